This design comes from an exercise in tuning for small area on the open sky130 flow, not from production work.
At most, simulation tests tie the RTL to the original design; equivalence was not proved.
The runs stand in the order in which they began. Some may have run side by side, so a run need not build on the results above it, and the first need not be the original design.
Not every run is shown, and edits may drop behaviour that the tests do not exercise.
Only the layout flow was run in runs 2, 3, 5 to 7 and 15; the RTL was not checked for function there.
No activity file was given, so power comes from the tool's default toggle rates.

--- design.v ---
module adder_tree #(
    parameter DATA_I_W      = 8,
    parameter DATA_NUM      = 16,
    parameter C_DATA_O_W    = DATA_I_W + $clog2(DATA_NUM)
    )(
    input   clk,
    input   rst_n,
    input   [DATA_I_W * DATA_NUM    -1 : 0] s_axis_din_data,
    input                                   s_axis_din_valid,
    output                                  s_axis_din_ready,
    output  [C_DATA_O_W             -1 : 0] m_axis_dout_data,
    output                                  m_axis_dout_valid,
    input                                   m_axis_dout_ready
    );
    localparam PIPE_NUM = C_DATA_O_W - DATA_I_W;
    reg     [PIPE_NUM  -1 : 0] valid_r;
    wire    has_workload = (|valid_r) || s_axis_din_valid;
    wire    stall = m_axis_dout_valid && !m_axis_dout_ready;
    always @ (posedge clk) begin
        if (~rst_n) begin
            valid_r <= {PIPE_NUM{1'b0}};
        end
        else if (!stall && has_workload) begin
            valid_r <= {valid_r[PIPE_NUM -2 : 0], s_axis_din_valid};
        end
    end
    assign  s_axis_din_ready = !stall;
    assign  m_axis_dout_valid = valid_r[PIPE_NUM - 1];
    wire    [C_DATA_O_W * (DATA_NUM * 2 - 1)    -1 : 0] internal_res;
    genvar i;
    generate
        for (i = 0; i < DATA_NUM - 1; i = i + 1) begin: ADDER_ARRAY
            reg     [C_DATA_O_W -1 : 0] sum_r;
            wire    [C_DATA_O_W -1 : 0] op1, op2;
            assign  internal_res[C_DATA_O_W * (i + 1) -1 -: C_DATA_O_W] = sum_r;
            assign  op1 = internal_res[C_DATA_O_W * (i * 2 + 2) -1 -: C_DATA_O_W];
            assign  op2 = internal_res[C_DATA_O_W * (i * 2 + 3) -1 -: C_DATA_O_W];
            always @ (posedge clk) begin
                if (!stall && has_workload) begin
                    sum_r <= op1 + op2;
                end
            end
        end: ADDER_ARRAY
        for (i = 0; i < DATA_NUM; i = i + 1) begin: INPUT_ARRAY
            wire    sign;
            assign  sign = s_axis_din_data[(i + 1) * DATA_I_W - 1];
            assign  internal_res[C_DATA_O_W * (DATA_NUM + i) -1 -: C_DATA_O_W] = {
                {(C_DATA_O_W - DATA_I_W){sign}},     
                s_axis_din_data[(i + 1) * DATA_I_W - 1 -: DATA_I_W]
            };
        end: INPUT_ARRAY
    endgenerate
    assign  m_axis_dout_data = internal_res[C_DATA_O_W  -1 : 0];
endmodule
--- run.sh ---
#!/bin/bash
# synth_recipe.tcl (not shown) runs the flow's synth.tcl, then flattens the netlist and writes it again
# the make line also repeats each setting of config.mk as NAME=value (left out here)
make -C /OpenROAD-flow-scripts/flow DESIGN_CONFIG=/design/flow/config.mk WORK_HOME=/design/flow/orfs CLKGATE_MAP_FILE= SYNTH_SCRIPT=/design/flow/synth_recipe.tcl finish
--- config.mk ---
export PLATFORM = sky130hd
export DESIGN_NAME = adder_tree
export DESIGN_NICKNAME = adder_tree
export VERILOG_FILES = /design/flow/design.v
export SDC_FILE = /design/flow/constraint.sdc
export NUM_CORES = 4
export LEC_CHECK = 0
export CAP_MARGIN = 20
export CORE_MARGIN = 2
export CORE_UTILIZATION = 40
export SLEW_MARGIN = 20
--- constraint.sdc ---
create_clock -name core_clock -period 3.7 [get_ports {clk}]
set_input_delay 0.7400 -clock core_clock [delete_from_list [all_inputs] [get_ports {clk}]]
set_output_delay 0.7400 -clock core_clock [all_outputs]
set_load 0.01 [all_outputs]
==> results of run 1 <==
==> cell usage in the layout (no fill, tap or decap), types with 19 or more instances in the layout <==
master,instances
clkdlybuf4s50_1,145
a21o_1,23
nor2_1,53
xnor2_1,63
nor3_1,25
a21oi_1,59
nand3_1,26
xor2_1,37
o21ai_0,37
edfxtp_1,156
inv_1,19
ha_1,133
nand2_1,49
==> metal layers <==
metal / vias up / global-route usage (%) / part of all wire, %
met4: 0 / 3.62 / 0.73
met3: 9 / 3.46 / 3.8
met2: 121 / 22.7 / 46
li1: 3552 / - / -
met1: 3126 / 20.0 / 50
met5: - / 0 / 0
==> worst min-delay path by stage <==
stage | from | end | slack [ns] | cells past startpoint
after floorplan | valid_r[0] | valid_r[0] | 0.45 | 2
after global placement | valid_r[2] | valid_r[2] | 0.47 | 2
after detailed placement | valid_r[0] | valid_r[0] | 0.48 | 2
after CTS | valid_r[0] | valid_r[0] | 0.49 | 2
after global routing | valid_r[0] | valid_r[0] | 0.51 | 2
final | valid_r[0] | valid_r[0] | 0.49 | 2
==> layout make-up <==
class / count / area (sq um) / share of cell area (%)
Clock inverter: 15 / 241 / 1.90
Timing Repair Buffer: 152 / 1550 / 12.2
Multi-Input combinational cell: 661 / 5240 / 41.2
Tap cell: 330 / 413 / 3.25
Sequential cell: 160 / 4760 / 37.5
Clock buffer: 17 / 425 / 3.35
Inverter: 19 / 71.3 / 0.561
==> worst min-delay path: cells and delay by family (launching register included) <==
kind             cells  cell delay [ns]
AND/OR/NAND/NOR      1             0.05
flip-flops           1             0.32
AO/OA/AOI/OAI        1             0.06
==> stage by stage <==
stage	cells	area (sq um)	power, mW	util (%)
floorplan	842	10100	6.15	-
global placement	1322	12000	7.17	48.3
detailed placement	1322	12000	7.20	48.3
CTS	1354	12700	9.21	50.9
global route	1354	12700	9.84	50.9
finish	1354	12700	9.14	50.9
==> flip-flops by register name, summed over array words and instances, names as in the netlist <==
signal,flops
ADDER_ARRAY.sum_r,156
valid_r,4
==> where the power goes <==
group | switching (mW) | internal (mW) | leakage [nW]
Combinational | 2.07 | 1.91 | 3.07
Sequential | 0.252 | 2.95 | 1.61
Clock | 0.698 | 1.26 | 0.316
==> cells by family after synthesis <==
| kind of cell | after synthesis | synth area share, % |
|---|---|---|
| buffers and inverters | 21 | 0.784 |
| flip-flops | 160 | 47.4 |
| adder cells (fa/ha/maj) | 148 | 19.5 |
| XOR/XNOR | 100 | 8.71 |
| AO/OA/AOI/OAI | 209 | 14.0 |
| AND/OR/NAND/NOR | 204 | 9.59 |
==> results.sh, run 1 <==
export IMPL_grt_usage_pct=14.4
export IMPL_drt_initial_drc_count=320
export IMPL_startpoint_type="input pin"
export IMPL_ctsResizeCount=0
export IMPL_final_nets=1291
export IMPL_grt_pass1_wl_mm=30.4
export IMPL_crit_path_end="s_axis_din_ready"
export IMPL_synth_seq_area_share_pct=47.4
export IMPL_layout_drive_gt1_share_pct=5.37
export IMPL_synthTopCellsByArea="edfxtp_1, ha_1, xnor2_1"
export IMPL_hp_class="reg -> reg"
export IMPL_period_share_pct=73.5
export IMPL_ys_flop_type="edfxtp_1"
export IMPL_die_area_sq_mm=0.0264
export IMPL_core_sq_mm=0.0250
export IMPL_grt_pass1_vias=6607
export IMPL_htree_levels=4
export IMPL_clkTransAtPathRegs_ns=0.06
export IMPL_tns_ns=0
export IMPL_crit_cells=4
export IMPL_drc=0
export IMPL_critPathMaxStageDelay_ns=0.49
export IMPL_antenna_left=0
export IMPL_totalWireLength_mm=18.0
export IMPL_ys_async_sr_fraction_pct=0
export IMPL_crit_path_max_fanout=6
export IMPL_rr_worst_depth=7
export IMPL_required_ns=2.96
export IMPL_rows=58
export IMPL_p_leak_nw=5.00
export IMPL_crit_top_cell="clkdlybuf4s50_1"
export IMPL_ios=146
export IMPL_slew_viol_final=0
export IMPL_hold_buffers=0
export IMPL_nFillCells=2227
export IMPL_reg2reg_slack_ns=1.16
export IMPL_ir_drop_mv=0.417
export IMPL_initial_core_util_pct=40.3
export IMPL_postCtsSetupBuffers=0
export IMPL_clock_skew_ns=0.00766
export IMPL_final_hold_viol_count=0
export IMPL_ys_top_cells_by_count="edfxtp_1, ha_1, xnor2_1"
export IMPL_rsz0062_at_grt="no"
export IMPL_grt_max_degree=39
export IMPL_cts_tree="yes"
export IMPL_io_buffers=145
export IMPL_cp_cell_sequence="clkdlybuf4s50_1, nor2b_4, inv_1, clkdlybuf4s50_1"
export IMPL_r2r_start="ADDER_ARRAY[5].sum_r[0]"
export IMPL_hpwlAfterDp_mm=14.2
export IMPL_gp_congestion=0.794
export IMPL_antennaDiodeCount=0
export IMPL_reg2reg_to="ADDER_ARRAY[2].sum_r[8]"
export IMPL_grt_overflow=0
export IMPL_syn_to_final_growth_pct=26.4
export IMPL_ys_types=42
export IMPL_yosys_warnings=1
export IMPL_firstDrtPassIters=5
export IMPL_max_slew_worst_pin_slew_ns=0.852
export IMPL_hold_slack_ns=0.486
export IMPL_wl_per_cell_um=13.3
export IMPL_synth_seq_cells=160
export IMPL_critPathKind="in -> out"
export IMPL_layout_min_cycle_time_ns=2.72
export IMPL_drv_cap=0
export IMPL_grt_antenna_before_repair=0
export IMPL_cp_slowest_cell="clkdlybuf4s50_1"
export IMPL_max_slew_margin_pct=43.0
export IMPL_syn_area_sq_mm=0.0101
export IMPL_path_buf_inv=3
export IMPL_critical_path_top_delay_family="buffers and inverters"
export IMPL_setup_slack_ns=0.982
export IMPL_cts_buffers_inserted=17
export IMPL_power_density_mw_per_mm2=719
export IMPL_cts_sinks=160
export IMPL_status="no timing/DRC/antenna violations"
export IMPL_ctsLongestPathBuffers=2
export IMPL_crit_start="m_axis_dout_ready"
export IMPL_die_h_um=163
export IMPL_clk_latency_ns=0.42
export IMPL_via_per_inst=5.03
export IMPL_netlist_instances=842
export IMPL_avgSynthCellArea_sq_um=11.9
export IMPL_vias=6808
export IMPL_yosysTopAreaCell="edfxtp_1"
export IMPL_arrival_ns=1.98
export IMPL_synth_most_common_cell="edfxtp_1"
export IMPL_preCtsSetupSlack_ns=0.709
export IMPL_synth_edff_count=156
export IMPL_die_w_um=163
export IMPL_cts_root_buf="clkbuf_16"
export IMPL_max_freq_mhz=368
export IMPL_synth_top_cell_area_share_pct=46.6
export IMPL_endpoint_kind="output pin"
export IMPL_setup_viol=0
==> inputs of run 2 (changes only) <==
==> design.v (replaced) <==
module adder_tree (
    input           clk,
    input           rst_n,
    input  [127:0]  s_axis_din_data,
    input           s_axis_din_valid,
    output          s_axis_din_ready,
    output [11:0]   m_axis_dout_data,
    output          m_axis_dout_valid,
    input           m_axis_dout_ready
);
    reg  vld;
    wire ld = ~vld | m_axis_dout_ready;
    assign s_axis_din_ready  = ld;
    assign m_axis_dout_valid = vld;
    always @(posedge clk)
        if (~rst_n) vld <= 1'b0;
        else if (ld) vld <= s_axis_din_valid;
    wire s1;
    wire c2;
    wire s3;
    wire c4;
    wire s5;
    wire c6;
    wire s7;
    wire c8;
    wire s9;
    wire c10;
    wire s11;
    wire c12;
    wire s13;
    wire c14;
    wire s15;
    wire c16;
    wire s17;
    wire c18;
    wire s19;
    wire c20;
    wire s21;
    wire c22;
    wire s23;
    wire c24;
    wire s25;
    wire c26;
    wire s27;
    wire c28;
    wire s29;
    wire c30;
    wire s31;
    wire c32;
    wire s33;
    wire c34;
    wire s35;
    wire c36;
    wire s37;
    wire c38;
    wire s39;
    wire c40;
    wire s41;
    wire c42;
    wire s43;
    wire c44;
    wire s45;
    wire c46;
    wire s47;
    wire c48;
    wire s49;
    wire c50;
    wire s51;
    wire c52;
    wire s53;
    wire c54;
    wire s55;
    wire c56;
    wire s57;
    wire c58;
    wire s59;
    wire c60;
    wire s61;
    wire c62;
    wire s63;
    wire c64;
    wire s65;
    wire c66;
    wire s67;
    wire c68;
    wire s69;
    wire c70;
    wire s71;
    wire c72;
    wire s73;
    wire c74;
    wire s75;
    wire c76;
    wire s77;
    wire c78;
    wire s79;
    wire c80;
    wire s81;
    wire c82;
    wire s83;
    wire c84;
    wire s85;
    wire c86;
    wire s87;
    wire c88;
    wire s89;
    wire c90;
    wire s91;
    wire c92;
    wire s93;
    wire c94;
    wire s95;
    wire c96;
    wire s97;
    wire c98;
    wire s99;
    wire c100;
    wire s101;
    wire c102;
    wire s103;
    wire c104;
    wire s105;
    wire c106;
    wire s107;
    wire c108;
    wire s109;
    wire c110;
    wire s111;
    wire c112;
    wire s113;
    wire c114;
    wire s115;
    wire c116;
    wire s117;
    wire c118;
    wire s119;
    wire c120;
    wire s121;
    wire c122;
    wire s123;
    wire c124;
    wire s125;
    wire c126;
    wire s127;
    wire c128;
    wire s129;
    wire c130;
    wire s131;
    wire c132;
    wire s133;
    wire c134;
    wire s135;
    wire c136;
    wire s137;
    wire c138;
    wire s139;
    wire c140;
    wire s141;
    wire c142;
    wire s143;
    wire c144;
    wire s145;
    wire c146;
    wire s147;
    wire c148;
    wire n149;
    wire s150;
    wire c151;
    wire s152;
    wire c153;
    wire s154;
    wire c155;
    wire s156;
    wire c157;
    wire s158;
    wire c159;
    wire s160;
    wire c161;
    wire s162;
    wire c163;
    wire s164;
    wire c165;
    wire s166;
    wire c167;
    wire s168;
    wire c169;
    wire s170;
    wire c171;
    wire s172;
    wire c173;
    wire s174;
    wire c175;
    wire s176;
    wire c177;
    wire s178;
    wire c179;
    wire s180;
    wire c181;
    wire s182;
    wire c183;
    wire n184;
    wire s185;
    wire c186;
    wire s187;
    wire c188;
    wire s189;
    wire c190;
    wire s191;
    wire c192;
    wire s193;
    wire c194;
    wire s195;
    wire c196;
    wire s197;
    wire c198;
    wire s199;
    wire c200;
    wire s201;
    wire c202;
    wire s203;
    wire c204;
    wire s205;
    wire c206;
    wire s207;
    wire c208;
    wire s209;
    wire c210;
    wire s211;
    wire c212;
    wire s213;
    wire c214;
    wire s215;
    wire c216;
    wire s217;
    wire c218;
    wire s219;
    wire c220;
    wire s221;
    wire c222;
    wire s223;
    wire c224;
    wire s225;
    wire c226;
    wire n227;
    wire s228;
    wire c229;
    wire n230;
    wire s231;
    wire c232;
    adder_tree_fa u_s1 (.a(s_axis_din_data[0]), .b(s_axis_din_data[8]), .c(s_axis_din_data[16]), .s(s1), .co(c2));
    adder_tree_ha u_s3 (.a(s_axis_din_data[24]), .b(s_axis_din_data[32]), .s(s3), .co(c4));
    adder_tree_fa u_s5 (.a(s_axis_din_data[1]), .b(s_axis_din_data[9]), .c(s_axis_din_data[17]), .s(s5), .co(c6));
    adder_tree_fa u_s7 (.a(s_axis_din_data[25]), .b(s_axis_din_data[33]), .c(s_axis_din_data[41]), .s(s7), .co(c8));
    adder_tree_ha u_s9 (.a(s_axis_din_data[49]), .b(s_axis_din_data[57]), .s(s9), .co(c10));
    adder_tree_fa u_s11 (.a(s_axis_din_data[2]), .b(s_axis_din_data[10]), .c(s_axis_din_data[18]), .s(s11), .co(c12));
    adder_tree_fa u_s13 (.a(s_axis_din_data[26]), .b(s_axis_din_data[34]), .c(s_axis_din_data[42]), .s(s13), .co(c14));
    adder_tree_fa u_s15 (.a(s_axis_din_data[50]), .b(s_axis_din_data[58]), .c(s_axis_din_data[66]), .s(s15), .co(c16));
    adder_tree_fa u_s17 (.a(s_axis_din_data[3]), .b(s_axis_din_data[11]), .c(s_axis_din_data[19]), .s(s17), .co(c18));
    adder_tree_fa u_s19 (.a(s_axis_din_data[27]), .b(s_axis_din_data[35]), .c(s_axis_din_data[43]), .s(s19), .co(c20));
    adder_tree_fa u_s21 (.a(s_axis_din_data[51]), .b(s_axis_din_data[59]), .c(s_axis_din_data[67]), .s(s21), .co(c22));
    adder_tree_fa u_s23 (.a(s_axis_din_data[4]), .b(s_axis_din_data[12]), .c(s_axis_din_data[20]), .s(s23), .co(c24));
    adder_tree_fa u_s25 (.a(s_axis_din_data[28]), .b(s_axis_din_data[36]), .c(s_axis_din_data[44]), .s(s25), .co(c26));
    adder_tree_fa u_s27 (.a(s_axis_din_data[52]), .b(s_axis_din_data[60]), .c(s_axis_din_data[68]), .s(s27), .co(c28));
    adder_tree_fa u_s29 (.a(s_axis_din_data[5]), .b(s_axis_din_data[13]), .c(s_axis_din_data[21]), .s(s29), .co(c30));
    adder_tree_fa u_s31 (.a(s_axis_din_data[29]), .b(s_axis_din_data[37]), .c(s_axis_din_data[45]), .s(s31), .co(c32));
    adder_tree_fa u_s33 (.a(s_axis_din_data[53]), .b(s_axis_din_data[61]), .c(s_axis_din_data[69]), .s(s33), .co(c34));
    adder_tree_fa u_s35 (.a(s_axis_din_data[6]), .b(s_axis_din_data[14]), .c(s_axis_din_data[22]), .s(s35), .co(c36));
    adder_tree_fa u_s37 (.a(s_axis_din_data[30]), .b(s_axis_din_data[38]), .c(s_axis_din_data[46]), .s(s37), .co(c38));
    adder_tree_fa u_s39 (.a(s_axis_din_data[54]), .b(s_axis_din_data[62]), .c(s_axis_din_data[70]), .s(s39), .co(c40));
    adder_tree_fa u_s41 (.a(s_axis_din_data[7]), .b(s_axis_din_data[15]), .c(s_axis_din_data[23]), .s(s41), .co(c42));
    adder_tree_fa u_s43 (.a(s_axis_din_data[31]), .b(s_axis_din_data[39]), .c(s_axis_din_data[47]), .s(s43), .co(c44));
    adder_tree_fa u_s45 (.a(s_axis_din_data[55]), .b(s_axis_din_data[63]), .c(s_axis_din_data[71]), .s(s45), .co(c46));
    adder_tree_fa u_s47 (.a(s1), .b(s3), .c(s_axis_din_data[40]), .s(s47), .co(c48));
    adder_tree_fa u_s49 (.a(s_axis_din_data[48]), .b(s_axis_din_data[56]), .c(s_axis_din_data[64]), .s(s49), .co(c50));
    adder_tree_fa u_s51 (.a(c2), .b(c4), .c(s5), .s(s51), .co(c52));
    adder_tree_fa u_s53 (.a(s7), .b(s9), .c(s_axis_din_data[65]), .s(s53), .co(c54));
    adder_tree_fa u_s55 (.a(s_axis_din_data[73]), .b(s_axis_din_data[81]), .c(s_axis_din_data[89]), .s(s55), .co(c56));
    adder_tree_fa u_s57 (.a(c6), .b(c8), .c(c10), .s(s57), .co(c58));
    adder_tree_fa u_s59 (.a(s11), .b(s13), .c(s15), .s(s59), .co(c60));
    adder_tree_fa u_s61 (.a(s_axis_din_data[74]), .b(s_axis_din_data[82]), .c(s_axis_din_data[90]), .s(s61), .co(c62));
    adder_tree_ha u_s63 (.a(s_axis_din_data[98]), .b(s_axis_din_data[106]), .s(s63), .co(c64));
    adder_tree_fa u_s65 (.a(c12), .b(c14), .c(c16), .s(s65), .co(c66));
    adder_tree_fa u_s67 (.a(s17), .b(s19), .c(s21), .s(s67), .co(c68));
    adder_tree_fa u_s69 (.a(s_axis_din_data[75]), .b(s_axis_din_data[83]), .c(s_axis_din_data[91]), .s(s69), .co(c70));
    adder_tree_fa u_s71 (.a(s_axis_din_data[99]), .b(s_axis_din_data[107]), .c(s_axis_din_data[115]), .s(s71), .co(c72));
    adder_tree_fa u_s73 (.a(c18), .b(c20), .c(c22), .s(s73), .co(c74));
    adder_tree_fa u_s75 (.a(s23), .b(s25), .c(s27), .s(s75), .co(c76));
    adder_tree_fa u_s77 (.a(s_axis_din_data[76]), .b(s_axis_din_data[84]), .c(s_axis_din_data[92]), .s(s77), .co(c78));
    adder_tree_fa u_s79 (.a(s_axis_din_data[100]), .b(s_axis_din_data[108]), .c(s_axis_din_data[116]), .s(s79), .co(c80));
    adder_tree_fa u_s81 (.a(c24), .b(c26), .c(c28), .s(s81), .co(c82));
    adder_tree_fa u_s83 (.a(s29), .b(s31), .c(s33), .s(s83), .co(c84));
    adder_tree_fa u_s85 (.a(s_axis_din_data[77]), .b(s_axis_din_data[85]), .c(s_axis_din_data[93]), .s(s85), .co(c86));
    adder_tree_fa u_s87 (.a(s_axis_din_data[101]), .b(s_axis_din_data[109]), .c(s_axis_din_data[117]), .s(s87), .co(c88));
    adder_tree_fa u_s89 (.a(c30), .b(c32), .c(c34), .s(s89), .co(c90));
    adder_tree_fa u_s91 (.a(s35), .b(s37), .c(s39), .s(s91), .co(c92));
    adder_tree_fa u_s93 (.a(s_axis_din_data[78]), .b(s_axis_din_data[86]), .c(s_axis_din_data[94]), .s(s93), .co(c94));
    adder_tree_fa u_s95 (.a(s_axis_din_data[102]), .b(s_axis_din_data[110]), .c(s_axis_din_data[118]), .s(s95), .co(c96));
    adder_tree_fa u_s97 (.a(s41), .b(s43), .c(s45), .s(s97), .co(c98));
    adder_tree_fa u_s99 (.a(s_axis_din_data[79]), .b(s_axis_din_data[87]), .c(s_axis_din_data[95]), .s(s99), .co(c100));
    adder_tree_fa u_s101 (.a(s_axis_din_data[103]), .b(s_axis_din_data[111]), .c(s_axis_din_data[119]), .s(s101), .co(c102));
    adder_tree_fa u_s103 (.a(c36), .b(c38), .c(c40), .s(s103), .co(c104));
    adder_tree_fa u_s105 (.a(s47), .b(s49), .c(s_axis_din_data[72]), .s(s105), .co(c106));
    adder_tree_ha u_s107 (.a(s_axis_din_data[80]), .b(s_axis_din_data[88]), .s(s107), .co(c108));
    adder_tree_fa u_s109 (.a(c48), .b(c50), .c(s51), .s(s109), .co(c110));
    adder_tree_fa u_s111 (.a(s53), .b(s55), .c(s_axis_din_data[97]), .s(s111), .co(c112));
    adder_tree_ha u_s113 (.a(s_axis_din_data[105]), .b(s_axis_din_data[113]), .s(s113), .co(c114));
    adder_tree_fa u_s115 (.a(c52), .b(c54), .c(c56), .s(s115), .co(c116));
    adder_tree_fa u_s117 (.a(s57), .b(s59), .c(s61), .s(s117), .co(c118));
    adder_tree_fa u_s119 (.a(s63), .b(s_axis_din_data[114]), .c(s_axis_din_data[122]), .s(s119), .co(c120));
    adder_tree_fa u_s121 (.a(c58), .b(c60), .c(c62), .s(s121), .co(c122));
    adder_tree_fa u_s123 (.a(c64), .b(s65), .c(s67), .s(s123), .co(c124));
    adder_tree_fa u_s125 (.a(s69), .b(s71), .c(s_axis_din_data[123]), .s(s125), .co(c126));
    adder_tree_fa u_s127 (.a(c66), .b(c68), .c(c70), .s(s127), .co(c128));
    adder_tree_fa u_s129 (.a(c72), .b(s73), .c(s75), .s(s129), .co(c130));
    adder_tree_fa u_s131 (.a(s77), .b(s79), .c(s_axis_din_data[124]), .s(s131), .co(c132));
    adder_tree_fa u_s133 (.a(c74), .b(c76), .c(c78), .s(s133), .co(c134));
    adder_tree_fa u_s135 (.a(c80), .b(s81), .c(s83), .s(s135), .co(c136));
    adder_tree_fa u_s137 (.a(s85), .b(s87), .c(s_axis_din_data[125]), .s(s137), .co(c138));
    adder_tree_fa u_s139 (.a(c82), .b(c84), .c(c86), .s(s139), .co(c140));
    adder_tree_fa u_s141 (.a(c88), .b(s89), .c(s91), .s(s141), .co(c142));
    adder_tree_fa u_s143 (.a(s93), .b(s95), .c(s_axis_din_data[126]), .s(s143), .co(c144));
    adder_tree_fa u_s145 (.a(s97), .b(s99), .c(s101), .s(s145), .co(c146));
    adder_tree_fa u_s147 (.a(c90), .b(c92), .c(c94), .s(s147), .co(c148));
    assign n149 = ~s_axis_din_data[127];
    adder_tree_fa u_s150 (.a(c96), .b(s103), .c(n149), .s(s150), .co(c151));
    adder_tree_fa u_s152 (.a(c98), .b(c100), .c(c102), .s(s152), .co(c153));
    adder_tree_fa u_s154 (.a(c42), .b(c44), .c(c46), .s(s154), .co(c155));
    adder_tree_fa u_s156 (.a(s105), .b(s107), .c(s_axis_din_data[96]), .s(s156), .co(c157));
    adder_tree_fa u_s158 (.a(c106), .b(c108), .c(s109), .s(s158), .co(c159));
    adder_tree_ha u_s160 (.a(s111), .b(s113), .s(s160), .co(c161));
    adder_tree_fa u_s162 (.a(c110), .b(c112), .c(c114), .s(s162), .co(c163));
    adder_tree_fa u_s164 (.a(s115), .b(s117), .c(s119), .s(s164), .co(c165));
    adder_tree_fa u_s166 (.a(c116), .b(c118), .c(c120), .s(s166), .co(c167));
    adder_tree_fa u_s168 (.a(s121), .b(s123), .c(s125), .s(s168), .co(c169));
    adder_tree_fa u_s170 (.a(c122), .b(c124), .c(c126), .s(s170), .co(c171));
    adder_tree_fa u_s172 (.a(s127), .b(s129), .c(s131), .s(s172), .co(c173));
    adder_tree_fa u_s174 (.a(c128), .b(c130), .c(c132), .s(s174), .co(c175));
    adder_tree_fa u_s176 (.a(s133), .b(s135), .c(s137), .s(s176), .co(c177));
    adder_tree_fa u_s178 (.a(c134), .b(c136), .c(c138), .s(s178), .co(c179));
    adder_tree_fa u_s180 (.a(s139), .b(s141), .c(s143), .s(s180), .co(c181));
    adder_tree_fa u_s182 (.a(c140), .b(c142), .c(c144), .s(s182), .co(c183));
    assign n184 = ~s145;
    adder_tree_fa u_s185 (.a(s147), .b(s150), .c(n184), .s(s185), .co(c186));
    adder_tree_fa u_s187 (.a(c146), .b(s152), .c(s154), .s(s187), .co(c188));
    adder_tree_fa u_s189 (.a(c148), .b(c151), .c(c104), .s(s189), .co(c190));
    adder_tree_ha u_s191 (.a(s156), .b(s_axis_din_data[104]), .s(s191), .co(c192));
    adder_tree_fa u_s193 (.a(c157), .b(s158), .c(s160), .s(s193), .co(c194));
    adder_tree_fa u_s195 (.a(c159), .b(c161), .c(s162), .s(s195), .co(c196));
    adder_tree_fa u_s197 (.a(c163), .b(c165), .c(s166), .s(s197), .co(c198));
    adder_tree_fa u_s199 (.a(c167), .b(c169), .c(s170), .s(s199), .co(c200));
    adder_tree_fa u_s201 (.a(c171), .b(c173), .c(s174), .s(s201), .co(c202));
    adder_tree_fa u_s203 (.a(c175), .b(c177), .c(s178), .s(s203), .co(c204));
    adder_tree_fa u_s205 (.a(c179), .b(c181), .c(s182), .s(s205), .co(c206));
    adder_tree_fa u_s207 (.a(c183), .b(c186), .c(s189), .s(s207), .co(c208));
    adder_tree_fa u_s209 (.a(c188), .b(c153), .c(c155), .s(s209), .co(c210));
    adder_tree_ha u_s211 (.a(s191), .b(s_axis_din_data[112]), .s(s211), .co(c212));
    adder_tree_fa u_s213 (.a(c192), .b(s193), .c(s_axis_din_data[121]), .s(s213), .co(c214));
    adder_tree_fa u_s215 (.a(c194), .b(s195), .c(s164), .s(s215), .co(c216));
    adder_tree_fa u_s217 (.a(c196), .b(s197), .c(s168), .s(s217), .co(c218));
    adder_tree_fa u_s219 (.a(c198), .b(s199), .c(s172), .s(s219), .co(c220));
    adder_tree_fa u_s221 (.a(c200), .b(s201), .c(s176), .s(s221), .co(c222));
    adder_tree_fa u_s223 (.a(c202), .b(s203), .c(s180), .s(s223), .co(c224));
    adder_tree_fa u_s225 (.a(c204), .b(s205), .c(s185), .s(s225), .co(c226));
    assign n227 = ~s187;
    adder_tree_fa u_s228 (.a(c206), .b(s207), .c(n227), .s(s228), .co(c229));
    assign n230 = ~s209;
    adder_tree_fa u_s231 (.a(c208), .b(c190), .c(n230), .s(s231), .co(c232));
    wire [11:0] ra = {1'b0, c232, c229, c226, c224, c222, c220, c218, c216, c214, c212, s211};
    wire [11:0] rb = {1'b0, ~c210, s231, s228, s225, s223, s221, s219, s217, s215, s213, s_axis_din_data[120]};
    reg  [11:0] qa, qb;
    always @(posedge clk)
        if (ld) begin qa <= ra; qb <= rb; end
    assign m_axis_dout_data = (qa + qb) ^ 12'h800;
endmodule
module adder_tree_fa (input a, input b, input c, output s, output co);
    assign s  = a ^ b ^ c;
    assign co = (a & b) | (a & c) | (b & c);
endmodule
module adder_tree_ha (input a, input b, output s, output co);
    assign s  = a ^ b;
    assign co = a & b;
endmodule
--- a/config.mk
+++ b/config.mk
@@ -11 +11,3 @@
 export SLEW_MARGIN = 20
+export SYNTH_HIERARCHICAL = 1
+export SYNTH_MINIMUM_KEEP_SIZE = 0
==> results.sh, run 2 <==
export IMPL_status="finished with violations"
export IMPL_violations="negative setup slack"
export IMPL_nFillCells=678
export IMPL_ys_top_cells_by_count="fa_1, edfxtp_1, ha_1"
export IMPL_drc=0
export IMPL_synth_top_cell_area_share_pct=62.0
export IMPL_clk_latency_ns=0.26
export IMPL_preCtsSetupSlack_ns=-0.637
export IMPL_reg2reg_to="qb[8]"
export IMPL_vias=2189
export IMPL_hpwlAfterDp_mm=6.47
export IMPL_rsz0062_at_grt="yes"
export IMPL_ctsLongestPathBuffers=2
export IMPL_cts_tree="yes"
export IMPL_required_ns=3.71
export IMPL_critPathKind="in -> reg"
export IMPL_avgSynthCellArea_sq_um=16.4
export IMPL_netlist_instances=210
export IMPL_grt_usage_pct=15.9
export IMPL_finalNonFillerCells=463
export IMPL_setup_viol=4
export IMPL_power_switching_mw=1.49
export IMPL_rows=33
export IMPL_cp_slowest_cell="fa_2"
export IMPL_initial_core_util_pct=41.6
export IMPL_power_frac_seq_pct=16.9
export IMPL_antenna_left=0
export IMPL_p_leak_nw=1.97
export IMPL_syn_to_final_growth_pct=45.7
export IMPL_arrival_ns=3.81
export IMPL_grt_overflow=0
export IMPL_period_share_pct=103
export IMPL_drt_initial_drc_count=39
export IMPL_gp_congestion=0.767
export IMPL_p_int_mw=2.22
export IMPL_final_hold_viol_count=0
export IMPL_ys_types=28
export IMPL_die_w_um=96.9
export IMPL_firstDrtPassIters=4
export IMPL_antennaDiodeCount=0
export IMPL_holdPathEnd="qa[10]"
export IMPL_place_area_sq_mm=0.00508
export IMPL_critical_path_top_delay_family="adder cells"
export IMPL_hp_class="reg -> reg"
export IMPL_rr_worst_depth=2
export IMPL_htree_levels=1
export IMPL_startpoint_type="input pin"
export IMPL_total_power_mw=3.71
export IMPL_die_h_um=96.9
export IMPL_cts_sinks=23
export IMPL_synth_seq_area_share_pct=19.7
export IMPL_crit_top_cell="fa_2"
export IMPL_dpl_cell_count=459
export IMPL_slew_viol_final=0
export IMPL_synth_edff_count=22
export IMPL_final_nets=617
export IMPL_synthTopCellsByArea="fa_1, edfxtp_1, ha_1"
export IMPL_ir_drop_mv=0.361
export IMPL_synth_seq_cells=23
export IMPL_grt_pass1_vias=2680
export IMPL_reg2reg_slack_ns=2.69
export IMPL_endpoint_kind="flop"
export IMPL_ys_async_sr_fraction_pct=0
export IMPL_max_freq_mhz=263
export IMPL_cts_root_buf="clkbuf_8"
export IMPL_grt_antenna_before_repair=0
export IMPL_ios=146
export IMPL_final_cell_mix="clkdlybuf4s50_1, fa_1, fa_2, buf_2, edfxtp_1"
export IMPL_comb_power_share_pct=78.9
export IMPL_min_path_cells=2
export IMPL_min_from="vld"
export IMPL_die_area_sq_mm=0.00939
export IMPL_cts_buffers_inserted=3
export IMPL_register_area_sq_um=681
export IMPL_max_slew_worst_pin_slew_ns=0.287
export IMPL_yosys_warnings=7
export IMPL_clkTransAtPathRegs_ns=0.08
export IMPL_power_density_mw_per_mm2=738
export IMPL_grt_pass1_wl_mm=12.3
export IMPL_max_slew_margin_pct=80.9
export IMPL_layout_commonest_cell="clkdlybuf4s50_1"
export IMPL_top_regs="qa (11), qb (11), vld (1)"
export IMPL_switching_share_pct=40.1
export IMPL_critPathMaxStageDelay_ns=0.58
export IMPL_syn_area_sq_mm=0.00345
export IMPL_core_sq_mm=0.00830
export IMPL_setup_slack_ns=-0.102
export IMPL_drv_cap=0
export IMPL_yosysTopAreaCell="fa_1"
export IMPL_stdcell_area_sq_mm=0.00503
export IMPL_crit_path_max_fanout=1
export IMPL_layout_drive_gt1_share_pct=34.1
export IMPL_cp_cell_sequence="clkdlybuf4s50_1, ha_4, fa_2, fa_2, fa_2, fa_2, fa_1"
export IMPL_totalWireLength_mm=6.84
export IMPL_grt_max_degree=24
export IMPL_synth_most_common_cell="fa_1"
export IMPL_wl_per_cell_um=14.8
export IMPL_clock_skew_ns=0.00224
export IMPL_layout_min_cycle_time_ns=3.80
export IMPL_via_per_inst=4.73
export IMPL_r2r_start="vld"
export IMPL_ys_flop_type="edfxtp_1"
export IMPL_path_buf_inv=1
export IMPL_tns_ns=-0.207
export IMPL_clockPowerShare_pct=4.2
export IMPL_io_buffers=145
export IMPL_multi_input_area_sq_mm=0.00286
run 2: cell count changes after synthesis, moves of 20 or more:
cell      change
a21o_1       -20
a21oi_1      -55
edfxtp_1    -134
fa_1         +92
ha_1        -114
nand2_1      -44
nand3_1      -24
nor2_1       -50
nor3_1       -25
o21ai_0      -37
xnor2_1      -56
xor2_1       -36
run 2: layer usage:
layer  up-vias  track usage [%]  share of wire (%)  wire [um]
met5         -                0                  0          0
met4         0             1.52               0.51         35
met3         6             3.18                5.9        405
met2        86             29.3                 53       3650
met1      1099             20.1                 40       2750
li1        998                -                  -          -
run 2: worst register-to-register path, cell delays in order, from the launching register on:
cell and delay (ns):
dfxtp_1 0.32, nand2b_1 0.08, buf_4 0.29
run 2: power groups by stage:
| stage | logic [mW] | clock network, mW | registers [mW] |
|---|---|---|---|
| after floorplan | 1.93 | 0 | 0.621 |
| after global placement | 2.93 | 0 | 0.632 |
| after detailed placement | 2.96 | 0 | 0.635 |
| after CTS | 2.99 | 0.164 | 0.630 |
| after global routing | 3.36 | 0.172 | 0.645 |
| final | 2.93 | 0.157 | 0.627 |
run 2: what timing repair did:
item | 4_1_cts | 5_1_grt
hold buffers | 0 | 0
gates resized for setup | 234 | 42
pin swaps | 69 | 50
setup buffers | 0 | 0
endpoints found under the setup margin | 19 | 16
run 2: layout make-up:
cell class                 count  area share, %
sequential                    23           13.5
inverter                      10          0.746
multi-input combinational    175           56.9
tap                          105           2.61
clock buffer                   3          0.820
timing repair buffer         146           25.3
clock inverter                 1          0.149
run 2: through the flow:
step,hold slack (ns),util (%)
final,0.832,60.6
after CTS,0.842,60.3
after global placement,0.810,61.2
after global routing,0.902,60.6
after detailed placement,0.824,61.2
after floorplan,0.839,-
run 2: worst max path at each step:
stage / from / end / slack (ns) / cells after the start
final: s_axis_din_data[24] / qb[1] / -0.10 / 7
after global routing: s_axis_din_data[17] / qb[1] / -0.14 / 7
after CTS: s_axis_din_data[17] / qb[1] / -0.14 / 7
after detailed placement: s_axis_din_data[1] / qb[1] / -0.64 / 7
after global placement: s_axis_din_data[1] / qb[1] / -0.62 / 7
after floorplan: s_axis_din_data[1] / qb[1] / -0.1 / 6
run 2: Yosys stat by module (local to each module, per instance):
module	cells inside	cell area [sq um]	flip-flops and latches	times used
adder_tree	96	1230	23	1
adder_tree_ha	1	12.5	0	8
adder_tree_fa	1	20.0	0	106
run 2: cell families after synthesis:
| family | Yosys count | synth area share, % |
|---|---|---|
| adders and majority gates | 126 | 68.9 |
| AOI/OAI and AO/OA | 24 | 4.89 |
| DFF | 23 | 19.7 |
| and+or+nand+nor | 15 | 2.14 |
| buffers and inverters | 12 | 1.74 |
| xor gates and xnor gates | 8 | 2.03 |
| muxes | 2 | 0.580 |
==> inputs of run 3 (changes only) <==
==> flow/run.sh (new file) <==
#!/bin/bash
# Own layout flow: the standard ORFS flow (standard.sh, unchanged
# synthesis), with two layout choices changed:
#  - the port buffers that global placement inserts on every input and output
#    are the smallest buffer, sky130_fd_sc_hd__buf_1, instead of the default
#    pick (a delay cell), and
#  - clock tree synthesis uses small clock buffers and inserts no dummy loads.
# Every tool's full output is kept: make's output in flow_make.log, and each
# ORFS step's log under orfs/logs/.
set -euo pipefail
cd "$(dirname "${BASH_SOURCE[0]}")/.."
CTS_BUFS="${CTS_BUFS:-sky130_fd_sc_hd__clkbuf_8}"
bash standard.sh REMOVE_ABC_BUFFERS=1 \
  "BUFFER_PORTS_ARGS=-buffer_cell sky130_fd_sc_hd__buf_1" \
  "CTS_ARGS=-sink_clustering_enable -repair_clock_nets -dont_use_dummy_load -buf_list $CTS_BUFS" \
  finish > flow_make.log 2>&1
test -f out/final.def
==> standard.sh (new file) <==
#!/bin/bash
# synth_recipe.tcl (not shown) runs the flow's synth.tcl, then flattens the netlist and writes it again
# the make line also repeats each setting of config.mk as NAME=value (left out here)
make -C /OpenROAD-flow-scripts/flow DESIGN_CONFIG=/design/flow/config.mk WORK_HOME=/design/flow/orfs CLKGATE_MAP_FILE= SYNTH_SCRIPT=/design/flow/synth_recipe.tcl "${@:-finish}"
removed: run.sh
==> results.sh, run 3 <==
export IMPL_cts_root_buf="clkbuf_8"
export IMPL_setup_viol=1
export IMPL_grt_max_degree=25
export IMPL_via_per_inst=4.69
export IMPL_ios=146
export IMPL_synthAdderAreaFrac_pct=68.9
export IMPL_synthMuxAreaShare_pct=0.580
export IMPL_top_regs="qa (11), qb (11), vld (1)"
export IMPL_max_freq_mhz=270
export IMPL_synth_edff_count=22
export IMPL_arrival_ns=3.70
export IMPL_cts_buffers_inserted=3
export IMPL_final_cell_mix="buf_1, fa_1, fa_2, edfxtp_1, ha_1"
export IMPL_crit_path_max_fanout=1
export IMPL_synth_xor_area_share_pct=2.03
export IMPL_avgSynthCellArea_sq_um=16.4
export IMPL_totalWireLength_mm=5.98
export IMPL_min_from="s_axis_din_data[120]"
export IMPL_r2r_start="vld"
export IMPL_syn_to_final_growth_pct=24.4
export IMPL_final_nets=617
export IMPL_layout_commonest_cell="buf_1"
export IMPL_setup_slack_ns=-0.00922
export IMPL_synth_top_family_by_area="adder cells"
export IMPL_synthSimpleGateAreaFrac_pct=2.14
export IMPL_slew_viol_final=0
export IMPL_grt_antenna_before_repair=0
export IMPL_firstDrtPassIters=4
export IMPL_yosys_warnings=7
export IMPL_ctsLongestPathBuffers=2
export IMPL_antennaDiodeCount=0
export IMPL_grt_overflow=0
export IMPL_synth_top_cell_area_share_pct=62.0
export IMPL_drc=0
export IMPL_power_density_mw_per_mm2=769
export IMPL_endpoint_kind="flop"
export IMPL_gp_congestion=0.780
export IMPL_yosysTopAreaCell="fa_1"
export IMPL_hp_class="in -> reg"
export IMPL_status="finished with violations"
export IMPL_ir_drop_mv=0.265
export IMPL_drt_initial_drc_count=58
export IMPL_clock_skew_ns=0.00931
export IMPL_critPathKind="in -> reg"
export IMPL_synthTopCellsByArea="fa_1, edfxtp_1, ha_1"
export IMPL_stdcell_area_sq_mm=0.00430
export IMPL_max_slew_margin_pct=79.5
export IMPL_synth_seq_cells=23
export IMPL_vias=2168
export IMPL_ys_flop_type="edfxtp_1"
export IMPL_period_share_pct=100
export IMPL_violations="negative setup slack"
export IMPL_hold_slack_ns=0.655
export IMPL_io_buffers=145
export IMPL_htree_levels=1
export IMPL_rows=33
export IMPL_drv_cap=0
export IMPL_synth_compound_area_share_pct=4.89
export IMPL_grt_pass1_wl_mm=11.2
export IMPL_postCtsSetupBuffers=0
export IMPL_final_hold_viol_count=0
export IMPL_place_area_sq_mm=0.00411
export IMPL_ys_top_cells_by_count="fa_1, edfxtp_1, ha_1"
export IMPL_clkTransAtPathRegs_ns=0.07
export IMPL_hpwlAfterDp_mm=5.72
export IMPL_crit_start="s_axis_din_data[1]"
export IMPL_netlist_instances=210
export IMPL_synth_most_common_cell="fa_1"
export IMPL_wl_per_cell_um=12.9
export IMPL_layout_drive_gt1_share_pct=14.3
export IMPL_max_slew_worst_pin_slew_ns=0.306
export IMPL_synth_seq_area_share_pct=19.7
export IMPL_initial_core_util_pct=41.6
export IMPL_ys_types=28
export IMPL_clk_latency_ns=0.26
export IMPL_ys_async_sr_fraction_pct=0
export IMPL_core_sq_mm=0.00830
export IMPL_grt_pass1_vias=2621
export IMPL_required_ns=3.69
export IMPL_p_leak_nw=1.55
export IMPL_layout_min_cycle_time_ns=3.71
export IMPL_die_area_sq_mm=0.00939
export IMPL_startpoint_type="input pin"
export IMPL_rsz0062_at_grt="yes"
export IMPL_cts_sinks=23
export IMPL_grt_usage_pct=14.3
export IMPL_total_power_mw=3.30
export IMPL_syn_area_sq_mm=0.00345
export IMPL_cts_tree="yes"
export IMPL_die_h_um=96.9
export IMPL_die_w_um=96.9
export IMPL_antenna_left=0
==> run 3: metrics by stage <==
stage / TNS, ns / worst slack [ns] / utilization (%) / instances
2_1_floorplan: -2.50 / -0.248 / - / 208
3_3_place_gp: -5.69 / -0.416 / 49.6 / 459
3_5_place_dp: -6.07 / -0.427 / 49.6 / 459
4_1_cts: -0.0264 / -0.0135 / 50.8 / 462
5_1_grt: -0.469 / -0.0944 / 51.8 / 462
6_report: -0.00922 / -0.00922 / 51.8 / 462
==> run 3: path summary, 6_finish.rpt <==
path                end  slack [ns]  depth (start not counted)
setup / recovery  qb[1]      -0.009                          7
hold / removal    qb[0]        0.65                          1
setup reg to reg  qa[3]        2.71                          2
hold reg to reg   qa[5]        0.81                          2
==> run 3: report_power, final <==
group	internal, mW	switching (mW)
combinational	1.19	1.35
clock	0.0725	0.0716
sequential	0.586	0.0381
total	1.85	1.45
==> run 3: critical path: stages <==
cell   delay, ns
buf_6       0.09
fa_1        0.55
fa_1        0.44
fa_1        0.52
fa_1        0.43
fa_1        0.52
fa_1        0.42
==> run 3: Yosys stat by module (local to each module, per instance) <==
module | flops+latches | area, sq um
adder_tree_ha | 0 | 12.5
adder_tree | 23 | 1230
adder_tree_fa | 0 | 20.0
==> run 3: routing by layer <==
layer	vias up	part of all wire (%)	track usage [%]
met4	0	0.30	0.975
met3	2	6.7	2.46
met5	-	0	0
met2	96	55	27.4
met1	1076	38	17.5
li1	994	-	-
==> run 3: area by class of cell <==
class | instances | area (sq um)
well taps | 105 | 131
clock buffers | 3 | 41.3
multi-input cells | 175 | 2800
flip-flops and latches | 23 | 681
repair buffers | 146 | 604
fillers | 753 | 4000
inverters | 10 | 37.5
==> run 3: timing repair <==
action | in CTS | in global routing
pin swaps | 24 | 29
gates cloned | 0 | 0
setup endpoints to repair | 15 | 15
hold buffers | 0 | 0
resized for setup | 25 | 25
==> run 3: kinds of logic after synthesis <==
| family | Yosys count |
|---|---|
| AO/OA/AOI/OAI | 24 |
| XOR/XNOR | 8 |
| adder cells (fa/ha/maj) | 126 |
| buffers and inverters | 12 |
| flip-flops | 23 |
| multiplexers | 2 |
| AND/OR/NAND/NOR | 15 |
==> inputs of run 4 (changes only) <==
==> design.v (replaced) <==
module adder_tree (
    input           clk,
    input           rst_n,
    input  [127:0]  s_axis_din_data,
    input           s_axis_din_valid,
    output          s_axis_din_ready,
    output [11:0]   m_axis_dout_data,
    output          m_axis_dout_valid,
    input           m_axis_dout_ready
);
    reg  vld;
    wire ld = ~vld | m_axis_dout_ready;
    assign s_axis_din_ready  = ld;
    assign m_axis_dout_valid = vld;
    always @(posedge clk)
        if (~rst_n) vld <= 1'b0;
        else if (ld) vld <= s_axis_din_valid;
    wire s1;
    wire c2;
    wire s3;
    wire c4;
    wire s5;
    wire c6;
    wire s7;
    wire c8;
    wire s9;
    wire c10;
    wire s11;
    wire c12;
    wire s13;
    wire c14;
    wire s15;
    wire c16;
    wire s17;
    wire c18;
    wire s19;
    wire c20;
    wire s21;
    wire c22;
    wire s23;
    wire c24;
    wire s25;
    wire c26;
    wire s27;
    wire c28;
    wire s29;
    wire c30;
    wire s31;
    wire c32;
    wire s33;
    wire c34;
    wire s35;
    wire c36;
    wire s37;
    wire c38;
    wire s39;
    wire c40;
    wire s41;
    wire c42;
    wire s43;
    wire c44;
    wire s45;
    wire c46;
    wire s47;
    wire c48;
    wire s49;
    wire c50;
    wire s51;
    wire c52;
    wire s53;
    wire c54;
    wire s55;
    wire c56;
    wire s57;
    wire c58;
    wire s59;
    wire c60;
    wire s61;
    wire c62;
    wire s63;
    wire c64;
    wire s65;
    wire c66;
    wire s67;
    wire c68;
    wire s69;
    wire c70;
    wire s71;
    wire c72;
    wire s73;
    wire c74;
    wire s75;
    wire c76;
    wire s77;
    wire c78;
    wire s79;
    wire c80;
    wire s81;
    wire c82;
    wire s83;
    wire c84;
    wire s85;
    wire c86;
    wire s87;
    wire c88;
    wire s89;
    wire c90;
    wire s91;
    wire c92;
    wire s93;
    wire c94;
    wire s95;
    wire c96;
    wire s97;
    wire c98;
    wire s99;
    wire c100;
    wire s101;
    wire c102;
    wire s103;
    wire c104;
    wire s105;
    wire c106;
    wire s107;
    wire c108;
    wire s109;
    wire c110;
    wire s111;
    wire c112;
    wire s113;
    wire c114;
    wire s115;
    wire c116;
    wire s117;
    wire c118;
    wire s119;
    wire c120;
    wire s121;
    wire c122;
    wire s123;
    wire c124;
    wire s125;
    wire c126;
    wire s127;
    wire c128;
    wire s129;
    wire c130;
    wire s131;
    wire c132;
    wire s133;
    wire c134;
    wire s135;
    wire c136;
    wire s137;
    wire c138;
    wire s139;
    wire c140;
    wire s141;
    wire c142;
    wire s143;
    wire c144;
    wire s145;
    wire c146;
    wire s147;
    wire c148;
    wire s149;
    wire c150;
    wire s151;
    wire c152;
    wire s153;
    wire c154;
    wire s155;
    wire c156;
    wire s157;
    wire c158;
    wire s159;
    wire c160;
    wire s161;
    wire c162;
    wire s163;
    wire c164;
    wire s165;
    wire c166;
    wire s167;
    wire c168;
    wire s169;
    wire c170;
    wire s171;
    wire c172;
    wire s173;
    wire c174;
    wire s175;
    wire c176;
    wire s177;
    wire c178;
    wire s179;
    wire c180;
    wire s181;
    wire c182;
    wire s183;
    wire c184;
    wire s185;
    wire c186;
    wire s187;
    wire c188;
    wire s189;
    wire c190;
    wire n191;
    wire s192;
    wire c193;
    wire s194;
    wire c195;
    wire s196;
    wire c197;
    wire n198;
    wire s199;
    wire c200;
    wire n201;
    wire s202;
    wire c203;
    wire n204;
    wire s205;
    wire c206;
    wire s207;
    wire c208;
    wire s209;
    wire c210;
    wire s211;
    wire c212;
    wire s213;
    wire c214;
    wire n215;
    wire s216;
    wire c217;
    wire s218;
    wire c219;
    wire s220;
    wire c221;
    wire n222;
    wire s223;
    wire c224;
    wire s225;
    wire c226;
    wire n227;
    wire s228;
    wire c229;
    wire n230;
    wire s231;
    wire c232;
    reg q0_0;
    reg q1_0;
    reg q2_0;
    reg q3_0;
    reg q3_1;
    reg q4_0;
    reg q4_1;
    reg q5_0;
    reg q5_1;
    reg q6_0;
    reg q6_1;
    reg q7_0;
    reg q7_1;
    reg q8_0;
    reg q8_1;
    reg q9_0;
    reg q9_1;
    reg q10_0;
    reg q10_1;
    always @(posedge clk)
        if (ld) begin
            q0_0 <= s15;
            q1_0 <= s39;
            q2_0 <= s67;
            q3_0 <= c68;
            q3_1 <= s95;
            q4_0 <= c96;
            q4_1 <= s123;
            q5_0 <= c124;
            q5_1 <= s151;
            q6_0 <= c152;
            q6_1 <= s179;
            q7_0 <= c180;
            q7_1 <= s211;
            q8_0 <= c212;
            q8_1 <= s225;
            q9_0 <= c226;
            q9_1 <= s231;
            q10_0 <= c229;
            q10_1 <= c232;
        end
    adder_tree_fa u_s1 (.a(s_axis_din_data[0]), .b(s_axis_din_data[8]), .ci(s_axis_din_data[16]), .s(s1), .co(c2));
    adder_tree_fa u_s3 (.a(s_axis_din_data[24]), .b(s_axis_din_data[32]), .ci(s_axis_din_data[40]), .s(s3), .co(c4));
    adder_tree_fa u_s5 (.a(s_axis_din_data[48]), .b(s_axis_din_data[56]), .ci(s_axis_din_data[64]), .s(s5), .co(c6));
    adder_tree_fa u_s7 (.a(s_axis_din_data[72]), .b(s_axis_din_data[80]), .ci(s_axis_din_data[88]), .s(s7), .co(c8));
    adder_tree_fa u_s9 (.a(s_axis_din_data[96]), .b(s_axis_din_data[104]), .ci(s_axis_din_data[112]), .s(s9), .co(c10));
    adder_tree_fa u_s11 (.a(s_axis_din_data[120]), .b(s1), .ci(s3), .s(s11), .co(c12));
    adder_tree_fa u_s13 (.a(s5), .b(s7), .ci(s9), .s(s13), .co(c14));
    adder_tree_ha u_s15 (.a(s11), .b(s13), .s(s15), .co(c16));
    adder_tree_fa u_s17 (.a(s_axis_din_data[1]), .b(s_axis_din_data[9]), .ci(s_axis_din_data[17]), .s(s17), .co(c18));
    adder_tree_fa u_s19 (.a(s_axis_din_data[25]), .b(s_axis_din_data[33]), .ci(s_axis_din_data[41]), .s(s19), .co(c20));
    adder_tree_fa u_s21 (.a(s_axis_din_data[49]), .b(s_axis_din_data[57]), .ci(s_axis_din_data[65]), .s(s21), .co(c22));
    adder_tree_fa u_s23 (.a(s_axis_din_data[73]), .b(s_axis_din_data[81]), .ci(s_axis_din_data[89]), .s(s23), .co(c24));
    adder_tree_fa u_s25 (.a(s_axis_din_data[97]), .b(s_axis_din_data[105]), .ci(s_axis_din_data[113]), .s(s25), .co(c26));
    adder_tree_fa u_s27 (.a(s_axis_din_data[121]), .b(c2), .ci(c4), .s(s27), .co(c28));
    adder_tree_fa u_s29 (.a(c6), .b(c8), .ci(c10), .s(s29), .co(c30));
    adder_tree_fa u_s31 (.a(s17), .b(s19), .ci(s21), .s(s31), .co(c32));
    adder_tree_fa u_s33 (.a(s23), .b(s25), .ci(c12), .s(s33), .co(c34));
    adder_tree_fa u_s35 (.a(s27), .b(c14), .ci(s29), .s(s35), .co(c36));
    adder_tree_fa u_s37 (.a(s31), .b(c16), .ci(s33), .s(s37), .co(c38));
    adder_tree_ha u_s39 (.a(s35), .b(s37), .s(s39), .co(c40));
    adder_tree_fa u_s41 (.a(s_axis_din_data[2]), .b(s_axis_din_data[10]), .ci(s_axis_din_data[18]), .s(s41), .co(c42));
    adder_tree_fa u_s43 (.a(s_axis_din_data[26]), .b(s_axis_din_data[34]), .ci(s_axis_din_data[42]), .s(s43), .co(c44));
    adder_tree_fa u_s45 (.a(s_axis_din_data[50]), .b(s_axis_din_data[58]), .ci(s_axis_din_data[66]), .s(s45), .co(c46));
    adder_tree_fa u_s47 (.a(s_axis_din_data[74]), .b(s_axis_din_data[82]), .ci(s_axis_din_data[90]), .s(s47), .co(c48));
    adder_tree_fa u_s49 (.a(s_axis_din_data[98]), .b(s_axis_din_data[106]), .ci(s_axis_din_data[114]), .s(s49), .co(c50));
    adder_tree_fa u_s51 (.a(s_axis_din_data[122]), .b(c18), .ci(c20), .s(s51), .co(c52));
    adder_tree_fa u_s53 (.a(c22), .b(c24), .ci(c26), .s(s53), .co(c54));
    adder_tree_fa u_s55 (.a(s41), .b(s43), .ci(s45), .s(s55), .co(c56));
    adder_tree_fa u_s57 (.a(s47), .b(s49), .ci(c28), .s(s57), .co(c58));
    adder_tree_fa u_s59 (.a(c30), .b(s51), .ci(c32), .s(s59), .co(c60));
    adder_tree_fa u_s61 (.a(s53), .b(s55), .ci(s57), .s(s61), .co(c62));
    adder_tree_fa u_s63 (.a(c34), .b(c36), .ci(s59), .s(s63), .co(c64));
    adder_tree_fa u_s65 (.a(s61), .b(c38), .ci(s63), .s(s65), .co(c66));
    adder_tree_ha u_s67 (.a(c40), .b(s65), .s(s67), .co(c68));
    adder_tree_fa u_s69 (.a(s_axis_din_data[3]), .b(s_axis_din_data[11]), .ci(s_axis_din_data[19]), .s(s69), .co(c70));
    adder_tree_fa u_s71 (.a(s_axis_din_data[27]), .b(s_axis_din_data[35]), .ci(s_axis_din_data[43]), .s(s71), .co(c72));
    adder_tree_fa u_s73 (.a(s_axis_din_data[51]), .b(s_axis_din_data[59]), .ci(s_axis_din_data[67]), .s(s73), .co(c74));
    adder_tree_fa u_s75 (.a(s_axis_din_data[75]), .b(s_axis_din_data[83]), .ci(s_axis_din_data[91]), .s(s75), .co(c76));
    adder_tree_fa u_s77 (.a(s_axis_din_data[99]), .b(s_axis_din_data[107]), .ci(s_axis_din_data[115]), .s(s77), .co(c78));
    adder_tree_fa u_s79 (.a(s_axis_din_data[123]), .b(c42), .ci(c44), .s(s79), .co(c80));
    adder_tree_fa u_s81 (.a(c46), .b(c48), .ci(c50), .s(s81), .co(c82));
    adder_tree_fa u_s83 (.a(s69), .b(s71), .ci(s73), .s(s83), .co(c84));
    adder_tree_fa u_s85 (.a(s75), .b(s77), .ci(c52), .s(s85), .co(c86));
    adder_tree_fa u_s87 (.a(c54), .b(s79), .ci(c56), .s(s87), .co(c88));
    adder_tree_fa u_s89 (.a(s81), .b(s83), .ci(c58), .s(s89), .co(c90));
    adder_tree_fa u_s91 (.a(s85), .b(c60), .ci(s87), .s(s91), .co(c92));
    adder_tree_fa u_s93 (.a(c62), .b(s89), .ci(c64), .s(s93), .co(c94));
    adder_tree_fa u_s95 (.a(s91), .b(c66), .ci(s93), .s(s95), .co(c96));
    adder_tree_fa u_s97 (.a(s_axis_din_data[4]), .b(s_axis_din_data[12]), .ci(s_axis_din_data[20]), .s(s97), .co(c98));
    adder_tree_fa u_s99 (.a(s_axis_din_data[28]), .b(s_axis_din_data[36]), .ci(s_axis_din_data[44]), .s(s99), .co(c100));
    adder_tree_fa u_s101 (.a(s_axis_din_data[52]), .b(s_axis_din_data[60]), .ci(s_axis_din_data[68]), .s(s101), .co(c102));
    adder_tree_fa u_s103 (.a(s_axis_din_data[76]), .b(s_axis_din_data[84]), .ci(s_axis_din_data[92]), .s(s103), .co(c104));
    adder_tree_fa u_s105 (.a(s_axis_din_data[100]), .b(s_axis_din_data[108]), .ci(s_axis_din_data[116]), .s(s105), .co(c106));
    adder_tree_fa u_s107 (.a(s_axis_din_data[124]), .b(c70), .ci(c72), .s(s107), .co(c108));
    adder_tree_fa u_s109 (.a(c74), .b(c76), .ci(c78), .s(s109), .co(c110));
    adder_tree_fa u_s111 (.a(s97), .b(s99), .ci(s101), .s(s111), .co(c112));
    adder_tree_fa u_s113 (.a(s103), .b(s105), .ci(c80), .s(s113), .co(c114));
    adder_tree_fa u_s115 (.a(c82), .b(s107), .ci(c84), .s(s115), .co(c116));
    adder_tree_fa u_s117 (.a(s109), .b(s111), .ci(c86), .s(s117), .co(c118));
    adder_tree_fa u_s119 (.a(s113), .b(c88), .ci(s115), .s(s119), .co(c120));
    adder_tree_fa u_s121 (.a(c90), .b(s117), .ci(c92), .s(s121), .co(c122));
    adder_tree_fa u_s123 (.a(s119), .b(c94), .ci(s121), .s(s123), .co(c124));
    adder_tree_fa u_s125 (.a(s_axis_din_data[5]), .b(s_axis_din_data[13]), .ci(s_axis_din_data[21]), .s(s125), .co(c126));
    adder_tree_fa u_s127 (.a(s_axis_din_data[29]), .b(s_axis_din_data[37]), .ci(s_axis_din_data[45]), .s(s127), .co(c128));
    adder_tree_fa u_s129 (.a(s_axis_din_data[53]), .b(s_axis_din_data[61]), .ci(s_axis_din_data[69]), .s(s129), .co(c130));
    adder_tree_fa u_s131 (.a(s_axis_din_data[77]), .b(s_axis_din_data[85]), .ci(s_axis_din_data[93]), .s(s131), .co(c132));
    adder_tree_fa u_s133 (.a(s_axis_din_data[101]), .b(s_axis_din_data[109]), .ci(s_axis_din_data[117]), .s(s133), .co(c134));
    adder_tree_fa u_s135 (.a(s_axis_din_data[125]), .b(c98), .ci(c100), .s(s135), .co(c136));
    adder_tree_fa u_s137 (.a(c102), .b(c104), .ci(c106), .s(s137), .co(c138));
    adder_tree_fa u_s139 (.a(s125), .b(s127), .ci(s129), .s(s139), .co(c140));
    adder_tree_fa u_s141 (.a(s131), .b(s133), .ci(c108), .s(s141), .co(c142));
    adder_tree_fa u_s143 (.a(c110), .b(s135), .ci(c112), .s(s143), .co(c144));
    adder_tree_fa u_s145 (.a(s137), .b(s139), .ci(c114), .s(s145), .co(c146));
    adder_tree_fa u_s147 (.a(s141), .b(c116), .ci(s143), .s(s147), .co(c148));
    adder_tree_fa u_s149 (.a(c118), .b(s145), .ci(c120), .s(s149), .co(c150));
    adder_tree_fa u_s151 (.a(s147), .b(c122), .ci(s149), .s(s151), .co(c152));
    adder_tree_fa u_s153 (.a(s_axis_din_data[6]), .b(s_axis_din_data[14]), .ci(s_axis_din_data[22]), .s(s153), .co(c154));
    adder_tree_fa u_s155 (.a(s_axis_din_data[30]), .b(s_axis_din_data[38]), .ci(s_axis_din_data[46]), .s(s155), .co(c156));
    adder_tree_fa u_s157 (.a(s_axis_din_data[54]), .b(s_axis_din_data[62]), .ci(s_axis_din_data[70]), .s(s157), .co(c158));
    adder_tree_fa u_s159 (.a(s_axis_din_data[78]), .b(s_axis_din_data[86]), .ci(s_axis_din_data[94]), .s(s159), .co(c160));
    adder_tree_fa u_s161 (.a(s_axis_din_data[102]), .b(s_axis_din_data[110]), .ci(s_axis_din_data[118]), .s(s161), .co(c162));
    adder_tree_fa u_s163 (.a(s_axis_din_data[126]), .b(c126), .ci(c128), .s(s163), .co(c164));
    adder_tree_fa u_s165 (.a(c130), .b(c132), .ci(c134), .s(s165), .co(c166));
    adder_tree_fa u_s167 (.a(s153), .b(s155), .ci(s157), .s(s167), .co(c168));
    adder_tree_fa u_s169 (.a(s159), .b(s161), .ci(c136), .s(s169), .co(c170));
    adder_tree_fa u_s171 (.a(c138), .b(s163), .ci(c140), .s(s171), .co(c172));
    adder_tree_fa u_s173 (.a(s165), .b(s167), .ci(c142), .s(s173), .co(c174));
    adder_tree_fa u_s175 (.a(s169), .b(c144), .ci(s171), .s(s175), .co(c176));
    adder_tree_fa u_s177 (.a(c146), .b(s173), .ci(c148), .s(s177), .co(c178));
    adder_tree_fa u_s179 (.a(s175), .b(c150), .ci(s177), .s(s179), .co(c180));
    adder_tree_fa u_s181 (.a(s_axis_din_data[7]), .b(s_axis_din_data[15]), .ci(s_axis_din_data[23]), .s(s181), .co(c182));
    adder_tree_fa u_s183 (.a(s_axis_din_data[31]), .b(s_axis_din_data[39]), .ci(s_axis_din_data[47]), .s(s183), .co(c184));
    adder_tree_fa u_s185 (.a(s_axis_din_data[55]), .b(s_axis_din_data[63]), .ci(s_axis_din_data[71]), .s(s185), .co(c186));
    adder_tree_fa u_s187 (.a(s_axis_din_data[79]), .b(s_axis_din_data[87]), .ci(s_axis_din_data[95]), .s(s187), .co(c188));
    adder_tree_fa u_s189 (.a(s_axis_din_data[103]), .b(s_axis_din_data[111]), .ci(s_axis_din_data[119]), .s(s189), .co(c190));
    assign n191 = ~s_axis_din_data[127];
    adder_tree_fa u_s192 (.a(n191), .b(c154), .ci(c156), .s(s192), .co(c193));
    adder_tree_fa u_s194 (.a(c158), .b(c160), .ci(c162), .s(s194), .co(c195));
    adder_tree_fa u_s196 (.a(s181), .b(s183), .ci(s185), .s(s196), .co(c197));
    assign n198 = ~s187;
    adder_tree_fa u_s199 (.a(n198), .b(c164), .ci(c166), .s(s199), .co(c200));
    assign n201 = ~s189;
    adder_tree_fa u_s202 (.a(n201), .b(s192), .ci(c168), .s(s202), .co(c203));
    assign n204 = ~s196;
    adder_tree_fa u_s205 (.a(s194), .b(n204), .ci(c170), .s(s205), .co(c206));
    adder_tree_fa u_s207 (.a(c172), .b(s199), .ci(s202), .s(s207), .co(c208));
    adder_tree_fa u_s209 (.a(c174), .b(s205), .ci(c176), .s(s209), .co(c210));
    adder_tree_fa u_s211 (.a(s207), .b(c178), .ci(s209), .s(s211), .co(c212));
    adder_tree_fa u_s213 (.a(c182), .b(c184), .ci(c186), .s(s213), .co(c214));
    assign n215 = ~c188;
    adder_tree_fa u_s216 (.a(n215), .b(c193), .ci(c195), .s(s216), .co(c217));
    adder_tree_fa u_s218 (.a(c190), .b(c197), .ci(s213), .s(s218), .co(c219));
    adder_tree_fa u_s220 (.a(c200), .b(c203), .ci(s216), .s(s220), .co(c221));
    assign n222 = ~s218;
    adder_tree_fa u_s223 (.a(n222), .b(c206), .ci(c208), .s(s223), .co(c224));
    adder_tree_fa u_s225 (.a(s220), .b(c210), .ci(s223), .s(s225), .co(c226));
    assign n227 = ~c217;
    adder_tree_fa u_s228 (.a(c214), .b(n227), .ci(c219), .s(s228), .co(c229));
    assign n230 = ~s228;
    adder_tree_fa u_s231 (.a(c221), .b(n230), .ci(c224), .s(s231), .co(c232));
    wire [11:0] ra = {1'b0, ~q10_0, q9_0, q8_0, q7_0, q6_0, q5_0, q4_0, q3_0, q2_0, q1_0, q0_0};
    wire [11:0] rb = {1'b0, q10_1, q9_1, q8_1, q7_1, q6_1, q5_1, q4_1, q3_1, 1'b0, 1'b0, 1'b0};
    assign m_axis_dout_data = (ra + rb) ^ 12'h800;
endmodule
module adder_tree_fa (input a, input b, input ci, output s, output co);
    assign s  = a ^ b ^ ci;
    assign co = (a & b) | (a & ci) | (b & ci);
endmodule
module adder_tree_ha (input a, input b, output s, output co);
    assign s  = a ^ b;
    assign co = a & b;
endmodule
--- a/flow/run.sh
+++ b/flow/run.sh
@@ -11,6 +11,6 @@
 cd "$(dirname "${BASH_SOURCE[0]}")/.."
-CTS_BUFS="${CTS_BUFS:-sky130_fd_sc_hd__clkbuf_8}"
+CTS_BUFS="${CTS_BUFS:-sky130_fd_sc_hd__clkbuf_4}"
 bash standard.sh REMOVE_ABC_BUFFERS=1 \
   "BUFFER_PORTS_ARGS=-buffer_cell sky130_fd_sc_hd__buf_1" \
-  "CTS_ARGS=-sink_clustering_enable -repair_clock_nets -dont_use_dummy_load -buf_list $CTS_BUFS" \
+  "CTS_ARGS=-sink_clustering_enable -repair_clock_nets -dont_use_dummy_load -sink_clustering_size ${CTS_CLUSTER:-10} -buf_list $CTS_BUFS" \
   finish > flow_make.log 2>&1
--- a/config.mk
+++ b/config.mk
@@ -9,3 +9,4 @@
 export CORE_MARGIN = 2
-export CORE_UTILIZATION = 40
+export CORE_UTILIZATION = 65
+export SETUP_SLACK_MARGIN = 0.05
 export SLEW_MARGIN = 20
==> results.sh, run 4 <==
export IMPL_required_ns=3.74
export IMPL_arrival_ns=3.62
export IMPL_period_share_pct=96.7
export IMPL_ys_async_sr_fraction_pct=0
export IMPL_yosys_warnings=7
export IMPL_ctsLongestPathBuffers=2
export IMPL_ir_drop_mv=0.552
export IMPL_multi_input_area_sq_mm=0.00253
export IMPL_netlist_instances=190
export IMPL_clk_latency_ns=0.31
export IMPL_rsz0062_at_grt="no"
export IMPL_register_area_sq_um=591
export IMPL_ys_flop_type="edfxtp_1"
export IMPL_grt_overflow=0
export IMPL_startpoint_type="input pin"
export IMPL_postCtsSetupBuffers=0
export IMPL_synthSimpleGateAreaFrac_pct=2.03
export IMPL_ios=146
export IMPL_io_buffers=145
export IMPL_final_util_pct=80.9
export IMPL_final_hold_viol_count=0
export IMPL_drt_initial_drc_count=45
export IMPL_cts_buffers_inserted=3
export IMPL_final_nets=591
export IMPL_cts_root_buf="clkbuf_4"
export IMPL_status="no timing/DRC/antenna violations"
export IMPL_clock_skew_ns=0.0145
export IMPL_cts_sinks=20
export IMPL_grt_pass1_wl_mm=9.20
export IMPL_grt_pass1_vias=2315
export IMPL_avgSynthCellArea_sq_um=16.9
export IMPL_syn_to_final_growth_pct=20.0
export IMPL_endpoint_kind="flop"
export IMPL_rows=25
export IMPL_core_sq_mm=0.00475
export IMPL_place_area_sq_mm=0.00382
export IMPL_setup_viol=0
export IMPL_antennaDiodeCount=0
export IMPL_vias=2007
export IMPL_die_area_sq_mm=0.00551
export IMPL_grt_antenna_before_repair=0
export IMPL_stdcell_area_sq_mm=0.00385
export IMPL_via_per_inst=4.98
export IMPL_grt_max_degree=22
export IMPL_synthAdderAreaFrac_pct=73.0
export IMPL_syn_area_sq_mm=0.00321
export IMPL_hold_buffers=0
export IMPL_layout_min_cycle_time_ns=3.58
export IMPL_synth_compound_area_share_pct=2.22
export IMPL_synth_edff_count=19
export IMPL_total_power_mw=2.66
export IMPL_max_slew_margin_pct=81.4
export IMPL_synth_top_cell_area_share_pct=68.7
export IMPL_hpwlAfterDp_mm=5.60
export IMPL_firstDrtPassIters=4
export IMPL_layout_commonest_cell="buf_1"
export IMPL_ys_types=22
export IMPL_initial_core_util_pct=67.4
export IMPL_wl_per_cell_um=13.8
export IMPL_drv_cap=0
export IMPL_die_w_um=74.2
export IMPL_max_slew_worst_pin_slew_ns=0.278
export IMPL_final_cell_mix="buf_1, fa_1, edfxtp_1, inv_1, ha_1"
export IMPL_critPathKind="in -> reg"
export IMPL_power_density_mw_per_mm2=691
export IMPL_ys_top_cells_by_count="fa_1, edfxtp_1, inv_1"
export IMPL_synth_top_family_by_area="adder cells"
export IMPL_synthMuxAreaShare_pct=0
export IMPL_synthTopCellsByArea="fa_1, edfxtp_1, ha_1"
export IMPL_clkTransAtPathRegs_ns=0.09
export IMPL_synth_xor_area_share_pct=1.64
export IMPL_slew_viol_final=0
export IMPL_synth_seq_cells=20
export IMPL_hp_class="in -> reg"
export IMPL_gp_congestion=0.758
export IMPL_layout_drive_gt1_share_pct=2.68
export IMPL_grt_usage_pct=22.6
export IMPL_drc=0
export IMPL_max_freq_mhz=279
export IMPL_die_h_um=74.2
export IMPL_synth_most_common_cell="fa_1"
export IMPL_yosysTopAreaCell="fa_1"
export IMPL_antenna_left=0
export IMPL_totalWireLength_mm=5.58
export IMPL_synth_seq_area_share_pct=18.4
export IMPL_crit_path_max_fanout=1
export IMPL_nFillCells=292
export IMPL_cts_tree="yes"
export IMPL_p_leak_nw=1.43
export IMPL_htree_levels=1
[run 4: cell types whose count changed after synthesis, sizes merged, moves of 2 or more]
cell	before	now
ha	19	11
inv	10	17
a21o	3	0
a21oi	7	4
a31oi	3	0
edfxtp	22	19
fa	107	110
o211ai	3	0
mux2i	2	0
nand3	2	0
xnor2	7	5
[run 4: metal layers]
| metal | global-route usage, % | vias up | share of wire (%) |
|---|---|---|---|
| li1 | - | 889 | - |
| met1 | 25.9 | 1019 | 32 |
| met2 | 44.4 | 89 | 61 |
| met3 | 2.30 | 10 | 5.5 |
| met4 | 6.75 | 0 | 1.5 |
| met5 | 0 | - | 0 |
[run 4: repair_timing]
item / CTS / global route
setup endpoints to repair: 0 / 1
hold endpoints to repair: 0 / 0
gates resized for setup: 0 / 2
[run 4: per-module statistics from Yosys (local to each module, per instance)]
| module | flops+latches | times used | area, sq um |
|---|---|---|---|
| adder_tree | 20 | 1 | 986 |
| adder_tree_fa | 0 | 109 | 20.0 |
| adder_tree_ha | 0 | 3 | 12.5 |
[run 4: path summary, 6_finish.rpt]
check                                        start     to  slack, ns  cells past startpoint
worst min-delay path                         rst_n    vld       0.66                      2
worst min register to register                 vld   q2_0       0.77                      2
worst max register to register                 vld  q10_0       2.75                      2
worst max-delay path            s_axis_din_data[5]   q8_1       0.12                      7
[run 4: per-stage QoR]
stage / hold WS [ns] / cells / setup slack [ns] / TNS (ns)
final: 0.661 / 403 / 0.122 / 0
after global routing: 0.674 / 403 / 0.0538 / 0
after CTS: 0.660 / 403 / 0.101 / 0
after detailed placement: 0.767 / 400 / -0.225 / -2.14
after global placement: 0.763 / 400 / -0.185 / -1.59
after floorplan: 0.879 / 187 / -0.00420 / -0.00420
[run 4: cell type report]
cell class	count	share of cell area [%]
tap	67	2.18
multi-input combinational	150	65.9
inverter	17	1.66
sequential	20	15.4
clock buffer	3	0.586
timing repair buffer	146	14.3
[run 4: cell families (layout without fill, tap and decap cells)]
group,after synthesis,after routing
AO/OA/AOI/OAI,10,10
buffers and inverters,20,166
adder cells (fa/ha/maj),121,121
XOR/XNOR,6,6
flip-flops,20,20
AND/OR/NAND/NOR,13,13
[run 4: power breakdown]
part | switching (mW) | internal [mW]
registers | 0.0352 | 0.526
logic | 1.06 | 0.934
clock network | 0.0617 | 0.0380
[run 4: critical path: stages]
cell and delay (ns):
buf_1 0.10, fa_1 0.46, fa_1 0.52, fa_1 0.45
fa_1 0.45, fa_1 0.51, fa_1 0.40
==> inputs of run 5 (changes only) <==
--- a/design.v
+++ b/design.v
@@ -207,20 +207,20 @@
     wire c190;
-    wire n191;
-    wire s192;
-    wire c193;
-    wire s194;
-    wire c195;
+    wire s191;
+    wire c192;
+    wire s193;
+    wire c194;
+    wire n195;
     wire s196;
     wire c197;
-    wire n198;
-    wire s199;
-    wire c200;
-    wire n201;
-    wire s202;
-    wire c203;
-    wire n204;
-    wire s205;
-    wire c206;
-    wire s207;
-    wire c208;
+    wire s198;
+    wire c199;
+    wire s200;
+    wire c201;
+    wire n202;
+    wire s203;
+    wire c204;
+    wire n205;
+    wire s206;
+    wire c207;
+    wire n208;
     wire s209;
@@ -231,20 +231,37 @@
     wire c214;
-    wire n215;
-    wire s216;
-    wire c217;
-    wire s218;
-    wire c219;
+    wire s215;
+    wire c216;
+    wire s217;
+    wire c218;
+    wire n219;
     wire s220;
     wire c221;
-    wire n222;
-    wire s223;
-    wire c224;
-    wire s225;
-    wire c226;
-    wire n227;
-    wire s228;
-    wire c229;
-    wire n230;
-    wire s231;
-    wire c232;
+    wire s222;
+    wire c223;
+    wire s224;
+    wire c225;
+    wire n226;
+    wire s227;
+    wire c228;
+    wire s229;
+    wire c230;
+    wire n231;
+    wire s232;
+    wire c233;
+    wire n234;
+    wire s235;
+    wire c236;
+    wire s237;
+    wire c238;
+    wire s239;
+    wire c240;
+    wire s241;
+    wire c242;
+    wire s243;
+    wire c244;
+    wire s245;
+    wire c246;
+    wire n247;
+    wire s248;
+    wire c249;
     reg q0_0;
@@ -253,7 +270,6 @@
     reg q3_0;
-    reg q3_1;
     reg q4_0;
-    reg q4_1;
     reg q5_0;
     reg q5_1;
+    reg q5_2;
     reg q6_0;
@@ -273,18 +289,17 @@
             q2_0 <= s67;
-            q3_0 <= c68;
-            q3_1 <= s95;
-            q4_0 <= c96;
-            q4_1 <= s123;
-            q5_0 <= c124;
-            q5_1 <= s151;
-            q6_0 <= c152;
-            q6_1 <= s179;
-            q7_0 <= c180;
-            q7_1 <= s211;
-            q8_0 <= c212;
-            q8_1 <= s225;
-            q9_0 <= c226;
-            q9_1 <= s231;
-            q10_0 <= c229;
-            q10_1 <= c232;
+            q3_0 <= s97;
+            q4_0 <= s127;
+            q5_0 <= c126;
+            q5_1 <= s155;
+            q5_2 <= c128;
+            q6_0 <= c156;
+            q6_1 <= s183;
+            q7_0 <= c184;
+            q7_1 <= s215;
+            q8_0 <= c216;
+            q8_1 <= s229;
+            q9_0 <= c230;
+            q9_1 <= s235;
+            q10_0 <= c233;
+            q10_1 <= c236;
         end
@@ -338,76 +353,85 @@
     adder_tree_fa u_s95 (.a(s91), .b(c66), .ci(s93), .s(s95), .co(c96));
-    adder_tree_fa u_s97 (.a(s_axis_din_data[4]), .b(s_axis_din_data[12]), .ci(s_axis_din_data[20]), .s(s97), .co(c98));
-    adder_tree_fa u_s99 (.a(s_axis_din_data[28]), .b(s_axis_din_data[36]), .ci(s_axis_din_data[44]), .s(s99), .co(c100));
-    adder_tree_fa u_s101 (.a(s_axis_din_data[52]), .b(s_axis_din_data[60]), .ci(s_axis_din_data[68]), .s(s101), .co(c102));
-    adder_tree_fa u_s103 (.a(s_axis_din_data[76]), .b(s_axis_din_data[84]), .ci(s_axis_din_data[92]), .s(s103), .co(c104));
-    adder_tree_fa u_s105 (.a(s_axis_din_data[100]), .b(s_axis_din_data[108]), .ci(s_axis_din_data[116]), .s(s105), .co(c106));
-    adder_tree_fa u_s107 (.a(s_axis_din_data[124]), .b(c70), .ci(c72), .s(s107), .co(c108));
-    adder_tree_fa u_s109 (.a(c74), .b(c76), .ci(c78), .s(s109), .co(c110));
-    adder_tree_fa u_s111 (.a(s97), .b(s99), .ci(s101), .s(s111), .co(c112));
-    adder_tree_fa u_s113 (.a(s103), .b(s105), .ci(c80), .s(s113), .co(c114));
-    adder_tree_fa u_s115 (.a(c82), .b(s107), .ci(c84), .s(s115), .co(c116));
-    adder_tree_fa u_s117 (.a(s109), .b(s111), .ci(c86), .s(s117), .co(c118));
-    adder_tree_fa u_s119 (.a(s113), .b(c88), .ci(s115), .s(s119), .co(c120));
-    adder_tree_fa u_s121 (.a(c90), .b(s117), .ci(c92), .s(s121), .co(c122));
-    adder_tree_fa u_s123 (.a(s119), .b(c94), .ci(s121), .s(s123), .co(c124));
-    adder_tree_fa u_s125 (.a(s_axis_din_data[5]), .b(s_axis_din_data[13]), .ci(s_axis_din_data[21]), .s(s125), .co(c126));
-    adder_tree_fa u_s127 (.a(s_axis_din_data[29]), .b(s_axis_din_data[37]), .ci(s_axis_din_data[45]), .s(s127), .co(c128));
-    adder_tree_fa u_s129 (.a(s_axis_din_data[53]), .b(s_axis_din_data[61]), .ci(s_axis_din_data[69]), .s(s129), .co(c130));
-    adder_tree_fa u_s131 (.a(s_axis_din_data[77]), .b(s_axis_din_data[85]), .ci(s_axis_din_data[93]), .s(s131), .co(c132));
-    adder_tree_fa u_s133 (.a(s_axis_din_data[101]), .b(s_axis_din_data[109]), .ci(s_axis_din_data[117]), .s(s133), .co(c134));
-    adder_tree_fa u_s135 (.a(s_axis_din_data[125]), .b(c98), .ci(c100), .s(s135), .co(c136));
-    adder_tree_fa u_s137 (.a(c102), .b(c104), .ci(c106), .s(s137), .co(c138));
-    adder_tree_fa u_s139 (.a(s125), .b(s127), .ci(s129), .s(s139), .co(c140));
-    adder_tree_fa u_s141 (.a(s131), .b(s133), .ci(c108), .s(s141), .co(c142));
-    adder_tree_fa u_s143 (.a(c110), .b(s135), .ci(c112), .s(s143), .co(c144));
-    adder_tree_fa u_s145 (.a(s137), .b(s139), .ci(c114), .s(s145), .co(c146));
-    adder_tree_fa u_s147 (.a(s141), .b(c116), .ci(s143), .s(s147), .co(c148));
-    adder_tree_fa u_s149 (.a(c118), .b(s145), .ci(c120), .s(s149), .co(c150));
-    adder_tree_fa u_s151 (.a(s147), .b(c122), .ci(s149), .s(s151), .co(c152));
-    adder_tree_fa u_s153 (.a(s_axis_din_data[6]), .b(s_axis_din_data[14]), .ci(s_axis_din_data[22]), .s(s153), .co(c154));
-    adder_tree_fa u_s155 (.a(s_axis_din_data[30]), .b(s_axis_din_data[38]), .ci(s_axis_din_data[46]), .s(s155), .co(c156));
-    adder_tree_fa u_s157 (.a(s_axis_din_data[54]), .b(s_axis_din_data[62]), .ci(s_axis_din_data[70]), .s(s157), .co(c158));
-    adder_tree_fa u_s159 (.a(s_axis_din_data[78]), .b(s_axis_din_data[86]), .ci(s_axis_din_data[94]), .s(s159), .co(c160));
-    adder_tree_fa u_s161 (.a(s_axis_din_data[102]), .b(s_axis_din_data[110]), .ci(s_axis_din_data[118]), .s(s161), .co(c162));
-    adder_tree_fa u_s163 (.a(s_axis_din_data[126]), .b(c126), .ci(c128), .s(s163), .co(c164));
-    adder_tree_fa u_s165 (.a(c130), .b(c132), .ci(c134), .s(s165), .co(c166));
-    adder_tree_fa u_s167 (.a(s153), .b(s155), .ci(s157), .s(s167), .co(c168));
-    adder_tree_fa u_s169 (.a(s159), .b(s161), .ci(c136), .s(s169), .co(c170));
-    adder_tree_fa u_s171 (.a(c138), .b(s163), .ci(c140), .s(s171), .co(c172));
-    adder_tree_fa u_s173 (.a(s165), .b(s167), .ci(c142), .s(s173), .co(c174));
-    adder_tree_fa u_s175 (.a(s169), .b(c144), .ci(s171), .s(s175), .co(c176));
-    adder_tree_fa u_s177 (.a(c146), .b(s173), .ci(c148), .s(s177), .co(c178));
-    adder_tree_fa u_s179 (.a(s175), .b(c150), .ci(s177), .s(s179), .co(c180));
-    adder_tree_fa u_s181 (.a(s_axis_din_data[7]), .b(s_axis_din_data[15]), .ci(s_axis_din_data[23]), .s(s181), .co(c182));
-    adder_tree_fa u_s183 (.a(s_axis_din_data[31]), .b(s_axis_din_data[39]), .ci(s_axis_din_data[47]), .s(s183), .co(c184));
-    adder_tree_fa u_s185 (.a(s_axis_din_data[55]), .b(s_axis_din_data[63]), .ci(s_axis_din_data[71]), .s(s185), .co(c186));
-    adder_tree_fa u_s187 (.a(s_axis_din_data[79]), .b(s_axis_din_data[87]), .ci(s_axis_din_data[95]), .s(s187), .co(c188));
-    adder_tree_fa u_s189 (.a(s_axis_din_data[103]), .b(s_axis_din_data[111]), .ci(s_axis_din_data[119]), .s(s189), .co(c190));
-    assign n191 = ~s_axis_din_data[127];
-    adder_tree_fa u_s192 (.a(n191), .b(c154), .ci(c156), .s(s192), .co(c193));
-    adder_tree_fa u_s194 (.a(c158), .b(c160), .ci(c162), .s(s194), .co(c195));
-    adder_tree_fa u_s196 (.a(s181), .b(s183), .ci(s185), .s(s196), .co(c197));
-    assign n198 = ~s187;
-    adder_tree_fa u_s199 (.a(n198), .b(c164), .ci(c166), .s(s199), .co(c200));
-    assign n201 = ~s189;
-    adder_tree_fa u_s202 (.a(n201), .b(s192), .ci(c168), .s(s202), .co(c203));
-    assign n204 = ~s196;
-    adder_tree_fa u_s205 (.a(s194), .b(n204), .ci(c170), .s(s205), .co(c206));
-    adder_tree_fa u_s207 (.a(c172), .b(s199), .ci(s202), .s(s207), .co(c208));
-    adder_tree_fa u_s209 (.a(c174), .b(s205), .ci(c176), .s(s209), .co(c210));
-    adder_tree_fa u_s211 (.a(s207), .b(c178), .ci(s209), .s(s211), .co(c212));
-    adder_tree_fa u_s213 (.a(c182), .b(c184), .ci(c186), .s(s213), .co(c214));
-    assign n215 = ~c188;
-    adder_tree_fa u_s216 (.a(n215), .b(c193), .ci(c195), .s(s216), .co(c217));
-    adder_tree_fa u_s218 (.a(c190), .b(c197), .ci(s213), .s(s218), .co(c219));
-    adder_tree_fa u_s220 (.a(c200), .b(c203), .ci(s216), .s(s220), .co(c221));
-    assign n222 = ~s218;
-    adder_tree_fa u_s223 (.a(n222), .b(c206), .ci(c208), .s(s223), .co(c224));
-    adder_tree_fa u_s225 (.a(s220), .b(c210), .ci(s223), .s(s225), .co(c226));
-    assign n227 = ~c217;
-    adder_tree_fa u_s228 (.a(c214), .b(n227), .ci(c219), .s(s228), .co(c229));
-    assign n230 = ~s228;
-    adder_tree_fa u_s231 (.a(c221), .b(n230), .ci(c224), .s(s231), .co(c232));
-    wire [11:0] ra = {1'b0, ~q10_0, q9_0, q8_0, q7_0, q6_0, q5_0, q4_0, q3_0, q2_0, q1_0, q0_0};
-    wire [11:0] rb = {1'b0, q10_1, q9_1, q8_1, q7_1, q6_1, q5_1, q4_1, q3_1, 1'b0, 1'b0, 1'b0};
+    adder_tree_ha u_s97 (.a(c68), .b(s95), .s(s97), .co(c98));
+    adder_tree_fa u_s99 (.a(s_axis_din_data[4]), .b(s_axis_din_data[12]), .ci(s_axis_din_data[20]), .s(s99), .co(c100));
+    adder_tree_fa u_s101 (.a(s_axis_din_data[28]), .b(s_axis_din_data[36]), .ci(s_axis_din_data[44]), .s(s101), .co(c102));
+    adder_tree_fa u_s103 (.a(s_axis_din_data[52]), .b(s_axis_din_data[60]), .ci(s_axis_din_data[68]), .s(s103), .co(c104));
+    adder_tree_fa u_s105 (.a(s_axis_din_data[76]), .b(s_axis_din_data[84]), .ci(s_axis_din_data[92]), .s(s105), .co(c106));
+    adder_tree_fa u_s107 (.a(s_axis_din_data[100]), .b(s_axis_din_data[108]), .ci(s_axis_din_data[116]), .s(s107), .co(c108));
+    adder_tree_fa u_s109 (.a(s_axis_din_data[124]), .b(c70), .ci(c72), .s(s109), .co(c110));
+    adder_tree_fa u_s111 (.a(c74), .b(c76), .ci(c78), .s(s111), .co(c112));
+    adder_tree_fa u_s113 (.a(s99), .b(s101), .ci(s103), .s(s113), .co(c114));
+    adder_tree_fa u_s115 (.a(s105), .b(s107), .ci(c80), .s(s115), .co(c116));
+    adder_tree_fa u_s117 (.a(c82), .b(s109), .ci(c84), .s(s117), .co(c118));
+    adder_tree_fa u_s119 (.a(s111), .b(s113), .ci(c86), .s(s119), .co(c120));
+    adder_tree_fa u_s121 (.a(s115), .b(c88), .ci(s117), .s(s121), .co(c122));
+    adder_tree_fa u_s123 (.a(c90), .b(s119), .ci(c92), .s(s123), .co(c124));
+    adder_tree_fa u_s125 (.a(s121), .b(c94), .ci(s123), .s(s125), .co(c126));
+    adder_tree_fa u_s127 (.a(c96), .b(s125), .ci(c98), .s(s127), .co(c128));
+    adder_tree_fa u_s129 (.a(s_axis_din_data[5]), .b(s_axis_din_data[13]), .ci(s_axis_din_data[21]), .s(s129), .co(c130));
+    adder_tree_fa u_s131 (.a(s_axis_din_data[29]), .b(s_axis_din_data[37]), .ci(s_axis_din_data[45]), .s(s131), .co(c132));
+    adder_tree_fa u_s133 (.a(s_axis_din_data[53]), .b(s_axis_din_data[61]), .ci(s_axis_din_data[69]), .s(s133), .co(c134));
+    adder_tree_fa u_s135 (.a(s_axis_din_data[77]), .b(s_axis_din_data[85]), .ci(s_axis_din_data[93]), .s(s135), .co(c136));
+    adder_tree_fa u_s137 (.a(s_axis_din_data[101]), .b(s_axis_din_data[109]), .ci(s_axis_din_data[117]), .s(s137), .co(c138));
+    adder_tree_fa u_s139 (.a(s_axis_din_data[125]), .b(c100), .ci(c102), .s(s139), .co(c140));
+    adder_tree_fa u_s141 (.a(c104), .b(c106), .ci(c108), .s(s141), .co(c142));
+    adder_tree_fa u_s143 (.a(s129), .b(s131), .ci(s133), .s(s143), .co(c144));
+    adder_tree_fa u_s145 (.a(s135), .b(s137), .ci(c110), .s(s145), .co(c146));
+    adder_tree_fa u_s147 (.a(c112), .b(s139), .ci(c114), .s(s147), .co(c148));
+    adder_tree_fa u_s149 (.a(s141), .b(s143), .ci(c116), .s(s149), .co(c150));
+    adder_tree_fa u_s151 (.a(s145), .b(c118), .ci(s147), .s(s151), .co(c152));
+    adder_tree_fa u_s153 (.a(c120), .b(s149), .ci(c122), .s(s153), .co(c154));
+    adder_tree_fa u_s155 (.a(s151), .b(c124), .ci(s153), .s(s155), .co(c156));
+    adder_tree_fa u_s157 (.a(s_axis_din_data[6]), .b(s_axis_din_data[14]), .ci(s_axis_din_data[22]), .s(s157), .co(c158));
+    adder_tree_fa u_s159 (.a(s_axis_din_data[30]), .b(s_axis_din_data[38]), .ci(s_axis_din_data[46]), .s(s159), .co(c160));
+    adder_tree_fa u_s161 (.a(s_axis_din_data[54]), .b(s_axis_din_data[62]), .ci(s_axis_din_data[70]), .s(s161), .co(c162));
+    adder_tree_fa u_s163 (.a(s_axis_din_data[78]), .b(s_axis_din_data[86]), .ci(s_axis_din_data[94]), .s(s163), .co(c164));
+    adder_tree_fa u_s165 (.a(s_axis_din_data[102]), .b(s_axis_din_data[110]), .ci(s_axis_din_data[118]), .s(s165), .co(c166));
+    adder_tree_fa u_s167 (.a(s_axis_din_data[126]), .b(c130), .ci(c132), .s(s167), .co(c168));
+    adder_tree_fa u_s169 (.a(c134), .b(c136), .ci(c138), .s(s169), .co(c170));
+    adder_tree_fa u_s171 (.a(s157), .b(s159), .ci(s161), .s(s171), .co(c172));
+    adder_tree_fa u_s173 (.a(s163), .b(s165), .ci(c140), .s(s173), .co(c174));
+    adder_tree_fa u_s175 (.a(c142), .b(s167), .ci(c144), .s(s175), .co(c176));
+    adder_tree_fa u_s177 (.a(s169), .b(s171), .ci(c146), .s(s177), .co(c178));
+    adder_tree_fa u_s179 (.a(s173), .b(c148), .ci(s175), .s(s179), .co(c180));
+    adder_tree_fa u_s181 (.a(c150), .b(s177), .ci(c152), .s(s181), .co(c182));
+    adder_tree_fa u_s183 (.a(s179), .b(c154), .ci(s181), .s(s183), .co(c184));
+    adder_tree_fa u_s185 (.a(s_axis_din_data[7]), .b(s_axis_din_data[15]), .ci(s_axis_din_data[23]), .s(s185), .co(c186));
+    adder_tree_fa u_s187 (.a(s_axis_din_data[31]), .b(s_axis_din_data[39]), .ci(s_axis_din_data[47]), .s(s187), .co(c188));
+    adder_tree_fa u_s189 (.a(s_axis_din_data[55]), .b(s_axis_din_data[63]), .ci(s_axis_din_data[71]), .s(s189), .co(c190));
+    adder_tree_fa u_s191 (.a(s_axis_din_data[79]), .b(s_axis_din_data[87]), .ci(s_axis_din_data[95]), .s(s191), .co(c192));
+    adder_tree_fa u_s193 (.a(s_axis_din_data[103]), .b(s_axis_din_data[111]), .ci(s_axis_din_data[119]), .s(s193), .co(c194));
+    assign n195 = ~s_axis_din_data[127];
+    adder_tree_fa u_s196 (.a(n195), .b(c158), .ci(c160), .s(s196), .co(c197));
+    adder_tree_fa u_s198 (.a(c162), .b(c164), .ci(c166), .s(s198), .co(c199));
+    adder_tree_fa u_s200 (.a(s185), .b(s187), .ci(s189), .s(s200), .co(c201));
+    assign n202 = ~s191;
+    adder_tree_fa u_s203 (.a(n202), .b(c168), .ci(c170), .s(s203), .co(c204));
+    assign n205 = ~s193;
+    adder_tree_fa u_s206 (.a(n205), .b(s196), .ci(c172), .s(s206), .co(c207));
+    assign n208 = ~s200;
+    adder_tree_fa u_s209 (.a(s198), .b(n208), .ci(c174), .s(s209), .co(c210));
+    adder_tree_fa u_s211 (.a(c176), .b(s203), .ci(s206), .s(s211), .co(c212));
+    adder_tree_fa u_s213 (.a(c178), .b(s209), .ci(c180), .s(s213), .co(c214));
+    adder_tree_fa u_s215 (.a(s211), .b(c182), .ci(s213), .s(s215), .co(c216));
+    adder_tree_fa u_s217 (.a(c186), .b(c188), .ci(c190), .s(s217), .co(c218));
+    assign n219 = ~c192;
+    adder_tree_fa u_s220 (.a(n219), .b(c197), .ci(c199), .s(s220), .co(c221));
+    adder_tree_fa u_s222 (.a(c194), .b(c201), .ci(s217), .s(s222), .co(c223));
+    adder_tree_fa u_s224 (.a(c204), .b(c207), .ci(s220), .s(s224), .co(c225));
+    assign n226 = ~s222;
+    adder_tree_fa u_s227 (.a(n226), .b(c210), .ci(c212), .s(s227), .co(c228));
+    adder_tree_fa u_s229 (.a(s224), .b(c214), .ci(s227), .s(s229), .co(c230));
+    assign n231 = ~c221;
+    adder_tree_fa u_s232 (.a(c218), .b(n231), .ci(c223), .s(s232), .co(c233));
+    assign n234 = ~s232;
+    adder_tree_fa u_s235 (.a(c225), .b(n234), .ci(c228), .s(s235), .co(c236));
+    adder_tree_fa u_s237 (.a(q5_0), .b(q5_1), .ci(q5_2), .s(s237), .co(c238));
+    adder_tree_fa u_s239 (.a(q6_0), .b(q6_1), .ci(c238), .s(s239), .co(c240));
+    adder_tree_fa u_s241 (.a(q7_0), .b(q7_1), .ci(c240), .s(s241), .co(c242));
+    adder_tree_fa u_s243 (.a(q8_0), .b(q8_1), .ci(c242), .s(s243), .co(c244));
+    adder_tree_fa u_s245 (.a(q9_0), .b(q9_1), .ci(c244), .s(s245), .co(c246));
+    assign n247 = ~q10_0;
+    adder_tree_fa u_s248 (.a(n247), .b(q10_1), .ci(c246), .s(s248), .co(c249));
+    wire [11:0] ra = {c249, s248, s245, s243, s241, s239, s237, q4_0, q3_0, q2_0, q1_0, q0_0};
+    wire [11:0] rb = {1'b0, 1'b0, 1'b0, 1'b0, 1'b0, 1'b0, 1'b0, 1'b0, 1'b0, 1'b0, 1'b0, 1'b0};
     assign m_axis_dout_data = (ra + rb) ^ 12'h800;
==> results.sh, run 5 <==
export IMPL_io_buffers=145
export IMPL_final_nets=554
export IMPL_max_freq_mhz=242
export IMPL_via_per_inst=5.06
export IMPL_die_w_um=72.9
export IMPL_wl_per_cell_um=14.8
export IMPL_initial_core_util_pct=66.1
export IMPL_synth_most_common_cell="fa_1"
export IMPL_ctsLongestPathBuffers=2
export IMPL_required_ns=3.73
export IMPL_slew_viol_final=0
export IMPL_p_leak_nw=1.33
export IMPL_cts_tree="yes"
export IMPL_layout_min_cycle_time_ns=4.12
export IMPL_setup_viol=5
export IMPL_antenna_left=0
export IMPL_hold_buffers=0
export IMPL_yosysTopAreaCell="fa_1"
export IMPL_setup_slack_ns=-0.424
export IMPL_cts_sinks=19
export IMPL_busiest_layer="met2"
export IMPL_synth_seq_area_share_pct=18.2
export IMPL_groute_layer_met1_usage_pct=24.3
export IMPL_clkTransAtPathRegs_ns=0.09
export IMPL_synthTopCellsByArea="fa_1, edfxtp_1, buf_4"
export IMPL_final_util_pct=79.7
export IMPL_clock_skew_ns=0.00546
export IMPL_grt_pass1_wl_mm=8.58
export IMPL_layout_commonest_cell="buf_1"
export IMPL_ys_types=8
export IMPL_die_h_um=72.9
export IMPL_layout_drive_gt1_share_pct=9.67
export IMPL_cts_buffers_inserted=3
export IMPL_power_density_mw_per_mm2=716
export IMPL_htree_levels=1
export IMPL_grt_antenna_before_repair=0
export IMPL_final_hold_viol_count=0
export IMPL_clk_latency_ns=0.29
export IMPL_hp_class="in -> reg"
export IMPL_grtUsageMet2_pct=42.8
export IMPL_arrival_ns=4.16
export IMPL_status="finished with violations"
export IMPL_final_cell_mix="buf_1, fa_1, fa_2, edfxtp_1, inv_1"
export IMPL_grt_max_degree=21
export IMPL_crit_path_max_fanout=1
export IMPL_drt_initial_drc_count=30
export IMPL_drv_cap=0
export IMPL_rows=25
export IMPL_firstDrtPassIters=4
export IMPL_ys_async_sr_fraction_pct=0
export IMPL_avgSynthCellArea_sq_um=18.9
export IMPL_totalWireLength_mm=5.25
export IMPL_core_sq_mm=0.00466
export IMPL_yosys_warnings=7
export IMPL_max_slew_margin_pct=82.4
export IMPL_grt_usage_pct=21.9
export IMPL_syn_area_sq_mm=0.00308
export IMPL_syn_to_final_growth_pct=20.6
export IMPL_rsz0062_at_grt="yes"
export IMPL_synth_seq_cells=19
export IMPL_endpoint_kind="flop"
export IMPL_vias=1792
export IMPL_drc=0
export IMPL_grt_use_met3_pct=4.01
export IMPL_grt_pass1_vias=2093
export IMPL_antennaDiodeCount=0
export IMPL_gp_congestion=0.838
export IMPL_grt_overflow=0
export IMPL_tns_ns=-1.07
export IMPL_ys_top_cells_by_count="fa_1, edfxtp_1, buf_4, inv_1, ha_1"
export IMPL_period_share_pct=111
export IMPL_netlist_instances=163
export IMPL_violations="negative setup slack"
export IMPL_ys_flop_type="edfxtp_1"
export IMPL_cts_root_buf="clkbuf_4"
export IMPL_max_slew_worst_pin_slew_ns=0.264
export IMPL_ios=146
export IMPL_ir_drop_mv=0.393
export IMPL_startpoint_type="input pin"
export IMPL_synth_edff_count=18
export IMPL_nFillCells=276
export IMPL_die_area_sq_mm=0.00531
export IMPL_critPathKind="in -> reg"
export IMPL_synth_top_cell_area_share_pct=75.4
export IMPL_hpwlAfterDp_mm=5.18
==> run 5: cell count changes after synthesis, moves of 2 or more <==
cell     delta
nand2_1     -4
a21oi_1     -3
nor2b_1     -2
fa_1        +6
inv_1       -6
ha_1        -7
nor2_1      -4
xnor2_1     -5
buf_4       +8
==> run 5: worst paths after layout <==
path	start	to	slack, ns	depth (start not counted)
max	s_axis_din_data[49]	q4_0	-0.42	9
min	s_axis_din_valid	vld	0.67	3
max reg2reg	vld	q5_0	2.82	1
min reg2reg	vld	vld	0.69	2
==> run 5: kinds of logic after synthesis <==
family | after synthesis | synth area share, %
compound gates | 1 | 0.365
fa+ha+maj | 120 | 77.0
simple gates | 1 | 0.447
flops | 19 | 18.2
buf+inv | 22 | 4.02
==> run 5: Yosys stat by module, one instance, submodules excluded <==
module	flip-flops and latches	cells
adder_tree	19	43
adder_tree_ha	0	1
adder_tree_fa	0	1
==> run 5: area by class of cell <==
class                           instances  area (sq um)  area share [%]
Sequential cell                        19           561            15.1
Tap cell                               54          67.6            1.82
Timing Repair Buffer                  145           567            15.3
Clock buffer                            3          22.5           0.606
Multi-Input combinational cell        122          2460            66.1
Inverter                               11          41.3            1.11
==> run 5: per-stage QoR <==
stage          hold WS [ns]  cell area (sq um)  power [mW]  cells  worst slack, ns
2_1_floorplan         0.690               3000        1.88    152           -0.626
3_3_place_gp          0.686               3610        2.39    351           -0.814
3_5_place_dp          0.693               3610        2.43    351           -0.878
4_1_cts               0.656               3680        2.64    354           -0.455
5_1_grt               0.665               3720        3.00    354           -0.485
6_report              0.669               3720        2.66    354           -0.424
==> run 5: power breakdown <==
group	internal [mW]	switching, mW	total (mW)
Sequential	0.531	0.0535	0.584
Clock	0.0378	0.0550	0.0928
Combinational	0.983	1.00	1.98
==> run 5: timing repair <==
item                                    CTS  global route
resized for setup                        17            11
pin swaps                                 7             3
buffers inserted                          0             0
endpoints found under the setup margin    6             5
==> run 5: per-layer routing <==
metal / part of all wire, % / wire length (um)
met2: 62 / 3280
met1: 30 / 1550
met4: 2.2 / 118
met5: 0 / 0
met3: 5.8 / 302
==> run 5: critical path, stage by stage <==
cell   delay, ns
buf_1       0.09
fa_1        0.52
fa_2        0.41
fa_1        0.47
fa_2        0.35
fa_1        0.47
fa_1        0.52
ha_4        0.18
fa_1        0.42
==> inputs of run 6 (changes only) <==
--- a/design.v
+++ b/design.v
@@ -207,20 +207,20 @@
     wire c190;
-    wire s191;
-    wire c192;
-    wire s193;
-    wire c194;
-    wire n195;
+    wire n191;
+    wire s192;
+    wire c193;
+    wire s194;
+    wire c195;
     wire s196;
     wire c197;
-    wire s198;
-    wire c199;
-    wire s200;
-    wire c201;
-    wire n202;
-    wire s203;
-    wire c204;
-    wire n205;
-    wire s206;
-    wire c207;
-    wire n208;
+    wire n198;
+    wire s199;
+    wire c200;
+    wire n201;
+    wire s202;
+    wire c203;
+    wire n204;
+    wire s205;
+    wire c206;
+    wire s207;
+    wire c208;
     wire s209;
@@ -231,22 +231,22 @@
     wire c214;
-    wire s215;
-    wire c216;
-    wire s217;
-    wire c218;
-    wire n219;
+    wire n215;
+    wire s216;
+    wire c217;
+    wire s218;
+    wire c219;
     wire s220;
     wire c221;
-    wire s222;
-    wire c223;
-    wire s224;
-    wire c225;
-    wire n226;
-    wire s227;
-    wire c228;
-    wire s229;
-    wire c230;
-    wire n231;
-    wire s232;
-    wire c233;
-    wire n234;
+    wire n222;
+    wire s223;
+    wire c224;
+    wire s225;
+    wire c226;
+    wire n227;
+    wire s228;
+    wire c229;
+    wire n230;
+    wire s231;
+    wire c232;
+    wire s233;
+    wire c234;
     wire s235;
@@ -266,2 +266,7 @@
     wire c249;
+    wire u250;
+    wire u251;
+    wire u252;
+    wire u253;
+    wire u254;
     reg q0_0;
@@ -270,6 +275,7 @@
     reg q3_0;
+    reg q3_1;
     reg q4_0;
+    reg q4_1;
     reg q5_0;
     reg q5_1;
-    reg q5_2;
     reg q6_0;
@@ -289,17 +295,18 @@
             q2_0 <= s67;
-            q3_0 <= s97;
-            q4_0 <= s127;
-            q5_0 <= c126;
-            q5_1 <= s155;
-            q5_2 <= c128;
-            q6_0 <= c156;
-            q6_1 <= s183;
-            q7_0 <= c184;
-            q7_1 <= s215;
-            q8_0 <= c216;
-            q8_1 <= s229;
-            q9_0 <= c230;
-            q9_1 <= s235;
-            q10_0 <= c233;
-            q10_1 <= c236;
+            q3_0 <= c68;
+            q3_1 <= s95;
+            q4_0 <= c96;
+            q4_1 <= s123;
+            q5_0 <= c124;
+            q5_1 <= s151;
+            q6_0 <= c152;
+            q6_1 <= s179;
+            q7_0 <= c180;
+            q7_1 <= s211;
+            q8_0 <= c212;
+            q8_1 <= s225;
+            q9_0 <= c226;
+            q9_1 <= s231;
+            q10_0 <= c229;
+            q10_1 <= c232;
         end
@@ -353,79 +360,79 @@
     adder_tree_fa u_s95 (.a(s91), .b(c66), .ci(s93), .s(s95), .co(c96));
-    adder_tree_ha u_s97 (.a(c68), .b(s95), .s(s97), .co(c98));
-    adder_tree_fa u_s99 (.a(s_axis_din_data[4]), .b(s_axis_din_data[12]), .ci(s_axis_din_data[20]), .s(s99), .co(c100));
-    adder_tree_fa u_s101 (.a(s_axis_din_data[28]), .b(s_axis_din_data[36]), .ci(s_axis_din_data[44]), .s(s101), .co(c102));
-    adder_tree_fa u_s103 (.a(s_axis_din_data[52]), .b(s_axis_din_data[60]), .ci(s_axis_din_data[68]), .s(s103), .co(c104));
-    adder_tree_fa u_s105 (.a(s_axis_din_data[76]), .b(s_axis_din_data[84]), .ci(s_axis_din_data[92]), .s(s105), .co(c106));
-    adder_tree_fa u_s107 (.a(s_axis_din_data[100]), .b(s_axis_din_data[108]), .ci(s_axis_din_data[116]), .s(s107), .co(c108));
-    adder_tree_fa u_s109 (.a(s_axis_din_data[124]), .b(c70), .ci(c72), .s(s109), .co(c110));
-    adder_tree_fa u_s111 (.a(c74), .b(c76), .ci(c78), .s(s111), .co(c112));
-    adder_tree_fa u_s113 (.a(s99), .b(s101), .ci(s103), .s(s113), .co(c114));
-    adder_tree_fa u_s115 (.a(s105), .b(s107), .ci(c80), .s(s115), .co(c116));
-    adder_tree_fa u_s117 (.a(c82), .b(s109), .ci(c84), .s(s117), .co(c118));
-    adder_tree_fa u_s119 (.a(s111), .b(s113), .ci(c86), .s(s119), .co(c120));
-    adder_tree_fa u_s121 (.a(s115), .b(c88), .ci(s117), .s(s121), .co(c122));
-    adder_tree_fa u_s123 (.a(c90), .b(s119), .ci(c92), .s(s123), .co(c124));
-    adder_tree_fa u_s125 (.a(s121), .b(c94), .ci(s123), .s(s125), .co(c126));
-    adder_tree_fa u_s127 (.a(c96), .b(s125), .ci(c98), .s(s127), .co(c128));
-    adder_tree_fa u_s129 (.a(s_axis_din_data[5]), .b(s_axis_din_data[13]), .ci(s_axis_din_data[21]), .s(s129), .co(c130));
-    adder_tree_fa u_s131 (.a(s_axis_din_data[29]), .b(s_axis_din_data[37]), .ci(s_axis_din_data[45]), .s(s131), .co(c132));
-    adder_tree_fa u_s133 (.a(s_axis_din_data[53]), .b(s_axis_din_data[61]), .ci(s_axis_din_data[69]), .s(s133), .co(c134));
-    adder_tree_fa u_s135 (.a(s_axis_din_data[77]), .b(s_axis_din_data[85]), .ci(s_axis_din_data[93]), .s(s135), .co(c136));
-    adder_tree_fa u_s137 (.a(s_axis_din_data[101]), .b(s_axis_din_data[109]), .ci(s_axis_din_data[117]), .s(s137), .co(c138));
-    adder_tree_fa u_s139 (.a(s_axis_din_data[125]), .b(c100), .ci(c102), .s(s139), .co(c140));
-    adder_tree_fa u_s141 (.a(c104), .b(c106), .ci(c108), .s(s141), .co(c142));
-    adder_tree_fa u_s143 (.a(s129), .b(s131), .ci(s133), .s(s143), .co(c144));
-    adder_tree_fa u_s145 (.a(s135), .b(s137), .ci(c110), .s(s145), .co(c146));
-    adder_tree_fa u_s147 (.a(c112), .b(s139), .ci(c114), .s(s147), .co(c148));
-    adder_tree_fa u_s149 (.a(s141), .b(s143), .ci(c116), .s(s149), .co(c150));
-    adder_tree_fa u_s151 (.a(s145), .b(c118), .ci(s147), .s(s151), .co(c152));
-    adder_tree_fa u_s153 (.a(c120), .b(s149), .ci(c122), .s(s153), .co(c154));
-    adder_tree_fa u_s155 (.a(s151), .b(c124), .ci(s153), .s(s155), .co(c156));
-    adder_tree_fa u_s157 (.a(s_axis_din_data[6]), .b(s_axis_din_data[14]), .ci(s_axis_din_data[22]), .s(s157), .co(c158));
-    adder_tree_fa u_s159 (.a(s_axis_din_data[30]), .b(s_axis_din_data[38]), .ci(s_axis_din_data[46]), .s(s159), .co(c160));
-    adder_tree_fa u_s161 (.a(s_axis_din_data[54]), .b(s_axis_din_data[62]), .ci(s_axis_din_data[70]), .s(s161), .co(c162));
-    adder_tree_fa u_s163 (.a(s_axis_din_data[78]), .b(s_axis_din_data[86]), .ci(s_axis_din_data[94]), .s(s163), .co(c164));
-    adder_tree_fa u_s165 (.a(s_axis_din_data[102]), .b(s_axis_din_data[110]), .ci(s_axis_din_data[118]), .s(s165), .co(c166));
-    adder_tree_fa u_s167 (.a(s_axis_din_data[126]), .b(c130), .ci(c132), .s(s167), .co(c168));
-    adder_tree_fa u_s169 (.a(c134), .b(c136), .ci(c138), .s(s169), .co(c170));
-    adder_tree_fa u_s171 (.a(s157), .b(s159), .ci(s161), .s(s171), .co(c172));
-    adder_tree_fa u_s173 (.a(s163), .b(s165), .ci(c140), .s(s173), .co(c174));
-    adder_tree_fa u_s175 (.a(c142), .b(s167), .ci(c144), .s(s175), .co(c176));
-    adder_tree_fa u_s177 (.a(s169), .b(s171), .ci(c146), .s(s177), .co(c178));
-    adder_tree_fa u_s179 (.a(s173), .b(c148), .ci(s175), .s(s179), .co(c180));
-    adder_tree_fa u_s181 (.a(c150), .b(s177), .ci(c152), .s(s181), .co(c182));
-    adder_tree_fa u_s183 (.a(s179), .b(c154), .ci(s181), .s(s183), .co(c184));
-    adder_tree_fa u_s185 (.a(s_axis_din_data[7]), .b(s_axis_din_data[15]), .ci(s_axis_din_data[23]), .s(s185), .co(c186));
-    adder_tree_fa u_s187 (.a(s_axis_din_data[31]), .b(s_axis_din_data[39]), .ci(s_axis_din_data[47]), .s(s187), .co(c188));
-    adder_tree_fa u_s189 (.a(s_axis_din_data[55]), .b(s_axis_din_data[63]), .ci(s_axis_din_data[71]), .s(s189), .co(c190));
-    adder_tree_fa u_s191 (.a(s_axis_din_data[79]), .b(s_axis_din_data[87]), .ci(s_axis_din_data[95]), .s(s191), .co(c192));
-    adder_tree_fa u_s193 (.a(s_axis_din_data[103]), .b(s_axis_din_data[111]), .ci(s_axis_din_data[119]), .s(s193), .co(c194));
-    assign n195 = ~s_axis_din_data[127];
-    adder_tree_fa u_s196 (.a(n195), .b(c158), .ci(c160), .s(s196), .co(c197));
-    adder_tree_fa u_s198 (.a(c162), .b(c164), .ci(c166), .s(s198), .co(c199));
-    adder_tree_fa u_s200 (.a(s185), .b(s187), .ci(s189), .s(s200), .co(c201));
-    assign n202 = ~s191;
-    adder_tree_fa u_s203 (.a(n202), .b(c168), .ci(c170), .s(s203), .co(c204));
-    assign n205 = ~s193;
-    adder_tree_fa u_s206 (.a(n205), .b(s196), .ci(c172), .s(s206), .co(c207));
-    assign n208 = ~s200;
-    adder_tree_fa u_s209 (.a(s198), .b(n208), .ci(c174), .s(s209), .co(c210));
-    adder_tree_fa u_s211 (.a(c176), .b(s203), .ci(s206), .s(s211), .co(c212));
-    adder_tree_fa u_s213 (.a(c178), .b(s209), .ci(c180), .s(s213), .co(c214));
-    adder_tree_fa u_s215 (.a(s211), .b(c182), .ci(s213), .s(s215), .co(c216));
-    adder_tree_fa u_s217 (.a(c186), .b(c188), .ci(c190), .s(s217), .co(c218));
-    assign n219 = ~c192;
-    adder_tree_fa u_s220 (.a(n219), .b(c197), .ci(c199), .s(s220), .co(c221));
-    adder_tree_fa u_s222 (.a(c194), .b(c201), .ci(s217), .s(s222), .co(c223));
-    adder_tree_fa u_s224 (.a(c204), .b(c207), .ci(s220), .s(s224), .co(c225));
-    assign n226 = ~s222;
-    adder_tree_fa u_s227 (.a(n226), .b(c210), .ci(c212), .s(s227), .co(c228));
-    adder_tree_fa u_s229 (.a(s224), .b(c214), .ci(s227), .s(s229), .co(c230));
-    assign n231 = ~c221;
-    adder_tree_fa u_s232 (.a(c218), .b(n231), .ci(c223), .s(s232), .co(c233));
-    assign n234 = ~s232;
-    adder_tree_fa u_s235 (.a(c225), .b(n234), .ci(c228), .s(s235), .co(c236));
-    adder_tree_fa u_s237 (.a(q5_0), .b(q5_1), .ci(q5_2), .s(s237), .co(c238));
+    adder_tree_fa u_s97 (.a(s_axis_din_data[4]), .b(s_axis_din_data[12]), .ci(s_axis_din_data[20]), .s(s97), .co(c98));
+    adder_tree_fa u_s99 (.a(s_axis_din_data[28]), .b(s_axis_din_data[36]), .ci(s_axis_din_data[44]), .s(s99), .co(c100));
+    adder_tree_fa u_s101 (.a(s_axis_din_data[52]), .b(s_axis_din_data[60]), .ci(s_axis_din_data[68]), .s(s101), .co(c102));
+    adder_tree_fa u_s103 (.a(s_axis_din_data[76]), .b(s_axis_din_data[84]), .ci(s_axis_din_data[92]), .s(s103), .co(c104));
+    adder_tree_fa u_s105 (.a(s_axis_din_data[100]), .b(s_axis_din_data[108]), .ci(s_axis_din_data[116]), .s(s105), .co(c106));
+    adder_tree_fa u_s107 (.a(s_axis_din_data[124]), .b(c70), .ci(c72), .s(s107), .co(c108));
+    adder_tree_fa u_s109 (.a(c74), .b(c76), .ci(c78), .s(s109), .co(c110));
+    adder_tree_fa u_s111 (.a(s97), .b(s99), .ci(s101), .s(s111), .co(c112));
+    adder_tree_fa u_s113 (.a(s103), .b(s105), .ci(c80), .s(s113), .co(c114));
+    adder_tree_fa u_s115 (.a(c82), .b(s107), .ci(c84), .s(s115), .co(c116));
+    adder_tree_fa u_s117 (.a(s109), .b(s111), .ci(c86), .s(s117), .co(c118));
+    adder_tree_fa u_s119 (.a(s113), .b(c88), .ci(s115), .s(s119), .co(c120));
+    adder_tree_fa u_s121 (.a(c90), .b(s117), .ci(c92), .s(s121), .co(c122));
+    adder_tree_fa u_s123 (.a(s119), .b(c94), .ci(s121), .s(s123), .co(c124));
+    adder_tree_fa u_s125 (.a(s_axis_din_data[5]), .b(s_axis_din_data[13]), .ci(s_axis_din_data[21]), .s(s125), .co(c126));
+    adder_tree_fa u_s127 (.a(s_axis_din_data[29]), .b(s_axis_din_data[37]), .ci(s_axis_din_data[45]), .s(s127), .co(c128));
+    adder_tree_fa u_s129 (.a(s_axis_din_data[53]), .b(s_axis_din_data[61]), .ci(s_axis_din_data[69]), .s(s129), .co(c130));
+    adder_tree_fa u_s131 (.a(s_axis_din_data[77]), .b(s_axis_din_data[85]), .ci(s_axis_din_data[93]), .s(s131), .co(c132));
+    adder_tree_fa u_s133 (.a(s_axis_din_data[101]), .b(s_axis_din_data[109]), .ci(s_axis_din_data[117]), .s(s133), .co(c134));
+    adder_tree_fa u_s135 (.a(s_axis_din_data[125]), .b(c98), .ci(c100), .s(s135), .co(c136));
+    adder_tree_fa u_s137 (.a(c102), .b(c104), .ci(c106), .s(s137), .co(c138));
+    adder_tree_fa u_s139 (.a(s125), .b(s127), .ci(s129), .s(s139), .co(c140));
+    adder_tree_fa u_s141 (.a(s131), .b(s133), .ci(c108), .s(s141), .co(c142));
+    adder_tree_fa u_s143 (.a(c110), .b(s135), .ci(c112), .s(s143), .co(c144));
+    adder_tree_fa u_s145 (.a(s137), .b(s139), .ci(c114), .s(s145), .co(c146));
+    adder_tree_fa u_s147 (.a(s141), .b(c116), .ci(s143), .s(s147), .co(c148));
+    adder_tree_fa u_s149 (.a(c118), .b(s145), .ci(c120), .s(s149), .co(c150));
+    adder_tree_fa u_s151 (.a(s147), .b(c122), .ci(s149), .s(s151), .co(c152));
+    adder_tree_fa u_s153 (.a(s_axis_din_data[6]), .b(s_axis_din_data[14]), .ci(s_axis_din_data[22]), .s(s153), .co(c154));
+    adder_tree_fa u_s155 (.a(s_axis_din_data[30]), .b(s_axis_din_data[38]), .ci(s_axis_din_data[46]), .s(s155), .co(c156));
+    adder_tree_fa u_s157 (.a(s_axis_din_data[54]), .b(s_axis_din_data[62]), .ci(s_axis_din_data[70]), .s(s157), .co(c158));
+    adder_tree_fa u_s159 (.a(s_axis_din_data[78]), .b(s_axis_din_data[86]), .ci(s_axis_din_data[94]), .s(s159), .co(c160));
+    adder_tree_fa u_s161 (.a(s_axis_din_data[102]), .b(s_axis_din_data[110]), .ci(s_axis_din_data[118]), .s(s161), .co(c162));
+    adder_tree_fa u_s163 (.a(s_axis_din_data[126]), .b(c126), .ci(c128), .s(s163), .co(c164));
+    adder_tree_fa u_s165 (.a(c130), .b(c132), .ci(c134), .s(s165), .co(c166));
+    adder_tree_fa u_s167 (.a(s153), .b(s155), .ci(s157), .s(s167), .co(c168));
+    adder_tree_fa u_s169 (.a(s159), .b(s161), .ci(c136), .s(s169), .co(c170));
+    adder_tree_fa u_s171 (.a(c138), .b(s163), .ci(c140), .s(s171), .co(c172));
+    adder_tree_fa u_s173 (.a(s165), .b(s167), .ci(c142), .s(s173), .co(c174));
+    adder_tree_fa u_s175 (.a(s169), .b(c144), .ci(s171), .s(s175), .co(c176));
+    adder_tree_fa u_s177 (.a(c146), .b(s173), .ci(c148), .s(s177), .co(c178));
+    adder_tree_fa u_s179 (.a(s175), .b(c150), .ci(s177), .s(s179), .co(c180));
+    adder_tree_fa u_s181 (.a(s_axis_din_data[7]), .b(s_axis_din_data[15]), .ci(s_axis_din_data[23]), .s(s181), .co(c182));
+    adder_tree_fa u_s183 (.a(s_axis_din_data[31]), .b(s_axis_din_data[39]), .ci(s_axis_din_data[47]), .s(s183), .co(c184));
+    adder_tree_fa u_s185 (.a(s_axis_din_data[55]), .b(s_axis_din_data[63]), .ci(s_axis_din_data[71]), .s(s185), .co(c186));
+    adder_tree_fa u_s187 (.a(s_axis_din_data[79]), .b(s_axis_din_data[87]), .ci(s_axis_din_data[95]), .s(s187), .co(c188));
+    adder_tree_fa u_s189 (.a(s_axis_din_data[103]), .b(s_axis_din_data[111]), .ci(s_axis_din_data[119]), .s(s189), .co(c190));
+    assign n191 = ~s_axis_din_data[127];
+    adder_tree_fa u_s192 (.a(n191), .b(c154), .ci(c156), .s(s192), .co(c193));
+    adder_tree_fa u_s194 (.a(c158), .b(c160), .ci(c162), .s(s194), .co(c195));
+    adder_tree_fa u_s196 (.a(s181), .b(s183), .ci(s185), .s(s196), .co(c197));
+    assign n198 = ~s187;
+    adder_tree_fa u_s199 (.a(n198), .b(c164), .ci(c166), .s(s199), .co(c200));
+    assign n201 = ~s189;
+    adder_tree_fa u_s202 (.a(n201), .b(s192), .ci(c168), .s(s202), .co(c203));
+    assign n204 = ~s196;
+    adder_tree_fa u_s205 (.a(s194), .b(n204), .ci(c170), .s(s205), .co(c206));
+    adder_tree_fa u_s207 (.a(c172), .b(s199), .ci(s202), .s(s207), .co(c208));
+    adder_tree_fa u_s209 (.a(c174), .b(s205), .ci(c176), .s(s209), .co(c210));
+    adder_tree_fa u_s211 (.a(s207), .b(c178), .ci(s209), .s(s211), .co(c212));
+    adder_tree_fa u_s213 (.a(c182), .b(c184), .ci(c186), .s(s213), .co(c214));
+    assign n215 = ~c188;
+    adder_tree_fa u_s216 (.a(n215), .b(c193), .ci(c195), .s(s216), .co(c217));
+    adder_tree_fa u_s218 (.a(c190), .b(c197), .ci(s213), .s(s218), .co(c219));
+    adder_tree_fa u_s220 (.a(c200), .b(c203), .ci(s216), .s(s220), .co(c221));
+    assign n222 = ~s218;
+    adder_tree_fa u_s223 (.a(n222), .b(c206), .ci(c208), .s(s223), .co(c224));
+    adder_tree_fa u_s225 (.a(s220), .b(c210), .ci(s223), .s(s225), .co(c226));
+    assign n227 = ~c217;
+    adder_tree_fa u_s228 (.a(c214), .b(n227), .ci(c219), .s(s228), .co(c229));
+    assign n230 = ~s228;
+    adder_tree_fa u_s231 (.a(c221), .b(n230), .ci(c224), .s(s231), .co(c232));
+    adder_tree_ha u_s233 (.a(q3_0), .b(q3_1), .s(s233), .co(c234));
+    adder_tree_fa u_s235 (.a(q4_0), .b(q4_1), .ci(c234), .s(s235), .co(c236));
+    adder_tree_fa u_s237 (.a(q5_0), .b(q5_1), .ci(c236), .s(s237), .co(c238));
     adder_tree_fa u_s239 (.a(q6_0), .b(q6_1), .ci(c238), .s(s239), .co(c240));
-    adder_tree_fa u_s241 (.a(q7_0), .b(q7_1), .ci(c240), .s(s241), .co(c242));
+    adder_tree_ha u_s241 (.a(q7_0), .b(q7_1), .s(s241), .co(c242));
     adder_tree_fa u_s243 (.a(q8_0), .b(q8_1), .ci(c242), .s(s243), .co(c244));
@@ -434,5 +441,8 @@
     adder_tree_fa u_s248 (.a(n247), .b(q10_1), .ci(c246), .s(s248), .co(c249));
-    wire [11:0] ra = {c249, s248, s245, s243, s241, s239, s237, q4_0, q3_0, q2_0, q1_0, q0_0};
-    wire [11:0] rb = {1'b0, 1'b0, 1'b0, 1'b0, 1'b0, 1'b0, 1'b0, 1'b0, 1'b0, 1'b0, 1'b0, 1'b0};
-    assign m_axis_dout_data = (ra + rb) ^ 12'h800;
+    assign u250 = s241 ^ (c240);
+    assign u251 = s243 ^ (c240 & s241);
+    assign u252 = s245 ^ (c240 & s241 & s243);
+    assign u253 = s248 ^ (c240 & s241 & s243 & s245);
+    assign u254 = c249 ^ (c240 & s241 & s243 & s245 & s248);
+    assign m_axis_dout_data = {u254, u253, u252, u251, u250, s239, s237, s235, s233, q2_0, q1_0, q0_0} ^ 12'h800;
 endmodule
==> results.sh, run 6 <==
export IMPL_io_buffers=145
export IMPL_synth_edff_count=19
export IMPL_grt_pass1_wl_mm=8.87
export IMPL_final_nets=563
export IMPL_synth_seq_area_share_pct=18.7
export IMPL_drc=0
export IMPL_slew_viol_final=0
export IMPL_rows=25
export IMPL_power_frac_seq_pct=22.2
export IMPL_min_from="s_axis_din_valid"
export IMPL_max_freq_mhz=278
export IMPL_core_sq_mm=0.00469
export IMPL_avgSynthCellArea_sq_um=18.8
export IMPL_ios=146
export IMPL_crit_top_cell="ha_4"
export IMPL_hold_slack_ns=0.651
export IMPL_ys_flop_type="edfxtp_1"
export IMPL_reg2reg_slack_ns=2.79
export IMPL_initial_core_util_pct=67.3
export IMPL_synth_seq_cells=20
export IMPL_min_path_cells=3
export IMPL_htree_levels=1
export IMPL_power_density_mw_per_mm2=692
export IMPL_ir_drop_mv=0.508
export IMPL_gp_congestion=0.745
export IMPL_finalNonFillerCells=359
export IMPL_hpwlAfterDp_mm=5.74
export IMPL_grt_antenna_before_repair=0
export IMPL_layout_commonest_cell="buf_1"
export IMPL_netlist_instances=168
export IMPL_max_slew_worst_pin_slew_ns=0.293
export IMPL_crit_start="q3_1"
export IMPL_ys_types=9
export IMPL_grt_max_degree=22
export IMPL_syn_area_sq_mm=0.00316
export IMPL_cts_sinks=20
export IMPL_wl_per_cell_um=16.0
export IMPL_drv_cap=0
export IMPL_antennaDiodeCount=0
export IMPL_synth_top_cell_area_share_pct=72.9
export IMPL_crit_path_max_fanout=1
export IMPL_vias=1840
export IMPL_drt_initial_drc_count=46
export IMPL_synth_most_common_cell="fa_1"
export IMPL_die_h_um=73.7
export IMPL_cp_cell_sequence="ha_4, fa_2, fa_2, fa_2, ha_4, ha_4, ha_4, ha_4, xnor2_2, buf_2"
export IMPL_final_cell_mix="buf_1, fa_1, edfxtp_1, inv_1, fa_2"
export IMPL_synth_top_family_by_area="adder cells"
export IMPL_layout_min_cycle_time_ns=3.60
export IMPL_synthTopCellsByArea="fa_1, edfxtp_1, ha_1"
export IMPL_synth_xor_area_share_pct=0.277
export IMPL_power_switching_mw=1.12
export IMPL_ctsLongestPathBuffers=2
export IMPL_switching_share_pct=42.6
export IMPL_yosysTopAreaCell="fa_1"
export IMPL_cp_slowest_cell="edfxtp_1"
export IMPL_required_ns=2.96
export IMPL_period_share_pct=97.2
export IMPL_rsz0062_at_grt="yes"
export IMPL_cts_buffers_inserted=3
export IMPL_cts_tree="yes"
export IMPL_synthAdderAreaFrac_pct=76.4
export IMPL_comb_power_share_pct=74.0
export IMPL_synthSimpleGateAreaFrac_pct=0.436
export IMPL_final_hold_viol_count=0
export IMPL_clk_latency_ns=0.30
export IMPL_clkTransAtPathRegs_ns=0.10
export IMPL_status="no timing/DRC/antenna violations"
export IMPL_grt_usage_pct=22.9
export IMPL_dpl_cell_count=356
export IMPL_grt_pass1_vias=2042
export IMPL_critPathMaxStageDelay_ns=0.44
export IMPL_clock_skew_ns=0.00113
export IMPL_ys_async_sr_fraction_pct=0
export IMPL_via_per_inst=5.13
export IMPL_die_area_sq_mm=0.00543
export IMPL_synth_compound_area_share_pct=0.356
export IMPL_die_w_um=73.7
export IMPL_layout_drive_gt1_share_pct=6.89
export IMPL_grt_overflow=0
export IMPL_critPathKind="reg -> out"
export IMPL_synthMuxAreaShare_pct=0
export IMPL_syn_to_final_growth_pct=20.3
export IMPL_cts_root_buf="clkbuf_4"
export IMPL_clockPowerShare_pct=3.8
export IMPL_critical_path_top_delay_family="adder cells"
export IMPL_holdPathEnd="vld"
export IMPL_p_int_mw=1.51
export IMPL_p_leak_nw=1.38
export IMPL_endpoint_kind="output pin"
export IMPL_setup_viol=0
export IMPL_startpoint_type="flop"
export IMPL_arrival_ns=2.86
export IMPL_r2r_start="vld"
export IMPL_totalWireLength_mm=5.73
export IMPL_firstDrtPassIters=4
export IMPL_reg2reg_to="q10_0"
export IMPL_ys_top_cells_by_count="fa_1, edfxtp_1, buf_4"
export IMPL_antenna_left=0
export IMPL_hp_class="in -> reg"
export IMPL_total_power_mw=2.63
export IMPL_rr_worst_depth=1
export IMPL_yosys_warnings=7
export IMPL_path_buf_inv=1
export IMPL_max_slew_margin_pct=80.4
-- run 6: cell count changes in the layout (fill, tap and decap cells not counted), sizes merged --
cell and delta:
edfxtp +1, fa -1, ha +5, inv -1, xnor2 +1
-- run 6: tightest hold or removal path, cell delays in order --
cell and delay, ns:
buf_1 0.07, inv_1 0.06, a21boi_2 0.04
-- run 6: routing by layer --
metal | GRT usage (%) | wire (um) | vias to the layer above | part of all wire, %
met4 | 5.05 | 89 | 0 | 1.6
met3 | 3.43 | 329 | 8 | 5.7
met1 | 25.6 | 1700 | 965 | 30
li1 | - | - | 787 | -
met2 | 45.2 | 3620 | 80 | 63
met5 | 0 | 0 | - | 0
-- run 6: per-stage QoR --
stage	setup slack, ns	TNS [ns]	cell area (sq um)	util, %
after floorplan	-0.00420	-0.00420	3080	-
after global placement	-0.160	-1.46	3690	78.6
after detailed placement	-0.331	-2.78	3690	78.6
after CTS	0.00592	0	3790	80.7
after global routing	0.0137	0	3800	81.0
final	0.104	0	3800	81.0
-- run 6: repair_timing --
action	in CTS	in global routing
gates resized for setup	18	3
hold buffers	0	0
setup buffers	0	0
endpoints found under the setup margin	5	4
pin swaps	6	6
-- run 6: worst max path at each step --
| stage | cells past startpoint | to | slack, ns |
|---|---|---|---|
| after floorplan | 6 | q3_1 | -0.004 |
| after global placement | 7 | q3_1 | -0.16 |
| after detailed placement | 7 | q3_1 | -0.33 |
| after CTS | 10 | m_axis_dout_data[11] | 0.006 |
| after global routing | 10 | m_axis_dout_data[11] | 0.01 |
| final | 10 | m_axis_dout_data[11] | 0.10 |
-- run 6: logic make-up after synthesis --
family                     count (synthesis)
adders and majority gates                124
buffers and inverters                     21
DFF                                       20
AOI/OAI and AO/OA                          1
xor gates and xnor gates                   1
and+or+nand+nor                            1
-- run 6: modules after synthesis (local to each module, per instance) --
module	copies in the design	flops+latches	cell area, sq um	cells inside
adder_tree_fa	115	0	20.0	1
adder_tree	1	20	795	48
adder_tree_ha	5	0	12.5	1
-- run 6: power by group through the flow --
stage / Clock, mW / Sequential (mW) / Combinational, mW
2_1_floorplan: 0 / 0.585 / 1.27
3_3_place_gp: 0 / 0.582 / 1.74
3_5_place_dp: 0 / 0.586 / 1.84
4_1_cts: 0.102 / 0.581 / 2.00
5_1_grt: 0.112 / 0.599 / 2.30
6_report: 0.0992 / 0.585 / 1.95
-- run 6: area by class of cell --
| type | count | area [sq um] |
|---|---|---|
| Sequential cell | 20 | 591 |
| Clock buffer | 3 | 22.5 |
| Multi-Input combinational cell | 127 | 2530 |
| Fill cell | 276 | 891 |
| Inverter | 10 | 37.5 |
| Tap cell | 54 | 67.6 |
| Timing Repair Buffer | 145 | 549 |
==> inputs of run 7 (changes only) <==
--- a/design.v
+++ b/design.v
@@ -270,3 +270,2 @@
     wire u253;
-    wire u254;
     reg q0_0;
@@ -436,4 +435,4 @@
     adder_tree_fa u_s239 (.a(q6_0), .b(q6_1), .ci(c238), .s(s239), .co(c240));
-    adder_tree_ha u_s241 (.a(q7_0), .b(q7_1), .s(s241), .co(c242));
-    adder_tree_fa u_s243 (.a(q8_0), .b(q8_1), .ci(c242), .s(s243), .co(c244));
+    adder_tree_fa u_s241 (.a(q7_0), .b(q7_1), .ci(c240), .s(s241), .co(c242));
+    adder_tree_ha u_s243 (.a(q8_0), .b(q8_1), .s(s243), .co(c244));
     adder_tree_fa u_s245 (.a(q9_0), .b(q9_1), .ci(c244), .s(s245), .co(c246));
@@ -441,8 +440,7 @@
     adder_tree_fa u_s248 (.a(n247), .b(q10_1), .ci(c246), .s(s248), .co(c249));
-    assign u250 = s241 ^ (c240);
-    assign u251 = s243 ^ (c240 & s241);
-    assign u252 = s245 ^ (c240 & s241 & s243);
-    assign u253 = s248 ^ (c240 & s241 & s243 & s245);
-    assign u254 = c249 ^ (c240 & s241 & s243 & s245 & s248);
-    assign m_axis_dout_data = {u254, u253, u252, u251, u250, s239, s237, s235, s233, q2_0, q1_0, q0_0} ^ 12'h800;
+    assign u250 = s243 ^ (c242);
+    assign u251 = s245 ^ (c242 & s243);
+    assign u252 = s248 ^ (c242 & s243 & s245);
+    assign u253 = c249 ^ (c242 & s243 & s245 & s248);
+    assign m_axis_dout_data = {u253, u252, u251, u250, s241, s239, s237, s235, s233, q2_0, q1_0, q0_0} ^ 12'h800;
 endmodule
==> results.sh, run 7 <==
export IMPL_ys_types=9
export IMPL_ys_async_sr_fraction_pct=0
export IMPL_final_nets=561
export IMPL_ys_top_cells_by_count="fa_1, edfxtp_1, buf_4"
export IMPL_place_area_sq_mm=0.00368
export IMPL_vias=1816
export IMPL_synthSimpleGateAreaFrac_pct=0.437
export IMPL_layout_drive_gt1_share_pct=5.59
export IMPL_status="finished with violations"
export IMPL_endpoint_kind="output pin"
export IMPL_initial_core_util_pct=67.1
export IMPL_die_area_sq_mm=0.00541
export IMPL_max_slew_worst_pin_slew_ns=0.287
export IMPL_antenna_left=0
export IMPL_power_switching_mw=1.11
export IMPL_grt_pass1_vias=2093
export IMPL_reg2reg_slack_ns=2.79
export IMPL_ctsLongestPathBuffers=2
export IMPL_layout_min_cycle_time_ns=3.79
export IMPL_grt_usage_pct=22.2
export IMPL_ios=146
export IMPL_arrival_ns=3.05
export IMPL_hp_class="in -> reg"
export IMPL_cts_sinks=20
export IMPL_rr_worst_depth=1
export IMPL_path_buf_inv=1
export IMPL_max_slew_margin_pct=80.9
export IMPL_crit_path_end="m_axis_dout_data[11]"
export IMPL_postCtsSetupBuffers=0
export IMPL_cp_slowest_cell="edfxtp_1"
export IMPL_violations="negative setup slack"
export IMPL_power_density_mw_per_mm2=706
export IMPL_gp_congestion=0.807
export IMPL_yosys_warnings=7
export IMPL_yosysTopAreaCell="fa_1"
export IMPL_firstDrtPassIters=4
export IMPL_critical_path_top_delay_family="adder cells"
export IMPL_cts_root_buf="clkbuf_4"
export IMPL_setup_slack_ns=-0.0890
export IMPL_htree_levels=1
export IMPL_via_per_inst=5.07
export IMPL_ir_drop_mv=0.514
export IMPL_synthTopCellsByArea="fa_1, edfxtp_1, ha_1"
export IMPL_preCtsSetupSlack_ns=-0.209
export IMPL_clock_skew_ns=0.00177
export IMPL_synth_top_cell_area_share_pct=73.2
export IMPL_grt_pass1_wl_mm=8.78
export IMPL_clkTransAtPathRegs_ns=0.10
export IMPL_grt_overflow=0
export IMPL_cts_buffers_inserted=3
export IMPL_max_freq_mhz=264
export IMPL_hold_slack_ns=0.645
export IMPL_totalWireLength_mm=5.38
export IMPL_switching_share_pct=41.5
export IMPL_period_share_pct=102
export IMPL_die_w_um=73.6
export IMPL_grt_antenna_before_repair=0
export IMPL_synth_seq_cells=20
export IMPL_cp_cell_sequence="ha_4, fa_2, fa_2, fa_2, fa_2, ha_4, ha_4, ha_4, xnor2_2, buf_2"
export IMPL_clk_latency_ns=0.29
export IMPL_drc=0
export IMPL_syn_area_sq_mm=0.00315
export IMPL_ys_flop_type="edfxtp_1"
export IMPL_synthMuxAreaShare_pct=0
export IMPL_rsz0062_at_grt="yes"
export IMPL_slew_viol_final=0
export IMPL_io_buffers=145
export IMPL_synth_seq_area_share_pct=18.8
export IMPL_avgSynthCellArea_sq_um=18.8
export IMPL_antennaDiodeCount=0
export IMPL_synth_most_common_cell="fa_1"
export IMPL_crit_cells=10
export IMPL_synth_xor_area_share_pct=0.278
export IMPL_clockPowerShare_pct=3.7
export IMPL_p_leak_nw=1.38
export IMPL_crit_start="q3_1"
export IMPL_register_area_sq_um=591
export IMPL_comb_power_share_pct=74.3
export IMPL_p_int_mw=1.56
export IMPL_r2r_start="vld"
export IMPL_stdcell_area_sq_mm=0.00378
export IMPL_crit_path_max_fanout=1
export IMPL_cts_tree="yes"
export IMPL_synthAdderAreaFrac_pct=76.3
export IMPL_critPathKind="reg -> out"
export IMPL_syn_to_final_growth_pct=20.2
export IMPL_multi_input_area_sq_mm=0.00250
export IMPL_nFillCells=284
export IMPL_startpoint_type="flop"
export IMPL_rows=25
export IMPL_synth_top_family_by_area="adder cells"
export IMPL_layout_commonest_cell="buf_1"
export IMPL_min_from="s_axis_din_valid"
export IMPL_critPathMaxStageDelay_ns=0.43
export IMPL_die_h_um=73.6
export IMPL_netlist_instances=167
export IMPL_drv_cap=0
export IMPL_final_hold_viol_count=0
export IMPL_synth_compound_area_share_pct=0.358
export IMPL_wl_per_cell_um=15.0
export IMPL_setup_viol=2
export IMPL_reg2reg_to="q10_0"
export IMPL_core_sq_mm=0.00469
export IMPL_drt_initial_drc_count=23
export IMPL_synth_edff_count=19
export IMPL_power_frac_seq_pct=22.0
export IMPL_grt_max_degree=22
export IMPL_final_cell_mix="buf_1, fa_1, edfxtp_1, inv_1"
export IMPL_hpwlAfterDp_mm=5.33
export IMPL_required_ns=2.96
==> run 7: cell types whose count changed after synthesis, sizes merged <==
cell	before	now
ha	9	8
==> run 7: power by group through the flow <==
| stage | combinational, mW | clock [mW] | sequential (mW) |
|---|---|---|---|
| global route | 2.31 | 0.108 | 0.602 |
| detailed placement | 1.81 | 0 | 0.586 |
| CTS | 2.05 | 0.101 | 0.581 |
| finish | 1.98 | 0.0981 | 0.587 |
| global placement | 1.71 | 0 | 0.584 |
| floorplan | 1.25 | 0 | 0.585 |
==> run 7: modules after synthesis, one instance, submodules excluded <==
module,flops+latches,cell area (sq um)
adder_tree_fa,0,20.0
adder_tree,20,782
adder_tree_ha,0,12.5
==> run 7: metal layers <==
metal  GRT usage (%)  vias up  wire length, um
li1                -      784                -
met1            24.4      943             1540
met2            44.4       83             3450
met3            4.12        6              328
met4            3.64        0               55
met5               0        -                0
==> run 7: cell families (layout without fill, tap and decap cells) <==
group                      count (synthesis)  count (layout)
AOI/OAI and AO/OA                          1               1
xor gates and xnor gates                   1               1
adders and majority gates                123             123
buffers and inverters                     21             158
DFF                                       20              20
and+or+nand+nor                            1               1
==> run 7: layout make-up <==
cell class | instances | share of cell area (%)
clock buffers | 3 | 0.595
repair buffers | 145 | 14.8
inverters | 10 | 0.992
flip-flops and latches | 20 | 15.6
well taps | 54 | 1.79
multi-input cells | 126 | 66.2
==> run 7: worst min-delay path by stage <==
stage,slack (ns),to,cells past startpoint
4_1_cts,0.64,vld,3
3_3_place_gp,0.69,vld,2
6_report,0.65,vld,3
2_1_floorplan,0.70,vld,2
3_5_place_dp,0.71,vld,2
5_1_grt,0.66,vld,3
==> run 7: per-stage QoR <==
step	cells	total power [mW]	utilization [%]	TNS, ns
after global placement	355	2.30	78.3	-1.50
after floorplan	156	1.84	-	-0.00420
after CTS	358	2.73	80.4	-0.331
final	358	2.67	80.6	-0.121
after global routing	358	3.02	80.6	-0.306
after detailed placement	355	2.40	78.3	-2.06
==> run 7: what timing repair did <==
action                     CTS  global route
gates resized for setup     17             1
setup endpoints to repair    3             4
pin swaps                    7             5
hold buffers                 0             0
==> inputs of run 8 (changes only) <==
--- a/design.v
+++ b/design.v
@@ -270,2 +270,4 @@
     wire u253;
+    wire u254;
+    wire u255;
     reg q0_0;
@@ -434,5 +436,5 @@
     adder_tree_fa u_s237 (.a(q5_0), .b(q5_1), .ci(c236), .s(s237), .co(c238));
-    adder_tree_fa u_s239 (.a(q6_0), .b(q6_1), .ci(c238), .s(s239), .co(c240));
+    adder_tree_ha u_s239 (.a(q6_0), .b(q6_1), .s(s239), .co(c240));
     adder_tree_fa u_s241 (.a(q7_0), .b(q7_1), .ci(c240), .s(s241), .co(c242));
-    adder_tree_ha u_s243 (.a(q8_0), .b(q8_1), .s(s243), .co(c244));
+    adder_tree_fa u_s243 (.a(q8_0), .b(q8_1), .ci(c242), .s(s243), .co(c244));
     adder_tree_fa u_s245 (.a(q9_0), .b(q9_1), .ci(c244), .s(s245), .co(c246));
@@ -440,7 +442,9 @@
     adder_tree_fa u_s248 (.a(n247), .b(q10_1), .ci(c246), .s(s248), .co(c249));
-    assign u250 = s243 ^ (c242);
-    assign u251 = s245 ^ (c242 & s243);
-    assign u252 = s248 ^ (c242 & s243 & s245);
-    assign u253 = c249 ^ (c242 & s243 & s245 & s248);
-    assign m_axis_dout_data = {u253, u252, u251, u250, s241, s239, s237, s235, s233, q2_0, q1_0, q0_0} ^ 12'h800;
+    assign u250 = s239 ^ (c238);
+    assign u251 = s241 ^ (c238 & s239);
+    assign u252 = s243 ^ (c238 & s239 & s241);
+    assign u253 = s245 ^ (c238 & s239 & s241 & s243);
+    assign u254 = s248 ^ (c238 & s239 & s241 & s243 & s245);
+    assign u255 = c249 ^ (c238 & s239 & s241 & s243 & s245 & s248);
+    assign m_axis_dout_data = {u255, u254, u253, u252, u251, u250, s237, s235, s233, q2_0, q1_0, q0_0} ^ 12'h800;
 endmodule
--- a/flow/run.sh
+++ b/flow/run.sh
@@ -14,3 +14,3 @@
   "BUFFER_PORTS_ARGS=-buffer_cell sky130_fd_sc_hd__buf_1" \
-  "CTS_ARGS=-sink_clustering_enable -repair_clock_nets -dont_use_dummy_load -sink_clustering_size ${CTS_CLUSTER:-10} -buf_list $CTS_BUFS" \
+  "CTS_ARGS=-sink_clustering_enable -repair_clock_nets -dont_use_dummy_load -sink_clustering_size ${CTS_CLUSTER:-25} -buf_list $CTS_BUFS" \
   finish > flow_make.log 2>&1
==> results.sh, run 8 <==
export IMPL_cp_slowest_cell="fa_1"
export IMPL_hpwlAfterDp_mm=5.28
export IMPL_grt_max_degree=22
export IMPL_ys_top_cells_by_count="fa_1, edfxtp_1, buf_4"
export IMPL_critPathKind="reg -> out"
export IMPL_min_from="s_axis_din_valid"
export IMPL_netlist_instances=169
export IMPL_antennaDiodeCount=0
export IMPL_ys_async_sr_fraction_pct=0
export IMPL_stdcell_area_sq_mm=0.00376
export IMPL_final_cell_mix="buf_1, fa_1, edfxtp_1, inv_1, ha_1"
export IMPL_critical_path_top_delay_family="adder cells"
export IMPL_postCtsSetupBuffers=0
export IMPL_grt_usage_pct=21.4
export IMPL_ys_types=9
export IMPL_initial_core_util_pct=67.2
export IMPL_cts_buffers_inserted=3
export IMPL_dpl_cell_count=370
export IMPL_crit_start="q6_0"
export IMPL_place_area_sq_mm=0.00372
export IMPL_layout_min_cycle_time_ns=3.60
export IMPL_vias=1847
export IMPL_slew_viol_final=0
export IMPL_layout_commonest_cell="buf_1"
export IMPL_clk_latency_ns=0.29
export IMPL_layout_drive_gt1_share_pct=4.25
export IMPL_hold_buffers=0
export IMPL_die_area_sq_mm=0.00545
export IMPL_core_sq_mm=0.00472
export IMPL_wl_per_cell_um=14.0
export IMPL_finalNonFillerCells=373
export IMPL_power_frac_seq_pct=22.7
export IMPL_crit_cells=8
export IMPL_cp_cell_sequence="ha_2, fa_2, fa_2, fa_2, fa_1, ha_2, xnor2_1, buf_2"
export IMPL_synth_seq_cells=20
export IMPL_via_per_inst=4.95
export IMPL_crit_top_cell="fa_2"
export IMPL_power_density_mw_per_mm2=679
export IMPL_synth_top_cell_area_share_pct=72.6
export IMPL_gp_congestion=0.786
export IMPL_power_switching_mw=1.08
export IMPL_endpoint_kind="output pin"
export IMPL_max_slew_margin_pct=81.1
export IMPL_ir_drop_mv=0.434
export IMPL_switching_share_pct=42.4
export IMPL_antenna_left=0
export IMPL_path_buf_inv=1
export IMPL_cts_sinks=20
export IMPL_drc=0
export IMPL_startpoint_type="flop"
export IMPL_yosys_warnings=7
export IMPL_ctsLongestPathBuffers=2
export IMPL_syn_to_final_growth_pct=18.7
export IMPL_total_power_mw=2.56
export IMPL_grt_antenna_before_repair=0
export IMPL_p_int_mw=1.47
export IMPL_hp_class="in -> reg"
export IMPL_r2r_start="vld"
export IMPL_die_w_um=73.9
export IMPL_synth_edff_count=19
export IMPL_hold_slack_ns=0.672
export IMPL_avgSynthCellArea_sq_um=18.8
export IMPL_max_freq_mhz=278
export IMPL_cts_tree="yes"
export IMPL_setup_viol=0
export IMPL_nFillCells=283
export IMPL_synth_most_common_cell="fa_1"
export IMPL_min_path_cells=3
export IMPL_arrival_ns=2.86
export IMPL_grt_overflow=0
export IMPL_final_hold_viol_count=0
export IMPL_drv_cap=0
export IMPL_status="no timing/DRC/antenna violations"
export IMPL_rr_worst_depth=1
export IMPL_max_slew_worst_pin_slew_ns=0.284
export IMPL_clock_skew_ns=0.0130
export IMPL_rows=25
export IMPL_io_buffers=145
export IMPL_syn_area_sq_mm=0.00317
export IMPL_grt_pass1_wl_mm=8.52
export IMPL_cts_root_buf="clkbuf_4"
export IMPL_totalWireLength_mm=5.24
export IMPL_rsz0062_at_grt="yes"
export IMPL_htree_levels=1
export IMPL_firstDrtPassIters=4
export IMPL_clockPowerShare_pct=3.7
export IMPL_setup_slack_ns=0.0997
export IMPL_p_leak_nw=1.38
export IMPL_comb_power_share_pct=73.6
export IMPL_ios=146
export IMPL_synth_seq_area_share_pct=18.6
export IMPL_period_share_pct=97.3
export IMPL_clkTransAtPathRegs_ns=0.10
export IMPL_die_h_um=73.9
export IMPL_synthTopCellsByArea="fa_1, edfxtp_1, ha_1"
export IMPL_required_ns=2.96
export IMPL_crit_path_max_fanout=1
export IMPL_final_nets=565
export IMPL_ys_flop_type="edfxtp_1"
export IMPL_critPathMaxStageDelay_ns=0.49
export IMPL_preCtsSetupSlack_ns=-0.233
export IMPL_grt_pass1_vias=2127
export IMPL_yosysTopAreaCell="fa_1"
export IMPL_drt_initial_drc_count=24
==> run 8: cell count changes after synthesis <==
| cell | change |
|---|---|
| ha_1 | +2 |
==> run 8: power by group through the flow <==
stage                     registers [mW]  logic, mW  clock network [mW]
after floorplan                    0.585       1.27                   0
after global placement             0.582       1.76                   0
after detailed placement           0.588       1.86                   0
after CTS                          0.584       1.89              0.0975
after global routing               0.595       2.17               0.108
final                              0.581       1.88              0.0939
==> run 8: final cells by class <==
class,count,area (sq um),area share (%)
tap,67,83.8,2.23
sequential,20,591,15.7
multi-input combinational,128,2480,65.8
timing repair buffer,145,553,14.7
inverter,10,37.5,0.997
clock buffer,3,22.5,0.598
==> run 8: through the flow <==
stage                     TNS (ns)  util, %
after global placement       -1.50     78.7
after floorplan           -0.00420        -
final                            0     79.7
after CTS                        0     79.4
after detailed placement     -2.15     78.7
after global routing       -0.0146     79.7
==> run 8: routing by layer <==
layer	GRT usage [%]	share of wire (%)	vias up
met5	0	0	-
met4	3.84	1.2	0
met3	3.16	6.4	6
met2	43.0	62	88
met1	23.7	30	961
li1	-	-	792
==> run 8: per-module statistics from Yosys, one instance, submodules excluded <==
module         times used  cells  cell area, sq um  flip-flops and latches
adder_tree              1     49               807                      20
adder_tree_ha           5      1              12.5                       0
adder_tree_fa         115      1              20.0                       0
==> run 8: cells by family after synthesis <==
family	count (synthesis)	synth area share (%)
fa+ha+maj	125	76.5
buf+inv	21	3.79
flops	20	18.6
compound gates	1	0.355
xor+xnor	1	0.276
simple gates	1	0.434
==> run 8: what timing repair did <==
action                                 in CTS  in global routing
cloned                                      0                  0
endpoints found under the hold margin       0                  0
gates resized for setup                     5                  5
setup endpoints to repair                   2                  3
pin swaps                                   0                  5
==> run 8: path summary, 6_finish.rpt <==
check	end	slack, ns
setup reg to reg	q4_1	2.80
hold / removal	vld	0.67
hold reg to reg	vld	0.71
setup / recovery	m_axis_dout_data[11]	0.1
==> inputs of run 9 (changes only) <==
--- a/flow/run.sh
+++ b/flow/run.sh
@@ -14,3 +14,3 @@
   "BUFFER_PORTS_ARGS=-buffer_cell sky130_fd_sc_hd__buf_1" \
-  "CTS_ARGS=-sink_clustering_enable -repair_clock_nets -dont_use_dummy_load -sink_clustering_size ${CTS_CLUSTER:-25} -buf_list $CTS_BUFS" \
+  "CTS_ARGS=-sink_clustering_enable -repair_clock_nets -dont_use_dummy_load -sink_clustering_size ${CTS_CLUSTER:-10} -buf_list $CTS_BUFS" \
   finish > flow_make.log 2>&1
==> results.sh, run 9 <==
export IMPL_status="no timing/DRC/antenna violations"
export IMPL_power_density_mw_per_mm2=679
export IMPL_drt_initial_drc_count=24
export IMPL_hold_slack_ns=0.672
export IMPL_ys_flop_type="edfxtp_1"
export IMPL_setup_viol=0
export IMPL_crit_top_cell="fa_2"
export IMPL_netlist_instances=169
export IMPL_grt_antenna_before_repair=0
export IMPL_tns_ns=0
export IMPL_die_area_sq_mm=0.00545
export IMPL_required_ns=2.96
export IMPL_totalWireLength_mm=5.24
export IMPL_period_share_pct=97.3
export IMPL_layout_drive_gt1_share_pct=4.25
export IMPL_drc=0
export IMPL_cts_buffers_inserted=3
export IMPL_wl_per_cell_um=14.0
export IMPL_max_slew_margin_pct=81.1
export IMPL_die_w_um=73.9
export IMPL_layout_min_cycle_time_ns=3.60
export IMPL_synth_top_cell_area_share_pct=72.6
export IMPL_p_leak_nw=1.38
export IMPL_grt_pass1_wl_mm=8.52
export IMPL_critPathMaxStageDelay_ns=0.49
export IMPL_die_h_um=73.9
export IMPL_synthAdderAreaFrac_pct=76.5
export IMPL_hold_buffers=0
export IMPL_max_slew_worst_pin_slew_ns=0.284
export IMPL_syn_to_final_growth_pct=18.7
export IMPL_cts_root_buf="clkbuf_4"
export IMPL_antennaDiodeCount=0
export IMPL_vias=1847
export IMPL_antenna_left=0
export IMPL_preCtsSetupSlack_ns=-0.233
export IMPL_via_per_inst=4.95
export IMPL_htree_levels=1
export IMPL_hp_class="in -> reg"
export IMPL_ctsLongestPathBuffers=2
export IMPL_final_nets=565
export IMPL_endpoint_kind="output pin"
export IMPL_final_util_pct=79.7
export IMPL_gp_congestion=0.786
export IMPL_path_buf_inv=1
export IMPL_cts_tree="yes"
export IMPL_avgSynthCellArea_sq_um=18.8
export IMPL_critical_path_top_delay_family="adder cells"
export IMPL_critPathKind="reg -> out"
export IMPL_initial_core_util_pct=67.2
export IMPL_grt_usage_pct=21.4
export IMPL_synth_seq_area_share_pct=18.6
export IMPL_hpwlAfterDp_mm=5.28
export IMPL_rr_worst_depth=1
export IMPL_clk_latency_ns=0.29
export IMPL_synth_edff_count=19
export IMPL_ir_drop_mv=0.434
export IMPL_rsz0062_at_grt="yes"
export IMPL_syn_area_sq_mm=0.00317
export IMPL_slew_viol_final=0
export IMPL_crit_cells=8
export IMPL_ys_top_cells_by_count="fa_1, edfxtp_1, buf_4"
export IMPL_cts_sinks=20
export IMPL_setup_slack_ns=0.0997
export IMPL_ios=146
export IMPL_power_switching_mw=1.08
export IMPL_clkTransAtPathRegs_ns=0.10
export IMPL_max_freq_mhz=278
export IMPL_cp_cell_sequence="ha_2, fa_2, fa_2, fa_2, fa_1, ha_2, xnor2_1, buf_2"
export IMPL_grt_overflow=0
export IMPL_clockPowerShare_pct=3.7
export IMPL_min_path_cells=3
export IMPL_p_int_mw=1.47
export IMPL_core_sq_mm=0.00472
export IMPL_synthMuxAreaShare_pct=0
export IMPL_cp_slowest_cell="fa_1"
export IMPL_grt_max_degree=22
export IMPL_comb_power_share_pct=73.6
export IMPL_synth_top_family_by_area="adder cells"
export IMPL_finalNonFillerCells=373
export IMPL_switching_share_pct=42.4
export IMPL_yosys_warnings=7
export IMPL_crit_path_max_fanout=1
export IMPL_ys_async_sr_fraction_pct=0
export IMPL_synthTopCellsByArea="fa_1, edfxtp_1, ha_1"
export IMPL_io_buffers=145
export IMPL_synth_compound_area_share_pct=0.355
export IMPL_yosysTopAreaCell="fa_1"
export IMPL_arrival_ns=2.86
export IMPL_startpoint_type="flop"
export IMPL_rows=25
export IMPL_final_hold_viol_count=0
export IMPL_ys_types=9
export IMPL_power_frac_seq_pct=22.7
export IMPL_postCtsSetupBuffers=0
export IMPL_grt_pass1_vias=2127
export IMPL_synth_xor_area_share_pct=0.276
export IMPL_drv_cap=0
export IMPL_dpl_cell_count=370
export IMPL_synth_seq_cells=20
export IMPL_clock_skew_ns=0.0130
export IMPL_firstDrtPassIters=4
export IMPL_layout_commonest_cell="buf_1"
export IMPL_synthSimpleGateAreaFrac_pct=0.434
export IMPL_final_cell_mix="buf_1, fa_1, edfxtp_1, inv_1, ha_1"
export IMPL_synth_most_common_cell="fa_1"
run 9: cell counts after synthesis:
No cell type changed its count.
run 9: per-stage QoR:
stage | instance area [sq um] | total power, mW
after floorplan | 3090 | 1.86
after global placement | 3720 | 2.34
after detailed placement | 3720 | 2.45
after CTS | 3750 | 2.57
after global routing | 3760 | 2.88
final | 3760 | 2.56
run 9: cell families after synthesis:
kind of cell               Yosys count
AOI/OAI and AO/OA                    1
xor gates and xnor gates             1
adders and majority gates          125
buffers and inverters               21
DFF                                 20
and+or+nand+nor                      1
run 9: metal layers:
| metal | global-route usage (%) | wire length (um) | vias to the layer above |
|---|---|---|---|
| li1 | - | - | 792 |
| met1 | 23.7 | 1570 | 961 |
| met2 | 43.0 | 3260 | 88 |
| met3 | 3.16 | 337 | 6 |
| met4 | 3.84 | 61 | 0 |
| met5 | 0 | 0 | - |
run 9: tightest hold or removal path, stage by stage:
cell and delay (ns):
buf_1 0.07, inv_1 0.06, a21boi_2 0.04
run 9: repair_timing:
| item | in CTS | in global routing |
|---|---|---|
| pin swaps | 0 | 5 |
| setup endpoints to repair | 2 | 3 |
| gates resized for setup | 5 | 5 |
| hold endpoints to repair | 0 | 0 |
run 9: power by group through the flow:
| stage | logic [mW] | clock network [mW] | registers, mW |
|---|---|---|---|
| final | 1.88 | 0.0939 | 0.581 |
| after floorplan | 1.27 | 0 | 0.585 |
| after global routing | 2.17 | 0.108 | 0.595 |
| after detailed placement | 1.86 | 0 | 0.588 |
| after global placement | 1.76 | 0 | 0.582 |
| after CTS | 1.89 | 0.0975 | 0.584 |
run 9: worst paths after layout:
kind / startpoint / to / slack (ns)
worst max-delay path: q6_0 / m_axis_dout_data[11] / 0.1
worst min-delay path: s_axis_din_valid / vld / 0.67
worst max register to register: vld / q4_1 / 2.80
worst min register to register: vld / vld / 0.71
run 9: layout make-up:
class | count | area [sq um]
Inverter | 10 | 37.5
Tap cell | 67 | 83.8
Sequential cell | 20 | 591
Timing Repair Buffer | 145 | 553
Multi-Input combinational cell | 128 | 2480
Clock buffer | 3 | 22.5
Fill cell | 283 | 960
run 9: per-module statistics from Yosys (local to each module, per instance):
module / flip-flops and latches / cells inside / area [sq um]
adder_tree: 20 / 49 / 807
adder_tree_fa: 0 / 1 / 20.0
adder_tree_ha: 0 / 1 / 12.5
==> inputs of run 10 (changes only) <==
--- a/config.mk
+++ b/config.mk
@@ -9,3 +9,3 @@
 export CORE_MARGIN = 2
-export CORE_UTILIZATION = 65
+export CORE_UTILIZATION = 80
 export SETUP_SLACK_MARGIN = 0.05
==> results.sh, run 10 <==
export IMPL_synth_seq_area_share_pct=18.6
export IMPL_rows=22
export IMPL_error_line="Error: detail_place.tcl, 38 bad optional access"
export IMPL_synth_top_family_by_area="adder cells"
export IMPL_synth_top_cell_area_share_pct=72.6
export IMPL_ys_async_sr_fraction_pct=0
export IMPL_ys_top_cells_by_count="fa_1, edfxtp_1, buf_4"
export IMPL_die_h_um=67.0
export IMPL_io_buffers=145
export IMPL_syn_area_sq_mm=0.00317
export IMPL_status="did not finish"
export IMPL_synth_seq_cells=20
export IMPL_yosysTopAreaCell="fa_1"
export IMPL_lastStage="detailed placement (3_5_place_dp)"
export IMPL_synthMuxAreaShare_pct=0
export IMPL_avgSynthCellArea_sq_um=18.8
export IMPL_synthSimpleGateAreaFrac_pct=0.434
export IMPL_yosys_warnings=7
export IMPL_ios=146
export IMPL_synth_most_common_cell="fa_1"
export IMPL_synth_xor_area_share_pct=0.276
export IMPL_synth_compound_area_share_pct=0.355
export IMPL_netlist_instances=169
export IMPL_gp_congestion=0.747
export IMPL_initial_core_util_pct=84.7
export IMPL_ys_types=9
export IMPL_synth_edff_count=19
export IMPL_die_w_um=67.0
export IMPL_synthAdderAreaFrac_pct=76.5
export IMPL_synthTopCellsByArea="fa_1, edfxtp_1, ha_1"
export IMPL_ys_flop_type="edfxtp_1"
-- run 10: logic make-up after synthesis --
family / after synthesis
buffers and inverters: 21
adders and majority gates: 125
xor gates and xnor gates: 1
AOI/OAI and AO/OA: 1
DFF: 20
and+or+nand+nor: 1
-- run 10: power groups by stage --
stage             Sequential [mW]  Clock [mW]  Combinational [mW]
floorplan                   0.585           0                1.27
global placement            0.581           0                1.71
-- run 10: per-module statistics from Yosys (local to each module, per instance) --
module / cells inside / cell area, sq um / copies in the design
adder_tree_fa: 1 / 20.0 / 115
adder_tree_ha: 1 / 12.5 / 5
adder_tree: 49 / 807 / 1
-- run 10: stage by stage --
| step | setup TNS [ns] | std cells | setup WS [ns] | hold slack (ns) |
|---|---|---|---|---|
| after floorplan | -0.00420 | 158 | -0.00420 | 0.698 |
| after global placement | -1.40 | 351 | -0.163 | 0.685 |
-- run 10: worst min-delay path by stage --
stage             start  end  slack, ns
global placement    vld  vld       0.69
floorplan           vld  vld       0.70
==> inputs of run 11 (changes only) <==
--- a/config.mk
+++ b/config.mk
@@ -7,5 +7,6 @@
 export LEC_CHECK = 0
+export ABC_AREA = 1
 export CAP_MARGIN = 20
 export CORE_MARGIN = 2
-export CORE_UTILIZATION = 80
+export CORE_UTILIZATION = 65
 export SETUP_SLACK_MARGIN = 0.05
==> results.sh, run 11 <==
export IMPL_grt_pass1_wl_mm=8.42
export IMPL_required_ns=3.73
export IMPL_ctsLongestPathBuffers=2
export IMPL_cts_buffers_inserted=3
export IMPL_cp_cell_sequence="buf_1, fa_1, fa_1, fa_1, fa_1, fa_1, fa_1"
export IMPL_final_hold_viol_count=0
export IMPL_drt_initial_drc_count=19
export IMPL_die_w_um=73.8
export IMPL_drc=0
export IMPL_ys_async_sr_fraction_pct=0
export IMPL_wl_per_cell_um=13.2
export IMPL_period_share_pct=96.4
export IMPL_syn_to_final_growth_pct=18.6
export IMPL_startpoint_type="input pin"
export IMPL_die_area_sq_mm=0.00545
export IMPL_critPathKind="in -> reg"
export IMPL_grt_antenna_before_repair=0
export IMPL_totalWireLength_mm=4.94
export IMPL_status="no timing/DRC/antenna violations"
export IMPL_final_util_pct=79.6
export IMPL_crit_path_max_fanout=1
export IMPL_register_area_sq_um=591
export IMPL_synth_seq_area_share_pct=18.6
export IMPL_yosys_warnings=7
export IMPL_yosysTopAreaCell="fa_1"
export IMPL_power_density_mw_per_mm2=654
export IMPL_grt_overflow=0
export IMPL_finalNonFillerCells=375
export IMPL_ir_drop_mv=0.417
export IMPL_netlist_instances=171
export IMPL_dpl_cell_count=372
export IMPL_synth_top_cell_area_share_pct=72.6
export IMPL_avgSynthCellArea_sq_um=18.5
export IMPL_cp_slowest_cell="fa_1"
export IMPL_r2r_start="vld"
export IMPL_htree_levels=1
export IMPL_postCtsSetupBuffers=0
export IMPL_cts_root_buf="clkbuf_4"
export IMPL_endpoint_kind="flop"
export IMPL_crit_start="s_axis_din_data[5]"
export IMPL_clk_latency_ns=0.28
export IMPL_crit_top_cell="fa_1"
export IMPL_final_nets=567
export IMPL_synthTopCellsByArea="fa_1, edfxtp_1, ha_1"
export IMPL_layout_min_cycle_time_ns=3.57
export IMPL_synth_most_common_cell="fa_1"
export IMPL_p_leak_nw=1.38
export IMPL_ys_types=9
export IMPL_clkTransAtPathRegs_ns=0.09
export IMPL_slew_viol_final=0
export IMPL_grt_max_degree=22
export IMPL_die_h_um=73.8
export IMPL_core_sq_mm=0.00472
export IMPL_io_buffers=145
export IMPL_min_from="rst_n"
export IMPL_hp_class="in -> reg"
export IMPL_grt_pass1_vias=2117
export IMPL_ys_flop_type="edfxtp_1"
export IMPL_drv_cap=0
export IMPL_ios=146
export IMPL_antennaDiodeCount=0
export IMPL_cts_sinks=20
export IMPL_setup_viol=0
export IMPL_cts_tree="yes"
export IMPL_firstDrtPassIters=4
export IMPL_vias=1824
export IMPL_syn_area_sq_mm=0.00317
export IMPL_synth_seq_cells=20
export IMPL_nFillCells=306
export IMPL_hpwlAfterDp_mm=5.06
export IMPL_antenna_left=0
export IMPL_multi_input_area_sq_mm=0.00247
export IMPL_max_slew_worst_pin_slew_ns=0.465
export IMPL_max_slew_margin_pct=68.9
export IMPL_synth_edff_count=19
export IMPL_arrival_ns=3.59
export IMPL_grt_usage_pct=20.5
export IMPL_critPathMaxStageDelay_ns=0.51
export IMPL_final_cell_mix="buf_1, fa_1, edfxtp_1, inv_1, ha_1"
export IMPL_rsz0062_at_grt="yes"
export IMPL_clock_skew_ns=0.000388
export IMPL_gp_congestion=0.786
export IMPL_max_freq_mhz=280
export IMPL_ys_top_cells_by_count="fa_1, edfxtp_1, inv_1"
export IMPL_total_power_mw=2.46
export IMPL_initial_core_util_pct=67.1
export IMPL_via_per_inst=4.86
export IMPL_rows=25
export IMPL_layout_drive_gt1_share_pct=4.55
export IMPL_layout_commonest_cell="buf_1"
[run 11: changes by cell type after synthesis, sizes merged]
| cell | delta |
|---|---|
| a21oi | +1 |
| nand2b | -1 |
| nand2 | +1 |
| a21boi | -1 |
| inv | +2 |
[run 11: through the flow]
stage | instance area, sq um | worst slack (ns) | hold slack [ns] | setup TNS, ns
2_1_floorplan | 3090 | -0.00420 | 0.784 | -0.00420
3_3_place_gp | 3710 | -0.174 | 0.810 | -1.54
3_5_place_dp | 3710 | -0.212 | 0.822 | -1.96
4_1_cts | 3750 | 0.0940 | 0.631 | 0
5_1_grt | 3760 | 0.0406 | 0.651 | 0
6_report | 3760 | 0.133 | 0.645 | 0
[run 11: logic make-up after synthesis]
family	Yosys count	share of synthesized area, %
and+or+nand+nor	1	0.198
adders and majority gates	125	76.6
xor gates and xnor gates	1	0.276
DFF	20	18.6
AOI/OAI and AO/OA	1	0.276
buffers and inverters	23	4.03
[run 11: final cells by class]
class                           count  area share (%)
Multi-Input combinational cell    128            65.7
Tap cell                           67            2.23
Sequential cell                    20            15.7
Clock buffer                        3           0.599
Timing Repair Buffer              145            14.5
Inverter                           12            1.20
[run 11: layer usage]
layer	up-vias	track usage, %	wire (um)
met3	4	2.47	283
li1	796	-	-
met4	0	2.42	27
met1	942	23.7	1460
met5	-	0	0
met2	82	41.4	3160
[run 11: worst max-delay path: cells and delay by family]
kind,cells,cell delay [ns]
buffers and inverters,1,0.09
adder cells (fa/ha/maj),6,2.77
[run 11: Yosys stat by module (local to each module, per instance)]
module / cells / flip-flops and latches / copies in the design
adder_tree: 51 / 20 / 1
adder_tree_ha: 1 / 0 / 5
adder_tree_fa: 1 / 0 / 115
[run 11: what timing repair did]
action,4_1_cts,5_1_grt
pin swaps,0,4
hold buffers,0,0
endpoints found under the setup margin,2,2
gates resized for setup,4,5
[run 11: path summary, 6_finish.rpt]
path | to | slack (ns) | depth (start not counted)
setup reg to reg | q9_0 | 2.67 | 1
hold reg to reg | vld | 0.80 | 2
hold / removal | vld | 0.64 | 3
setup / recovery | q8_1 | 0.13 | 7
[run 11: where the power goes]
group | total (mW) | internal (mW) | switching, mW | leakage, nW
sequential | 0.582 | 0.529 | 0.0523 | 0.206
clock | 0.0908 | 0.0377 | 0.0531 | 0.0138
combinational | 1.78 | 0.847 | 0.937 | 1.16
==> inputs of run 12 (changes only) <==
--- a/config.mk
+++ b/config.mk
@@ -11,3 +11,3 @@
 export CORE_UTILIZATION = 65
-export SETUP_SLACK_MARGIN = 0.05
+export SETUP_SLACK_MARGIN = 0
 export SLEW_MARGIN = 20
==> results.sh, run 12 <==
export IMPL_ys_async_sr_fraction_pct=0
export IMPL_gp_congestion=0.786
export IMPL_ys_types=9
export IMPL_register_area_sq_um=591
export IMPL_grt_max_degree=22
export IMPL_synth_edff_count=19
export IMPL_final_cell_mix="buf_1, fa_1, edfxtp_1, inv_1, ha_1"
export IMPL_drv_cap=0
export IMPL_yosysTopAreaCell="fa_1"
export IMPL_grt_pass1_vias=2114
export IMPL_clkTransAtPathRegs_ns=0.09
export IMPL_cts_tree="yes"
export IMPL_max_slew_margin_pct=68.7
export IMPL_initial_core_util_pct=67.1
export IMPL_avgSynthCellArea_sq_um=18.5
export IMPL_synth_most_common_cell="fa_1"
export IMPL_drc=0
export IMPL_period_share_pct=96.7
export IMPL_clk_latency_ns=0.28
export IMPL_status="no timing/DRC/antenna violations"
export IMPL_arrival_ns=3.61
export IMPL_die_area_sq_mm=0.00545
export IMPL_postCtsSetupBuffers=0
export IMPL_endpoint_kind="flop"
export IMPL_synth_seq_area_share_pct=18.6
export IMPL_grt_antenna_before_repair=0
export IMPL_htree_levels=1
export IMPL_crit_top_cell="fa_1"
export IMPL_p_int_mw=1.41
export IMPL_slew_viol_final=0
export IMPL_crit_path_max_fanout=1
export IMPL_layout_drive_gt1_share_pct=3.57
export IMPL_layout_min_cycle_time_ns=3.58
export IMPL_rows=25
export IMPL_comb_power_share_pct=72.6
export IMPL_firstDrtPassIters=4
export IMPL_ir_drop_mv=0.407
export IMPL_core_sq_mm=0.00472
export IMPL_multi_input_area_sq_mm=0.00246
export IMPL_power_density_mw_per_mm2=653
export IMPL_critPathMaxStageDelay_ns=0.54
export IMPL_finalNonFillerCells=375
export IMPL_cp_cell_sequence="buf_1, fa_1, fa_1, fa_1, fa_1, fa_1, fa_1"
export IMPL_ys_flop_type="edfxtp_1"
export IMPL_switching_share_pct=42.5
export IMPL_power_frac_seq_pct=23.6
export IMPL_synthTopCellsByArea="fa_1, edfxtp_1, ha_1"
export IMPL_hold_buffers=0
export IMPL_preCtsSetupSlack_ns=-0.212
export IMPL_netlist_instances=171
export IMPL_die_h_um=73.8
export IMPL_cp_slowest_cell="fa_1"
export IMPL_synth_seq_cells=20
export IMPL_setup_slack_ns=0.124
export IMPL_synth_top_cell_area_share_pct=72.6
export IMPL_die_w_um=73.8
export IMPL_ctsLongestPathBuffers=2
export IMPL_wl_per_cell_um=13.2
export IMPL_reg2reg_slack_ns=2.67
export IMPL_via_per_inst=4.86
export IMPL_drt_initial_drc_count=14
export IMPL_hpwlAfterDp_mm=5.06
export IMPL_final_nets=567
export IMPL_syn_to_final_growth_pct=18.4
export IMPL_vias=1822
export IMPL_grt_usage_pct=20.5
export IMPL_required_ns=3.73
export IMPL_dpl_cell_count=372
export IMPL_critPathKind="in -> reg"
export IMPL_setup_viol=0
export IMPL_ys_top_cells_by_count="fa_1, edfxtp_1, inv_1"
export IMPL_ios=146
export IMPL_p_leak_nw=1.38
export IMPL_power_switching_mw=1.04
export IMPL_yosys_warnings=7
export IMPL_cts_root_buf="clkbuf_4"
export IMPL_max_freq_mhz=280
export IMPL_tns_ns=0
export IMPL_totalWireLength_mm=4.95
export IMPL_final_hold_viol_count=0
export IMPL_nFillCells=307
export IMPL_layout_commonest_cell="buf_1"
export IMPL_startpoint_type="input pin"
export IMPL_antennaDiodeCount=0
export IMPL_cts_buffers_inserted=3
export IMPL_cts_sinks=20
export IMPL_io_buffers=145
export IMPL_antenna_left=0
export IMPL_place_area_sq_mm=0.00371
export IMPL_grt_pass1_wl_mm=8.40
export IMPL_clockPowerShare_pct=3.7
export IMPL_syn_area_sq_mm=0.00317
export IMPL_stdcell_area_sq_mm=0.00375
export IMPL_max_slew_worst_pin_slew_ns=0.467
export IMPL_grt_overflow=0
export IMPL_hp_class="in -> reg"
export IMPL_clock_skew_ns=0.000813
## run 12: cell counts after synthesis
No cell type changed its count.
## run 12: worst max-delay path, delay by kind of cell
| family | cells | cell delay [ns] |
|---|---|---|
| adder cells (fa/ha/maj) | 6 | 2.78 |
| buffers and inverters | 1 | 0.09 |
## run 12: layout make-up
cell class | instances | area share [%]
inverter | 12 | 1.20
timing repair buffer | 145 | 14.5
multi-input combinational | 128 | 65.7
tap | 67 | 2.23
clock buffer | 3 | 0.600
sequential | 20 | 15.7
## run 12: worst paths after layout
path | startpoint | to | cells after the start
worst min-delay path | rst_n | vld | 3
worst min register to register | vld | vld | 2
worst max register to register | vld | q8_1 | 1
worst max-delay path | s_axis_din_data[1] | q3_1 | 7
## run 12: stage by stage
step | hold slack, ns | power, mW | util [%]
3_5_place_dp | 0.822 | 2.42 | 78.6
5_1_grt | 0.651 | 2.80 | 79.4
2_1_floorplan | 0.784 | 1.86 | -
4_1_cts | 0.631 | 2.53 | 79.2
6_report | 0.645 | 2.45 | 79.4
3_3_place_gp | 0.810 | 2.33 | 78.6
## run 12: kinds of logic (layout without fill, tap and decap cells)
logic type      after synthesis  after routing  synth area share [%]
compound gates                1              1                 0.276
buf+inv                      23            160                  4.03
xor+xnor                      1              1                 0.276
simple gates                  1              1                 0.198
flops                        20             20                  18.6
fa+ha+maj                   125            125                  76.6
## run 12: power groups by stage
stage | Sequential [mW] | Combinational [mW] | Clock [mW]
2_1_floorplan | 0.585 | 1.27 | 0
3_3_place_gp | 0.582 | 1.75 | 0
3_5_place_dp | 0.587 | 1.83 | 0
4_1_cts | 0.582 | 1.85 | 0.0973
5_1_grt | 0.594 | 2.10 | 0.105
6_report | 0.579 | 1.78 | 0.0913
## run 12: per-module statistics from Yosys, one instance, submodules excluded
module | times used | cells inside
adder_tree_fa | 115 | 1
adder_tree_ha | 5 | 1
adder_tree | 1 | 51
## run 12: timing repair
| item | CTS | global route |
|---|---|---|
| gates resized for setup | 2 | 4 |
| endpoints found under the setup margin | 1 | 2 |
| hold endpoints to repair | 0 | 0 |
| pin swaps | 0 | 2 |
## run 12: routing by layer
| layer | GRT usage [%] | vias to the layer above | part of all wire (%) |
|---|---|---|---|
| met5 | 0 | - | 0 |
| met4 | 2.42 | 0 | 0.61 |
| met3 | 2.47 | 4 | 5.9 |
| met2 | 41.4 | 84 | 64 |
| met1 | 23.6 | 938 | 30 |
| li1 | - | 796 | - |
==> inputs of run 13 (changes only) <==
--- a/config.mk
+++ b/config.mk
@@ -10,3 +10,3 @@
 export CORE_MARGIN = 2
-export CORE_UTILIZATION = 65
+export CORE_UTILIZATION = 70
 export SETUP_SLACK_MARGIN = 0
==> results.sh, run 13 <==
export IMPL_ys_async_sr_fraction_pct=0
export IMPL_rr_worst_depth=1
export IMPL_cts_buffers_inserted=3
export IMPL_max_slew_margin_pct=66.1
export IMPL_clkTransAtPathRegs_ns=0.11
export IMPL_cts_tree="yes"
export IMPL_grt_pass1_wl_mm=10.3
export IMPL_required_ns=2.96
export IMPL_p_int_mw=1.44
export IMPL_final_nets=567
export IMPL_firstDrtPassIters=4
export IMPL_vias=1907
export IMPL_grt_overflow=0
export IMPL_nFillCells=223
export IMPL_syn_area_sq_mm=0.00317
export IMPL_setup_viol=0
export IMPL_register_area_sq_um=591
export IMPL_rsz0062_at_grt="yes"
export IMPL_ir_drop_mv=0.472
export IMPL_hp_class="in -> reg"
export IMPL_synth_seq_area_share_pct=18.6
export IMPL_ys_flop_type="edfxtp_1"
export IMPL_cts_root_buf="clkbuf_4"
export IMPL_antennaDiodeCount=0
export IMPL_gp_congestion=0.807
export IMPL_endpoint_kind="output pin"
export IMPL_arrival_ns=2.91
export IMPL_max_freq_mhz=274
export IMPL_comb_power_share_pct=72.9
export IMPL_hold_slack_ns=0.646
export IMPL_drt_initial_drc_count=56
export IMPL_power_switching_mw=1.10
export IMPL_grt_antenna_before_repair=0
export IMPL_postCtsSetupBuffers=0
export IMPL_ys_types=9
export IMPL_die_area_sq_mm=0.00508
export IMPL_clockPowerShare_pct=4.0
export IMPL_final_hold_viol_count=0
export IMPL_ctsResizeCount=5
export IMPL_antenna_left=0
export IMPL_drc=0
export IMPL_synth_top_cell_area_share_pct=72.6
export IMPL_die_w_um=71.3
export IMPL_switching_share_pct=43.5
export IMPL_power_density_mw_per_mm2=680
export IMPL_ios=146
export IMPL_clk_latency_ns=0.31
export IMPL_layout_commonest_cell="buf_1"
export IMPL_htree_levels=1
export IMPL_hold_buffers=0
export IMPL_ys_top_cells_by_count="fa_1, edfxtp_1, inv_1"
export IMPL_drv_cap=0
export IMPL_core_sq_mm=0.00435
export IMPL_total_power_mw=2.54
export IMPL_wl_per_cell_um=17.9
export IMPL_clock_skew_ns=0.0170
export IMPL_synthTopCellsByArea="fa_1, edfxtp_1, ha_1"
export IMPL_io_buffers=145
export IMPL_yosys_warnings=7
export IMPL_tns_ns=0
export IMPL_grt_usage_pct=28.3
export IMPL_multi_input_area_sq_mm=0.00247
export IMPL_ctsLongestPathBuffers=2
export IMPL_layout_drive_gt1_share_pct=4.55
export IMPL_final_cell_mix="buf_1, fa_1, edfxtp_1, inv_1, ha_1"
export IMPL_grt_max_degree=22
export IMPL_period_share_pct=98.6
export IMPL_synth_most_common_cell="fa_1"
export IMPL_slew_viol_final=0
export IMPL_critPathKind="reg -> out"
export IMPL_via_per_inst=5.30
export IMPL_p_leak_nw=1.38
export IMPL_cts_sinks=20
export IMPL_crit_path_max_fanout=1
export IMPL_yosysTopAreaCell="fa_1"
export IMPL_rows=24
export IMPL_status="no timing/DRC/antenna violations"
export IMPL_syn_to_final_growth_pct=18.0
export IMPL_startpoint_type="flop"
export IMPL_max_slew_worst_pin_slew_ns=0.506
export IMPL_avgSynthCellArea_sq_um=18.5
export IMPL_power_frac_seq_pct=23.1
export IMPL_die_h_um=71.3
export IMPL_layout_min_cycle_time_ns=3.65
export IMPL_grt_pass1_vias=2401
export IMPL_synth_edff_count=19
export IMPL_initial_core_util_pct=72.8
export IMPL_netlist_instances=171
export IMPL_min_path_cells=3
export IMPL_totalWireLength_mm=6.45
export IMPL_hpwlAfterDp_mm=6.26
export IMPL_synth_seq_cells=20
-- run 13: cell counts after synthesis --
Identical to the previous run, type by type.
-- run 13: power by group through the flow --
stage	registers [mW]	clock network (mW)	logic, mW
3_3_place_gp	0.582	0	1.73
6_report	0.587	0.100	1.85
4_1_cts	0.586	0.103	1.89
2_1_floorplan	0.585	0	1.27
5_1_grt	0.601	0.115	2.15
3_5_place_dp	0.589	0	1.88
-- run 13: area by class of cell --
| type | count | share of cell area (%) |
|---|---|---|
| clock buffer | 3 | 0.602 |
| inverter | 12 | 1.20 |
| multi-input combinational | 128 | 66.0 |
| sequential | 20 | 15.8 |
| tap | 52 | 1.74 |
| timing repair buffer | 145 | 14.6 |
-- run 13: final timing paths --
kind,from,endpoint,slack (ns)
worst max-delay path,q6_0,m_axis_dout_data[11],0.05
worst min-delay path,rst_n,vld,0.65
worst max register to register,vld,q3_1,2.63
worst min register to register,vld,vld,0.84
-- run 13: cell families (layout without fill, tap and decap cells) --
group                      count (synthesis)  in the layout  share of synthesized area [%]
adders and majority gates                125            125                           76.6
buffers and inverters                     23            160                           4.03
DFF                                       20             20                           18.6
AOI/OAI and AO/OA                          1              1                          0.276
xor gates and xnor gates                   1              1                          0.276
and+or+nand+nor                            1              1                          0.198
-- run 13: per-stage QoR --
| step | utilization [%] | std cells | worst slack, ns | instance area, sq um |
|---|---|---|---|---|
| 2_1_floorplan | - | 160 | -0.00420 | 3090 |
| 3_3_place_gp | 84.9 | 357 | -0.183 | 3700 |
| 3_5_place_dp | 84.9 | 357 | -0.256 | 3700 |
| 4_1_cts | 85.7 | 360 | 0.0129 | 3730 |
| 5_1_grt | 85.9 | 360 | -0.0669 | 3740 |
| 6_report | 85.9 | 360 | 0.0519 | 3740 |
-- run 13: metal layers --
metal	part of all wire, %	GRT usage, %	up-vias	routed length, um
met5	0	0	-	0
met4	5.2	13.8	0	337
met3	5.7	4.92	26	366
met2	63	56.9	111	4080
met1	26	26.7	976	1660
li1	-	-	794	-
-- run 13: modules after synthesis, one instance, submodules excluded --
module,copies in the design,cells inside
adder_tree,1,51
adder_tree_fa,115,1
adder_tree_ha,5,1
-- run 13: worst max-delay path: stages, from the launching register on --
cell and delay (ns):
edfxtp_1 0.40, ha_2 0.21, fa_2 0.34, fa_2 0.35, fa_2 0.35, fa_1 0.44, ha_2 0.20, xnor2_1 0.15
buf_2 0.15
==> inputs of run 14 (changes only) <==
--- a/config.mk
+++ b/config.mk
@@ -10,3 +10,4 @@
 export CORE_MARGIN = 2
-export CORE_UTILIZATION = 70
+export CORE_UTILIZATION = 65
+export GPL_TIMING_DRIVEN = 1
 export SETUP_SLACK_MARGIN = 0
==> results.sh, run 14 <==
export IMPL_status="no timing/DRC/antenna violations"
export IMPL_cts_root_buf="clkbuf_4"
export IMPL_clock_skew_ns=0.000813
export IMPL_grt_pass1_vias=2114
export IMPL_dpl_cell_count=372
export IMPL_max_slew_worst_pin_slew_ns=0.467
export IMPL_yosys_warnings=7
export IMPL_ir_drop_mv=0.407
export IMPL_firstDrtPassIters=4
export IMPL_antennaDiodeCount=0
export IMPL_ys_types=9
export IMPL_synthTopCellsByArea="fa_1, edfxtp_1, ha_1"
export IMPL_ys_async_sr_fraction_pct=0
export IMPL_layout_min_cycle_time_ns=3.58
export IMPL_max_freq_mhz=280
export IMPL_slew_viol_final=0
export IMPL_min_path_cells=3
export IMPL_core_sq_mm=0.00472
export IMPL_netlist_instances=171
export IMPL_drc=0
export IMPL_p_int_mw=1.41
export IMPL_cts_tree="yes"
export IMPL_final_hold_viol_count=0
export IMPL_wl_per_cell_um=13.2
export IMPL_power_frac_seq_pct=23.6
export IMPL_stdcell_area_sq_mm=0.00375
export IMPL_die_h_um=73.8
export IMPL_gp_congestion=0.786
export IMPL_drv_cap=0
export IMPL_final_nets=567
export IMPL_final_util_pct=79.4
export IMPL_htree_levels=1
export IMPL_grt_overflow=0
export IMPL_switching_share_pct=42.5
export IMPL_final_cell_mix="buf_1, fa_1, edfxtp_1, inv_1, ha_1"
export IMPL_synth_edff_count=19
export IMPL_power_density_mw_per_mm2=653
export IMPL_startpoint_type="input pin"
export IMPL_syn_area_sq_mm=0.00317
export IMPL_p_leak_nw=1.38
export IMPL_tns_ns=0
export IMPL_initial_core_util_pct=67.1
export IMPL_synth_xor_area_share_pct=0.276
export IMPL_synthSimpleGateAreaFrac_pct=0.197
export IMPL_layout_commonest_cell="buf_1"
export IMPL_layout_drive_gt1_share_pct=3.57
export IMPL_hold_buffers=0
export IMPL_power_switching_mw=1.04
export IMPL_comb_power_share_pct=72.6
export IMPL_total_power_mw=2.45
export IMPL_grt_antenna_before_repair=0
export IMPL_antenna_left=0
export IMPL_ctsLongestPathBuffers=2
export IMPL_drt_initial_drc_count=14
export IMPL_synth_most_common_cell="fa_1"
export IMPL_critPathKind="in -> reg"
export IMPL_via_per_inst=4.86
export IMPL_syn_to_final_growth_pct=18.4
export IMPL_synthMuxAreaShare_pct=0
export IMPL_ys_top_cells_by_count="fa_1, edfxtp_1, inv_1"
export IMPL_required_ns=3.73
export IMPL_period_share_pct=96.7
export IMPL_rows=25
export IMPL_finalNonFillerCells=375
export IMPL_grt_usage_pct=20.5
export IMPL_synthAdderAreaFrac_pct=76.6
export IMPL_clkTransAtPathRegs_ns=0.09
export IMPL_cts_buffers_inserted=3
export IMPL_postCtsSetupBuffers=0
export IMPL_clk_latency_ns=0.28
export IMPL_hp_class="in -> reg"
export IMPL_synth_compound_area_share_pct=0.276
export IMPL_synth_top_cell_area_share_pct=72.6
export IMPL_synth_seq_area_share_pct=18.6
export IMPL_synth_top_family_by_area="adder cells"
export IMPL_crit_path_max_fanout=1
export IMPL_clockPowerShare_pct=3.7
export IMPL_setup_viol=0
export IMPL_ios=146
export IMPL_synth_seq_cells=20
export IMPL_rr_worst_depth=1
export IMPL_max_slew_margin_pct=68.7
export IMPL_vias=1822
export IMPL_cts_sinks=20
export IMPL_avgSynthCellArea_sq_um=18.5
export IMPL_totalWireLength_mm=4.95
export IMPL_grt_max_degree=22
export IMPL_endpoint_kind="flop"
export IMPL_hpwlAfterDp_mm=5.06
export IMPL_io_buffers=145
export IMPL_yosysTopAreaCell="fa_1"
export IMPL_place_area_sq_mm=0.00371
export IMPL_grt_pass1_wl_mm=8.40
export IMPL_die_area_sq_mm=0.00545
export IMPL_ys_flop_type="edfxtp_1"
export IMPL_arrival_ns=3.61
export IMPL_die_w_um=73.8
run 14: cell counts after synthesis:
No cell type changed its count.
run 14: through the flow:
stage / worst slack (ns) / hold WS (ns)
after CTS: 0.00456 / 0.631
after global routing: -0.00830 / 0.651
after floorplan: -0.00420 / 0.784
final: 0.124 / 0.645
after detailed placement: -0.212 / 0.822
after global placement: -0.174 / 0.810
run 14: what timing repair did:
action	CTS	global route
resized for setup	2	4
setup endpoints to repair	1	2
pin swaps	0	2
gates cloned	0	0
run 14: cell type report:
class | count | area, sq um
Multi-Input combinational cell | 128 | 2460
Tap cell | 67 | 83.8
Fill cell | 307 | 972
Sequential cell | 20 | 591
Inverter | 12 | 45.0
Clock buffer | 3 | 22.5
Timing Repair Buffer | 145 | 546
run 14: path summary, 6_finish.rpt:
check,from,endpoint,slack [ns]
hold / removal,rst_n,vld,0.64
setup reg to reg,vld,q8_1,2.67
setup / recovery,s_axis_din_data[1],q3_1,0.12
hold reg to reg,vld,vld,0.81
run 14: worst max-delay path: stages:
cell and delay [ns]:
buf_1 0.09, fa_1 0.45, fa_1 0.50, fa_1 0.54
fa_1 0.43, fa_1 0.40, fa_1 0.46
run 14: kinds of logic after synthesis:
kind of cell	Yosys count
AND/OR/NAND/NOR	1
adder cells (fa/ha/maj)	125
buffers and inverters	23
flip-flops	20
XOR/XNOR	1
AO/OA/AOI/OAI	1
run 14: modules after synthesis (local to each module, per instance):
| module | cell area [sq um] | cells | flip-flops and latches |
|---|---|---|---|
| adder_tree | 805 | 51 | 20 |
| adder_tree_fa | 20.0 | 1 | 0 |
| adder_tree_ha | 12.5 | 1 | 0 |
run 14: routing by layer:
metal	up-vias	GRT usage (%)	part of all wire, %
li1	796	-	-
met1	938	23.6	30
met2	84	41.4	64
met3	4	2.47	5.9
met4	0	2.42	0.61
met5	-	0	0
run 14: power groups by stage:
| stage | registers (mW) | clock network [mW] | logic [mW] |
|---|---|---|---|
| final | 0.579 | 0.0913 | 1.78 |
| after global routing | 0.594 | 0.105 | 2.10 |
| after CTS | 0.582 | 0.0973 | 1.85 |
| after detailed placement | 0.587 | 0 | 1.83 |
| after global placement | 0.582 | 0 | 1.75 |
| after floorplan | 0.585 | 0 | 1.27 |
==> inputs of run 15 (changes only) <==
==> design.v (replaced) <==
module adder_tree (
    input           clk,
    input           rst_n,
    input  [127:0]  s_axis_din_data,
    input           s_axis_din_valid,
    output          s_axis_din_ready,
    output [11:0]   m_axis_dout_data,
    output          m_axis_dout_valid,
    input           m_axis_dout_ready
);
    reg  vld;
    wire ld = ~vld | m_axis_dout_ready;
    assign s_axis_din_ready  = ld;
    assign m_axis_dout_valid = vld;
    always @(posedge clk)
        if (~rst_n) vld <= 1'b0;
        else if (ld) vld <= s_axis_din_valid;
    wire s1;
    wire c2;
    wire s3;
    wire c4;
    wire s5;
    wire c6;
    wire s7;
    wire c8;
    wire s9;
    wire c10;
    wire s11;
    wire c12;
    wire s13;
    wire c14;
    wire s15;
    wire c16;
    wire s17;
    wire c18;
    wire s19;
    wire c20;
    wire s21;
    wire c22;
    wire s23;
    wire c24;
    wire s25;
    wire c26;
    wire s27;
    wire c28;
    wire s29;
    wire c30;
    wire s31;
    wire c32;
    wire s33;
    wire c34;
    wire s35;
    wire c36;
    wire s37;
    wire c38;
    wire s39;
    wire c40;
    wire s41;
    wire c42;
    wire s43;
    wire c44;
    wire s45;
    wire c46;
    wire s47;
    wire c48;
    wire s49;
    wire c50;
    wire s51;
    wire c52;
    wire s53;
    wire c54;
    wire s55;
    wire c56;
    wire s57;
    wire c58;
    wire s59;
    wire c60;
    wire s61;
    wire c62;
    wire s63;
    wire c64;
    wire s65;
    wire c66;
    wire s67;
    wire c68;
    wire s69;
    wire c70;
    wire s71;
    wire c72;
    wire s73;
    wire c74;
    wire s75;
    wire c76;
    wire s77;
    wire c78;
    wire s79;
    wire c80;
    wire s81;
    wire c82;
    wire s83;
    wire c84;
    wire s85;
    wire c86;
    wire s87;
    wire c88;
    wire s89;
    wire c90;
    wire s91;
    wire c92;
    wire s93;
    wire c94;
    wire s95;
    wire c96;
    wire s97;
    wire c98;
    wire s99;
    wire c100;
    wire s101;
    wire c102;
    wire s103;
    wire c104;
    wire s105;
    wire c106;
    wire s107;
    wire c108;
    wire s109;
    wire c110;
    wire s111;
    wire c112;
    wire s113;
    wire c114;
    wire s115;
    wire c116;
    wire s117;
    wire c118;
    wire s119;
    wire c120;
    wire s121;
    wire c122;
    wire s123;
    wire c124;
    wire s125;
    wire c126;
    wire s127;
    wire c128;
    wire s129;
    wire c130;
    wire s131;
    wire c132;
    wire s133;
    wire c134;
    wire s135;
    wire c136;
    wire s137;
    wire c138;
    wire s139;
    wire c140;
    wire s141;
    wire c142;
    wire s143;
    wire c144;
    wire s145;
    wire c146;
    wire s147;
    wire c148;
    wire s149;
    wire c150;
    wire s151;
    wire c152;
    wire s153;
    wire c154;
    wire s155;
    wire c156;
    wire s157;
    wire c158;
    wire s159;
    wire c160;
    wire s161;
    wire c162;
    wire s163;
    wire c164;
    wire s165;
    wire c166;
    wire s167;
    wire c168;
    wire s169;
    wire c170;
    wire s171;
    wire c172;
    wire s173;
    wire c174;
    wire s175;
    wire c176;
    wire s177;
    wire c178;
    wire s179;
    wire c180;
    wire n181;
    wire s182;
    wire c183;
    wire s184;
    wire c185;
    wire s186;
    wire c187;
    wire n188;
    wire s189;
    wire c190;
    wire n191;
    wire s192;
    wire c193;
    wire n194;
    wire s195;
    wire c196;
    wire s197;
    wire c198;
    wire s199;
    wire c200;
    wire s201;
    wire c202;
    wire n203;
    wire s204;
    wire c205;
    wire s206;
    wire c207;
    wire s208;
    wire c209;
    wire n210;
    wire s211;
    wire c212;
    wire n213;
    wire s214;
    wire c215;
    wire s216;
    wire c217;
    wire s218;
    wire c219;
    wire s220;
    wire c221;
    wire s222;
    wire c223;
    wire s224;
    wire c225;
    wire s226;
    wire c227;
    wire n228;
    wire s229;
    wire c230;
    reg q0_0;
    reg q1_0;
    reg q2_0;
    reg q2_1;
    reg q3_0;
    reg q3_1;
    reg q3_2;
    reg q4_0;
    reg q4_1;
    reg q4_2;
    reg q5_0;
    reg q5_1;
    reg q5_2;
    reg q6_0;
    reg q6_1;
    reg q6_2;
    reg q7_0;
    reg q7_1;
    reg q7_2;
    reg q8_0;
    reg q8_1;
    reg q8_2;
    reg q9_0;
    reg q9_1;
    reg q9_2;
    reg q10_0;
    always @(posedge clk)
        if (ld) begin
            q0_0 <= s15;
            q1_0 <= s39;
            q2_0 <= c40;
            q2_1 <= s65;
            q3_0 <= s89;
            q3_1 <= c66;
            q3_2 <= s91;
            q4_0 <= s115;
            q4_1 <= c92;
            q4_2 <= s117;
            q5_0 <= s141;
            q5_1 <= c118;
            q5_2 <= s143;
            q6_0 <= s167;
            q6_1 <= c144;
            q6_2 <= s169;
            q7_0 <= s197;
            q7_1 <= c170;
            q7_2 <= s199;
            q8_0 <= s208;
            q8_1 <= c200;
            q8_2 <= s211;
            q9_0 <= c209;
            q9_1 <= s214;
            q9_2 <= c212;
            q10_0 <= c215;
        end
    adder_tree_fa u_s1 (.a(s_axis_din_data[0]), .b(s_axis_din_data[8]), .ci(s_axis_din_data[16]), .s(s1), .co(c2));
    adder_tree_fa u_s3 (.a(s_axis_din_data[24]), .b(s_axis_din_data[32]), .ci(s_axis_din_data[40]), .s(s3), .co(c4));
    adder_tree_fa u_s5 (.a(s_axis_din_data[48]), .b(s_axis_din_data[56]), .ci(s_axis_din_data[64]), .s(s5), .co(c6));
    adder_tree_fa u_s7 (.a(s_axis_din_data[72]), .b(s_axis_din_data[80]), .ci(s_axis_din_data[88]), .s(s7), .co(c8));
    adder_tree_fa u_s9 (.a(s_axis_din_data[96]), .b(s_axis_din_data[104]), .ci(s_axis_din_data[112]), .s(s9), .co(c10));
    adder_tree_fa u_s11 (.a(s_axis_din_data[120]), .b(s1), .ci(s3), .s(s11), .co(c12));
    adder_tree_fa u_s13 (.a(s5), .b(s7), .ci(s9), .s(s13), .co(c14));
    adder_tree_ha u_s15 (.a(s11), .b(s13), .s(s15), .co(c16));
    adder_tree_fa u_s17 (.a(s_axis_din_data[1]), .b(s_axis_din_data[9]), .ci(s_axis_din_data[17]), .s(s17), .co(c18));
    adder_tree_fa u_s19 (.a(s_axis_din_data[25]), .b(s_axis_din_data[33]), .ci(s_axis_din_data[41]), .s(s19), .co(c20));
    adder_tree_fa u_s21 (.a(s_axis_din_data[49]), .b(s_axis_din_data[57]), .ci(s_axis_din_data[65]), .s(s21), .co(c22));
    adder_tree_fa u_s23 (.a(s_axis_din_data[73]), .b(s_axis_din_data[81]), .ci(s_axis_din_data[89]), .s(s23), .co(c24));
    adder_tree_fa u_s25 (.a(s_axis_din_data[97]), .b(s_axis_din_data[105]), .ci(s_axis_din_data[113]), .s(s25), .co(c26));
    adder_tree_fa u_s27 (.a(s_axis_din_data[121]), .b(c2), .ci(c4), .s(s27), .co(c28));
    adder_tree_fa u_s29 (.a(c6), .b(c8), .ci(c10), .s(s29), .co(c30));
    adder_tree_fa u_s31 (.a(s17), .b(s19), .ci(s21), .s(s31), .co(c32));
    adder_tree_fa u_s33 (.a(s23), .b(s25), .ci(c12), .s(s33), .co(c34));
    adder_tree_fa u_s35 (.a(s27), .b(c14), .ci(s29), .s(s35), .co(c36));
    adder_tree_fa u_s37 (.a(s31), .b(c16), .ci(s33), .s(s37), .co(c38));
    adder_tree_ha u_s39 (.a(s35), .b(s37), .s(s39), .co(c40));
    adder_tree_fa u_s41 (.a(s_axis_din_data[2]), .b(s_axis_din_data[10]), .ci(s_axis_din_data[18]), .s(s41), .co(c42));
    adder_tree_fa u_s43 (.a(s_axis_din_data[26]), .b(s_axis_din_data[34]), .ci(s_axis_din_data[42]), .s(s43), .co(c44));
    adder_tree_fa u_s45 (.a(s_axis_din_data[50]), .b(s_axis_din_data[58]), .ci(s_axis_din_data[66]), .s(s45), .co(c46));
    adder_tree_fa u_s47 (.a(s_axis_din_data[74]), .b(s_axis_din_data[82]), .ci(s_axis_din_data[90]), .s(s47), .co(c48));
    adder_tree_fa u_s49 (.a(s_axis_din_data[98]), .b(s_axis_din_data[106]), .ci(s_axis_din_data[114]), .s(s49), .co(c50));
    adder_tree_fa u_s51 (.a(s_axis_din_data[122]), .b(c18), .ci(c20), .s(s51), .co(c52));
    adder_tree_fa u_s53 (.a(c22), .b(c24), .ci(c26), .s(s53), .co(c54));
    adder_tree_fa u_s55 (.a(s41), .b(s43), .ci(s45), .s(s55), .co(c56));
    adder_tree_fa u_s57 (.a(s47), .b(s49), .ci(c28), .s(s57), .co(c58));
    adder_tree_fa u_s59 (.a(c30), .b(s51), .ci(c32), .s(s59), .co(c60));
    adder_tree_fa u_s61 (.a(s53), .b(s55), .ci(s57), .s(s61), .co(c62));
    adder_tree_fa u_s63 (.a(c34), .b(c36), .ci(s59), .s(s63), .co(c64));
    adder_tree_fa u_s65 (.a(s61), .b(c38), .ci(s63), .s(s65), .co(c66));
    adder_tree_fa u_s67 (.a(s_axis_din_data[3]), .b(s_axis_din_data[11]), .ci(s_axis_din_data[19]), .s(s67), .co(c68));
    adder_tree_fa u_s69 (.a(s_axis_din_data[27]), .b(s_axis_din_data[35]), .ci(s_axis_din_data[43]), .s(s69), .co(c70));
    adder_tree_fa u_s71 (.a(s_axis_din_data[51]), .b(s_axis_din_data[59]), .ci(s_axis_din_data[67]), .s(s71), .co(c72));
    adder_tree_fa u_s73 (.a(s_axis_din_data[75]), .b(s_axis_din_data[83]), .ci(s_axis_din_data[91]), .s(s73), .co(c74));
    adder_tree_fa u_s75 (.a(s_axis_din_data[99]), .b(s_axis_din_data[107]), .ci(s_axis_din_data[115]), .s(s75), .co(c76));
    adder_tree_fa u_s77 (.a(s_axis_din_data[123]), .b(c42), .ci(c44), .s(s77), .co(c78));
    adder_tree_fa u_s79 (.a(c46), .b(c48), .ci(c50), .s(s79), .co(c80));
    adder_tree_fa u_s81 (.a(s67), .b(s69), .ci(s71), .s(s81), .co(c82));
    adder_tree_fa u_s83 (.a(s73), .b(s75), .ci(c52), .s(s83), .co(c84));
    adder_tree_fa u_s85 (.a(c54), .b(s77), .ci(c56), .s(s85), .co(c86));
    adder_tree_fa u_s87 (.a(s79), .b(s81), .ci(c58), .s(s87), .co(c88));
    adder_tree_fa u_s89 (.a(s83), .b(c60), .ci(s85), .s(s89), .co(c90));
    adder_tree_fa u_s91 (.a(c62), .b(s87), .ci(c64), .s(s91), .co(c92));
    adder_tree_fa u_s93 (.a(s_axis_din_data[4]), .b(s_axis_din_data[12]), .ci(s_axis_din_data[20]), .s(s93), .co(c94));
    adder_tree_fa u_s95 (.a(s_axis_din_data[28]), .b(s_axis_din_data[36]), .ci(s_axis_din_data[44]), .s(s95), .co(c96));
    adder_tree_fa u_s97 (.a(s_axis_din_data[52]), .b(s_axis_din_data[60]), .ci(s_axis_din_data[68]), .s(s97), .co(c98));
    adder_tree_fa u_s99 (.a(s_axis_din_data[76]), .b(s_axis_din_data[84]), .ci(s_axis_din_data[92]), .s(s99), .co(c100));
    adder_tree_fa u_s101 (.a(s_axis_din_data[100]), .b(s_axis_din_data[108]), .ci(s_axis_din_data[116]), .s(s101), .co(c102));
    adder_tree_fa u_s103 (.a(s_axis_din_data[124]), .b(c68), .ci(c70), .s(s103), .co(c104));
    adder_tree_fa u_s105 (.a(c72), .b(c74), .ci(c76), .s(s105), .co(c106));
    adder_tree_fa u_s107 (.a(s93), .b(s95), .ci(s97), .s(s107), .co(c108));
    adder_tree_fa u_s109 (.a(s99), .b(s101), .ci(c78), .s(s109), .co(c110));
    adder_tree_fa u_s111 (.a(c80), .b(s103), .ci(c82), .s(s111), .co(c112));
    adder_tree_fa u_s113 (.a(s105), .b(s107), .ci(c84), .s(s113), .co(c114));
    adder_tree_fa u_s115 (.a(s109), .b(c86), .ci(s111), .s(s115), .co(c116));
    adder_tree_fa u_s117 (.a(c88), .b(s113), .ci(c90), .s(s117), .co(c118));
    adder_tree_fa u_s119 (.a(s_axis_din_data[5]), .b(s_axis_din_data[13]), .ci(s_axis_din_data[21]), .s(s119), .co(c120));
    adder_tree_fa u_s121 (.a(s_axis_din_data[29]), .b(s_axis_din_data[37]), .ci(s_axis_din_data[45]), .s(s121), .co(c122));
    adder_tree_fa u_s123 (.a(s_axis_din_data[53]), .b(s_axis_din_data[61]), .ci(s_axis_din_data[69]), .s(s123), .co(c124));
    adder_tree_fa u_s125 (.a(s_axis_din_data[77]), .b(s_axis_din_data[85]), .ci(s_axis_din_data[93]), .s(s125), .co(c126));
    adder_tree_fa u_s127 (.a(s_axis_din_data[101]), .b(s_axis_din_data[109]), .ci(s_axis_din_data[117]), .s(s127), .co(c128));
    adder_tree_fa u_s129 (.a(s_axis_din_data[125]), .b(c94), .ci(c96), .s(s129), .co(c130));
    adder_tree_fa u_s131 (.a(c98), .b(c100), .ci(c102), .s(s131), .co(c132));
    adder_tree_fa u_s133 (.a(s119), .b(s121), .ci(s123), .s(s133), .co(c134));
    adder_tree_fa u_s135 (.a(s125), .b(s127), .ci(c104), .s(s135), .co(c136));
    adder_tree_fa u_s137 (.a(c106), .b(s129), .ci(c108), .s(s137), .co(c138));
    adder_tree_fa u_s139 (.a(s131), .b(s133), .ci(c110), .s(s139), .co(c140));
    adder_tree_fa u_s141 (.a(s135), .b(c112), .ci(s137), .s(s141), .co(c142));
    adder_tree_fa u_s143 (.a(c114), .b(s139), .ci(c116), .s(s143), .co(c144));
    adder_tree_fa u_s145 (.a(s_axis_din_data[6]), .b(s_axis_din_data[14]), .ci(s_axis_din_data[22]), .s(s145), .co(c146));
    adder_tree_fa u_s147 (.a(s_axis_din_data[30]), .b(s_axis_din_data[38]), .ci(s_axis_din_data[46]), .s(s147), .co(c148));
    adder_tree_fa u_s149 (.a(s_axis_din_data[54]), .b(s_axis_din_data[62]), .ci(s_axis_din_data[70]), .s(s149), .co(c150));
    adder_tree_fa u_s151 (.a(s_axis_din_data[78]), .b(s_axis_din_data[86]), .ci(s_axis_din_data[94]), .s(s151), .co(c152));
    adder_tree_fa u_s153 (.a(s_axis_din_data[102]), .b(s_axis_din_data[110]), .ci(s_axis_din_data[118]), .s(s153), .co(c154));
    adder_tree_fa u_s155 (.a(s_axis_din_data[126]), .b(c120), .ci(c122), .s(s155), .co(c156));
    adder_tree_fa u_s157 (.a(c124), .b(c126), .ci(c128), .s(s157), .co(c158));
    adder_tree_fa u_s159 (.a(s145), .b(s147), .ci(s149), .s(s159), .co(c160));
    adder_tree_fa u_s161 (.a(s151), .b(s153), .ci(c130), .s(s161), .co(c162));
    adder_tree_fa u_s163 (.a(c132), .b(s155), .ci(c134), .s(s163), .co(c164));
    adder_tree_fa u_s165 (.a(s157), .b(s159), .ci(c136), .s(s165), .co(c166));
    adder_tree_fa u_s167 (.a(s161), .b(c138), .ci(s163), .s(s167), .co(c168));
    adder_tree_fa u_s169 (.a(c140), .b(s165), .ci(c142), .s(s169), .co(c170));
    adder_tree_fa u_s171 (.a(s_axis_din_data[7]), .b(s_axis_din_data[15]), .ci(s_axis_din_data[23]), .s(s171), .co(c172));
    adder_tree_fa u_s173 (.a(s_axis_din_data[31]), .b(s_axis_din_data[39]), .ci(s_axis_din_data[47]), .s(s173), .co(c174));
    adder_tree_fa u_s175 (.a(s_axis_din_data[55]), .b(s_axis_din_data[63]), .ci(s_axis_din_data[71]), .s(s175), .co(c176));
    adder_tree_fa u_s177 (.a(s_axis_din_data[79]), .b(s_axis_din_data[87]), .ci(s_axis_din_data[95]), .s(s177), .co(c178));
    adder_tree_fa u_s179 (.a(s_axis_din_data[103]), .b(s_axis_din_data[111]), .ci(s_axis_din_data[119]), .s(s179), .co(c180));
    assign n181 = ~s_axis_din_data[127];
    adder_tree_fa u_s182 (.a(n181), .b(c146), .ci(c148), .s(s182), .co(c183));
    adder_tree_fa u_s184 (.a(c150), .b(c152), .ci(c154), .s(s184), .co(c185));
    adder_tree_fa u_s186 (.a(s171), .b(s173), .ci(s175), .s(s186), .co(c187));
    assign n188 = ~s177;
    adder_tree_fa u_s189 (.a(n188), .b(c156), .ci(c158), .s(s189), .co(c190));
    assign n191 = ~s179;
    adder_tree_fa u_s192 (.a(n191), .b(s182), .ci(c160), .s(s192), .co(c193));
    assign n194 = ~s186;
    adder_tree_fa u_s195 (.a(s184), .b(n194), .ci(c162), .s(s195), .co(c196));
    adder_tree_fa u_s197 (.a(c164), .b(s189), .ci(s192), .s(s197), .co(c198));
    adder_tree_fa u_s199 (.a(c166), .b(s195), .ci(c168), .s(s199), .co(c200));
    adder_tree_fa u_s201 (.a(c172), .b(c174), .ci(c176), .s(s201), .co(c202));
    assign n203 = ~c178;
    adder_tree_fa u_s204 (.a(n203), .b(c183), .ci(c185), .s(s204), .co(c205));
    adder_tree_fa u_s206 (.a(c180), .b(c187), .ci(s201), .s(s206), .co(c207));
    adder_tree_fa u_s208 (.a(c190), .b(c193), .ci(s204), .s(s208), .co(c209));
    assign n210 = ~s206;
    adder_tree_fa u_s211 (.a(n210), .b(c196), .ci(c198), .s(s211), .co(c212));
    assign n213 = ~c205;
    adder_tree_fa u_s214 (.a(c202), .b(n213), .ci(c207), .s(s214), .co(c215));
    adder_tree_fa u_s216 (.a(q3_0), .b(q3_1), .ci(q3_2), .s(s216), .co(c217));
    adder_tree_fa u_s218 (.a(q4_0), .b(q4_1), .ci(q4_2), .s(s218), .co(c219));
    adder_tree_fa u_s220 (.a(q5_0), .b(q5_1), .ci(q5_2), .s(s220), .co(c221));
    adder_tree_fa u_s222 (.a(q6_0), .b(q6_1), .ci(q6_2), .s(s222), .co(c223));
    adder_tree_fa u_s224 (.a(q7_0), .b(q7_1), .ci(q7_2), .s(s224), .co(c225));
    adder_tree_fa u_s226 (.a(q8_0), .b(q8_1), .ci(q8_2), .s(s226), .co(c227));
    assign n228 = ~q9_1;
    adder_tree_fa u_s229 (.a(q9_0), .b(n228), .ci(q9_2), .s(s229), .co(c230));
    wire [11:0] ra = {1'b0, ~q10_0, c227, c225, c223, c221, c219, c217, s216, q2_0, q1_0, q0_0};
    wire [11:0] rb = {1'b0, c230, s229, s226, s224, s222, s220, s218, 1'b0, q2_1, 1'b0, 1'b0};
    assign m_axis_dout_data = (ra + rb) ^ 12'h800;
endmodule
module adder_tree_fa (input a, input b, input ci, output s, output co);
    assign s  = a ^ b ^ ci;
    assign co = (a & b) | (a & ci) | (b & ci);
endmodule
module adder_tree_ha (input a, input b, output s, output co);
    assign s  = a ^ b;
    assign co = a & b;
endmodule
==> run.sh (new file) <==
#!/bin/bash
# synth_recipe.tcl (not shown) runs the flow's synth.tcl, then flattens the netlist and writes it again
# the make line also repeats each setting of config.mk as NAME=value (left out here)
make -C /OpenROAD-flow-scripts/flow DESIGN_CONFIG=/design/flow/config.mk WORK_HOME=/design/flow/orfs CLKGATE_MAP_FILE= SYNTH_SCRIPT=/design/flow/synth_recipe.tcl finish
--- a/config.mk
+++ b/config.mk
@@ -11,4 +11,4 @@
 export CORE_UTILIZATION = 65
-export GPL_TIMING_DRIVEN = 1
-export SETUP_SLACK_MARGIN = 0
+export CTS_BUF_LIST = sky130_fd_sc_hd__clkbuf_4
+export SETUP_SLACK_MARGIN = 0.05
 export SLEW_MARGIN = 20
removed: flow/run.sh
removed: standard.sh
==> results.sh, run 15 <==
export IMPL_status="did not finish"
export IMPL_lastStage="detailed placement (3_5_place_dp)"
export IMPL_error_line="Error: detail_place.tcl, 38 bad optional access"
export IMPL_io_buffers=145
export IMPL_ios=146
export IMPL_synthTopCellsByArea="fa_1, edfxtp_1, ha_1"
export IMPL_ys_flop_type="edfxtp_1"
export IMPL_rows=26
export IMPL_yosysTopAreaCell="fa_1"
export IMPL_synth_top_cell_area_share_pct=61.8
export IMPL_die_h_um=77.7
export IMPL_initial_core_util_pct=68.3
export IMPL_synth_edff_count=26
export IMPL_gp_congestion=0.824
export IMPL_netlist_instances=236
export IMPL_syn_area_sq_mm=0.00353
export IMPL_ys_types=18
export IMPL_ys_async_sr_fraction_pct=0
export IMPL_die_w_um=77.7
export IMPL_yosys_warnings=7
export IMPL_ys_top_cells_by_count="fa_1, nand2_1, edfxtp_1"
export IMPL_synth_seq_area_share_pct=22.7
export IMPL_synth_most_common_cell="fa_1"
export IMPL_avgSynthCellArea_sq_um=15.0
export IMPL_synth_seq_cells=27
==> run 15: cell count changes after synthesis, moves of 2 or more <==
cell / previous run / this run
nand2_2: 1 / 4
nor2_1: 0 / 6
a21oi_1: 0 / 4
nand2_1: 0 / 30
inv_2: 0 / 2
nand3_1: 0 / 8
fa_1: 115 / 109
xor2_1: 0 / 3
edfxtp_1: 19 / 26
inv_1: 12 / 25
buf_4: 11 / 2
==> run 15: per-module statistics from Yosys (local to each module, per instance) <==
| module | times used | flip-flops and latches |
|---|---|---|
| adder_tree_fa | 109 | 0 |
| adder_tree_ha | 2 | 0 |
| adder_tree | 1 | 27 |
==> run 15: worst min-delay path by stage <==
| stage | cells after the start | slack (ns) | to | start |
|---|---|---|---|---|
| 2_1_floorplan | 2 | 0.88 | vld | s_axis_din_valid |
| 3_3_place_gp | 2 | 0.82 | q9_1 | vld |
==> run 15: cells by family after synthesis <==
family	count (synthesis)	share of synthesized area, %
fa+ha+maj	120	65.7
simple gates	48	5.67
buf+inv	30	3.40
flops	27	22.7
compound gates	7	1.56
xor+xnor	4	0.992
==> run 15: per-stage QoR <==
| stage | TNS (ns) | cell area (sq um) | cells | power (mW) |
|---|---|---|---|---|
| after global placement | -0.326 | 5060 | 450 | 3.81 |
| after floorplan | 0 | 3530 | 236 | 2.69 |
==> run 15: power by group through the flow <==
stage / Sequential (mW) / Combinational [mW] / Clock (mW)
floorplan: 0.669 / 2.02 / 0
global placement: 0.678 / 3.13 / 0
==> inputs of run 16 (changes only) <==
==> design.v: back to that of run 8 <==
==> results.sh, run 16 <==
export IMPL_netlist_instances=171
export IMPL_ys_async_sr_fraction_pct=0
export IMPL_avgSynthCellArea_sq_um=18.5
export IMPL_syn_area_sq_mm=0.00317
export IMPL_initial_core_util_pct=67.1
export IMPL_yosys_warnings=7
export IMPL_error_line="[ERROR GPL-0301] Utilization 104.096 % exceeds 100%."
export IMPL_io_buffers=145
export IMPL_ys_top_cells_by_count="fa_1, edfxtp_1, inv_1"
export IMPL_rows=25
export IMPL_synth_edff_count=19
export IMPL_ys_types=9
export IMPL_ios=146
export IMPL_status="did not finish"
export IMPL_die_w_um=73.8
export IMPL_synth_seq_cells=20
export IMPL_lastStage="global placement (3_3_place_gp)"
export IMPL_yosysTopAreaCell="fa_1"
export IMPL_synth_seq_area_share_pct=18.6
export IMPL_die_h_um=73.8
export IMPL_synthTopCellsByArea="fa_1, edfxtp_1, ha_1"
export IMPL_ys_flop_type="edfxtp_1"
export IMPL_synth_most_common_cell="fa_1"
export IMPL_synth_top_cell_area_share_pct=72.6
-- run 16: changes by cell type after synthesis, sizes merged --
cell    before  now
clkinv       1    0
nor2         6    0
nand2       34    1
inv         27   12
xor2         3    0
fa         109  115
a21oi        5    1
ha          11   10
a21boi       1    0
edfxtp      26   19
buf          2   11
o21bai       1    0
nand3        8    0
-- run 16: kinds of logic after synthesis --
family	count (synthesis)	share of synthesized area [%]
adder cells (fa/ha/maj)	125	76.6
buffers and inverters	23	4.03
flip-flops	20	18.6
AO/OA/AOI/OAI	1	0.276
XOR/XNOR	1	0.276
AND/OR/NAND/NOR	1	0.198
-- run 16: modules after synthesis, one instance, submodules excluded --
module / flip-flops and latches / cell area, sq um / cells
adder_tree_ha: 0 / 12.5 / 1
adder_tree: 20 / 805 / 51
adder_tree_fa: 0 / 20.0 / 1
==> inputs of run 17 (changes only) <==
--- a/config.mk
+++ b/config.mk
@@ -10,3 +10,3 @@
 export CORE_MARGIN = 2
-export CORE_UTILIZATION = 65
+export CORE_UTILIZATION = 45
 export CTS_BUF_LIST = sky130_fd_sc_hd__clkbuf_4
==> results.sh, run 17 <==
export IMPL_max_slew_margin_pct=82.6
export IMPL_die_w_um=87.9
export IMPL_grt_max_degree=21
export IMPL_arrival_ns=3.66
export IMPL_avgSynthCellArea_sq_um=18.5
export IMPL_finalNonFillerCells=406
export IMPL_syn_to_final_growth_pct=50.0
export IMPL_hp_class="reg -> reg"
export IMPL_slew_viol_final=0
export IMPL_drc=0
export IMPL_ys_top_cells_by_count="fa_1, edfxtp_1, inv_1"
export IMPL_final_hold_viol_count=0
export IMPL_synth_most_common_cell="fa_1"
export IMPL_critPathMaxStageDelay_ns=0.53
export IMPL_rsz0062_at_grt="yes"
export IMPL_final_cell_mix="fa_2, dlygate4sd2_1, fa_1, clkdlybuf4s50_1, clkdlybuf4s15_1"
export IMPL_totalWireLength_mm=6.35
export IMPL_cp_cell_sequence="dlygate4sd2_1, fa_2, fa_2, fa_1, fa_2, fa_1, fa_1"
export IMPL_core_sq_mm=0.00679
export IMPL_synth_top_cell_area_share_pct=72.6
export IMPL_cts_buffers_inserted=3
export IMPL_gp_congestion=0.776
export IMPL_antenna_left=0
export IMPL_max_freq_mhz=276
export IMPL_vias=1854
export IMPL_clk_latency_ns=0.29
export IMPL_status="no timing/DRC/antenna violations"
export IMPL_power_frac_seq_pct=20.4
export IMPL_synthSimpleGateAreaFrac_pct=0.197
export IMPL_period_share_pct=97.9
export IMPL_firstDrtPassIters=2
export IMPL_hpwlAfterDp_mm=6.19
export IMPL_rows=30
export IMPL_yosys_warnings=7
export IMPL_die_h_um=87.9
export IMPL_clockPowerShare_pct=3.9
export IMPL_p_int_mw=1.76
export IMPL_max_slew_worst_pin_slew_ns=0.261
export IMPL_grt_use_met3_pct=3.96
export IMPL_busiest_layer="met2"
export IMPL_drt_initial_drc_count=21
export IMPL_required_ns=3.74
export IMPL_cp_slowest_cell="fa_1"
export IMPL_io_buffers=145
export IMPL_layout_drive_gt1_share_pct=30.0
export IMPL_nFillCells=504
export IMPL_r2r_start="vld"
export IMPL_cts_sinks=20
export IMPL_reg2reg_to="q6_1"
export IMPL_cts_tree="yes"
export IMPL_synthAdderAreaFrac_pct=76.6
export IMPL_critPathKind="in -> reg"
export IMPL_grt_antenna_before_repair=0
export IMPL_synth_seq_cells=20
export IMPL_htree_levels=1
export IMPL_synthMuxAreaShare_pct=0
export IMPL_power_density_mw_per_mm2=605
export IMPL_initial_core_util_pct=46.6
export IMPL_comb_power_share_pct=75.8
export IMPL_ys_flop_type="edfxtp_1"
export IMPL_wl_per_cell_um=15.6
export IMPL_grtUsageMet2_pct=36.4
export IMPL_setup_viol=0
export IMPL_via_per_inst=4.57
export IMPL_grt_usage_pct=17.1
export IMPL_synth_edff_count=19
export IMPL_synth_seq_area_share_pct=18.6
export IMPL_crit_path_max_fanout=1
export IMPL_crit_cells=7
export IMPL_ios=146
export IMPL_reg2reg_slack_ns=2.72
export IMPL_dpl_cell_count=402
export IMPL_cts_root_buf="clkbuf_4"
export IMPL_p_leak_nw=1.89
export IMPL_drv_cap=0
export IMPL_layout_commonest_cell="fa_2"
export IMPL_groute_layer_met1_usage_pct=17.0
export IMPL_netlist_instances=171
export IMPL_crit_start="s_axis_din_data[58]"
export IMPL_synth_compound_area_share_pct=0.276
export IMPL_clock_skew_ns=0.00548
export IMPL_ys_async_sr_fraction_pct=0
export IMPL_yosysTopAreaCell="fa_1"
export IMPL_path_buf_inv=1
export IMPL_synth_xor_area_share_pct=0.276
export IMPL_tns_ns=0
export IMPL_clkTransAtPathRegs_ns=0.11
export IMPL_multi_input_area_sq_mm=0.00263
export IMPL_switching_share_pct=38.7
export IMPL_final_nets=568
export IMPL_critical_path_top_delay_family="adder cells"
export IMPL_grt_pass1_vias=2304
export IMPL_ctsLongestPathBuffers=2
export IMPL_hold_buffers=0
export IMPL_layout_min_cycle_time_ns=3.62
export IMPL_endpoint_kind="flop"
export IMPL_startpoint_type="input pin"
export IMPL_grt_pass1_wl_mm=9.79
export IMPL_die_area_sq_mm=0.00773
export IMPL_syn_area_sq_mm=0.00317
export IMPL_total_power_mw=2.87
export IMPL_antennaDiodeCount=0
export IMPL_postCtsSetupBuffers=0
export IMPL_register_area_sq_um=591
export IMPL_ys_types=9
export IMPL_crit_path_end="q4_1"
export IMPL_synthTopCellsByArea="fa_1, edfxtp_1, ha_1"
export IMPL_grt_overflow=0
export IMPL_power_switching_mw=1.11
export IMPL_ir_drop_mv=0.385
export IMPL_synth_top_family_by_area="adder cells"
export IMPL_rr_worst_depth=2
[run 17: per-stage QoR]
step / hold slack, ns / instance area [sq um] / util, % / worst slack (ns)
5_1_grt: 0.831 / 4750 / 70.0 / 0.0105
4_1_cts: 0.782 / 4730 / 69.7 / 0.0501
3_5_place_dp: 0.767 / 4710 / 69.3 / -0.531
6_report: 0.775 / 4750 / 70.0 / 0.0780
2_1_floorplan: 0.784 / 3210 / - / 0.0379
3_3_place_gp: 0.751 / 4710 / 69.3 / -0.475
[run 17: area by class of cell]
cell class / count / area share, %
inverter: 12 / 0.947
clock buffer: 4 / 0.632
tap: 96 / 2.53
sequential: 20 / 12.4
timing repair buffer: 146 / 28.2
multi-input combinational: 128 / 55.3
[run 17: how the worst min path moves through the flow]
stage          start   to  slack [ns]  cells past startpoint
2_1_floorplan    vld  vld        0.78                      2
3_3_place_gp     vld  vld        0.75                      3
3_5_place_dp     vld  vld        0.77                      3
4_1_cts          vld  vld        0.78                      3
5_1_grt          vld  vld        0.83                      3
6_report         vld  vld        0.78                      3
[run 17: worst register-to-register path, stage by stage (launching register included)]
cell and delay, ns:
dfxtp_1 0.33, nand2_2 0.07, buf_4 0.27
[run 17: modules after synthesis (local to each module, per instance)]
module,cells,cell area (sq um)
adder_tree,51,805
adder_tree_fa,1,20.0
adder_tree_ha,1,12.5
[run 17: repair_timing]
action,CTS,global route
pin swaps,90,29
gates cloned,0,0
gates resized for setup,222,8
setup endpoints to repair,19,9
[run 17: logic make-up after synthesis]
kind of cell / Yosys count
buffers and inverters: 23
and+or+nand+nor: 1
adders and majority gates: 125
xor gates and xnor gates: 1
AOI/OAI and AO/OA: 1
DFF: 20
[run 17: per-layer routing]
| layer | wire, um | vias up | share of wire [%] |
|---|---|---|---|
| met5 | 0 | - | 0 |
| met4 | 38 | 0 | 0.60 |
| met3 | 419 | 4 | 6.6 |
| met2 | 4010 | 81 | 63 |
| met1 | 1890 | 971 | 30 |
| li1 | - | 798 | - |
[run 17: power groups by stage]
stage | combinational (mW) | clock [mW] | sequential, mW
finish | 2.18 | 0.111 | 0.586
global route | 2.52 | 0.126 | 0.599
CTS | 2.25 | 0.113 | 0.585
detailed placement | 2.26 | 0 | 0.588
global placement | 2.19 | 0 | 0.581
floorplan | 1.51 | 0 | 0.574
==> inputs of run 18 (changes only) <==
==> flow/run.sh (new file) <==
#!/bin/bash
# Own layout flow: the standard ORFS flow (standard.sh, unchanged
# synthesis), with two layout choices changed:
#  - the port buffers that global placement inserts on every input and output
#    are the smallest buffer, sky130_fd_sc_hd__buf_1, instead of the default
#    pick (a delay cell), and
#  - clock tree synthesis uses small clock buffers and inserts no dummy loads.
# Every tool's full output is kept: make's output in flow_make.log, and each
# ORFS step's log under orfs/logs/.
set -euo pipefail
cd "$(dirname "${BASH_SOURCE[0]}")/.."
CTS_BUFS="${CTS_BUFS:-sky130_fd_sc_hd__clkbuf_4}"
bash standard.sh REMOVE_ABC_BUFFERS=1 \
  "BUFFER_PORTS_ARGS=-buffer_cell sky130_fd_sc_hd__buf_1" \
  "CTS_ARGS=-sink_clustering_enable -repair_clock_nets -dont_use_dummy_load -sink_clustering_size ${CTS_CLUSTER:-10} -buf_list $CTS_BUFS" \
  finish > flow_make.log 2>&1
test -f out/final.def
==> standard.sh (new file) <==
#!/bin/bash
# synth_recipe.tcl (not shown) runs the flow's synth.tcl, then flattens the netlist and writes it again
# the make line also repeats each setting of config.mk as NAME=value (left out here)
make -C /OpenROAD-flow-scripts/flow DESIGN_CONFIG=/design/flow/config.mk WORK_HOME=/design/flow/orfs CLKGATE_MAP_FILE= SYNTH_SCRIPT=/design/flow/synth_recipe.tcl "${@:-finish}"
--- a/config.mk
+++ b/config.mk
@@ -10,5 +10,4 @@
 export CORE_MARGIN = 2
-export CORE_UTILIZATION = 45
-export CTS_BUF_LIST = sky130_fd_sc_hd__clkbuf_4
-export SETUP_SLACK_MARGIN = 0.05
+export CORE_UTILIZATION = 60
+export SETUP_SLACK_MARGIN = 0
 export SLEW_MARGIN = 20
removed: run.sh
==> results.sh, run 18 <==
export IMPL_ctsLongestPathBuffers=2
export IMPL_clock_skew_ns=0.00157
export IMPL_path_buf_inv=1
export IMPL_finalNonFillerCells=378
export IMPL_grt_overflow=0
export IMPL_p_int_mw=1.43
export IMPL_synth_most_common_cell="fa_1"
export IMPL_cts_root_buf="clkbuf_4"
export IMPL_yosysTopAreaCell="fa_1"
export IMPL_io_buffers=145
export IMPL_die_w_um=76.7
export IMPL_endpoint_kind="output pin"
export IMPL_hp_class="in -> reg"
export IMPL_status="no timing/DRC/antenna violations"
export IMPL_arrival_ns=2.84
export IMPL_layout_commonest_cell="buf_1"
export IMPL_crit_top_cell="ha_1"
export IMPL_switching_share_pct=42.9
export IMPL_htree_levels=1
export IMPL_max_freq_mhz=279
export IMPL_antenna_left=0
export IMPL_syn_to_final_growth_pct=18.5
export IMPL_netlist_instances=171
export IMPL_crit_start="q3_1"
export IMPL_slew_viol_final=0
export IMPL_r2r_start="vld"
export IMPL_p_leak_nw=1.38
export IMPL_power_frac_seq_pct=23.3
export IMPL_max_slew_worst_pin_slew_ns=0.492
export IMPL_rr_worst_depth=1
export IMPL_ios=146
export IMPL_ys_top_cells_by_count="fa_1, edfxtp_1, inv_1"
export IMPL_cts_sinks=20
export IMPL_crit_path_end="m_axis_dout_data[10]"
export IMPL_initial_core_util_pct=62.1
export IMPL_grt_antenna_before_repair=0
export IMPL_drc=0
export IMPL_power_density_mw_per_mm2=664
export IMPL_vias=1811
export IMPL_antennaDiodeCount=0
export IMPL_setup_viol=0
export IMPL_core_sq_mm=0.00511
export IMPL_synth_top_cell_area_share_pct=72.6
export IMPL_hold_slack_ns=0.633
export IMPL_grt_usage_pct=19.7
export IMPL_reg2reg_slack_ns=2.64
export IMPL_clkTransAtPathRegs_ns=0.10
export IMPL_period_share_pct=96.8
export IMPL_rows=26
export IMPL_hpwlAfterDp_mm=5.32
export IMPL_ys_flop_type="edfxtp_1"
export IMPL_critPathKind="reg -> out"
export IMPL_cp_cell_sequence="ha_1, fa_1, fa_1, ha_1, ha_1, ha_1, ha_1, ha_2, buf_1"
export IMPL_yosys_warnings=7
export IMPL_clockPowerShare_pct=3.9
export IMPL_crit_path_max_fanout=1
export IMPL_final_util_pct=73.5
export IMPL_ys_types=9
export IMPL_via_per_inst=4.79
export IMPL_ys_async_sr_fraction_pct=0
export IMPL_comb_power_share_pct=72.9
export IMPL_cp_slowest_cell="edfxtp_1"
export IMPL_final_cell_mix="buf_1, fa_1, edfxtp_1, inv_1, ha_1"
export IMPL_startpoint_type="flop"
export IMPL_dpl_cell_count=375
export IMPL_wl_per_cell_um=13.9
export IMPL_firstDrtPassIters=4
export IMPL_drv_cap=0
export IMPL_gp_congestion=0.757
export IMPL_syn_area_sq_mm=0.00317
export IMPL_grt_pass1_wl_mm=8.96
export IMPL_die_h_um=76.7
export IMPL_synth_edff_count=19
export IMPL_critPathMaxStageDelay_ns=0.40
export IMPL_avgSynthCellArea_sq_um=18.5
export IMPL_layout_min_cycle_time_ns=3.58
export IMPL_ir_drop_mv=0.402
export IMPL_synth_seq_area_share_pct=18.6
export IMPL_cts_buffers_inserted=3
export IMPL_required_ns=2.96
export IMPL_cts_tree="yes"
export IMPL_grt_max_degree=22
export IMPL_max_slew_margin_pct=67.1
export IMPL_final_nets=567
export IMPL_totalWireLength_mm=5.26
export IMPL_clk_latency_ns=0.29
export IMPL_final_hold_viol_count=0
export IMPL_die_area_sq_mm=0.00588
export IMPL_power_switching_mw=1.07
export IMPL_synth_seq_cells=20
export IMPL_reg2reg_to="q7_1"
export IMPL_rsz0062_at_grt="no"
export IMPL_crit_cells=9
export IMPL_synthTopCellsByArea="fa_1, edfxtp_1, ha_1"
export IMPL_grt_pass1_vias=2141
export IMPL_drt_initial_drc_count=24
export IMPL_critical_path_top_delay_family="adder cells"
export IMPL_layout_drive_gt1_share_pct=3.57
export IMPL_nFillCells=388
-- run 18: cell types whose count changed in the layout (fill, tap and decap cells not counted), sizes merged --
cell / before / now
buf: 13 / 145
clkdlybuf4s50: 35 / 0
clkdlybuf4s15: 26 / 0
clkbuf: 4 / 3
dlygate4sd2: 66 / 0
dlymetal6s2s: 6 / 0
-- run 18: how the worst min path moves through the flow --
stage               startpoint  end  slack [ns]  cells past startpoint
floorplan                  vld  vld        0.78                      2
global placement           vld  vld        0.81                      2
detailed placement         vld  vld        0.81                      2
CTS                      rst_n  vld        0.62                      3
global route             rst_n  vld        0.65                      3
finish                   rst_n  vld        0.63                      3
-- run 18: area by class of cell --
class	instances	area, sq um	share of cell area, %
multi-input cells	128	2460	65.6
flip-flops and latches	20	591	15.7
repair buffers	145	546	14.5
well taps	70	87.6	2.33
inverters	12	45.0	1.20
clock buffers	3	22.5	0.600
-- run 18: cells by family after synthesis --
family	after synthesis	share of synthesized area [%]
adder cells (fa/ha/maj)	125	76.6
AND/OR/NAND/NOR	1	0.198
AO/OA/AOI/OAI	1	0.276
buffers and inverters	23	4.03
flip-flops	20	18.6
XOR/XNOR	1	0.276
-- run 18: power groups by stage --
stage          Combinational (mW)  Sequential [mW]  Clock (mW)
6_report                     1.82            0.580      0.0961
5_1_grt                      2.10            0.593       0.107
4_1_cts                      1.87            0.582       0.101
3_5_place_dp                 1.87            0.586           0
3_3_place_gp                 1.76            0.584           0
2_1_floorplan                1.27            0.585           0
-- run 18: per-stage QoR --
stage	setup TNS, ns	total power, mW	area [sq um]	setup WS (ns)
2_1_floorplan	-0.00420	1.86	3090	-0.00420
3_3_place_gp	-1.53	2.34	3720	-0.178
3_5_place_dp	-2.08	2.45	3720	-0.214
4_1_cts	0	2.56	3750	0.0405
5_1_grt	0	2.80	3750	0.00637
6_report	0	2.49	3750	0.118
-- run 18: timing repair --
| item | CTS | global route |
|---|---|---|
| buffers inserted | 0 | 0 |
| hold endpoints to repair | 0 | 0 |
| setup endpoints to repair | 1 | 1 |
| gates resized for setup | 3 | 3 |
| hold buffers | 0 | 0 |
-- run 18: worst min-delay path, cell delays in order --
cell     delay (ns)
buf_1          0.07
inv_1          0.05
a21oi_2        0.03
-- run 18: Yosys stat by module, one instance, submodules excluded --
module / flip-flops and latches / copies in the design / cells
adder_tree_fa: 0 / 115 / 1
adder_tree_ha: 0 / 5 / 1
adder_tree: 20 / 1 / 51
-- run 18: layer usage --
layer / up-vias / global-route usage, % / part of all wire, %
met1: 930 / 23.4 / 32
met2: 82 / 39.3 / 62
met3: 2 / 2.59 / 5.6
met5: - / 0 / 0
met4: 0 / 1.64 / 0.27
li1: 797 / - / -
==> inputs of run 19 (changes only) <==
--- a/config.mk
+++ b/config.mk
@@ -10,4 +10,4 @@
 export CORE_MARGIN = 2
-export CORE_UTILIZATION = 60
-export SETUP_SLACK_MARGIN = 0
+export CORE_UTILIZATION = 65
+export SETUP_SLACK_MARGIN = -0.1
 export SLEW_MARGIN = 20
==> results.sh, run 19 <==
export IMPL_cts_sinks=20
export IMPL_crit_path_max_fanout=1
export IMPL_preCtsSetupSlack_ns=-0.212
export IMPL_rr_worst_depth=1
export IMPL_totalWireLength_mm=4.95
export IMPL_max_slew_worst_pin_slew_ns=0.472
export IMPL_layout_drive_gt1_share_pct=2.60
export IMPL_antenna_left=0
export IMPL_rows=25
export IMPL_arrival_ns=2.89
export IMPL_cp_slowest_cell="fa_1"
export IMPL_via_per_inst=4.86
export IMPL_setup_viol=0
export IMPL_die_w_um=73.8
export IMPL_grt_usage_pct=20.5
export IMPL_gp_congestion=0.786
export IMPL_ios=146
export IMPL_min_path_cells=3
export IMPL_syn_area_sq_mm=0.00317
export IMPL_r2r_start="vld"
export IMPL_synthTopCellsByArea="fa_1, edfxtp_1, ha_1"
export IMPL_ys_top_cells_by_count="fa_1, edfxtp_1, inv_1"
export IMPL_vias=1823
export IMPL_wl_per_cell_um=13.2
export IMPL_required_ns=2.96
export IMPL_synth_edff_count=19
export IMPL_die_area_sq_mm=0.00545
export IMPL_netlist_instances=171
export IMPL_synth_top_cell_area_share_pct=72.6
export IMPL_die_h_um=73.8
export IMPL_grt_antenna_before_repair=0
export IMPL_reg2reg_slack_ns=2.66
export IMPL_grt_overflow=0
export IMPL_critPathKind="reg -> out"
export IMPL_top_layer_used="met4"
export IMPL_antennaDiodeCount=0
export IMPL_hpwlAfterDp_mm=5.06
export IMPL_reg2reg_to="q8_1"
export IMPL_critical_path_top_delay_family="adder cells"
export IMPL_startpoint_type="flop"
export IMPL_synth_seq_cells=20
export IMPL_cp_cell_sequence="ha_1, fa_1, fa_2, fa_2, fa_1, ha_1, xnor2_1, buf_2"
export IMPL_drt_met1_wl_mm=1.48
export IMPL_io_buffers=145
export IMPL_holdPathEnd="vld"
export IMPL_ys_types=9
export IMPL_period_share_pct=98.1
export IMPL_wl_met2_mm=3.14
export IMPL_grt_pass1_vias=2114
export IMPL_min_from="rst_n"
export IMPL_clk_latency_ns=0.28
export IMPL_drv_cap=0
export IMPL_postCtsSetupBuffers=0
export IMPL_dr_wl_met3_um=293
export IMPL_endpoint_kind="output pin"
export IMPL_drc=0
export IMPL_initial_core_util_pct=67.1
export IMPL_cts_tree="yes"
export IMPL_grt_pass1_wl_mm=8.40
export IMPL_avgSynthCellArea_sq_um=18.5
export IMPL_critPathMaxStageDelay_ns=0.44
export IMPL_layout_min_cycle_time_ns=3.63
export IMPL_grt_max_degree=22
export IMPL_final_hold_viol_count=0
export IMPL_ctsLongestPathBuffers=2
export IMPL_firstDrtPassIters=4
export IMPL_yosysTopAreaCell="fa_1"
export IMPL_ys_flop_type="edfxtp_1"
export IMPL_synth_seq_area_share_pct=18.6
export IMPL_core_sq_mm=0.00472
export IMPL_slew_viol_final=0
export IMPL_max_slew_margin_pct=68.4
export IMPL_max_freq_mhz=275
export IMPL_yosys_warnings=7
export IMPL_clock_skew_ns=0.00107
export IMPL_hold_buffers=0
export IMPL_clkTransAtPathRegs_ns=0.09
export IMPL_cts_root_buf="clkbuf_4"
export IMPL_power_density_mw_per_mm2=652
export IMPL_drt_initial_drc_count=23
export IMPL_synth_most_common_cell="fa_1"
export IMPL_hp_class="in -> reg"
export IMPL_tns_ns=0
export IMPL_setup_slack_ns=0.0698
export IMPL_path_buf_inv=1
export IMPL_layout_commonest_cell="buf_1"
export IMPL_final_nets=567
export IMPL_syn_to_final_growth_pct=18.1
export IMPL_ir_drop_mv=0.405
export IMPL_ys_async_sr_fraction_pct=0
export IMPL_crit_start="q6_0"
export IMPL_htree_levels=1
export IMPL_cts_buffers_inserted=3
export IMPL_status="no timing/DRC/antenna violations"
export IMPL_final_cell_mix="buf_1, fa_1, edfxtp_1, inv_1, ha_1"
export IMPL_p_leak_nw=1.39
run 19: cell count changes in the layout (fill, tap and decap cells not counted):
cell / delta
fa_1: +1
fa_2: -1
ha_1: +2
ha_2: -2
run 19: logic make-up after synthesis:
family | synth area share [%]
AOI/OAI and AO/OA | 0.276
xor gates and xnor gates | 0.276
adders and majority gates | 76.6
buffers and inverters | 4.03
DFF | 18.6
and+or+nand+nor | 0.198
run 19: worst max-delay path by stage:
stage	endpoint	slack, ns	cells past startpoint
after floorplan	q3_1	-0.004	6
after global placement	q3_1	-0.17	7
after detailed placement	q3_1	-0.21	7
after CTS	m_axis_dout_data[11]	-0.07	8
after global routing	m_axis_dout_data[11]	-0.08	8
final	m_axis_dout_data[11]	0.07	8
run 19: where the power goes:
part / internal, mW / switching [mW]
registers: 0.529 / 0.0494
logic: 0.835 / 0.935
clock network: 0.0377 / 0.0538
total: 1.40 / 1.04
run 19: timing repair:
| item | in CTS | in global routing |
|---|---|---|
| endpoints found under the setup margin | 0 | 1 |
| hold endpoints to repair | 0 | 0 |
| resized for setup | 0 | 4 |
run 19: cell type report:
class	instances	area, sq um
inverter	12	45.0
fill	306	980
clock buffer	3	22.5
multi-input combinational	128	2460
timing repair buffer	145	546
tap	67	83.8
sequential	20	591
run 19: Yosys stat by module, one instance, submodules excluded:
module         flops+latches  area (sq um)
adder_tree_fa              0          20.0
adder_tree                20           805
adder_tree_ha              0          12.5
run 19: stage by stage:
stage | cell area [sq um] | instances | hold WS (ns) | utilization (%) | power, mW
finish | 3740 | 375 | 0.644 | 79.3 | 2.44
global route | 3740 | 375 | 0.651 | 79.3 | 2.79
CTS | 3740 | 375 | 0.631 | 79.1 | 2.52
detailed placement | 3710 | 372 | 0.822 | 78.6 | 2.42
global placement | 3710 | 372 | 0.810 | 78.6 | 2.33
floorplan | 3090 | 160 | 0.784 | - | 1.86
run 19: layer usage:
metal / track usage (%) / vias up
li1: - / 794
met3: 2.47 / 4
met2: 41.4 / 84
met5: 0 / -
met4: 2.42 / 0
met1: 23.6 / 941

[port drivers added, routing unchanged]
Ports are ideal in the flow. The routed layouts listed here were re-timed in OpenROAD. Step 1, drivers: a clkbuf_16 drives clk and a buf_2 each remaining input, both assumed. Step 2 adds t to the input delays and takes it off the output delays; t is the mean of the earliest and latest rising clock arrival at the registers after step 1. Input paths then give back, and output paths get back, about the clock's delay inside the block. Slacks: ideal / step 1 / step 2; pairs: ideal / step 1.
| run | t (ns) | setup slack, ns | hold slack, ns | worst register clock-pin slew, ns | worst slew at a driven data input, ns |
|---|---|---|---|---|---|
| run 1 | 0.461 | 0.982 / 0.962 / 0.690 | 0.486 / 0.486 / 0.486 | 0.06 / 0.06 | 0.04 |
| run 2 | 0.288 | -0.102 / -0.104 / -0.393 | 0.832 / 0.832 / 0.832 | 0.08 / 0.08 | 0.05 |
| run 3 | 0.281 | -0.009 / -0.016 / -0.298 | 0.655 / 0.654 / 0.806 | 0.08 / 0.08 | 0.05 |
| run 4 | 0.317 | 0.122 / 0.116 / -0.200 | 0.661 / 0.663 / 0.771 | 0.11 / 0.11 | 0.05 |
| run 5 | 0.300 | -0.424 / -0.430 / -0.731 | 0.669 / 0.681 / 0.693 | 0.10 / 0.10 | 0.05 |
| run 6 | 0.314 | 0.104 / 0.087 / -0.205 | 0.651 / 0.660 / 0.719 | 0.10 / 0.10 | 0.04 |
| run 7 | 0.313 | -0.089 / -0.110 / -0.169 | 0.645 / 0.646 / 0.713 | 0.10 / 0.10 | 0.04 |
| run 8 | 0.304 | 0.100 / 0.079 / -0.189 | 0.672 / 0.671 / 0.710 | 0.10 / 0.10 | 0.04 |
| run 9 | 0.304 | 0.100 / 0.079 / -0.189 | 0.672 / 0.671 / 0.710 | 0.10 / 0.10 | 0.04 |
| run 11 | 0.297 | 0.133 / 0.127 / -0.171 | 0.645 / 0.646 / 0.804 | 0.09 / 0.09 | 0.04 |
| run 12 | 0.297 | 0.124 / 0.118 / -0.178 | 0.645 / 0.646 / 0.806 | 0.09 / 0.09 | 0.04 |
| run 13 | 0.319 | 0.052 / 0.032 / -0.193 | 0.646 / 0.645 / 0.842 | 0.11 / 0.11 | 0.05 |
| run 14 | 0.297 | 0.124 / 0.118 / -0.178 | 0.645 / 0.646 / 0.806 | 0.09 / 0.09 | 0.04 |
| run 17 | 0.312 | 0.078 / 0.075 / -0.238 | 0.775 / 0.775 / 0.775 | 0.11 / 0.11 | 0.05 |
| run 18 | 0.306 | 0.118 / 0.098 / -0.189 | 0.633 / 0.633 / 0.819 | 0.10 / 0.10 | 0.05 |
| run 19 | 0.298 | 0.070 / 0.051 / -0.178 | 0.644 / 0.646 / 0.809 | 0.09 / 0.09 | 0.04 |
Met with ideal ports but missed after step 2: setup timing in 11 of these runs. The setup slack of run 4, which loses most, moves by -0.006 ns with the drivers and by -0.322 ns with both steps.
